Context: an optimization exercise on an open-source flow, tuned for small area, a short achievable clock period and few clock cycles. The choices shown serve that exercise and are no tape-out recipe.
At most, simulation tests tie the RTL to the original design; equivalence was not proved.
Runs are listed by start time; runs that overlapped did not see each other's results, and the first one shown may already differ from the original design.
The series may have gaps, and a smaller design here may also do less where the tests do not look.
Only the layout flow was run in runs 2 to 9, 13 to 19, 21 and 24; the RTL was not checked for function there.

==> flow/design.v <==
module brv32p_muldiv (
  input  logic        clk,
  input  logic        rst_n,
  input  logic        start,
  input  logic        hold,        
  input  logic [2:0]  op,          
  input  logic [31:0] a,           
  input  logic [31:0] b,           
  output logic [31:0] result,
  output logic        busy,
  output logic        valid        
);
  localparam logic [2:0] MD_MUL    = 3'b000;
  localparam logic [2:0] MD_MULH   = 3'b001;
  localparam logic [2:0] MD_MULHSU = 3'b010;
  localparam logic [2:0] MD_MULHU  = 3'b011;
  localparam logic [2:0] MD_DIV    = 3'b100;
  localparam logic [2:0] MD_DIVU   = 3'b101;
  localparam logic [2:0] MD_REM    = 3'b110;
  localparam logic [2:0] MD_REMU   = 3'b111;
  logic signed [63:0] mul_ss;
  logic signed [63:0] mul_su;
  logic        [63:0] mul_uu;
  assign mul_ss = $signed(a) * $signed(b);
  assign mul_su = $signed(a) * $signed({1'b0, b});
  assign mul_uu = $unsigned(a) * $unsigned(b);
  logic        div_active;
  logic [5:0]  div_count;
  logic        div_signed;
  logic        div_rem;
  logic        negate_result;
  logic        negate_remainder;
  logic [31:0] dividend;
  logic [31:0] divisor_reg;
  logic [63:0] div_acc;     
  logic [31:0] div_result;
  logic        div_done;
  assign div_done = div_active && (div_count == 6'd32);
  logic is_div_op;
  logic div_launch;
  assign is_div_op  = (op == MD_DIV || op == MD_DIVU || op == MD_REM || op == MD_REMU);
  assign div_launch = start && !div_active && is_div_op;
  always_ff @(posedge clk or negedge rst_n) begin
    if (!rst_n) begin
      div_active       <= 1'b0;
      div_count        <= 6'd0;
      div_acc          <= 64'd0;
      divisor_reg      <= 32'd0;
      div_signed       <= 1'b0;
      div_rem          <= 1'b0;
      negate_result    <= 1'b0;
      negate_remainder <= 1'b0;
    end else if (div_launch) begin
      div_active <= 1'b1;
      div_count  <= 6'd0;
      div_signed <= (op == MD_DIV) || (op == MD_REM);
      div_rem    <= (op == MD_REM) || (op == MD_REMU);
      if ((op == MD_DIV) || (op == MD_REM)) begin
        logic [31:0] abs_a, abs_b;
        abs_a = a[31] ? (~a + 1) : a;
        abs_b = b[31] ? (~b + 1) : b;
        div_acc     <= {32'd0, abs_a};
        divisor_reg <= abs_b;
        negate_result    <= a[31] ^ b[31];
        negate_remainder <= a[31];
      end else begin
        div_acc     <= {32'd0, a};
        divisor_reg <= b;
        negate_result    <= 1'b0;
        negate_remainder <= 1'b0;
      end
    end else if (div_active) begin
      if (div_count < 6'd32) begin
        logic [32:0] rem_sh;
        logic [33:0] diff;
        rem_sh = {div_acc[63:32], div_acc[31]};
        diff   = {1'b0, rem_sh} - {2'b0, divisor_reg};
        if (!diff[33]) begin
          div_acc <= {diff[31:0], div_acc[30:0], 1'b1};
        end else begin
          div_acc <= {rem_sh[31:0], div_acc[30:0], 1'b0};
        end
        div_count <= div_count + 1'b1;
      end else if (!hold) begin
        div_active <= 1'b0;
      end
    end
  end
  always_comb begin
    if (div_rem) begin
      div_result = negate_remainder ? (~div_acc[63:32] + 1) : div_acc[63:32];
    end else begin
      div_result = negate_result ? (~div_acc[31:0] + 1) : div_acc[31:0];
    end
    if (divisor_reg == 32'd0) begin
      if (div_rem)
        div_result = dividend;
      else
        div_result = 32'hFFFF_FFFF;
    end
  end
  logic is_mul;
  assign is_mul = (op == MD_MUL || op == MD_MULH || op == MD_MULHSU || op == MD_MULHU);
  always_comb begin
    valid  = 1'b0;
    busy   = div_launch || (div_active && !div_done);
    result = 32'b0;
    if (start && !div_active && is_mul) begin
      valid = 1'b1;
      case (op)
        MD_MUL:    result = mul_ss[31:0];
        MD_MULH:   result = mul_ss[63:32];
        MD_MULHSU: result = mul_su[63:32];
        MD_MULHU:  result = mul_uu[63:32];
        default:   result = 32'b0;
      endcase
    end else if (div_done) begin
      valid  = 1'b1;
      result = div_result;
    end
  end
  always_ff @(posedge clk) begin
    if (div_launch)
      dividend <= a;
  end
endmodule
==> flow/config.mk <==
export PLATFORM = sky130hd
export DESIGN_NAME = brv32p_muldiv
export DESIGN_NICKNAME = brv32p_muldiv
export VERILOG_FILES = /design/flow/design.v
export SDC_FILE = /design/flow/constraint.sdc
export NUM_CORES = 8
export LEC_CHECK = 0
export CAP_MARGIN = 20
export CORE_MARGIN = 2
export CORE_UTILIZATION = 45
export PLACE_DENSITY = 0.6
export SETUP_SLACK_MARGIN = 0.5
export SLEW_MARGIN = 20
==> flow/run.sh <==
#!/bin/bash
# synth_recipe.tcl (not shown) runs the flow's synth.tcl, then flattens the netlist and writes it again
# the make line also repeats each setting of config.mk as NAME=value (left out here)
make -C /OpenROAD-flow-scripts/flow DESIGN_CONFIG=/design/flow/config.mk WORK_HOME=/design/flow/orfs CLKGATE_MAP_FILE= SYNTH_SCRIPT=/design/flow/synth_recipe.tcl finish
==> flow/constraint.sdc <==
create_clock -name core_clock -period 16.0 [get_ports {clk}]
set_input_delay 3.2000 -clock core_clock [delete_from_list [all_inputs] [get_ports {clk}]]
set_output_delay 3.2000 -clock core_clock [all_outputs]
set_load 0.01 [all_outputs]
==> impl_metrics.json, run 1 <==
{
  "syn_area_per_cell_um2": 9.32,
  "finalWirelength_mm": 307,
  "largest_reg_flops": 64,
  "synthTopCellsByArea": "fa_1 (52%), inv_1 (12%), ha_1 (9.9%)",
  "synth_top_area_share_pct": 51.9,
  "antenna_found_initial": 25,
  "htree_levels": 4,
  "track_usage_pct": 31.8,
  "vias": 65100,
  "numCtsBuffers": 17,
  "hpwl_mm": 271,
  "gr-total-overflow": 0,
  "synth-main-ff-cell": "dfrtp_1",
  "nNetsFinal": 12500,
  "synth_area_um2": 87800,
  "grt_max_degree": 97,
  "synth_edf_count": 32,
  "period_share_pct": 95.9,
  "holdWs_ns": 0.525,
  "first_pass_iters": 5,
  "chipHeight_um": 446,
  "syn_inst": 9420,
  "seq_area_frac_synth_pct": 4.12,
  "clock_sinks": 138,
  "rsz0062_at_grt": "false",
  "clkLatencyLatePin_ns": 0.46,
  "dieWidth_um": 446,
  "start_kind": "input port",
  "ioPinCount": 105,
  "start_util_pct": 45.2,
  "wire_per_inst_um": 25.5,
  "cpPeakStageDelay_ns": 0.65,
  "crit_arrival_ns": 12.15,
  "min_path_type": "flop to flop",
  "core.rowCount": 162,
  "path_class": "input port to output port",
  "r2r-start": "div_acc[41]",
  "path_clk_slew_ns": 0.06,
  "coreArea_um2": 194000,
  "slowest_stage": "fa_1",
  "gp_congestion": 0.979,
  "fin_worst_skew_ns": 0.0175,
  "drt_iter0_markers": 4700,
  "ant_nets": 0,
  "finalSetupViolCount": 0,
  "finalHoldViolCount": 0,
  "yosys_warnings": 1,
  "slew_viol_final": 0,
  "synth_top_area_cell": "fa_1",
  "max_freq_mhz": 65.2,
  "critical_path.most_common_cell": "fa_1",
  "async_flop_share_pct": 76.8,
  "grt_pass1_wl_mm": 465,
  "fin_crit_ns": 15.35,
  "cts_buffer_depth": 2,
  "drcViolationCount": 0,
  "vias_per_cell": 5.39,
  "grt_pass1_vias": 72100,
  "drive_gt1_share_pct": 5.65,
  "synth_seq_cells": 138,
  "cts_tree": "built",
  "synth_fp_nets": 12500,
  "min_from": "divisor_reg[4]",
  "critPathMaxFanout": 9,
  "required_ns": 12.80,
  "tightestPinTransition_ns": 1.15,
  "outcome": "timing/DRC/antenna clean",
  "crit_path_start": "b[18]",
  "dieArea_um2": 199000,
  "syn2layout_area_growth_pct": 7.62,
  "numPortBuffers": 104,
  "cap_violations": 0,
  "yosysUniqueCellTypes": 91,
  "root_buffer": "clkbuf_16",
  "slew_headroom_pct": 23.1,
  "endpoint_kind": "output port"
}
## kinds of logic after synthesis
group,count (synthesis),share of synthesized area (%)
buf+inv,3142,13.4
fa+ha+maj,2974,61.8
simple gates,1831,9.96
flops,138,4.12
mux,30,0.345
xor+xnor,280,2.80
compound gates,1025,7.49
## Yosys cell counts (all sizes together) (32+ instances only)
cell type / n
xnor2: 156
edfxtp: 32
o21ai: 287
a22oi: 46
xor2: 124
nand2: 862
nand4: 40
ha: 698
and2: 426
clkbuf: 338
fa: 2276
inv: 2761
nor3: 42
a21o: 79
nor2: 228
a21oi: 263
nand3: 58
o31ai: 38
buf: 42
dfrtp: 106
## path summary, 6_finish.rpt
path / to / slack (ns) / cells past startpoint
max in group asynchronous: div_acc[18] / 11.88 / 2
min in group asynchronous: div_acc[58] / 2.91 / 1
hold reg to reg: divisor_reg[4] / 0.53 / 2
setup / recovery: result[26] / 0.65 / 31
setup reg to reg: div_acc[47] / 12.08 / 12
hold / removal: divisor_reg[4] / 0.53 / 2
## critical path: cells and delay by family
| family | cells | cell delay, ns |
|---|---|---|
| buffers and inverters | 12 | 2.25 |
| adder cells (fa/ha/maj) | 9 | 4.38 |
| AND/OR/NAND/NOR | 4 | 1.01 |
| AO/OA/AOI/OAI | 5 | 1.06 |
| XOR/XNOR | 1 | 0.19 |
## cell usage in the layout, fill, tap and decap left out, types with 26 or more instances in the layout
cell,count
edfxtp_1,32
buf_12,38
a31oi_1,29
nand2_1,860
inv_1,2759
a211oi_1,28
ha_1,690
a221oi_1,26
a21o_1,79
xnor2_1,156
nor2_1,220
or3_1,27
nand4_1,39
a22oi_1,46
dfrtp_1,106
o31ai_1,32
and2_1,425
a21oi_1,255
buf_4,306
nor3_1,41
o21ai_0,264
xor2_1,123
clkdlybuf4s50_1,37
nand3_1,57
mux2i_1,27
fa_1,2271
## metal layers
metal  vias to the layer above  part of all wire, %  wire length [µm]  global-route usage (%)
met2                      2292                   48            148000                    53.2
met1                     34100                   40            121000                    41.1
met5                         -                0.013                39                       0
li1                      28100                    -                 -                       -
met4                         6                  6.0             18500                    15.5
met3                       573                  6.2             19000                    3.79
## area by class of cell
type                       count  area (µm²)
multi-input combinational   6140       72700
clock inverter                14        98.8
sequential                   138        3610
inverter                    2762       10400
antenna                       12        30.0
tap                         2542        3180
fill                       18500       99900
clock buffer                  18         450
timing repair buffer         443        4020
## per-stage QoR
| stage | util [%] | instance area (µm²) | setup TNS, ns | setup WS (ns) | cells |
|---|---|---|---|---|---|
| finish | 48.6 | 94500 | 0 | 0.655 | 12100 |
| global route | 48.6 | 94500 | 0 | 0.499 | 12100 |
| CTS | 48.4 | 94000 | 0 | 0.440 | 12100 |
| detailed placement | 48.0 | 93200 | -1.02 | -0.221 | 12000 |
| global placement | 48.0 | 93200 | -3.94 | -0.663 | 12000 |
| floorplan | - | 87800 | 0 | 1.60 | 9420 |
## what timing repair did
action,4_1_cts,5_1_grt
gates resized for setup,54,104
hold buffers,0,0
endpoints found under the setup margin,29,25
buffers inserted,2,5
pin swaps,3,10
gates cloned,0,2
Testbench counts, summed over its fixed seeds: cycles 103,146.
Power of run 1 is not shown: default switching activity piles up to over one toggle a cycle in this logic, so the estimate is an artifact.
==> run 2: changes to the inputs <==
==> flow/design.v (replaced) <==
module brv32p_muldiv (
  input  logic        clk,
  input  logic        rst_n,
  input  logic        start,
  input  logic        hold,        
  input  logic [2:0]  op,          
  input  logic [31:0] a,           
  input  logic [31:0] b,           
  output logic [31:0] result,
  output logic        busy,
  output logic        valid        
);
  localparam logic [2:0] MD_MUL    = 3'b000;
  localparam logic [2:0] MD_MULH   = 3'b001;
  localparam logic [2:0] MD_MULHSU = 3'b010;
  localparam logic [2:0] MD_MULHU  = 3'b011;
  localparam logic [2:0] MD_DIV    = 3'b100;
  localparam logic [2:0] MD_DIVU   = 3'b101;
  localparam logic [2:0] MD_REM    = 3'b110;
  localparam logic [2:0] MD_REMU   = 3'b111;
  logic        mul_sa, mul_sb;
  logic [32:0] mx;                             
  logic [34:0] my;                             
  assign mul_sa = (op[1:0] == 2'b01) || (op[1:0] == 2'b10);
  assign mul_sb = (op[1:0] == 2'b01);
  assign mx = {mul_sa & a[31], a};
  assign my = {{2{mul_sb & b[31]}}, b, 1'b0};
  logic [65:0] pp_row [18];
  logic [16:0] pp_neg;
  always_comb begin
    for (int k = 0; k < 17; k++) begin
      logic y0, y1, y2, one, two, neg;
      logic [33:0] mag, pp;
      y0  = my[2*k];
      y1  = my[2*k+1];
      y2  = my[2*k+2];
      neg = y2 & ~(y1 & y0);
      one = y1 ^ y0;
      two = (y2 & ~y1 & ~y0) | (~y2 & y1 & y0);
      mag = ({34{one}} & {mx[32], mx}) | ({34{two}} & {mx, 1'b0});
      pp  = mag ^ {34{neg}};
      pp_neg[k] = neg;
      pp_row[k] = ({32'd0, ~pp[33], pp[32:0]} << (2*k))
                | ((k > 0) ? ({65'd0, pp_neg[k-1]} << (2*k-2)) : 66'd0);
    end
    pp_row[17] = ({65'd0, pp_neg[16]} << 32) | 66'h1_5555_5556_0000_0000;
  end
  logic [65:0] prod;
  assign prod = pp_row[0]  + pp_row[1]  + pp_row[2]  + pp_row[3]  + pp_row[4]  + pp_row[5]
              + pp_row[6]  + pp_row[7]  + pp_row[8]  + pp_row[9]  + pp_row[10] + pp_row[11]
              + pp_row[12] + pp_row[13] + pp_row[14] + pp_row[15] + pp_row[16] + pp_row[17];
  logic        div_signed;
  logic        a_neg, b_neg, d_cin;
  logic [31:0] abs_a, b_nx, b_mag;
  assign div_signed = ~op[0];                  
  assign a_neg = div_signed & a[31];
  assign b_neg = div_signed & b[31];
  assign d_cin = ~b_neg;
  assign abs_a = a_neg ? (~a + 32'd1) : a;
  assign b_nx  = b_neg ? b : ~b;               
  assign b_mag = ~b_nx;                        
  logic b_zero, a_lt_b;
  logic [32:0] cmp;
  assign b_zero = (b == 32'd0);
  assign cmp    = {1'b0, abs_a} + {1'b1, b_nx} + {32'd0, d_cin};
  assign a_lt_b = cmp[32];
  function automatic logic [5:0] bitlen(input logic [31:0] x);
    logic [15:0] z1; logic [15:0] c1;
    logic [7:0]  z2; logic [15:0] c2;
    logic [3:0]  z3; logic [11:0] c3;
    logic [1:0]  z4; logic [7:0]  c4;
    logic        z5; logic [4:0]  c5;
    for (int i = 0; i < 16; i++) begin
      z1[i] = ~(x[2*i+1] | x[2*i]);
      c1[i] = ~x[2*i+1];
    end
    for (int i = 0; i < 8; i++) begin
      z2[i] = z1[2*i+1] & z1[2*i];
      c2[2*i +: 2] = z1[2*i+1] ? {1'b1, c1[2*i]} : {1'b0, c1[2*i+1]};
    end
    for (int i = 0; i < 4; i++) begin
      z3[i] = z2[2*i+1] & z2[2*i];
      c3[3*i +: 3] = z2[2*i+1] ? {1'b1, c2[4*i +: 2]} : {1'b0, c2[4*i+2 +: 2]};
    end
    for (int i = 0; i < 2; i++) begin
      z4[i] = z3[2*i+1] & z3[2*i];
      c4[4*i +: 4] = z3[2*i+1] ? {1'b1, c3[6*i +: 3]} : {1'b0, c3[6*i+3 +: 3]};
    end
    z5 = z4[1] & z4[0];
    c5 = z4[1] ? {1'b1, c4[3:0]} : {1'b0, c4[7:4]};
    bitlen = z5 ? 6'd0 : (6'd32 - {1'b0, c5});
  endfunction
  logic [5:0] len_a, len_b;
  assign len_a = bitlen(abs_a);
  assign len_b = (b_mag == 32'd0) ? 6'd1 : bitlen(b_mag);
  logic [5:0] q_bits;
  logic [2:0] k_m1;
  assign q_bits = len_a - len_b + 6'd1;
  assign k_m1   = 3'((q_bits - 6'd1) >> 2);
  logic [35:0] d_init;
  always_comb begin
    logic [35:0] d3;
    d3 = {1'b1, b_nx, {3{d_cin}}};          
    d_init = d3;
    case (k_m1)
      3'd0: d_init = d3;
      3'd1: d_init = {d3[31:0], {4{d_cin}}};
      3'd2: d_init = {d3[27:0], {8{d_cin}}};
      3'd3: d_init = {d3[23:0], {12{d_cin}}};
      3'd4: d_init = {d3[19:0], {16{d_cin}}};
      3'd5: d_init = {d3[15:0], {20{d_cin}}};
      3'd6: d_init = {d3[11:0], {24{d_cin}}};
      default: d_init = {d3[7:0], {28{d_cin}}};
    endcase
  end
  logic        div_active;
  logic [2:0]  div_cnt;                        
  logic        div_rem;
  logic        neg_q, neg_r, cin_r;
  logic [31:0] rem_r, quo_r;
  logic [35:0] dv_r;
  logic is_div_op, div_launch, div_fast;
  assign is_div_op  = op[2];
  assign div_fast   = b_zero | a_lt_b;
  assign div_launch = start && !div_active && is_div_op && !div_fast;
  logic [31:0] rem_n, quo_n;
  logic [35:0] dv_n;
  always_comb begin
    logic [31:0] rm;
    logic [35:0] dv, diff;
    rm = rem_r;
    dv = dv_r;
    quo_n = quo_r;
    for (int s = 0; s < 4; s++) begin
      diff = {4'd0, rm} + dv + {35'd0, cin_r};
      if (!diff[35])
        rm = diff[31:0];
      quo_n = {quo_n[30:0], ~diff[35]};
      dv = {dv[35], dv[35:1]};
    end
    rem_n = rm;
    dv_n  = dv;
  end
  logic div_last;
  assign div_last = div_active && (div_cnt == 3'd0);
  always_ff @(posedge clk or negedge rst_n) begin
    if (!rst_n) begin
      div_active <= 1'b0;
    end else if (div_launch) begin
      div_active <= 1'b1;
    end else if (div_last && !hold) begin
      div_active <= 1'b0;
    end
  end
  always_ff @(posedge clk) begin
    if (div_launch) begin
      div_cnt <= k_m1;
      div_rem <= op[1];
      neg_q   <= a_neg ^ b_neg;
      neg_r   <= a_neg;
      cin_r   <= d_cin;
      rem_r   <= abs_a;
      quo_r   <= 32'd0;
      dv_r    <= d_init;
    end else if (div_active && !div_last) begin
      div_cnt <= div_cnt - 3'd1;
      rem_r   <= rem_n;
      quo_r   <= quo_n;
      dv_r    <= dv_n;
    end
  end
  logic [31:0] div_result;
  always_comb begin
    logic        ng;
    logic [31:0] sel;
    sel = div_rem ? rem_n : quo_n;
    ng  = div_rem ? neg_r : neg_q;
    div_result = (sel ^ {32{ng}}) + {31'd0, ng};
  end
  logic [31:0] fast_result;
  assign fast_result = op[1] ? a : {32{b_zero}};
  always_comb begin
    valid  = 1'b0;
    busy   = 1'b0;
    result = 32'b0;
    if (start) begin
      if (div_active) begin
        valid  = div_last;
        busy   = !div_last;
        result = div_result;
      end else if (!is_div_op) begin
        valid  = 1'b1;
        result = (op[1:0] == 2'b00) ? prod[31:0] : prod[63:32];
      end else if (div_fast) begin
        valid  = 1'b1;
        result = fast_result;
      end else begin
        busy   = 1'b1;
      end
    end
  end
endmodule
==> run 2 against run 1 <==
Net effect:
- count of clock-buffer cells in the layout is 8 lower
- worst setup slack worse by 0.28 ns
- design area is 37% lower
- sequential share of layout area is 0.97 points higher
- global-route usage is 8.6 points higher
- highest routed layer unchanged
- worst hold slack worse by 0.066 ns
- utilization is 6.0 points higher
- final cell count is 33% lower
- critical path depth is 25 higher
- critical path type is now flop to output port
- wire length is 24% lower
==> impl_metrics.json, run 2 <==
{
  "start_util_pct": 45.2,
  "tightestPinTransition_ns": 1.23,
  "yosys_warnings": 2,
  "largest_reg_flops": 36,
  "path_clk_slew_ns": 0.08,
  "regMostFlops": "dv_r",
  "synth_seq_cells": 104,
  "syn_area_per_cell_um2": 7.89,
  "synthTopCellsByArea": "fa_1 (19%), ha_1 (10%), xnor2_1 (9.7%)",
  "numPortBuffers": 104,
  "fin_util_pct": 54.6,
  "fin_worst_skew_ns": 0.0157,
  "finalWirelength_mm": 233,
  "clock_sinks": 104,
  "dieArea_um2": 111000,
  "critical_path.most_common_cell": "buf_4",
  "synth_fp_nets": 7143,
  "grt_pass1_wl_mm": 339,
  "vias_per_cell": 6.50,
  "drcViolationCount": 0,
  "drive_gt1_share_pct": 20.3,
  "async_flop_share_pct": 0.962,
  "cts_tree": "built",
  "root_buffer": "clkbuf_16",
  "synth_common_cells": "xnor2_1 (540), inv_1 (531), a22oi_1 (476)",
  "critPathTopFamily": "simple AND/OR/NAND/NOR gates",
  "synth_top_area_cell": "fa_1",
  "period_share_pct": 97.7,
  "synth_top_area_share_pct": 19.3,
  "seq_area_frac_synth_pct": 5.80,
  "holdWs_ns": 0.460,
  "max_freq_mhz": 64.0,
  "fin_crit_ns": 15.63,
  "numCtsBuffers": 9,
  "syn2layout_area_growth_pct": 21.0,
  "grt_pass1_vias": 50700,
  "synth-main-ff-cell": "edfxtp_1",
  "path_class": "flop to output port",
  "grt_max_degree": 76,
  "outcome": "timing/DRC/antenna clean",
  "endpoint_kind": "output port",
  "gr-total-overflow": 0,
  "syn_inst": 6202,
  "htree_levels": 3,
  "ioPinCount": 105,
  "crit_arrival_ns": 12.43,
  "yosysUniqueCellTypes": 120,
  "yosysMostFrequentCell": "xnor2_1",
  "clkLatencyLatePin_ns": 0.40,
  "fin_setup_tns_ns": 0,
  "layout_common_cells": "buf_4 (774), xnor2_1 (529), inv_1 (523)",
  "stdcell_area_um2": 59200,
  "first_pass_iters": 6,
  "gp_congestion": 1.05,
  "chipHeight_um": 334,
  "final_common_cell": "buf_4",
  "finalHoldViolCount": 0,
  "critPathMaxFanout": 16,
  "ant_nets": 0,
  "post_dp_cell_area_um2": 55600,
  "slew_viol_final": 0,
  "nNetsFinal": 7561,
  "track_usage_pct": 40.5,
  "rsz0062_at_grt": "true",
  "wire_per_inst_um": 29.0,
  "synth_edf_count": 75,
  "coreArea_um2": 108000,
  "start_kind": "flop",
  "vias": 52300,
  "required_ns": 12.80,
  "cap_violations": 0,
  "min_path_type": "flop to flop",
  "hpwl_mm": 178,
  "dieWidth_um": 334,
  "slew_headroom_pct": 18.1,
  "crit_buf_inv": 18,
  "finalSetupViolCount": 0,
  "cpPeakStageDelay_ns": 0.58,
  "drt_iter0_markers": 6420,
  "synth_area_um2": 49000,
  "slowest_stage": "or4_4",
  "antenna_found_initial": 8,
  "cts_buffer_depth": 2,
  "core.rowCount": 121
}
run 2: changes by cell type after synthesis, moves of 60 or more:
cell / change
and2_1: -364
nor3_1: +60
inv_1: -2230
a22oi_1: +430
dfrtp_1: -105
clkbuf_1: +80
a21oi_1: +133
xnor2_1: +384
nor2_1: +83
xor2_1: +145
fa_1: -1803
nand2_1: -420
ha_1: -301
run 2: cell type report:
cell class	count	area, µm²
Fill cell	10300	49200
Multi-Input combinational cell	5018	44300
Timing Repair Buffer	946	7940
Sequential cell	104	2840
Inverter	541	2040
Tap cell	1414	1770
Clock buffer	10	229
Clock inverter	6	85.1
Antenna cell	1	2.50
run 2: routing by layer:
layer | vias up | share of wire (%) | global-route usage (%)
met5 | - | 0.014 | 0
met4 | 6 | 7.6 | 25.2
met3 | 786 | 10 | 8.49
met2 | 3274 | 44 | 62.5
met1 | 25500 | 39 | 51.6
li1 | 22700 | - | -
run 2: worst register-to-register path: cells and delay by family, from the launching register on:
family / cells / cell delay, ns
AOI/OAI and AO/OA: 10 / 3.25
adders and majority gates: 4 / 1.19
buffers and inverters: 15 / 2.42
DFF: 1 / 0.50
and+or+nand+nor: 18 / 3.28
run 2: stage by stage:
step | cells | setup WS (ns)
after detailed placement | 7903 | -0.685
after global routing | 8039 | 0.237
after floorplan | 6202 | 0.568
after global placement | 7902 | -0.587
final | 8040 | 0.372
after CTS | 7966 | 0.366
run 2: path summary, 6_finish.rpt:
| kind | slack (ns) | depth (start not counted) | from | to |
|---|---|---|---|---|
| max reg2reg | 5.04 | 47 | rem_r[15] | rem_r[14] |
| max in group asynchronous | 12.77 | 1 | rst_n | div_active |
| min in group asynchronous | 3.02 | 1 | rst_n | div_active |
| max | 0.37 | 56 | rem_r[15] | result[28] |
| min | 0.46 | 2 | quo_r[27] | quo_r[27] |
| min reg2reg | 0.46 | 2 | quo_r[27] | quo_r[27] |
run 2: logic make-up (layout without fill, tap and decap cells):
| kind of cell | count (synthesis) | after routing | synth area share, % |
|---|---|---|---|
| buffers and inverters | 1080 | 1503 | 8.46 |
| adder cells (fa/ha/maj) | 870 | 870 | 29.5 |
| flip-flops | 104 | 104 | 5.80 |
| multiplexers | 71 | 71 | 1.48 |
| other | 1 | 2 | 0.00766 |
| AND/OR/NAND/NOR | 1429 | 1429 | 14.5 |
| AO/OA/AOI/OAI | 1834 | 1834 | 25.6 |
| XOR/XNOR | 813 | 813 | 14.7 |
run 2: repair_timing:
item	4_1_cts	5_1_grt
endpoints found under the setup margin	31	30
cloned	1	5
pin swaps	57	144
hold buffers	0	0
resized for setup	192	282
setup buffers	46	68
Power of run 2 is left out for the same reason.
--- run 3: outline of the changes from run 2 ---
flow/design.v: 202 -> 1447 lines; modules unchanged: 0
  brv32p_muldiv: edited, 202 -> 1447 lines, shown in part
==> module brv32p_muldiv, changes in run 3, first 34 of 1391 lines <==
@@ -25,30 +25,1268 @@
   assign mul_sb = (op[1:0] == 2'b01);
   assign mx = {mul_sa & a[31], a};
   assign my = {{2{mul_sb & b[31]}}, b, 1'b0};
-  logic [65:0] pp_row [18];
-  logic [16:0] pp_neg;
-  always_comb begin
-    for (int k = 0; k < 17; k++) begin
-      logic y0, y1, y2, one, two, neg;
-      logic [33:0] mag, pp;
-      y0  = my[2*k];
-      y1  = my[2*k+1];
-      y2  = my[2*k+2];
-      neg = y2 & ~(y1 & y0);
-      one = y1 ^ y0;
-      two = (y2 & ~y1 & ~y0) | (~y2 & y1 & y0);
-      mag = ({34{one}} & {mx[32], mx}) | ({34{two}} & {mx, 1'b0});
-      pp  = mag ^ {34{neg}};
-      pp_neg[k] = neg;
-      pp_row[k] = ({32'd0, ~pp[33], pp[32:0]} << (2*k))
-                | ((k > 0) ? ({65'd0, pp_neg[k-1]} << (2*k-2)) : 66'd0);
-    end
-    pp_row[17] = ({65'd0, pp_neg[16]} << 32) | 66'h1_5555_5556_0000_0000;
-  end
-  logic [65:0] prod;
-  assign prod = pp_row[0]  + pp_row[1]  + pp_row[2]  + pp_row[3]  + pp_row[4]  + pp_row[5]
-              + pp_row[6]  + pp_row[7]  + pp_row[8]  + pp_row[9]  + pp_row[10] + pp_row[11]
-              + pp_row[12] + pp_row[13] + pp_row[14] + pp_row[15] + pp_row[16] + pp_row[17];
+  logic [63:0] prod;
+  logic [16:0] bneg, bone, btwo;
+  logic pp0_0, pp0_1, pp0_2, pp0_3, pp0_4, pp0_5, pp0_6, pp0_7, pp0_8, pp0_9, pp0_10, pp0_11, pp0_12, pp0_13, pp0_14, pp0_15;
+  logic pp0_16, pp0_17, pp0_18, pp0_19, pp0_20, pp0_21, pp0_22, pp0_23, pp0_24, pp0_25, pp0_26, pp0_27, pp0_28, pp0_29, pp0_30, pp0_31;
+  logic pp0_32, pp0_33, pp1_0, pp1_1, pp1_2, pp1_3, pp1_4, pp1_5, pp1_6, pp1_7, pp1_8, pp1_9, pp1_10, pp1_11, pp1_12, pp1_13;
+  logic pp1_14, pp1_15, pp1_16, pp1_17, pp1_18, pp1_19, pp1_20, pp1_21, pp1_22, pp1_23, pp1_24, pp1_25, pp1_26, pp1_27, pp1_28, pp1_29;
==> run 3 against run 2 <==
Net effect:
- still clean
- critical path depth fell by 29
- non-clock buffer count fell by 650
- design area fell by 20%
- worst setup slack improved by 0.38 ns
- count of clock-buffer cells in the layout fell by 1
- sequential share of layout area rose by 1.3 points
- area after synthesis fell by 8.8%
- via count fell by 17%
- worst hold slack improved by 0.014 ns
- wire length fell by 20%
==> impl_metrics.json, run 3 <==
{
  "min_path_type": "flop to flop",
  "synth_seq_cells": 107,
  "wire_per_inst_um": 27.9,
  "seq_area_frac_synth_pct": 6.51,
  "synth_common_cells": "xor2_1 (492), a22oi_1 (485), fa_1 (468)",
  "layout_common_cells": "xor2_1 (492), a22oi_1 (485), fa_1 (468)",
  "first_pass_iters": 6,
  "dieWidth_um": 319,
  "clkLatencyLatePin_ns": 0.39,
  "synth_fp_nets": 6398,
  "path_class": "input port to output port",
  "yosys_warnings": 1,
  "crit_path_start": "b[7]",
  "chipHeight_um": 319,
  "required_ns": 12.80,
  "drcViolationCount": 0,
  "fin_util_pct": 48.2,
  "synthTopCellsByArea": "fa_1 (21%), xor2_1 (9.7%), ha_1 (8.6%)",
  "critical_path.most_common_cell": "fa_1",
  "crit_arrival_ns": 12.05,
  "ioPinCount": 105,
  "syn_area_per_cell_um2": 8.04,
  "async_flop_share_pct": 0.935,
  "syn_inst": 5551,
  "yosysUniqueCellTypes": 111,
  "core.rowCount": 115,
  "cap_violations": 0,
  "track_usage_pct": 35.8,
  "drt_iter0_markers": 5116,
  "dieArea_um2": 102000,
  "cts_buffer_depth": 2,
  "cts_hold_buf": 0,
  "vias": 43500,
  "synth_area_um2": 44600,
  "grt_pass1_vias": 42300,
  "regMostFlops": "dv_r",
  "outcome": "timing/DRC/antenna clean",
  "slowest_stage": "ha_2",
  "synth-main-ff-cell": "edfxtp_1",
  "antenna_found_initial": 2,
  "path_clk_slew_ns": 0.09,
  "clock_sinks": 107,
  "largest_reg_flops": 36,
  "nNetsFinal": 6232,
  "max_freq_mhz": 65.6,
  "finalSetupViolCount": 0,
  "fin_crit_ns": 15.25,
  "slew_viol_final": 0,
  "yosysMostFrequentCell": "xor2_1",
  "synth_edf_count": 76,
  "num-fill-cells": 9754,
  "numPortBuffers": 104,
  "tightestPinTransition_ns": 1.11,
  "r2r-start": "rem_r[0]",
  "synth_top_area_cell": "fa_1",
  "fin_worst_skew_ns": 0.0221,
  "final_common_cell": "xor2_1",
  "drive_gt1_share_pct": 6.88,
  "min_from": "quo_r[28]",
  "synth_top_area_share_pct": 21.0,
  "hpwl_mm": 145,
  "critPathMaxFanout": 20,
  "fin_setup_tns_ns": 0,
  "gp_congestion": 1.03,
  "gr-total-overflow": 0,
  "endpoint_kind": "output port",
  "htree_levels": 3,
  "numCtsBuffers": 9,
  "cts_tree": "built",
  "vias_per_cell": 6.52,
  "syn2layout_area_growth_pct": 6.20,
  "coreArea_um2": 98400,
  "grt_max_degree": 91,
  "start_kind": "input port",
  "start_util_pct": 45.4,
  "finalWirelength_mm": 187,
  "period_share_pct": 95.3,
  "finalHoldViolCount": 0,
  "ant_nets": 0,
  "rsz0062_at_grt": "true",
  "grt_pass1_wl_mm": 277,
  "slew_headroom_pct": 26.3,
  "cpPeakStageDelay_ns": 0.73,
  "root_buffer": "clkbuf_16"
}
run 3: changes by cell type after synthesis, moves of 20 or more:
cell	before	now
a21oi_1	395	334
clkbuf_1	418	372
ha_1	397	308
inv_1	531	386
mux2i_1	58	31
nand3_1	116	78
nor2_1	311	268
o211ai_1	41	21
o31ai_1	59	27
xnor2_1	540	321
xor2_1	268	492
run 3: path summary, 6_finish.rpt:
| check | endpoint | slack (ns) | cells past startpoint |
|---|---|---|---|
| max in group asynchronous | div_active | 12.95 | 1 |
| min | quo_r[28] | 0.47 | 2 |
| min in group asynchronous | div_active | 2.94 | 1 |
| min reg2reg | quo_r[28] | 0.47 | 2 |
| max reg2reg | rem_r[0] | 1.43 | 49 |
| max | result[19] | 0.75 | 27 |
run 3: per-layer routing:
layer / wire length (µm) / global-route usage (%) / vias to the layer above
met2: 83300 / 56.7 / 2504
met3: 18200 / 7.06 / 600
met4: 12200 / 19.7 / 4
li1: - / - / 19200
met1: 72900 / 45.8 / 21200
met5: 26 / 0 / -
run 3: logic make-up (layout without fill, tap and decap cells):
kind of cell	Yosys count	in the layout	synth area share (%)
multiplexers	66	66	1.62
buffers and inverters	865	704	7.42
AND/OR/NAND/NOR	1247	1247	13.3
other	1	3	0.00840
flip-flops	107	107	6.51
AO/OA/AOI/OAI	1675	1675	25.5
XOR/XNOR	814	814	16.0
adder cells (fa/ha/maj)	776	776	29.6
run 3: critical path, delay by kind of cell:
family,cells,cell delay (ns)
simple gates,5,0.97
fa+ha+maj,8,3.82
buf+inv,5,1.69
compound gates,7,1.88
xor+xnor,2,0.45
run 3: through the flow:
step	setup WS (ns)	hold slack (ns)	cells	instance area, µm²
5_1_grt	0.436	0.497	6677	47400
6_report	0.754	0.474	6679	47400
4_1_cts	0.503	0.473	6659	47200
2_1_floorplan	2.05	0.435	5551	44600
3_5_place_dp	0.381	0.460	6643	46900
3_3_place_gp	0.343	0.449	6643	46900
run 3: cell type report:
type	count	area, µm²	area share [%]
Clock buffer	9	225	0.475
Clock inverter	7	66.3	0.140
Timing Repair Buffer	296	2380	5.03
Inverter	392	1470	3.11
Sequential cell	107	2910	6.14
Multi-Input combinational cell	4579	38700	81.7
Antenna cell	2	5.00	0.0106
Tap cell	1287	1610	3.40
run 3: what timing repair did:
| item | CTS | global route |
|---|---|---|
| gates resized for setup | 6 | 19 |
| setup buffers | 0 | 18 |
| setup endpoints to repair | 3 | 11 |
| pin swaps | 0 | 2 |
Power of run 3 is left out for the same reason.
==> run 4: changes to the inputs <==
--- a/flow/config.mk
+++ b/flow/config.mk
@@ -5,9 +5,9 @@
 export SDC_FILE = /design/flow/constraint.sdc
 export NUM_CORES = 8
 export LEC_CHECK = 0
-export CAP_MARGIN = 20
+export CAP_MARGIN = 0
 export CORE_MARGIN = 2
 export CORE_UTILIZATION = 45
 export PLACE_DENSITY = 0.6
 export SETUP_SLACK_MARGIN = 0.5
-export SLEW_MARGIN = 20
+export SLEW_MARGIN = 0
==> run 4 against run 3 <==
Net effect:
- area after synthesis stayed put
- sequential cell count stayed put
- still clean on timing, DRC and antenna
- critical endpoint unchanged
- count of clock-buffer cells in the layout stayed put
==> impl_metrics.json, run 4 <==
{
  "synth_edf_count": 76,
  "syn_inst": 5551,
  "root_buffer": "clkbuf_16",
  "yosysUniqueCellTypes": 111,
  "fin_crit_ns": 15.25,
  "track_usage_pct": 35.8,
  "path_clk_slew_ns": 0.09,
  "cpPeakStageDelay_ns": 0.73,
  "cts_buffer_depth": 2,
  "antenna_found_initial": 2,
  "clkLatencyLatePin_ns": 0.39,
  "largest_reg_flops": 36,
  "required_ns": 12.80,
  "rsz0062_at_grt": "true",
  "drcViolationCount": 0,
  "first_pass_iters": 6,
  "dieWidth_um": 319,
  "syn_area_per_cell_um2": 8.04,
  "finalHoldViolCount": 0,
  "setup_ws_ns": 0.754,
  "yosys_warnings": 1,
  "cap_violations": 0,
  "gr-total-overflow": 0,
  "vias": 43500,
  "ant_nets": 0,
  "synth_common_cells": "xor2_1 (492), a22oi_1 (485), fa_1 (468)",
  "htree_levels": 3,
  "slew_headroom_pct": 26.3,
  "coreArea_um2": 98400,
  "hpwl_mm": 145,
  "synth_seq_cells": 107,
  "gp_congestion": 1.03,
  "synth_area_um2": 44600,
  "fin_util_pct": 48.2,
  "outcome": "timing/DRC/antenna clean",
  "synth_top_area_share_pct": 21.0,
  "chipHeight_um": 319,
  "grt_max_degree": 91,
  "num-fill-cells": 9754,
  "dp_slack_ns": 0.381,
  "synth_top_area_cell": "fa_1",
  "layout_common_cells": "xor2_1 (492), a22oi_1 (485), fa_1 (468)",
  "synth-main-ff-cell": "edfxtp_1",
  "min_path_type": "flop to flop",
  "tightestPinTransition_ns": 1.11,
  "synthTopCellsByArea": "fa_1 (21%), xor2_1 (9.7%), ha_1 (8.6%)",
  "dieArea_um2": 102000,
  "fin_worst_skew_ns": 0.0221,
  "finalSetupViolCount": 0,
  "slew_viol_final": 0,
  "drt_iter0_markers": 5116,
  "critical_path.most_common_cell": "fa_1",
  "max_freq_mhz": 65.6,
  "cts_tree": "built",
  "clock_sinks": 107,
  "vias_per_cell": 6.52,
  "drive_gt1_share_pct": 6.88,
  "core.rowCount": 115,
  "slowest_stage": "ha_2",
  "numCtsBuffers": 9,
  "yosysMostFrequentCell": "xor2_1",
  "crit_arrival_ns": 12.05,
  "stdcell_count": 6679,
  "regMostFlops": "dv_r",
  "numPortBuffers": 104,
  "ioPinCount": 105,
  "nNetsFinal": 6232,
  "wire_per_inst_um": 27.9,
  "period_share_pct": 95.3,
  "seq_area_frac_synth_pct": 6.51,
  "path_class": "input port to output port",
  "fin_setup_tns_ns": 0,
  "critPathMaxFanout": 20,
  "synth_fp_nets": 6398,
  "grt_pass1_wl_mm": 277,
  "syn2layout_area_growth_pct": 6.20,
  "start_kind": "input port",
  "finalWirelength_mm": 187,
  "async_flop_share_pct": 0.935,
  "grt_pass1_vias": 42300,
  "final_common_cell": "xor2_1",
  "dpl.cell_count": 6643,
  "endpoint_kind": "output port",
  "start_util_pct": 45.4
}
==> run 4: per-stage QoR <==
stage	instance area, µm²	hold slack (ns)
6_report	47400	0.474
5_1_grt	47400	0.497
4_1_cts	47200	0.473
3_5_place_dp	46900	0.460
3_3_place_gp	46900	0.449
2_1_floorplan	44600	0.435
==> run 4: kinds of logic (layout without fill, tap and decap cells) <==
logic type / after synthesis / after routing / share of synthesized area, %
fa+ha+maj: 776 / 776 / 29.6
mux: 66 / 66 / 1.62
compound gates: 1675 / 1675 / 25.5
other cells: 1 / 3 / 0.00840
buf+inv: 865 / 704 / 7.42
flops: 107 / 107 / 6.51
xor+xnor: 814 / 814 / 16.0
simple gates: 1247 / 1247 / 13.3
==> run 4: worst paths after layout <==
| kind | cells after the start | startpoint | slack [ns] | to |
|---|---|---|---|---|
| min reg2reg | 2 | quo_r[28] | 0.47 | quo_r[28] |
| min in group asynchronous | 1 | rst_n | 2.94 | div_active |
| max in group asynchronous | 1 | rst_n | 12.95 | div_active |
| max | 27 | b[7] | 0.75 | result[19] |
| max reg2reg | 49 | rem_r[0] | 1.43 | rem_r[0] |
| min | 2 | quo_r[28] | 0.47 | quo_r[28] |
==> run 4: area by class of cell <==
cell class / count / area (µm²) / area share, %
antenna: 2 / 5.00 / 0.0106
tap: 1287 / 1610 / 3.40
clock buffer: 9 / 225 / 0.475
timing repair buffer: 296 / 2380 / 5.03
sequential: 107 / 2910 / 6.14
multi-input combinational: 4579 / 38700 / 81.7
inverter: 392 / 1470 / 3.11
clock inverter: 7 / 66.3 / 0.140
==> run 4: layer usage <==
metal | share of wire (%) | track usage [%] | up-vias
met5 | 0.014 | 0 | -
met4 | 6.5 | 19.7 | 4
met3 | 9.7 | 7.06 | 600
met2 | 45 | 56.7 | 2504
met1 | 39 | 45.8 | 21200
li1 | - | - | 19200
==> run 4: worst max-delay path, delay by kind of cell <==
| kind | cells | cell delay (ns) |
|---|---|---|
| adders and majority gates | 8 | 3.82 |
| AOI/OAI and AO/OA | 7 | 1.88 |
| buffers and inverters | 5 | 1.69 |
| and+or+nand+nor | 5 | 0.97 |
| xor gates and xnor gates | 2 | 0.45 |
==> run 4: what timing repair did <==
action	in CTS	in global routing
gates resized for setup	6	19
buffers inserted	0	18
pin swaps	0	2
hold buffers	0	0
gates cloned	0	0
setup endpoints to repair	3	11
Power of run 4 is left out for the same reason.
==> run 5: changes to the inputs <==
==> flow/config.mk (replaced) <==
export PLATFORM = sky130hd
export DESIGN_NAME = brv32p_muldiv
export DESIGN_NICKNAME = brv32p_muldiv
export VERILOG_FILES = /design/flow/design.v
export SDC_FILE = /design/flow/constraint.sdc
export NUM_CORES = 8
export LEC_CHECK = 0
export CAP_MARGIN = 20
export CORE_MARGIN = 2
export CORE_UTILIZATION = 45
export PLACE_DENSITY = 0.6
export SETUP_SLACK_MARGIN = 2
export SLEW_MARGIN = 20
==> run 5 against run 4 <==
Net effect:
- still clean on timing, DRC and antenna
- synthesized cell count unchanged
- die area unchanged
- maximum frequency up 9.3%
- register-to-register slack better by 1.2 ns
- first-iteration DRC count up 4.0%
- non-clock buffer count up 72
- worst hold slack worse by 0.0049 ns
- area after synthesis unchanged
- via count up 1.3%
- wire length up 1.5%
- highest routed layer unchanged
==> impl_metrics.json, run 5 <==
{
  "endpoint_kind": "output port",
  "synth_xor_area_share_pct": 16.0,
  "path_class": "input port to output port",
  "fin_crit_ns": 13.95,
  "vias_per_cell": 6.53,
  "crit_arrival_ns": 10.75,
  "holdWs_ns": 0.469,
  "drcViolationCount": 0,
  "slew_viol_final": 0,
  "synth_compound_area_share_pct": 25.5,
  "period_share_pct": 87.2,
  "numPortBuffers": 104,
  "synth_top_family_by_area": "adder cells",
  "grt_pass1_wl_mm": 280,
  "r2r_slack_ns": 2.60,
  "ioPinCount": 105,
  "synth-main-ff-cell": "edfxtp_1",
  "start_util_pct": 45.4,
  "synthAdderAreaFrac_pct": 29.6,
  "slew_headroom_pct": 22.0,
  "syn_inst": 5551,
  "synth_top_area_cell": "fa_1",
  "r2r_end": "rem_r[29]",
  "synthTopCellsByArea": "fa_1 (21%), xor2_1 (9.7%), ha_1 (8.6%)",
  "htree_levels": 3,
  "nNetsFinal": 6304,
  "grt_pass1_vias": 42700,
  "dieWidth_um": 319,
  "gr-total-overflow": 0,
  "r2r-start": "rem_r[0]",
  "rsz0062_at_grt": "true",
  "tightestPinTransition_ns": 1.17,
  "track_usage_pct": 36.1,
  "setup_ws_ns": 2.05,
  "slowest_stage": "clkdlybuf4s50_1",
  "finalSetupViolCount": 0,
  "yosysMostFrequentCell": "xor2_1",
  "cts_hold_buf": 0,
  "layout_common_cells": "xor2_1 (486), a22oi_1 (484), nand2_1 (451)",
  "crit_path_start": "b[3]",
  "async_flop_share_pct": 0.935,
  "first_pass_iters": 6,
  "finalWirelength_mm": 189,
  "synth_common_cells": "xor2_1 (492), a22oi_1 (485), fa_1 (468)",
  "yosys_warnings": 1,
  "max_freq_mhz": 71.7,
  "outcome": "timing/DRC/antenna clean",
  "stdcell_area_um2": 49200,
  "drive_gt1_share_pct": 11.3,
  "yosysUniqueCellTypes": 111,
  "antenna_cells": 0,
  "critPathMaxFanout": 11,
  "num-fill-cells": 9591,
  "hpwl_mm": 145,
  "core.rowCount": 115,
  "synth_area_um2": 44600,
  "dieArea_um2": 102000,
  "post_dp_cell_area_um2": 46900,
  "synthMuxAreaShare_pct": 1.62,
  "fin_setup_tns_ns": 0,
  "coreArea_um2": 98400,
  "syn_area_per_cell_um2": 8.04,
  "regArea_um2": 2910,
  "finalHoldViolCount": 0,
  "gp_congestion": 1.03,
  "cap_violations": 0,
  "synthSimpleGateAreaFrac_pct": 13.3,
  "cts_buffer_depth": 2,
  "cpPeakStageDelay_ns": 0.61,
  "syn2layout_area_growth_pct": 10.2,
  "min_path_type": "flop to flop",
  "regMostFlops": "dv_r",
  "cts_tree": "built",
  "clkLatencyLatePin_ns": 0.39,
  "largest_reg_flops": 36,
  "vias": 44100,
  "crit_path_end": "result[6]",
  "synth_seq_cells": 107,
  "grt_max_degree": 91,
  "start_kind": "input port",
  "path_clk_slew_ns": 0.08,
  "synth_top_area_share_pct": 21.0,
  "root_buffer": "clkbuf_16",
  "antenna_found_initial": 2,
  "hold_depth": 2,
  "ant_nets": 0,
  "clock_sinks": 107,
  "numCtsBuffers": 9,
  "reg2regPathDepth": 49,
  "synth_fp_nets": 6398,
  "dp_slack_ns": 0.381,
  "chipHeight_um": 319,
  "synth_edf_count": 76,
  "wire_per_inst_um": 28.1,
  "critical_path.most_common_cell": "fa_1",
  "seq_area_frac_synth_pct": 6.51,
  "fin_worst_skew_ns": 0.0197,
  "drt_iter0_markers": 5322,
  "required_ns": 12.80,
  "multiInputGateArea_um2": 39700,
  "final_common_cell": "xor2_1"
}
run 5: how the worst min path moves through the flow:
stage	start	slack (ns)	to
2_1_floorplan	quo_r[27]	0.44	quo_r[27]
5_1_grt	quo_r[28]	0.50	quo_r[28]
4_1_cts	quo_r[29]	0.47	quo_r[29]
3_5_place_dp	quo_r[29]	0.46	quo_r[29]
3_3_place_gp	quo_r[29]	0.45	quo_r[29]
6_report	quo_r[28]	0.47	quo_r[28]
run 5: what timing repair did:
item,4_1_cts,5_1_grt
hold endpoints to repair,0,0
setup endpoints to repair,42,65
gates cloned,1,2
pin swaps,35,81
gates resized for setup,227,200
buffers inserted,49,38
run 5: cell type report:
| type | instances | share of cell area, % |
|---|---|---|
| clock buffer | 9 | 0.458 |
| clock inverter | 7 | 0.135 |
| inverter | 392 | 3.01 |
| multi-input combinational | 4579 | 80.6 |
| sequential | 107 | 5.91 |
| tap | 1287 | 3.27 |
| timing repair buffer | 368 | 6.59 |
run 5: per-layer routing:
layer | global-route usage, % | wire length (µm) | part of all wire [%] | up-vias
li1 | - | - | - | 19300
met1 | 45.7 | 72700 | 38 | 21400
met2 | 57.1 | 83700 | 44 | 2677
met3 | 7.61 | 19600 | 10 | 661
met4 | 20.4 | 13500 | 7.1 | 4
met5 | 0 | 24 | 0.013 | -
run 5: stage by stage:
| stage | std cells | utilization [%] |
|---|---|---|
| after floorplan | 5551 | - |
| after global placement | 6643 | 47.6 |
| after detailed placement | 6643 | 47.6 |
| after CTS | 6709 | 49.1 |
| after global routing | 6749 | 50.0 |
| final | 6749 | 50.0 |
run 5: critical path: cells and delay by family:
kind                     cells  cell delay (ns)
AO/OA/AOI/OAI               14             2.92
adder cells (fa/ha/maj)      5             2.33
buffers and inverters        6             1.43
XOR/XNOR                     2             0.57
AND/OR/NAND/NOR              2             0.26
run 5: kinds of logic (layout without fill, tap and decap cells):
group | count (synthesis) | in the layout
AND/OR/NAND/NOR | 1247 | 1247
AO/OA/AOI/OAI | 1675 | 1675
multiplexers | 66 | 66
buffers and inverters | 865 | 776
XOR/XNOR | 814 | 814
adder cells (fa/ha/maj) | 776 | 776
other | 1 | 1
flip-flops | 107 | 107
Power of run 5 is left out for the same reason.
==> run 6: changes to the inputs <==
--- a/flow/config.mk
+++ b/flow/config.mk
@@ -9,5 +9,5 @@
 export CORE_MARGIN = 2
 export CORE_UTILIZATION = 45
 export PLACE_DENSITY = 0.6
-export SETUP_SLACK_MARGIN = 2
+export SETUP_SLACK_MARGIN = 4
 export SLEW_MARGIN = 20
==> run 6 against run 5 <==
Net effect:
- still clean
- area after synthesis unchanged
- sequential share of layout area down 0.51 points
- maximum frequency increased by 3.5%
- worst hold slack got worse by 0.0053 ns
- critical path depth rose by 5
- count of clock-buffer cells in the layout stayed put
- die area unchanged
- wire length grew 6.0%
- via count grew 3.6%
- synthesized cell count unchanged
==> impl_metrics.json, run 6 <==
{
  "cpPeakStageDelay_ns": 0.56,
  "grt_pass1_vias": 45100,
  "chipHeight_um": 319,
  "cts_tree": "built",
  "gr-total-overflow": 0,
  "track_usage_pct": 38.4,
  "wire_per_inst_um": 28.8,
  "ant_nets": 0,
  "synth_seq_cells": 107,
  "finalHoldViolCount": 0,
  "syn_area_per_cell_um2": 8.04,
  "finalSetupViolCount": 0,
  "start_util_pct": 45.4,
  "dieArea_um2": 102000,
  "fin_setup_tns_ns": 0,
  "synth_compound_area_share_pct": 25.5,
  "r2r-start": "dv_r[0]",
  "drive_gt1_share_pct": 21.1,
  "synth_top_area_cell": "fa_1",
  "crit_path_end": "result[22]",
  "slew_viol_final": 0,
  "critPathMaxFanout": 6,
  "r2r_slack_ns": 4.44,
  "coreArea_um2": 98400,
  "finalWirelength_mm": 201,
  "dieWidth_um": 319,
  "largest_reg_flops": 36,
  "stdcell_area_um2": 53900,
  "synthTopCellsByArea": "fa_1 (21%), xor2_1 (9.7%), ha_1 (8.6%)",
  "seq_area_frac_synth_pct": 6.51,
  "crit_buf_inv": 10,
  "synthAdderAreaFrac_pct": 29.6,
  "synth_fp_nets": 6398,
  "root_buffer": "clkbuf_16",
  "path_clk_slew_ns": 0.08,
  "synthSimpleGateAreaFrac_pct": 13.3,
  "clock_sinks": 107,
  "hpwl_mm": 146,
  "slew_headroom_pct": 27.6,
  "async_flop_share_pct": 0.935,
  "vias_per_cell": 6.55,
  "vias": 45700,
  "layout_common_cells": "xor2_1 (473), a22oi_1 (448), nand2_1 (443)",
  "drt_iter0_markers": 5472,
  "crit_path_start": "b[1]",
  "synth_top_family_by_area": "adder cells",
  "yosys_warnings": 1,
  "yosysMostFrequentCell": "xor2_1",
  "ioPinCount": 105,
  "cap_violations": 0,
  "htree_levels": 3,
  "fin_worst_skew_ns": 0.0147,
  "synth_edf_count": 76,
  "synth_xor_area_share_pct": 16.0,
  "fin_crit_ns": 13.48,
  "final_common_cell": "xor2_1",
  "synth_area_um2": 44600,
  "r2r_end": "rem_r[29]",
  "path_class": "input port to output port",
  "critPathTopFamily": "adder cells",
  "tightestPinTransition_ns": 1.09,
  "outcome": "timing/DRC/antenna clean",
  "cts_buffer_depth": 2,
  "reg2regPathDepth": 48,
  "num-fill-cells": 9004,
  "first_pass_iters": 6,
  "period_share_pct": 84.2,
  "start_kind": "input port",
  "rsz0062_at_grt": "true",
  "clkLatencyLatePin_ns": 0.39,
  "synth_common_cells": "xor2_1 (492), a22oi_1 (485), fa_1 (468)",
  "max_freq_mhz": 74.2,
  "regMostFlops": "dv_r",
  "yosysUniqueCellTypes": 111,
  "critical_path.most_common_cell": "fa_2",
  "drcViolationCount": 0,
  "slowest_stage": "fa_1",
  "numPortBuffers": 104,
  "crit_arrival_ns": 10.28,
  "cts_hold_buf": 0,
  "syn2layout_area_growth_pct": 20.7,
  "grt_max_degree": 74,
  "nNetsFinal": 6527,
  "required_ns": 12.80,
  "core.rowCount": 115,
  "synth_top_area_share_pct": 21.0,
  "endpoint_kind": "output port",
  "worstSetupPathDepth": 34,
  "gp_congestion": 0.983,
  "synthMuxAreaShare_pct": 1.62,
  "antenna_found_initial": 7,
  "syn_inst": 5551,
  "grt_pass1_wl_mm": 296,
  "post_dp_cell_area_um2": 47100,
  "min_path_type": "flop to flop",
  "synth-main-ff-cell": "edfxtp_1",
  "numCtsBuffers": 9
}
run 6: cell types whose count changed in the layout (fill, tap and decap cells not counted), sizes merged, moves of 2 or more:
cell / before / now
clkdlybuf4s15: 6 / 4
inv: 391 / 389
diode: 0 / 4
dlygate4sd2: 16 / 5
bufbuf: 1 / 7
clkdlybuf4s50: 22 / 7
dlymetal6s2s: 9 / 0
buf: 297 / 560
clkbuf: 25 / 14
run 6: how the worst min path moves through the flow:
stage | startpoint | end | slack [ns] | depth (start not counted)
finish | quo_r[27] | quo_r[27] | 0.46 | 2
CTS | quo_r[27] | quo_r[27] | 0.47 | 2
global placement | quo_r[27] | quo_r[27] | 0.45 | 2
detailed placement | quo_r[28] | quo_r[28] | 0.46 | 2
global route | quo_r[24] | quo_r[24] | 0.49 | 2
floorplan | quo_r[27] | quo_r[27] | 0.44 | 2
run 6: metal layers:
metal  track usage (%)  wire length [µm]
met5                 0                66
met4              25.4             16200
met3              9.20             20400
met2              60.4             89200
met1              46.8             74800
run 6: metrics by stage:
step	worst slack, ns	hold WS, ns	cells	util, %
2_1_floorplan	2.97	0.435	5551	-
3_3_place_gp	0.569	0.446	6636	47.8
3_5_place_dp	0.634	0.457	6638	47.8
4_1_cts	2.70	0.470	6881	52.9
5_1_grt	2.37	0.494	6973	54.7
6_report	2.52	0.463	6976	54.7
run 6: kinds of logic after synthesis:
family,Yosys count
multiplexers,66
AND/OR/NAND/NOR,1247
other,1
buffers and inverters,865
AO/OA/AOI/OAI,1675
XOR/XNOR,814
adder cells (fa/ha/maj),776
flip-flops,107
run 6: area by class of cell:
type | count | area (µm²) | share of cell area, %
diodes | 4 | 10.0 | 0.0186
clock buffers | 9 | 225 | 0.418
clock inverters | 7 | 72.6 | 0.135
inverters | 392 | 1490 | 2.76
multi-input cells | 4582 | 41800 | 77.5
flip-flops and latches | 107 | 2910 | 5.40
well taps | 1287 | 1610 | 2.99
repair buffers | 588 | 5780 | 10.7
run 6: what timing repair did:
item / CTS / global route
gates resized for setup: 897 / 222
setup endpoints to repair: 102 / 102
pin swaps: 277 / 174
buffers inserted: 217 / 88
cloned: 10 / 3
run 6: worst register-to-register path: cells and delay by family (launching register included):
| family | cells | cell delay (ns) |
|---|---|---|
| AOI/OAI and AO/OA | 26 | 5.85 |
| adders and majority gates | 6 | 2.11 |
| buffers and inverters | 4 | 0.62 |
| DFF | 1 | 0.43 |
| muxes | 1 | 0.33 |
| and+or+nand+nor | 11 | 1.99 |
Power of run 6 is left out for the same reason.
==> run 7: changes to the inputs <==
--- a/flow/design.v
+++ b/flow/design.v
@@ -1365,17 +1365,18 @@
   logic [35:0] dv_n;
   always_comb begin
     logic [31:0] rm, qv;
-    logic [35:0] dv, diff;
+    logic [35:0] dv;
+    logic [36:0] diff;
     rm = rem_r;
     dv = dv_r;
     qv = quo_r;
     rem_2 = rem_r;
     quo_2 = quo_r;
     for (int s = 0; s < 4; s++) begin
-      diff = {4'd0, rm} + dv + {35'd0, cin_r};
-      if (!diff[35])
-        rm = diff[31:0];
-      qv = {qv[30:0], ~diff[35]};
+      diff = {4'd0, rm, 1'b1} + {dv, cin_r};
+      if (!diff[36])
+        rm = diff[32:1];
+      qv = {qv[30:0], ~diff[36]};
       dv = {dv[35], dv[35:1]};
       if (s == 1) begin
         rem_2 = rm;
--- a/flow/config.mk
+++ b/flow/config.mk
@@ -9,5 +9,5 @@
 export CORE_MARGIN = 2
 export CORE_UTILIZATION = 45
 export PLACE_DENSITY = 0.6
-export SETUP_SLACK_MARGIN = 4
+export SETUP_SLACK_MARGIN = 2
 export SLEW_MARGIN = 20
==> run 7 against run 6 <==
Net effect:
- still clean on timing, DRC and antenna
- sequential share of layout area increased by 0.44 points
- final cell count decreased by 2.3%
- die area decreased by 0.94%
- critical path depth decreased by 2
- register-to-register slack got worse by 1.7 ns
- count of clock-buffer cells in the layout increased by 1
- worst setup slack got worse by 0.50 ns
- global-route usage decreased by 1.1 points
- non-clock buffer count decreased by 149
- via count decreased by 2.2%
- synthesized cell count decreased by 0.34%
- highest routed layer unchanged
==> impl_metrics.json, run 7 <==
{
  "period_share_pct": 87.3,
  "fin_crit_ns": 13.98,
  "syn_inst": 5532,
  "ant_nets": 0,
  "dieArea_um2": 101000,
  "yosysUniqueCellTypes": 99,
  "path_class": "input port to output port",
  "dieWidth_um": 317,
  "post_dp_cell_area_um2": 47100,
  "slew_viol_final": 0,
  "chipHeight_um": 317,
  "yosysMostFrequentCell": "xor2_1",
  "final_common_cell": "xor2_1",
  "cpPeakStageDelay_ns": 0.55,
  "syn2layout_area_growth_pct": 12.7,
  "drcViolationCount": 0,
  "cts_buffer_depth": 2,
  "slowest_stage": "fa_1",
  "antenna_found_initial": 8,
  "synth_area_um2": 44200,
  "regMostFlops": "dv_r",
  "drt_iter0_markers": 5724,
  "rsz0062_at_grt": "true",
  "numCtsBuffers": 9,
  "fin_setup_tns_ns": 0,
  "fin_util_pct": 51.4,
  "largest_reg_flops": 36,
  "cts_tree": "built",
  "ioPinCount": 105,
  "dpl.cell_count": 6705,
  "yosys_warnings": 1,
  "layout_common_cells": "xor2_1 (497), a22oi_1 (474), fa_1 (442)",
  "htree_levels": 3,
  "synth_common_cells": "xor2_1 (503), a22oi_1 (485), fa_1 (464)",
  "synth_top_area_share_pct": 21.0,
  "gr-total-overflow": 0,
  "synth_seq_cells": 107,
  "tightestPinTransition_ns": 1.25,
  "start_kind": "input port",
  "core.rowCount": 114,
  "synthTopCellsByArea": "fa_1 (21%), xor2_1 (10%), ha_1 (8.8%)",
  "cap_violations": 0,
  "nNetsFinal": 6375,
  "vias_per_cell": 6.55,
  "critPathMaxFanout": 8,
  "crit_arrival_ns": 10.78,
  "start_util_pct": 45.6,
  "hpwl_mm": 150,
  "finalHoldViolCount": 0,
  "synth-main-ff-cell": "edfxtp_1",
  "grt_pass1_vias": 42700,
  "async_flop_share_pct": 0.935,
  "outcome": "timing/DRC/antenna clean",
  "clock_sinks": 107,
  "stdcell_count": 6813,
  "grt_pass1_wl_mm": 286,
  "slew_headroom_pct": 16.2,
  "drive_gt1_share_pct": 12.7,
  "vias": 44600,
  "finalWirelength_mm": 194,
  "coreArea_um2": 97000,
  "seq_area_frac_synth_pct": 6.58,
  "cts_hold_buf": 0,
  "root_buffer": "clkbuf_16",
  "endpoint_kind": "output port",
  "required_ns": 12.80,
  "fin_worst_skew_ns": 0.0233,
  "syn_area_per_cell_um2": 7.99,
  "clkLatencyLatePin_ns": 0.41,
  "path_clk_slew_ns": 0.09,
  "stdcell_area_um2": 49900,
  "synth_fp_nets": 6379,
  "min_path_type": "flop to flop",
  "first_pass_iters": 7,
  "max_freq_mhz": 71.6,
  "gp_congestion": 1.02,
  "track_usage_pct": 37.2,
  "grt_max_degree": 73,
  "synth_top_area_cell": "fa_1",
  "wire_per_inst_um": 28.5,
  "finalSetupViolCount": 0,
  "synth_edf_count": 76,
  "numPortBuffers": 104
}
-- run 7: cell type report --
class,instances,area [µm²]
fill,9450,47100
antenna,4,10.0
inverter,396,1490
tap,1276,1600
sequential,107,2910
multi-input combinational,4575,39700
clock buffer,10,229
clock inverter,6,50.0
timing repair buffer,439,3900
-- run 7: logic make-up after synthesis --
kind of cell,Yosys count,synth area share (%)
AOI/OAI and AO/OA,1662,25.4
DFF,107,6.58
buffers and inverters,851,7.23
xor gates and xnor gates,834,16.5
and+or+nand+nor,1249,13.2
adders and majority gates,776,29.8
other,1,0.00848
muxes,52,1.23
-- run 7: final timing paths --
path	startpoint	endpoint	slack, ns	depth (start not counted)
worst max-delay path	op[0]	result[29]	2.02	32
worst min-delay path	quo_r[28]	quo_r[28]	0.46	2
worst max register to register	cin_r	rem_r[9]	2.73	51
worst min register to register	quo_r[28]	quo_r[28]	0.46	2
max in group asynchronous	rst_n	div_active	12.94	1
min in group asynchronous	rst_n	div_active	2.95	1
-- run 7: timing repair --
item,in CTS,in global routing
buffers inserted,51,30
gates resized for setup,234,187
cloned,3,4
pin swaps,41,69
setup endpoints to repair,50,65
-- run 7: metrics by stage --
| step | hold WS (ns) | worst slack, ns |
|---|---|---|
| after floorplan | 0.429 | 2.68 |
| after global placement | 0.442 | 0.404 |
| after detailed placement | 0.448 | 0.343 |
| after CTS | 0.462 | 1.89 |
| after global routing | 0.490 | 1.85 |
| final | 0.462 | 2.02 |
-- run 7: metal layers --
metal  vias to the layer above  part of all wire (%)  global-route usage (%)
li1                      19400                     -                       -
met3                       466                    13                    9.87
met5                         -                 0.012                       0
met1                     21900                    41                    52.0
met2                      2799                    41                    53.9
met4                         4                   5.0                    16.1
-- run 7: critical path: cells and delay by family --
| kind | cells | cell delay (ns) |
|---|---|---|
| AOI/OAI and AO/OA | 8 | 1.25 |
| muxes | 1 | 0.20 |
| adders and majority gates | 8 | 3.51 |
| buffers and inverters | 9 | 1.47 |
| and+or+nand+nor | 6 | 1.12 |
Power of run 7 is left out for the same reason.
==> run 8: changes to the inputs <==
==> flow/flow/run.sh (new file) <==
#!/bin/bash
# Own flow: the standard layout, except that the synthesis maps the logic
# with an area-oriented ABC script (flow/abc_area.script) in place of ORFS's
# speed script. Everything else, registers included, is the standard synthesis:
# the same synth_recipe.tcl and ORFS synth.tcl, with only the abc call's script
# swapped. Timing is then repaired by the standard placement and CTS steps.
set -euo pipefail
W=$(pwd)
FLOWDIR=$(cd "$(dirname "${BASH_SOURCE[0]}")" && pwd)

# ORFS synth.tcl with the abc script replaced
sed "s#log_cmd abc {\*}\$abc_args#log_cmd abc {*}[lreplace \$abc_args 0 1 -script $FLOWDIR/abc_area.script]#" \
  "$FLOW_HOME/scripts/synth.tcl" > "$W/own_synth_body.tcl"
grep -q "abc_area.script" "$W/own_synth_body.tcl"
sed "s#source \$::env(SCRIPTS_DIR)/synth.tcl#source $W/own_synth_body.tcl#" \
  "$W/synth_recipe.tcl" > "$W/own_synth.tcl"
grep -q "own_synth_body.tcl" "$W/own_synth.tcl"

# standard.sh with the synthesis script swapped, for the synthesis step only
sed "s#SYNTH_SCRIPT=[^ ]*#SYNTH_SCRIPT=$W/own_synth.tcl#" "$W/standard.sh" > "$W/own_standard.sh"
grep -q "own_synth.tcl" "$W/own_standard.sh"

bash "$W/own_standard.sh" synth > "$W/synth_make.log" 2>&1
bash "$W/standard.sh" finish > "$W/finish_make.log" 2>&1
test -f "$W/out/final.def"
==> flow/flow/abc_area.script (new file) <==
strash
dch
map -a
topo
stime -c
==> flow/standard.sh (new file) <==
#!/bin/bash
# synth_recipe.tcl (not shown) runs the flow's synth.tcl, then flattens the netlist and writes it again
# the make line also repeats each setting of config.mk as NAME=value (left out here)
make -C /OpenROAD-flow-scripts/flow DESIGN_CONFIG=/design/flow/config.mk WORK_HOME=/design/flow/orfs CLKGATE_MAP_FILE= SYNTH_SCRIPT=/design/flow/synth_recipe.tcl "${@:-finish}"
removed: flow/run.sh
==> run 8 against run 7 <==
Net effect:
- worst setup slack gained 0.037 ns
- area after synthesis shrank 9.7%
- largest cell class unchanged
- final cell count grew 0.60%
- first-iteration DRC count shrank 13%
- worst hold slack gained 0.0032 ns
- non-clock buffer count grew 12
- design area shrank 5.1%
==> impl_metrics.json, run 8 <==
{
  "synth_xor_area_share_pct": 16.6,
  "reg2regPathDepth": 90,
  "finalSetupViolCount": 0,
  "grt_use_met1_pct": 50.4,
  "post_dp_cell_area_um2": 44600,
  "dieWidth_um": 302,
  "synthAdderAreaFrac_pct": 33.0,
  "cts_tree": "built",
  "vias_per_cell": 6.29,
  "synth_top_area_share_pct": 23.3,
  "synth_top_family_by_area": "adder cells",
  "ioPinCount": 105,
  "regMostFlops": "dv_r",
  "syn_inst": 5214,
  "drt_iter0_markers": 4968,
  "clkLatencyLatePin_ns": 0.39,
  "finalWirelength_mm": 192,
  "yosysUniqueCellTypes": 47,
  "root_buffer": "clkbuf_16",
  "gr-total-overflow": 0,
  "grt.busiest_layer": "met2",
  "chipHeight_um": 302,
  "synthSimpleGateAreaFrac_pct": 12.0,
  "synth_edf_count": 76,
  "drcViolationCount": 0,
  "synth-main-ff-cell": "edfxtp_1",
  "critPathMaxFanout": 9,
  "numCtsBuffers": 9,
  "synth_common_cells": "clkinv_1 (800), xor2_1 (728), o22ai_1 (586)",
  "slew_viol_final": 0,
  "hold_end": "quo_r[27]",
  "coreArea_um2": 88200,
  "synthMuxAreaShare_pct": 0,
  "slowest_stage": "clkdlybuf4s50_1",
  "antenna_found_initial": 11,
  "outcome": "timing/DRC/antenna clean",
  "clock_sinks": 107,
  "cts_buffer_depth": 2,
  "min_from": "quo_r[27]",
  "htree_levels": 3,
  "met3_usage_pct": 7.76,
  "endpoint_kind": "output port",
  "first_pass_iters": 8,
  "wire_per_inst_um": 28.0,
  "critPathTopFamily": "adder cells",
  "grt_pass1_vias": 42400,
  "ant_nets": 0,
  "required_ns": 12.80,
  "grtUsageMet2_pct": 64.4,
  "synth_seq_cells": 107,
  "path_class": "input port to output port",
  "syn_area_per_cell_um2": 7.66,
  "synth_area_um2": 39900,
  "dieArea_um2": 91200,
  "tightestPinTransition_ns": 1.19,
  "syn2layout_area_growth_pct": 18.5,
  "final_common_cell": "xor2_1",
  "cpPeakStageDelay_ns": 0.67,
  "start_kind": "input port",
  "yosys_warnings": 1,
  "seq_area_frac_synth_pct": 7.28,
  "nNetsFinal": 6527,
  "critical_path.most_common_cell": "clkinv_1",
  "cts_hold_buf": 0,
  "fin_setup_tns_ns": 0,
  "grt_pass1_wl_mm": 277,
  "slew_headroom_pct": 19.9,
  "period_share_pct": 87.1,
  "stdcell_area_um2": 47300,
  "synth_fp_nets": 6061,
  "synthTopCellsByArea": "fa_1 (23%), xor2_1 (16%), ha_1 (9.8%)",
  "track_usage_pct": 41.0,
  "path_clk_slew_ns": 0.09,
  "drive_gt1_share_pct": 12.9,
  "numPortBuffers": 104,
  "synth_top_area_cell": "fa_1",
  "r2r_slack_ns": 2.90,
  "r2r_end": "rem_r[18]",
  "cap_violations": 0,
  "max_freq_mhz": 71.7,
  "layout_common_cells": "xor2_1 (719), clkinv_1 (715), o22ai_1 (569)",
  "fin_worst_skew_ns": 0.0100,
  "largest_reg_flops": 36,
  "r2r-start": "cin_r",
  "hpwl_mm": 150,
  "rsz0062_at_grt": "true",
  "gp_congestion": 1.07,
  "synth_compound_area_share_pct": 23.5,
  "fin_crit_ns": 13.94,
  "crit_buf_inv": 12,
  "crit_arrival_ns": 10.74,
  "core.rowCount": 109,
  "min_path_type": "flop to flop",
  "vias": 43100,
  "finalHoldViolCount": 0,
  "grt_max_degree": 62,
  "start_util_pct": 45.3,
  "yosysMostFrequentCell": "clkinv_1",
  "async_flop_share_pct": 0.935,
  "hold_depth": 2
}
==> run 8: cell types whose count changed after synthesis, sizes merged, moves of 225 or more <==
cell and change:
clkinv +795, o22ai +561, a22oi -468, inv -391, clkbuf -381, xnor2 -300
xor2 +225
==> run 8: routing by layer <==
layer / vias to the layer above / routed length, µm
met5: - / 105
met4: 16 / 17200
met3: 626 / 20000
met2: 2515 / 83900
met1: 20800 / 70600
li1: 19100 / -
==> run 8: worst min-delay path: stages (launching register included) <==
cell,delay (ns)
dfxtp_1,0.31
clkinv_1,0.05
o22ai_1,0.06
==> run 8: worst max path at each step <==
stage	end	from	depth (start not counted)
finish	result[4]	b[2]	30
global route	result[27]	a[15]	29
CTS	result[21]	b[22]	32
detailed placement	rem_r[18]	cin_r	93
global placement	result[21]	op[0]	32
floorplan	result[30]	b[21]	31
==> run 8: repair_timing <==
item	4_1_cts	5_1_grt
endpoints found under the setup margin	65	66
pin swaps	28	63
setup buffers	40	41
gates resized for setup	358	308
gates cloned	2	7
==> run 8: through the flow <==
stage          std cells  hold WS (ns)  setup slack [ns]  util [%]
3_3_place_gp        6744         0.444             0.527      50.6
6_report            6854         0.465              2.06      53.6
5_1_grt             6850         0.499              1.82      53.6
2_1_floorplan       5214         0.434              2.01         -
4_1_cts             6802         0.465              2.00      52.2
3_5_place_dp        6744         0.452             0.415      50.6
==> run 8: layout make-up <==
| cell class | count | area [µm²] |
|---|---|---|
| repair inverters | 4 | 21.3 |
| inverters | 800 | 3240 |
| flip-flops and latches | 107 | 2910 |
| repair buffers | 451 | 4070 |
| diodes | 4 | 10.0 |
| well taps | 1165 | 1460 |
| multi-input cells | 4307 | 35300 |
| clock buffers | 9 | 225 |
| fillers | 8659 | 40900 |
| clock inverters | 7 | 81.3 |
==> run 8: cells by family (layout without fill, tap and decap cells) <==
family                   count (synthesis)  in the layout
XOR/XNOR                               759            759
AND/OR/NAND/NOR                       1161           1162
buffers and inverters                  801           1271
other                                    1              5
adder cells (fa/ha/maj)                776            776
flip-flops                             107            107
AO/OA/AOI/OAI                         1609           1609
Power of run 8 is left out for the same reason.
==> run 9: changes to the inputs <==
--- a/flow/config.mk
+++ b/flow/config.mk
@@ -9,5 +9,5 @@
 export CORE_MARGIN = 2
 export CORE_UTILIZATION = 45
 export PLACE_DENSITY = 0.6
-export SETUP_SLACK_MARGIN = 2
+export SETUP_SLACK_MARGIN = 3
 export SLEW_MARGIN = 20
==> run 9 against run 8 <==
Net effect:
- highest routed layer unchanged
- critical path depth decreased by 4
- synthesized cell count unchanged
- final cell count grew 2.5%
- area after synthesis unchanged
- wire length grew 8.9%
- first-iteration DRC count increased by 14%
- maximum frequency is 4.4% higher
- utilization is 5.9 points higher
- sequential cell count is the same
- worst setup slack better by 0.59 ns
- largest cell class unchanged
==> impl_metrics.json, run 9 <==
{
  "outcome": "timing/DRC/antenna clean",
  "synth_top_area_cell": "fa_1",
  "synth_common_cells": "clkinv_1 (800), xor2_1 (728), o22ai_1 (586)",
  "fin_setup_tns_ns": 0,
  "synth_area_um2": 39900,
  "vias": 45700,
  "grtUsageMet2_pct": 67.3,
  "syn_area_per_cell_um2": 7.66,
  "root_buffer": "clkbuf_16",
  "grt_max_degree": 85,
  "met3_usage_pct": 13.9,
  "ant_nets": 0,
  "tightestPinTransition_ns": 1.32,
  "hpwl_mm": 148,
  "yosysUniqueCellTypes": 47,
  "grt_pass1_wl_mm": 298,
  "final_common_cell": "xor2_1",
  "crit_arrival_ns": 10.15,
  "start_util_pct": 45.3,
  "yosys_warnings": 1,
  "nNetsFinal": 6694,
  "core.rowCount": 109,
  "period_share_pct": 83.4,
  "required_ns": 12.80,
  "grt_pass1_vias": 44600,
  "numCtsBuffers": 9,
  "start_kind": "input port",
  "slew_viol_final": 0,
  "synth_seq_cells": 107,
  "cap_violations": 0,
  "yosysMostFrequentCell": "clkinv_1",
  "path_class": "input port to output port",
  "dieWidth_um": 302,
  "cts_hold_buf": 0,
  "slew_headroom_pct": 10.8,
  "finalHoldViolCount": 0,
  "gr-total-overflow": 0,
  "wire_per_inst_um": 29.7,
  "synth_fp_nets": 6061,
  "gp_congestion": 1.12,
  "seq_area_frac_synth_pct": 7.28,
  "drcViolationCount": 0,
  "cts_buffer_depth": 2,
  "synth-main-ff-cell": "edfxtp_1",
  "syn2layout_area_growth_pct": 31.5,
  "dieArea_um2": 91200,
  "clock_sinks": 107,
  "regMostFlops": "dv_r",
  "layout_common_cells": "xor2_1 (708), clkinv_1 (609), o22ai_1 (528)",
  "clkLatencyLatePin_ns": 0.39,
  "grt_use_met1_pct": 52.3,
  "numPortBuffers": 104,
  "first_pass_iters": 6,
  "vias_per_cell": 6.50,
  "synthTopCellsByArea": "fa_1 (23%), xor2_1 (16%), ha_1 (9.8%)",
  "rsz0062_at_grt": "true",
  "critPathMaxFanout": 21,
  "drt_iter0_markers": 5655,
  "synth_edf_count": 76,
  "ioPinCount": 105,
  "drive_gt1_share_pct": 24.3,
  "track_usage_pct": 44.5,
  "cts_tree": "built",
  "fin_worst_skew_ns": 0.0176,
  "finalSetupViolCount": 0,
  "max_freq_mhz": 74.9,
  "htree_levels": 3,
  "syn_inst": 5214,
  "path_clk_slew_ns": 0.09,
  "chipHeight_um": 302,
  "grt.busiest_layer": "met2",
  "coreArea_um2": 88200,
  "finalWirelength_mm": 209,
  "largest_reg_flops": 36,
  "async_flop_share_pct": 0.935,
  "fin_crit_ns": 13.35,
  "min_path_type": "flop to flop",
  "antenna_found_initial": 13,
  "endpoint_kind": "output port",
  "synth_top_area_share_pct": 23.3
}
==> run 9: cell counts after synthesis <==
No cell type changed its count.
==> run 9: what timing repair did <==
item,in CTS,in global routing
cloned,23,5
resized for setup,1273,412
buffers inserted,189,87
endpoints found under the setup margin,92,99
pin swaps,281,250
==> run 9: cell families (layout without fill, tap and decap cells) <==
logic type	Yosys count	in the layout	synth area share, %
xor gates and xnor gates	759	759	16.6
AOI/OAI and AO/OA	1609	1609	23.5
and+or+nand+nor	1161	1162	12.0
buffers and inverters	801	1438	7.53
adders and majority gates	776	776	33.0
other	1	8	0.00939
DFF	107	107	7.28
==> run 9: layout make-up <==
cell class	count	area, µm²
clock inverters	7	88.8
well taps	1165	1460
flip-flops and latches	107	2910
fillers	8007	35700
multi-input cells	4307	38000
diodes	7	17.5
clock buffers	9	225
repair inverters	8	75.1
repair buffers	614	6060
inverters	800	3680
==> run 9: stage by stage <==
stage	setup slack [ns]	utilization (%)	area (µm²)	hold WS [ns]	cells
2_1_floorplan	3.01	-	40100	0.434	5214
3_5_place_dp	0.680	50.3	44400	0.447	6696
4_1_cts	2.71	56.8	50100	0.460	6924
3_3_place_gp	0.694	50.3	44400	0.444	6696
6_report	2.65	59.5	52500	0.457	7024
5_1_grt	2.50	59.5	52500	0.477	7018
==> run 9: metal layers <==
layer | vias up | wire length [µm]
met3 | 1039 | 25700
li1 | 19500 | -
met4 | 10 | 21300
met1 | 22000 | 73600
met2 | 3157 | 88200
met5 | - | 64
==> run 9: critical path, stage by stage <==
cell and delay (ns):
buf_2 0.18, clkinv_2 0.13, buf_6 0.24, buf_8 0.29, o22ai_1 0.14, xor2_1 0.20, fa_2 0.64, fa_1 0.47
fa_2 0.50, fa_2 0.38, fa_1 0.50, fa_1 0.58, clkinv_2 0.12, ha_4 0.25, a21oi_1 0.30, o21a_1 0.19
clkinv_1 0.10, a21oi_1 0.17, nand2_1 0.11, clkinv_2 0.08, buf_4 0.11, o21ai_0 0.08, a21oi_1 0.31, nor3_1 0.10
o311a_4 0.44, dlygate4sd2_1 0.30
==> run 9: worst paths after layout <==
| path | startpoint | to | slack, ns | cells past startpoint |
|---|---|---|---|---|
| max | a[21] | result[6] | 2.65 | 26 |
| min | quo_r[26] | quo_r[26] | 0.46 | 2 |
| max reg2reg | rem_r[0] | rem_r[24] | 3.59 | 106 |
| min reg2reg | quo_r[26] | quo_r[26] | 0.46 | 2 |
| max in group asynchronous | rst_n | div_active | 12.92 | 1 |
| min in group asynchronous | rst_n | div_active | 2.96 | 1 |
Power of run 9 is left out for the same reason.
==> run 10: changes to the inputs <==
--- a/flow/design.v
+++ b/flow/design.v
@@ -1425,24 +1425,16 @@
   end
   logic [31:0] fast_result;
   assign fast_result = op[1] ? a : {32{b_zero}};
+  logic [31:0] mul_result;
+  assign mul_result = (op[1:0] == 2'b00) ? prod[31:0] : prod[63:32];
   always_comb begin
-    valid  = 1'b0;
-    busy   = 1'b0;
-    result = 32'b0;
-    if (start) begin
-      if (div_active) begin
-        valid  = div_last;
-        busy   = !div_last;
-        result = div_result;
-      end else if (!is_div_op) begin
-        valid  = 1'b1;
-        result = (op[1:0] == 2'b00) ? prod[31:0] : prod[63:32];
-      end else if (div_fast) begin
-        valid  = 1'b1;
-        result = fast_result;
-      end else begin
-        busy   = 1'b1;
-      end
-    end
+    if (div_active)
+      result = div_result;
+    else if (is_div_op)
+      result = fast_result;
+    else
+      result = mul_result;
+    valid = start & (div_active ? div_last : (!is_div_op || div_fast));
+    busy  = start & (div_active ? !div_last : (is_div_op && !div_fast));
   end
 endmodule
==> flow/flow/abc_area.script (replaced) <==
&get -n
&st
&dch
&nf -D 11000
&put
topo
stime -c
--- a/flow/config.mk
+++ b/flow/config.mk
@@ -9,5 +9,5 @@
 export CORE_MARGIN = 2
 export CORE_UTILIZATION = 45
 export PLACE_DENSITY = 0.6
-export SETUP_SLACK_MARGIN = 3
+export SETUP_SLACK_MARGIN = 2
 export SLEW_MARGIN = 20
==> run 10 against run 9 <==
Net effect:
- worst setup slack got worse by 0.62 ns
- sequential cell count unchanged
- count of clock-buffer cells in the layout did not move
- die area grew 2.5%
- final cell count fell by 9.6%
- area after synthesis rose by 2.5%
- critical path type unchanged
==> impl_metrics.json, run 10 <==
{
  "regMostFlops": "dv_r",
  "chipHeight_um": 306,
  "vias_per_cell": 6.61,
  "slowest_stage": "fa_1",
  "wire_per_inst_um": 28.5,
  "tightestPinTransition_ns": 1.13,
  "synth_top_area_share_pct": 22.7,
  "dieArea_um2": 93400,
  "cap_violations": 0,
  "crit_buf_inv": 7,
  "critPathMaxFanout": 10,
  "drive_gt1_share_pct": 8.50,
  "ant_nets": 0,
  "antenna_found_initial": 8,
  "slew_headroom_pct": 24.9,
  "root_buffer": "clkbuf_16",
  "met3_usage_pct": 8.00,
  "vias": 42000,
  "nNetsFinal": 6007,
  "critPathTopFamily": "adder cells",
  "path_clk_slew_ns": 0.08,
  "gr-total-overflow": 0,
  "slew_viol_final": 0,
  "core.rowCount": 110,
  "cts_buffer_depth": 2,
  "finalWirelength_mm": 181,
  "dieWidth_um": 306,
  "clkLatencyLatePin_ns": 0.40,
  "fin_setup_tns_ns": 0,
  "synth-main-ff-cell": "edfxtp_1",
  "min_path_type": "flop to flop",
  "synth_fp_nets": 5663,
  "crit_arrival_ns": 10.77,
  "grt.busiest_layer": "met2",
  "endpoint_kind": "output port",
  "grt_pass1_wl_mm": 270,
  "clock_sinks": 107,
  "syn_inst": 4817,
  "outcome": "timing/DRC/antenna clean",
  "required_ns": 12.80,
  "synth_area_um2": 40900,
  "cts_tree": "built",
  "cts_hold_buf": 0,
  "coreArea_um2": 90100,
  "syn2layout_area_growth_pct": 13.7,
  "grtUsageMet2_pct": 60.2,
  "fin_worst_skew_ns": 0.0130,
  "start_kind": "input port",
  "path_class": "input port to output port",
  "finalSetupViolCount": 0,
  "drcViolationCount": 0,
  "numCtsBuffers": 9,
  "fin_util_pct": 51.6,
  "final_common_cell": "a22oi_1",
  "critical_path.most_common_cell": "fa_1",
  "track_usage_pct": 38.0,
  "drt_iter0_markers": 4962,
  "htree_levels": 3,
  "hpwl_mm": 138,
  "ioPinCount": 105,
  "grt_pass1_vias": 42300,
  "max_freq_mhz": 71.6,
  "gp_congestion": 0.986,
  "largest_reg_flops": 36,
  "synthTopCellsByArea": "fa_1 (23%), a22oi_1 (9.6%), ha_1 (9.5%)",
  "yosysMostFrequentCell": "a22oi_1",
  "grt_use_met1_pct": 49.6,
  "synth_common_cells": "a22oi_1 (524), fa_1 (464), a21oi_1 (442)",
  "yosys_warnings": 1,
  "seq_area_frac_synth_pct": 7.10,
  "fin_crit_ns": 13.97,
  "synth_edf_count": 76,
  "synth_seq_cells": 107,
  "first_pass_iters": 9,
  "cpPeakStageDelay_ns": 0.63,
  "finalHoldViolCount": 0,
  "start_util_pct": 45.4,
  "grt_max_degree": 75,
  "numPortBuffers": 104,
  "period_share_pct": 87.3,
  "rsz0062_at_grt": "true",
  "async_flop_share_pct": 0.935,
  "yosysUniqueCellTypes": 65,
  "synth_top_area_cell": "fa_1",
  "syn_area_per_cell_um2": 8.50,
  "layout_common_cells": "a22oi_1 (521), fa_1 (461), xor2_1 (436)"
}
==> run 10: cell types whose count changed after synthesis, sizes merged, moves of 125 or more <==
cell / change
a22oi: +507
nand2: -125
xor2: -289
clkinv: -449
xnor2: +355
o22ai: -562
==> run 10: logic make-up after synthesis <==
| group | after synthesis | share of synthesized area (%) |
|---|---|---|
| AO/OA/AOI/OAI | 1684 | 26.8 |
| AND/OR/NAND/NOR | 1003 | 11.2 |
| XOR/XNOR | 825 | 17.6 |
| adder cells (fa/ha/maj) | 775 | 32.2 |
| buffers and inverters | 351 | 3.22 |
| flip-flops | 107 | 7.10 |
| multiplexers | 71 | 1.88 |
| other | 1 | 0.00916 |
==> run 10: layout make-up <==
type | count | area (µm²)
Inverter | 351 | 1330
Tap cell | 1176 | 1470
Antenna cell | 5 | 12.5
Sequential cell | 107 | 2910
Timing Repair Buffer | 331 | 2930
Clock buffer | 9 | 225
Fill cell | 8693 | 43600
Clock inverter | 7 | 91.3
Multi-Input combinational cell | 4361 | 37600
==> run 10: metal layers <==
| metal | share of wire [%] | vias up |
|---|---|---|
| li1 | - | 18400 |
| met1 | 39 | 20500 |
| met2 | 45 | 2563 |
| met3 | 11 | 543 |
| met4 | 5.7 | 6 |
| met5 | 0.020 | - |
==> run 10: metrics by stage <==
step / setup WS (ns) / cells / area [µm²] / hold WS, ns
2_1_floorplan: 2.00 / 4817 / 41000 / 0.442
3_3_place_gp: 0.358 / 6258 / 44800 / 0.462
3_5_place_dp: 0.440 / 6258 / 44800 / 0.460
4_1_cts: 1.98 / 6328 / 46100 / 0.480
5_1_grt: 1.89 / 6343 / 46500 / 0.503
6_report: 2.03 / 6347 / 46500 / 0.485
==> run 10: timing repair <==
item	CTS	global route
pin swaps	13	31
setup endpoints to repair	32	61
gates cloned	3	2
hold endpoints to repair	0	0
setup buffers	51	12
resized for setup	164	132
==> run 10: path summary, 6_finish.rpt <==
path,to,depth (start not counted),slack [ns],start
setup / recovery,result[28],29,2.03,b[11]
hold / removal,quo_r[27],1,0.49,quo_r[27]
setup reg to reg,rem_r[31],47,2.92,dv_r[8]
hold reg to reg,quo_r[27],1,0.49,quo_r[27]
max in group asynchronous,div_active,1,12.97,rst_n
min in group asynchronous,div_active,1,2.94,rst_n
Testbench counts for the RTL of run 10, summed over its fixed seeds: cycles 17,182.
Power of run 10 is left out for the same reason.
==> run 11: changes to the inputs <==
--- a/flow/flow/run.sh
+++ b/flow/flow/run.sh
@@ -4,6 +4,7 @@
 # speed script. Everything else, registers included, is the standard synthesis:
 # the same synth_recipe.tcl and ORFS synth.tcl, with only the abc call's script
 # swapped. Timing is then repaired by the standard placement and CTS steps.
+# Port buffers are buf_2 cells instead of ORFS's default pick.
 set -euo pipefail
 W=$(pwd)
 FLOWDIR=$(cd "$(dirname "${BASH_SOURCE[0]}")" && pwd)
@@ -19,7 +20,11 @@
 # standard.sh with the synthesis script swapped, for the synthesis step only
 sed "s#SYNTH_SCRIPT=[^ ]*#SYNTH_SCRIPT=$W/own_synth.tcl#" "$W/standard.sh" > "$W/own_standard.sh"
 grep -q "own_synth.tcl" "$W/own_standard.sh"
+# standard.sh whose port buffers are buf_2 cells (ORFS's default pick is a
+# delay cell); every port still gets its buffer
+sed "s#CLKGATE_MAP_FILE= #CLKGATE_MAP_FILE= BUFFER_PORTS_ARGS=-buffer_cell\\\\ sky130_fd_sc_hd__buf_2 #" "$W/standard.sh" > "$W/own_finish.sh"
+grep -q "BUFFER_PORTS_ARGS" "$W/own_finish.sh"
 
 bash "$W/own_standard.sh" synth > "$W/synth_make.log" 2>&1
-bash "$W/standard.sh" finish > "$W/finish_make.log" 2>&1
+bash "$W/own_finish.sh" finish > "$W/finish_make.log" 2>&1
 test -f "$W/out/final.def"
==> run 11 against run 10 <==
Net effect:
- wire length is 1.2% higher
- critical path depth is 4 lower
- clock skew is 0.0052 ns higher
- still clean on timing, DRC and antenna
==> impl_metrics.json, run 11 <==
{
  "outcome": "timing/DRC/antenna clean",
  "drt_iter0_markers": 5168,
  "coreArea_um2": 90100,
  "stdcell_count": 6328,
  "drcViolationCount": 0,
  "syn2layout_area_growth_pct": 11.2,
  "drive_gt1_share_pct": 7.92,
  "antenna_found_initial": 8,
  "period_share_pct": 86.5,
  "clock_sinks": 107,
  "dieWidth_um": 306,
  "final_common_cell": "a22oi_1",
  "synth_top_area_cell": "fa_1",
  "numPortBuffers": 104,
  "syn_area_per_cell_um2": 8.50,
  "endpoint_kind": "output port",
  "yosysMostFrequentCell": "a22oi_1",
  "yosys_warnings": 1,
  "grt_max_degree": 75,
  "layout_common_cells": "a22oi_1 (524), fa_1 (464), xor2_1 (439)",
  "finalWirelength_mm": 183,
  "ioPinCount": 105,
  "critical_path.most_common_cell": "fa_1",
  "largest_reg_flops": 36,
  "track_usage_pct": 38.3,
  "critPathTopFamily": "adder cells",
  "max_freq_mhz": 72.3,
  "core.rowCount": 110,
  "root_buffer": "clkbuf_16",
  "regMostFlops": "dv_r",
  "cap_violations": 0,
  "path_class": "input port to output port",
  "grt_pass1_wl_mm": 271,
  "dieArea_um2": 93400,
  "nNetsFinal": 5990,
  "seq_area_frac_synth_pct": 7.10,
  "finalHoldViolCount": 0,
  "start_kind": "input port",
  "synthAdderAreaFrac_pct": 32.2,
  "critPathMaxFanout": 24,
  "dpl.cell_count": 6258,
  "cts_hold_buf": 0,
  "hpwl_mm": 138,
  "required_ns": 12.80,
  "synth_edf_count": 76,
  "async_flop_share_pct": 0.935,
  "slew_headroom_pct": 33.6,
  "vias": 42300,
  "synth_compound_area_share_pct": 26.8,
  "crit_arrival_ns": 10.64,
  "syn_inst": 4817,
  "start_util_pct": 45.4,
  "cts_buffer_depth": 2,
  "finalSetupViolCount": 0,
  "synthTopCellsByArea": "fa_1 (23%), a22oi_1 (9.6%), ha_1 (9.5%)",
  "path_clk_slew_ns": 0.08,
  "htree_levels": 3,
  "vias_per_cell": 6.68,
  "synth_xor_area_share_pct": 17.6,
  "min_path_type": "flop to flop",
  "wire_per_inst_um": 29.0,
  "yosysUniqueCellTypes": 65,
  "crit_buf_inv": 5,
  "fin_worst_skew_ns": 0.0181,
  "cpPeakStageDelay_ns": 0.66,
  "numCtsBuffers": 9,
  "clkLatencyLatePin_ns": 0.39,
  "first_pass_iters": 9,
  "grt_pass1_vias": 42000,
  "gr-total-overflow": 0,
  "synth_fp_nets": 5663,
  "fin_setup_tns_ns": 0,
  "fin_crit_ns": 13.84,
  "cts_tree": "built",
  "synthSimpleGateAreaFrac_pct": 11.2,
  "synth-main-ff-cell": "edfxtp_1",
  "synth_seq_cells": 107,
  "synth_common_cells": "a22oi_1 (524), fa_1 (464), a21oi_1 (442)",
  "chipHeight_um": 306,
  "fin_util_pct": 50.5,
  "synthMuxAreaShare_pct": 1.88,
  "slowest_stage": "fa_1",
  "rsz0062_at_grt": "true",
  "synth_area_um2": 40900,
  "gp_congestion": 1.01,
  "tightestPinTransition_ns": 0.990,
  "slew_viol_final": 0,
  "ant_nets": 0,
  "synth_top_area_share_pct": 22.7,
  "synth_top_family_by_area": "adder cells"
}
[run 11: final timing paths]
kind | start | end | slack (ns) | cells past startpoint
min in group asynchronous | rst_n | div_active | 2.58 | 1
setup reg to reg | dv_r[17] | rem_r[15] | 2.95 | 48
hold / removal | quo_r[28] | quo_r[28] | 0.49 | 1
hold reg to reg | quo_r[28] | quo_r[28] | 0.49 | 1
max in group asynchronous | rst_n | div_active | 13.33 | 1
setup / recovery | op[1] | result[29] | 2.16 | 25
[run 11: area by class of cell]
class,instances,area [µm²]
fillers,8792,44600
multi-input cells,4361,37200
well taps,1176,1470
clock inverters,7,91.3
clock buffers,9,225
diodes,3,7.51
repair buffers,314,2290
inverters,351,1320
flip-flops and latches,107,2910
[run 11: metal layers]
metal	share of wire (%)	routed length [µm]	up-vias	global-route usage, %
li1	-	-	18300	-
met5	0.092	169	-	0
met4	5.9	10800	12	18.4
met3	11	20100	629	8.84
met1	40	72500	20600	50.3
met2	44	79800	2696	59.3
[run 11: stage by stage]
stage	hold WS [ns]	instance area [µm²]	setup WS (ns)
finish	0.493	45500	2.16
global route	0.523	45500	1.99
CTS	0.490	45000	1.92
detailed placement	0.462	44400	1.04
global placement	0.463	44400	0.773
floorplan	0.442	41000	2.00
[run 11: worst register-to-register path, delay by kind of cell, from the launching register on]
family	cells	cell delay, ns
mux	1	0.43
flops	1	0.57
simple gates	12	2.33
xor+xnor	1	0.15
buf+inv	5	1.52
compound gates	25	6.16
fa+ha+maj	4	1.61
[run 11: kinds of logic after synthesis]
kind of cell | after synthesis
AND/OR/NAND/NOR | 1003
XOR/XNOR | 825
AO/OA/AOI/OAI | 1684
multiplexers | 71
adder cells (fa/ha/maj) | 775
other | 1
buffers and inverters | 351
flip-flops | 107
[run 11: what timing repair did]
action | in CTS | in global routing
gates resized for setup | 28 | 55
endpoints found under the setup margin | 24 | 55
gates cloned | 1 | 1
pin swaps | 3 | 8
setup buffers | 12 | 37
hold endpoints to repair | 0 | 0
Power of run 11 is left out for the same reason.
==> run 12: changes to the inputs <==
--- a/flow/config.mk
+++ b/flow/config.mk
@@ -9,5 +9,5 @@
 export CORE_MARGIN = 2
 export CORE_UTILIZATION = 45
 export PLACE_DENSITY = 0.6
-export SETUP_SLACK_MARGIN = 2
+export SETUP_SLACK_MARGIN = 2.5
 export SLEW_MARGIN = 20
==> run 12 against run 11 <==
Net effect:
- sequential cell count did not move
- design area grew 4.1%
- register-to-register slack better by 0.45 ns
- critical endpoint is now result[25]
- largest cell class unchanged
- final cell count grew 1.4%
- die area did not move
- worst setup slack gained 0.23 ns
- worst hold slack got worse by 0.0095 ns
==> impl_metrics.json, run 12 <==
{
  "r2r_end": "rem_r[3]",
  "critical_path.most_common_cell": "fa_1",
  "endpoint_kind": "output port",
  "yosysUniqueCellTypes": 65,
  "dieWidth_um": 306,
  "drt_iter0_markers": 5108,
  "finalHoldViolCount": 0,
  "grt_pass1_wl_mm": 275,
  "grt_max_degree": 75,
  "nNetsFinal": 6078,
  "start_util_pct": 45.4,
  "finalSetupViolCount": 0,
  "numCtsBuffers": 9,
  "numPortBuffers": 104,
  "crit_buf_inv": 3,
  "core.rowCount": 110,
  "grt_pass1_vias": 42300,
  "yosys_warnings": 1,
  "cts_tree": "built",
  "path_cells": "clkbuf_4 -> ha_4 -> nor2b_4 -> xor2_1 -> fa_1 -> fa_1 -> fa_1 -> fa_1 -> fa_1 -> fa_1 -> clkinv_1 -> ha_2 -> a21oi_2 -> o21ai_0 -> a21oi_1 -> o41ai_4 -> a31oi_2 -> o21ai_1 -> a21oi_1 -> xor2_1 -> o21ai_1 -> nand2_2 -> o31ai_1 -> buf_2",
  "critPathTopFamily": "adder cells",
  "synth_fp_nets": 5663,
  "r2r_slack_ns": 3.40,
  "vias": 42900,
  "hold_depth": 1,
  "synth_top_area_cell": "fa_1",
  "yosysMostFrequentCell": "a22oi_1",
  "start_kind": "input port",
  "finalWirelength_mm": 192,
  "fin_setup_tns_ns": 0,
  "synthTopCellsByArea": "fa_1 (23%), a22oi_1 (9.6%), ha_1 (9.5%)",
  "synth_edf_count": 76,
  "clock_sinks": 107,
  "regMostFlops": "dv_r",
  "gr-total-overflow": 0,
  "final_common_cell": "a22oi_1",
  "rsz0062_at_grt": "true",
  "cts_hold_buf": 0,
  "drcViolationCount": 0,
  "synth-main-ff-cell": "edfxtp_1",
  "required_ns": 12.80,
  "ant_nets": 0,
  "htree_levels": 3,
  "vias_per_cell": 6.69,
  "antenna_found_initial": 9,
  "hpwl_mm": 138,
  "min_from": "quo_r[29]",
  "clkLatencyLatePin_ns": 0.39,
  "synth_seq_cells": 107,
  "wire_per_inst_um": 30.0,
  "critPathMaxFanout": 10,
  "first_pass_iters": 6,
  "period_share_pct": 85.0,
  "layout_common_cells": "a22oi_1 (522), fa_1 (460), xor2_1 (436)",
  "syn_inst": 4817,
  "slowest_stage": "nor2b_4",
  "reg2regPathDepth": 50,
  "max_freq_mhz": 73.5,
  "track_usage_pct": 39.2,
  "syn_area_per_cell_um2": 8.50,
  "chipHeight_um": 306,
  "root_buffer": "clkbuf_16",
  "fin_worst_skew_ns": 0.0113,
  "coreArea_um2": 90100,
  "slew_viol_final": 0,
  "syn2layout_area_growth_pct": 15.8,
  "synth_top_area_share_pct": 22.7,
  "cap_violations": 0,
  "fin_crit_ns": 13.61,
  "drive_gt1_share_pct": 11.2,
  "min_path_type": "flop to flop",
  "async_flop_share_pct": 0.935,
  "outcome": "timing/DRC/antenna clean",
  "slew_headroom_pct": 20.7,
  "hold_end": "quo_r[29]",
  "gp_congestion": 0.998,
  "largest_reg_flops": 36,
  "path_clk_slew_ns": 0.08,
  "cpPeakStageDelay_ns": 0.62,
  "synth_common_cells": "a22oi_1 (524), fa_1 (464), a21oi_1 (442)",
  "crit_arrival_ns": 10.41,
  "synth_area_um2": 40900,
  "tightestPinTransition_ns": 1.19,
  "cts_buffer_depth": 2,
  "dieArea_um2": 93400,
  "seq_area_frac_synth_pct": 7.10,
  "path_class": "input port to output port",
  "ioPinCount": 105,
  "r2r-start": "dv_r[9]"
}
-- run 12: cell counts after synthesis --
Identical to the previous run, type by type.
-- run 12: worst max path at each step --
| stage | startpoint | end | slack (ns) | depth (start not counted) |
|---|---|---|---|---|
| 2_1_floorplan | b[30] | result[30] | 2.51 | 24 |
| 3_3_place_gp | b[1] | result[30] | 1.43 | 27 |
| 3_5_place_dp | b[1] | result[30] | 1.38 | 27 |
| 4_1_cts | b[1] | result[31] | 2.35 | 27 |
| 5_1_grt | b[8] | result[25] | 2.35 | 24 |
| 6_report | b[8] | result[25] | 2.39 | 24 |
-- run 12: routing by layer --
layer  part of all wire (%)  GRT usage (%)
met1                     38           49.5
met2                     44           62.3
met3                     11           8.64
met4                    7.4           21.2
met5                  0.023              0
-- run 12: final cells by class --
type,instances,area [µm²]
antenna,5,12.5
clock buffer,9,225
clock inverter,7,90.1
fill,8671,42700
inverter,351,1330
multi-input combinational,4364,37900
sequential,107,2910
tap,1176,1470
timing repair buffer,398,3490
timing repair inverter,1,8.76
-- run 12: cell families (layout without fill, tap and decap cells) --
logic type	Yosys count	in the layout	synth area share, %
compound gates	1684	1686	26.8
xor+xnor	825	825	17.6
fa+ha+maj	775	775	32.2
buf+inv	351	766	3.22
flops	107	107	7.10
mux	71	71	1.88
other cells	1	6	0.00916
simple gates	1003	1006	11.2
-- run 12: metrics by stage --
| step | std cells | worst slack, ns | area [µm²] | hold slack, ns | util, % |
|---|---|---|---|---|---|
| after floorplan | 4817 | 2.51 | 41000 | 0.442 | - |
| after global placement | 6255 | 1.43 | 44400 | 0.464 | 49.3 |
| after detailed placement | 6255 | 1.38 | 44400 | 0.459 | 49.3 |
| after CTS | 6322 | 2.35 | 45700 | 0.480 | 50.7 |
| after global routing | 6415 | 2.35 | 47400 | 0.508 | 52.6 |
| final | 6418 | 2.39 | 47400 | 0.484 | 52.6 |
-- run 12: repair_timing --
item	4_1_cts	5_1_grt
cloned	6	12
gates resized for setup	109	177
setup endpoints to repair	65	61
pin swaps	15	49
buffers inserted	45	79
-- run 12: worst register-to-register path: cells and delay by family, from the launching register on --
family          cells  cell delay (ns)
buf+inv             5             1.13
simple gates       13             2.51
xor+xnor            1             0.19
fa+ha+maj           4             1.48
mux                 1             0.40
flops               1             0.57
compound gates     26             6.03
Power of run 12 is left out for the same reason.
==> run 13: changes to the inputs <==
--- a/flow/design.v
+++ b/flow/design.v
@@ -1297,11 +1297,8 @@
   assign abs_a = a_neg ? (~a + 32'd1) : a;
   assign b_nx  = b_neg ? b : ~b;               
   assign b_mag = ~b_nx;                        
-  logic b_zero, a_lt_b;
-  logic [32:0] cmp;
+  logic b_zero;
   assign b_zero = (b == 32'd0);
-  assign cmp    = {1'b0, abs_a} + {1'b1, b_nx} + {32'd0, d_cin};
-  assign a_lt_b = cmp[32];
   function automatic logic [5:0] bitlen(input logic [31:0] x);
     logic [15:0] z1; logic [15:0] c1;
     logic [7:0]  z2; logic [15:0] c2;
@@ -1359,7 +1356,7 @@
   logic [35:0] dv_r;
   logic is_div_op, div_launch, div_fast;
   assign is_div_op  = op[2];
-  assign div_fast   = b_zero | a_lt_b;
+  assign div_fast   = b_zero | (len_a < len_b);    
   assign div_launch = start && !div_active && is_div_op && !div_fast;
   logic [31:0] rem_n, quo_n, rem_2, quo_2;
   logic [35:0] dv_n;
--- a/flow/config.mk
+++ b/flow/config.mk
@@ -9,5 +9,5 @@
 export CORE_MARGIN = 2
 export CORE_UTILIZATION = 45
 export PLACE_DENSITY = 0.6
-export SETUP_SLACK_MARGIN = 2.5
+export SETUP_SLACK_MARGIN = 2
 export SLEW_MARGIN = 20
==> run 13 against run 12 <==
Net effect:
- non-clock buffer count fell by 75
- count of clock-buffer cells in the layout rose by 1
- utilization fell by 2.4 points
- critical endpoint is now result[30]
- sequential share of layout area rose by 0.31 points
- worst hold slack barely moved
- wire length fell by 7.1%
- synthesized cell count rose by 0.46%
- global-route usage fell by 1.8 points
==> impl_metrics.json, run 13 <==
{
  "synth_top_area_cell": "fa_1",
  "synthMuxAreaShare_pct": 2.12,
  "critPathTopFamily": "adder cells",
  "synth_edf_count": 76,
  "fin_crit_ns": 13.88,
  "path_cells": "buf_2 -> ha_2 -> buf_4 -> a22oi_1 -> xnor2_1 -> fa_1 -> fa_1 -> fa_1 -> fa_1 -> fa_1 -> fa_1 -> clkinv_1 -> ha_1 -> nand2_1 -> nor2_1 -> nand2_1 -> o21ai_0 -> a31oi_2 -> o21ai_0 -> a31oi_1 -> xor2_1 -> o21ai_0 -> a22o_1 -> buf_2",
  "async_flop_share_pct": 0.935,
  "chipHeight_um": 305,
  "yosysUniqueCellTypes": 61,
  "outcome": "timing/DRC/antenna clean",
  "numCtsBuffers": 9,
  "finalSetupViolCount": 0,
  "fin_util_pct": 50.3,
  "wire_per_inst_um": 28.1,
  "cpPeakStageDelay_ns": 0.60,
  "cts_buffer_depth": 2,
  "synth_seq_cells": 107,
  "clock_sinks": 107,
  "largest_reg_flops": 36,
  "ioPinCount": 105,
  "start_util_pct": 45.3,
  "stdcell_area_um2": 45200,
  "min_path_type": "flop to flop",
  "cts_tree": "built",
  "critical_path.most_common_cell": "fa_1",
  "synth-main-ff-cell": "edfxtp_1",
  "antenna_found_initial": 5,
  "fin_setup_tns_ns": 0,
  "dieArea_um2": 92900,
  "path_class": "input port to output port",
  "synth_area_um2": 40700,
  "r2r-start": "cin_r",
  "synth_xor_area_share_pct": 18.2,
  "crit_path_start": "b[15]",
  "drt_iter0_markers": 5211,
  "slew_headroom_pct": 18.5,
  "vias": 41800,
  "synthTopCellsByArea": "fa_1 (23%), xor2_1 (11%), a22oi_1 (9.5%)",
  "coreArea_um2": 89900,
  "crit_arrival_ns": 10.68,
  "min_from": "quo_r[28]",
  "num-fill-cells": 8823,
  "vias_per_cell": 6.57,
  "dieWidth_um": 305,
  "rsz0062_at_grt": "false",
  "regMostFlops": "dv_r",
  "track_usage_pct": 37.3,
  "yosys_warnings": 1,
  "post_dp_cell_area_um2": 43900,
  "endpoint_kind": "output port",
  "numPortBuffers": 104,
  "critPathMaxFanout": 21,
  "synth_top_family_by_area": "adder cells",
  "finalWirelength_mm": 179,
  "nNetsFinal": 5995,
  "syn2layout_area_growth_pct": 10.9,
  "slew_viol_final": 0,
  "start_kind": "input port",
  "yosysMostFrequentCell": "xor2_1",
  "dp_slack_ns": 1.80,
  "fin_worst_skew_ns": 0.0193,
  "setup_ws_ns": 2.12,
  "root_buffer": "clkbuf_16",
  "period_share_pct": 86.7,
  "grt_max_degree": 70,
  "synth_compound_area_share_pct": 25.9,
  "core.rowCount": 110,
  "grt_pass1_vias": 41300,
  "first_pass_iters": 6,
  "tightestPinTransition_ns": 1.22,
  "synth_common_cells": "xor2_1 (517), a22oi_1 (516), fa_1 (466)",
  "gr-total-overflow": 0,
  "syn_area_per_cell_um2": 8.42,
  "finalHoldViolCount": 0,
  "hpwl_mm": 134,
  "ant_nets": 0,
  "synthAdderAreaFrac_pct": 31.6,
  "required_ns": 12.80,
  "path_clk_slew_ns": 0.08,
  "synth_top_area_share_pct": 22.9,
  "syn_inst": 4839,
  "clkLatencyLatePin_ns": 0.39,
  "grt_pass1_wl_mm": 262,
  "seq_area_frac_synth_pct": 7.14,
  "crit_buf_inv": 4,
  "slowest_stage": "ha_2",
  "synth_fp_nets": 5660,
  "drcViolationCount": 0,
  "max_freq_mhz": 72.0,
  "synthSimpleGateAreaFrac_pct": 12.0,
  "layout_common_cells": "xor2_1 (516), a22oi_1 (516), fa_1 (466)",
  "htree_levels": 3,
  "drive_gt1_share_pct": 7.78,
  "gp_congestion": 1.02,
  "cap_violations": 0
}
## run 13: cells by family (layout without fill, tap and decap cells)
kind of cell	Yosys count	in the layout
compound gates	1657	1657
fa+ha+maj	750	750
xor+xnor	848	848
other cells	1	2
buf+inv	325	664
mux	79	79
simple gates	1072	1073
flops	107	107
## run 13: repair_timing
action / 4_1_cts / 5_1_grt
resized for setup: 1 / 48
setup endpoints to repair: 4 / 48
setup buffers: 0 / 96
hold buffers: 0 / 0
cloned: 0 / 1
pin swaps: 0 / 3
## run 13: final cells by class
class / count / area [µm²] / share of cell area, %
multi-input cells: 4408 / 37000 / 81.8
flip-flops and latches: 107 / 2910 / 6.44
clock inverters: 6 / 52.6 / 0.116
clock buffers: 10 / 229 / 0.507
inverters: 325 / 1220 / 2.70
diodes: 1 / 2.50 / 0.00554
well taps: 1176 / 1470 / 3.26
repair buffers: 323 / 2320 / 5.14
## run 13: final timing paths
| check | depth (start not counted) | slack, ns | end |
|---|---|---|---|
| max in group asynchronous | 1 | 13.35 | div_active |
| max | 24 | 2.12 | result[30] |
| min reg2reg | 1 | 0.48 | quo_r[28] |
| min in group asynchronous | 1 | 2.57 | div_active |
| min | 1 | 0.48 | quo_r[28] |
| max reg2reg | 45 | 2.76 | rem_r[28] |
## run 13: layer usage
| layer | global-route usage (%) | wire [µm] |
|---|---|---|
| met5 | 0 | 16 |
| met4 | 24.5 | 14200 |
| met3 | 6.68 | 17200 |
| met2 | 59.3 | 79100 |
| met1 | 46.6 | 68300 |
## run 13: metrics by stage
step / cells / hold slack [ns]
4_1_cts: 6258 / 0.487
5_1_grt: 6355 / 0.513
6_report: 6356 / 0.484
3_5_place_dp: 6242 / 0.460
2_1_floorplan: 4839 / 0.442
3_3_place_gp: 6242 / 0.459
Power of run 13 is left out for the same reason.
==> run 14: changes to the inputs <==
--- a/flow/config.mk
+++ b/flow/config.mk
@@ -9,5 +9,5 @@
 export CORE_MARGIN = 2
 export CORE_UTILIZATION = 45
 export PLACE_DENSITY = 0.6
-export SETUP_SLACK_MARGIN = 2
+export SETUP_SLACK_MARGIN = 1.5
 export SLEW_MARGIN = 20
==> run 14 against run 13 <==
Net effect:
- still clean on timing, DRC and antenna
- via count fell by 1.4%
- sequential cell count did not move
- die area did not move
- wire length fell by 0.83%
- utilization fell by 0.90 points
- non-clock buffer count fell by 81
- clock skew fell by 0.0065 ns
- count of clock-buffer cells in the layout fell by 1
- global-route usage rose by 0.19 points
- critical endpoint unchanged
- largest cell class unchanged
==> impl_metrics.json, run 14 <==
{
  "synth_seq_cells": 107,
  "vias": 41200,
  "grt_max_degree": 66,
  "min_path_type": "flop to flop",
  "path_clk_slew_ns": 0.08,
  "endpoint_kind": "output port",
  "cts_hold_buf": 0,
  "wire_per_inst_um": 28.3,
  "finalHoldViolCount": 0,
  "yosysMostFrequentCell": "xor2_1",
  "max_freq_mhz": 70.0,
  "syn_area_per_cell_um2": 8.42,
  "vias_per_cell": 6.57,
  "seq_area_frac_synth_pct": 7.14,
  "outcome": "timing/DRC/antenna clean",
  "finalWirelength_mm": 177,
  "numPortBuffers": 104,
  "clkLatencyLatePin_ns": 0.39,
  "syn2layout_area_growth_pct": 8.91,
  "antenna_found_initial": 4,
  "start_util_pct": 45.3,
  "synth-main-ff-cell": "edfxtp_1",
  "dieArea_um2": 92900,
  "tightestPinTransition_ns": 1.23,
  "clock_sinks": 107,
  "yosys_warnings": 1,
  "synth_top_area_cell": "fa_1",
  "rsz0062_at_grt": "false",
  "slew_viol_final": 0,
  "crit_arrival_ns": 11.09,
  "reg2regPathDepth": 44,
  "synth_area_um2": 40700,
  "cts_tree": "built",
  "period_share_pct": 89.3,
  "ioPinCount": 105,
  "fin_crit_ns": 14.29,
  "yosysUniqueCellTypes": 61,
  "gr-total-overflow": 0,
  "grt_pass1_wl_mm": 264,
  "cts_buffer_depth": 2,
  "path_class": "input port to output port",
  "chipHeight_um": 305,
  "coreArea_um2": 89900,
  "finalSetupViolCount": 0,
  "r2r-start": "dv_r[6]",
  "synthTopCellsByArea": "fa_1 (23%), xor2_1 (11%), a22oi_1 (9.5%)",
  "num-fill-cells": 8873,
  "synth_top_area_share_pct": 22.9,
  "first_pass_iters": 6,
  "synth_fp_nets": 5660,
  "dieWidth_um": 305,
  "cap_violations": 0,
  "final_common_cell": "xor2_1",
  "grt_pass1_vias": 41500,
  "min_from": "quo_r[28]",
  "syn_inst": 4839,
  "root_buffer": "clkbuf_16",
  "htree_levels": 3,
  "ant_nets": 0,
  "async_flop_share_pct": 0.935,
  "gp_congestion": 1.02,
  "drt_iter0_markers": 4831,
  "synth_edf_count": 76,
  "slew_headroom_pct": 17.9,
  "numCtsBuffers": 9,
  "synth_common_cells": "xor2_1 (517), a22oi_1 (516), fa_1 (466)",
  "required_ns": 12.80,
  "hold_depth": 1,
  "largest_reg_flops": 36,
  "track_usage_pct": 37.5,
  "start_kind": "input port",
  "nNetsFinal": 5913,
  "critPathMaxFanout": 19,
  "crit_path_start": "b[17]",
  "core.rowCount": 110,
  "regMostFlops": "dv_r",
  "fin_worst_skew_ns": 0.0128,
  "fin_setup_tns_ns": 0,
  "drcViolationCount": 0,
  "layout_common_cells": "xor2_1 (517), a22oi_1 (516), fa_1 (466)",
  "hpwl_mm": 135,
  "drive_gt1_share_pct": 6.08
}
[run 14: metal layers]
metal	track usage, %	part of all wire (%)	vias to the layer above
met5	0	0.0085	-
met4	24.0	7.3	2
met3	7.29	9.7	536
met2	60.4	45	2340
met1	46.0	38	20200
li1	-	-	18200
[run 14: final timing paths]
path	slack, ns	endpoint
max in group asynchronous	13.34	div_active
max	1.71	result[30]
min	0.49	quo_r[28]
min reg2reg	0.49	quo_r[28]
min in group asynchronous	2.57	div_active
max reg2reg	2.39	rem_r[28]
[run 14: final cells by class]
cell class,instances,area [µm²],share of cell area (%)
antenna,3,7.51,0.0169
tap,1176,1470,3.32
clock inverter,7,62.6,0.141
inverter,325,1220,2.75
timing repair buffer,242,1590,3.57
clock buffer,9,225,0.508
sequential,107,2910,6.56
multi-input combinational,4407,36900,83.1
[run 14: critical path, cell delays in order]
cell      delay [ns]
buf_2           0.18
ha_1            0.25
nor2b_4         0.78
buf_4           0.47
xor2_1          0.14
fa_1            0.51
clkinv_1        0.08
fa_1            0.51
clkinv_1        0.09
fa_1            0.41
fa_1            0.47
fa_1            0.54
clkinv_1        0.14
ha_1            0.48
a21oi_1         0.17
o21ai_0         0.43
a21o_1          0.15
a31oi_2         0.07
o21ai_0         0.40
a31oi_1         0.19
o21ai_0         0.48
a31oi_1         0.18
xor2_1          0.16
o21ai_0         0.22
a22o_1          0.23
buf_2           0.14
[run 14: metrics by stage]
stage | worst slack [ns] | hold slack, ns | utilization (%) | std cells | instance area (µm²)
floorplan | 1.72 | 0.442 | - | 4839 | 40700
global placement | 1.53 | 0.459 | 48.9 | 6248 | 43900
CTS | 1.53 | 0.488 | 49.2 | 6264 | 44200
detailed placement | 1.48 | 0.460 | 48.9 | 6248 | 43900
finish | 1.71 | 0.488 | 49.3 | 6276 | 44400
global route | 1.51 | 0.511 | 49.3 | 6274 | 44300
[run 14: repair_timing]
item                                    in CTS  in global routing
gates cloned                                 0                  0
buffers inserted                             0                  8
pin swaps                                    0                  1
endpoints found under the setup margin       1                 49
resized for setup                            2                 16
hold endpoints to repair                     0                  0
[run 14: cells by family after synthesis]
kind of cell,synth area share (%)
compound gates,25.9
xor+xnor,18.2
fa+ha+maj,31.6
buf+inv,3.00
flops,7.14
mux,2.12
other cells,0.00921
simple gates,12.0
Power of run 14 is left out for the same reason.
==> run 15: changes to the inputs <==
==> flow/flow/abc_area.script (replaced) <==
&get -n
&st
&dch
&nf
&st
&dch
&nf
&put
topo
stime -c
--- a/flow/config.mk
+++ b/flow/config.mk
@@ -9,5 +9,5 @@
 export CORE_MARGIN = 2
 export CORE_UTILIZATION = 45
 export PLACE_DENSITY = 0.6
-export SETUP_SLACK_MARGIN = 1.5
+export SETUP_SLACK_MARGIN = 2
 export SLEW_MARGIN = 20
==> run 15 against run 14 <==
Net effect:
- worst hold slack got worse by 0.0041 ns
- final cell count rose by 2.1%
- synthesized cell count rose by 1.2%
- critical endpoint is now result[18]
- area after synthesis barely moved
- register-to-register slack improved by 0.31 ns
- sequential cell count did not move
- critical path type unchanged
- largest cell class unchanged
- still clean on timing, DRC and antenna
- global-route usage rose by 2.7 points
- wire length rose by 7.9%
- count of clock-buffer cells in the layout rose by 1
==> impl_metrics.json, run 15 <==
{
  "dieWidth_um": 305,
  "htree_levels": 3,
  "clock_sinks": 107,
  "async_flop_share_pct": 0.935,
  "start_util_pct": 45.3,
  "required_ns": 12.80,
  "gr-total-overflow": 0,
  "period_share_pct": 86.7,
  "crit_arrival_ns": 10.67,
  "yosysUniqueCellTypes": 69,
  "r2r_end": "rem_r[8]",
  "endpoint_kind": "output port",
  "slowest_stage": "ha_2",
  "outcome": "timing/DRC/antenna clean",
  "slew_viol_final": 0,
  "synth_edf_count": 76,
  "grt_pass1_wl_mm": 280,
  "critPathMaxFanout": 20,
  "hold_depth": 1,
  "hpwl_mm": 146,
  "path_cells": "buf_2 -> ha_2 -> buf_4 -> a22oi_1 -> xor2_1 -> ha_1 -> clkinv_1 -> fa_1 -> fa_1 -> fa_1 -> fa_1 -> fa_1 -> clkinv_1 -> ha_2 -> a21oi_2 -> o21ai_1 -> a221o_1 -> a221o_1 -> a221o_1 -> xnor2_1 -> nor2_1 -> or3_1 -> a32o_1 -> buf_2",
  "syn_inst": 4898,
  "crit_buf_inv": 5,
  "layout_common_cells": "xnor2_1 (622), a22oi_1 (485), nand2_1 (469)",
  "root_buffer": "clkbuf_16",
  "core.rowCount": 110,
  "antenna_found_initial": 6,
  "first_pass_iters": 7,
  "fin_worst_skew_ns": 0.0283,
  "slew_headroom_pct": 21.9,
  "cts_tree": "built",
  "finalHoldViolCount": 0,
  "gp_congestion": 1.09,
  "synth_seq_cells": 107,
  "path_clk_slew_ns": 0.08,
  "r2r_slack_ns": 2.70,
  "coreArea_um2": 89900,
  "start_kind": "input port",
  "drt_iter0_markers": 4995,
  "track_usage_pct": 40.2,
  "stdcell_count": 6407,
  "ioPinCount": 105,
  "cap_violations": 0,
  "vias": 42700,
  "tightestPinTransition_ns": 1.16,
  "drcViolationCount": 0,
  "max_freq_mhz": 72.1,
  "syn2layout_area_growth_pct": 11.2,
  "cpPeakStageDelay_ns": 0.69,
  "wire_per_inst_um": 29.9,
  "finalSetupViolCount": 0,
  "seq_area_frac_synth_pct": 7.15,
  "nNetsFinal": 6044,
  "hold_end": "quo_r[27]",
  "ant_nets": 0,
  "synthTopCellsByArea": "fa_1 (23%), xnor2_1 (13%), a22oi_1 (8.9%)",
  "regMostFlops": "dv_r",
  "synth_top_area_cell": "fa_1",
  "vias_per_cell": 6.66,
  "largest_reg_flops": 36,
  "grt_max_degree": 69,
  "synth_fp_nets": 5719,
  "numPortBuffers": 104,
  "synth_area_um2": 40700,
  "setup_ws_ns": 2.13,
  "clkLatencyLatePin_ns": 0.40,
  "min_from": "quo_r[27]",
  "rsz0062_at_grt": "true",
  "finalWirelength_mm": 191,
  "syn_area_per_cell_um2": 8.31,
  "critical_path.most_common_cell": "fa_1",
  "reg2regPathDepth": 52,
  "dpl.cell_count": 6349,
  "yosysMostFrequentCell": "xnor2_1",
  "synth_common_cells": "xnor2_1 (623), a22oi_1 (485), nand2_1 (472)",
  "chipHeight_um": 305,
  "min_path_type": "flop to flop",
  "path_class": "input port to output port",
  "dieArea_um2": 92900,
  "r2r-start": "dv_r[14]",
  "cts_hold_buf": 0,
  "grt_pass1_vias": 41900,
  "dp_slack_ns": 1.27,
  "drive_gt1_share_pct": 8.21,
  "fin_setup_tns_ns": 0,
  "synth-main-ff-cell": "edfxtp_1",
  "yosys_warnings": 1,
  "synth_top_area_share_pct": 22.9,
  "critPathTopFamily": "adder cells",
  "cts_buffer_depth": 2,
  "final_common_cell": "xnor2_1",
  "numCtsBuffers": 9,
  "fin_crit_ns": 13.87
}
-- run 15: changes by cell type after synthesis, moves of 27 or more --
| cell | delta |
|---|---|
| xor2_1 | -376 |
| xnor2_1 | +292 |
| a21oi_1 | -73 |
| nand2_1 | +56 |
| mux2_1 | -53 |
| clkinv_1 | +45 |
| o31ai_1 | +43 |
| a31oi_1 | +42 |
| o22ai_1 | -35 |
| a222oi_1 | +34 |
| a22oi_1 | -31 |
| nand3_1 | +27 |
-- run 15: cells by family (layout without fill, tap and decap cells) --
group / after synthesis / count (layout) / synth area share, %
AO/OA/AOI/OAI: 1694 / 1694 / 27.5
AND/OR/NAND/NOR: 1180 / 1182 / 13.0
XOR/XNOR: 764 / 764 / 16.4
adder cells (fa/ha/maj): 750 / 750 / 31.7
buffers and inverters: 370 / 698 / 3.41
flip-flops: 107 / 107 / 7.15
multiplexers: 32 / 32 / 0.802
other: 1 / 4 / 0.00922
-- run 15: worst max path at each step --
stage / start / to / slack (ns) / depth (start not counted)
floorplan: b[1] / result[22] / 2.07 / 25
detailed placement: op[0] / result[22] / 1.27 / 26
CTS: b[3] / result[22] / 1.94 / 25
global placement: dv_r[6] / rem_r[2] / 1.29 / 52
finish: b[17] / result[18] / 2.13 / 24
global route: b[1] / result[18] / 1.97 / 25
-- run 15: layout make-up --
type	instances	area (µm²)
fillers	8980	44600
multi-input cells	4423	36900
flip-flops and latches	107	2910
repair buffers	312	2230
well taps	1176	1470
inverters	370	1400
clock buffers	10	239
clock inverters	6	51.3
diodes	3	7.51
-- run 15: metal layers --
| layer | GRT usage [%] | share of wire [%] | wire (µm) |
|---|---|---|---|
| met1 | 49.9 | 38 | 73000 |
| met5 | 0 | 0 | 0 |
| met4 | 29.4 | 8.6 | 16400 |
| met3 | 6.82 | 9.0 | 17300 |
| met2 | 63.2 | 44 | 84700 |
-- run 15: stage by stage --
stage                     instance area [µm²]  hold slack, ns  utilization (%)
after detailed placement                44200           0.455             49.1
after CTS                               44800           0.477             49.8
after global routing                    45200           0.506             50.3
final                                   45200           0.483             50.3
after global placement                  44200           0.458             49.1
after floorplan                         40700           0.435                -
-- run 15: timing repair --
action,in CTS,in global routing
setup buffers,16,21
pin swaps,4,8
gates resized for setup,41,65
gates cloned,1,1
setup endpoints to repair,60,56
Power of run 15 is left out for the same reason.
==> run 16: changes to the inputs <==
==> flow/flow/abc_area.script (replaced) <==
&get -n
&st
&dch
&nf -D 11000
&put
topo
stime -c
--- a/flow/config.mk
+++ b/flow/config.mk
@@ -7,7 +7,7 @@
 export LEC_CHECK = 0
 export CAP_MARGIN = 20
 export CORE_MARGIN = 2
-export CORE_UTILIZATION = 45
-export PLACE_DENSITY = 0.6
+export CORE_UTILIZATION = 50
+export PLACE_DENSITY = 0.65
 export SETUP_SLACK_MARGIN = 2
 export SLEW_MARGIN = 20
==> run 16 against run 15 <==
Net effect:
- still clean
- die area down 9.8%
- worst setup slack better by 0.049 ns
- non-clock buffer count down 46
- area after synthesis about the same
- wire length down 8.9%
- largest cell class unchanged
==> impl_metrics.json, run 16 <==
{
  "ant_nets": 0,
  "min_from": "quo_r[28]",
  "dieWidth_um": 289,
  "clock_sinks": 107,
  "yosys_warnings": 1,
  "r2r_slack_ns": 2.46,
  "cts_tree": "built",
  "core.rowCount": 104,
  "synth_fp_nets": 5660,
  "finalHoldViolCount": 0,
  "slew_viol_final": 0,
  "multiInputGateArea_um2": 37100,
  "synth_seq_cells": 107,
  "r2r_end": "rem_r[4]",
  "htree_levels": 3,
  "hold_end": "quo_r[28]",
  "slew_headroom_pct": 26.7,
  "period_share_pct": 86.4,
  "async_flop_share_pct": 0.935,
  "crit_buf_inv": 5,
  "tightestPinTransition_ns": 1.10,
  "syn2layout_area_growth_pct": 9.84,
  "vias_per_cell": 6.73,
  "reg2regPathDepth": 47,
  "synth_area_um2": 40700,
  "path_class": "input port to output port",
  "syn_area_per_cell_um2": 8.42,
  "drcViolationCount": 0,
  "grt_pass1_vias": 40800,
  "num-fill-cells": 7690,
  "dieArea_um2": 83700,
  "finalWirelength_mm": 174,
  "max_freq_mhz": 72.4,
  "antenna_found_initial": 5,
  "largest_reg_flops": 36,
  "drt_iter0_markers": 4820,
  "min_path_type": "flop to flop",
  "final_common_cell": "xor2_1",
  "numCtsBuffers": 9,
  "track_usage_pct": 40.5,
  "grt_max_degree": 72,
  "synth_top_area_cell": "fa_1",
  "rsz0062_at_grt": "true",
  "wire_per_inst_um": 28.2,
  "first_pass_iters": 6,
  "numPortBuffers": 104,
  "coreArea_um2": 80500,
  "hold_depth": 1,
  "crit_arrival_ns": 10.62,
  "slowest_stage": "ha_2",
  "cpPeakStageDelay_ns": 0.71,
  "ioPinCount": 105,
  "cts_buffer_depth": 2,
  "cts_hold_buf": 0,
  "synth_top_area_share_pct": 22.9,
  "finalSetupViolCount": 0,
  "clkLatencyLatePin_ns": 0.39,
  "regMostFlops": "dv_r",
  "critPathTopFamily": "adder cells",
  "start_kind": "input port",
  "fin_worst_skew_ns": 0.0191,
  "synth-main-ff-cell": "edfxtp_1",
  "fin_crit_ns": 13.82,
  "yosysUniqueCellTypes": 61,
  "root_buffer": "clkbuf_16",
  "critPathMaxFanout": 21,
  "synth_edf_count": 76,
  "synthTopCellsByArea": "fa_1 (23%), xor2_1 (11%), a22oi_1 (9.5%)",
  "grt_pass1_wl_mm": 256,
  "vias": 41600,
  "critical_path.most_common_cell": "fa_1",
  "outcome": "timing/DRC/antenna clean",
  "fin_setup_tns_ns": 0,
  "seq_area_frac_synth_pct": 7.14,
  "r2r-start": "dv_r[6]",
  "gr-total-overflow": 0,
  "gp_congestion": 1.02,
  "drive_gt1_share_pct": 6.87,
  "regArea_um2": 2910,
  "layout_common_cells": "xor2_1 (517), a22oi_1 (516), fa_1 (466)",
  "required_ns": 12.80,
  "endpoint_kind": "output port",
  "synth_common_cells": "xor2_1 (517), a22oi_1 (516), fa_1 (466)",
  "yosysMostFrequentCell": "xor2_1",
  "cap_violations": 0,
  "syn_inst": 4839,
  "hpwl_mm": 132,
  "chipHeight_um": 289,
  "start_util_pct": 50.6,
  "path_clk_slew_ns": 0.07,
  "nNetsFinal": 5942
}
[run 16: cell type report]
cell class / count / area share [%]
Multi-Input combinational cell: 4412 / 82.9
Tap cell: 1060 / 2.97
Inverter: 325 / 2.73
Clock buffer: 9 / 0.504
Timing Repair Buffer: 266 / 4.27
Antenna cell: 3 / 0.0168
Clock inverter: 7 / 0.157
Sequential cell: 107 / 6.50
[run 16: timing repair]
item | 4_1_cts | 5_1_grt
gates resized for setup | 12 | 49
buffers inserted | 0 | 32
pin swaps | 0 | 4
setup endpoints to repair | 41 | 51
gates cloned | 0 | 6
[run 16: how the worst max path moves through the flow]
stage                from    endpoint  slack [ns]  cells past startpoint
floorplan           b[14]  result[28]        2.03                     26
global placement     b[1]  result[30]        1.77                     29
detailed placement   b[1]  result[30]        1.65                     29
CTS                  b[1]  result[30]        1.89                     29
global route        b[11]  result[28]        1.97                     30
finish               b[3]  result[30]        2.18                     26
[run 16: cells by family (layout without fill, tap and decap cells)]
group                      after synthesis  in the layout  share of synthesized area (%)
AOI/OAI and AO/OA                     1657           1657                           25.9
and+or+nand+nor                       1072           1076                           12.0
xor gates and xnor gates               848            849                           18.2
adders and majority gates              750            750                           31.6
buffers and inverters                  325            607                           3.00
DFF                                    107            107                           7.14
muxes                                   79             79                           2.12
other                                    1              4                        0.00921
[run 16: stage by stage]
step | worst slack [ns] | utilization, % | hold WS (ns) | std cells | cell area (µm²)
floorplan | 2.03 | - | 0.442 | 4839 | 40800
global placement | 1.77 | 54.3 | 0.469 | 6132 | 43800
detailed placement | 1.65 | 54.3 | 0.460 | 6132 | 43800
CTS | 1.89 | 54.7 | 0.490 | 6148 | 44100
global route | 1.97 | 55.5 | 0.529 | 6186 | 44700
finish | 2.18 | 55.5 | 0.493 | 6189 | 44700
[run 16: metal layers]
metal / part of all wire (%) / routed length [µm] / vias to the layer above / GRT usage, %
met4: 7.6 / 13300 / 4 / 24.9
met3: 10 / 17600 / 615 / 6.36
met5: 0.013 / 23 / - / 0
li1: - / - / 18300 / -
met1: 38 / 65900 / 20100 / 51.7
met2: 45 / 77700 / 2663 / 64.5
Power of run 16 is left out for the same reason.
==> run 17: changes to the inputs <==
--- a/flow/config.mk
+++ b/flow/config.mk
@@ -7,7 +7,7 @@
 export LEC_CHECK = 0
 export CAP_MARGIN = 20
 export CORE_MARGIN = 2
-export CORE_UTILIZATION = 50
-export PLACE_DENSITY = 0.65
+export CORE_UTILIZATION = 55
+export PLACE_DENSITY = 0.7
 export SETUP_SLACK_MARGIN = 2
 export SLEW_MARGIN = 20
==> run 17 against run 16 <==
Net effect:
- sequential cell count unchanged
- critical path depth down 2
- maximum frequency down 0.82%
==> impl_metrics.json, run 17 <==
{
  "outcome": "timing/DRC/antenna clean",
  "core.rowCount": 99,
  "vias": 42100,
  "critPathMaxFanout": 15,
  "vias_per_cell": 6.91,
  "nNetsFinal": 5944,
  "multiInputGateArea_um2": 37000,
  "regArea_um2": 2910,
  "num-fill-cells": 6812,
  "synth_compound_area_share_pct": 25.9,
  "crit_path_start": "b[1]",
  "drcViolationCount": 0,
  "tightestPinTransition_ns": 1.22,
  "start_util_pct": 55.7,
  "ioPinCount": 105,
  "gp_congestion": 1.02,
  "slew_viol_final": 0,
  "numCtsBuffers": 9,
  "path_clk_slew_ns": 0.08,
  "grt_max_degree": 75,
  "r2r_slack_ns": 2.53,
  "yosys_warnings": 1,
  "root_buffer": "clkbuf_16",
  "dieArea_um2": 76200,
  "endpoint_kind": "output port",
  "fin_crit_ns": 13.93,
  "drt_iter0_markers": 4528,
  "seq_area_frac_synth_pct": 7.14,
  "numPortBuffers": 104,
  "hpwl_mm": 131,
  "gr-total-overflow": 0,
  "reg2regPathDepth": 45,
  "synth_top_area_cell": "fa_1",
  "path_class": "input port to output port",
  "finalSetupViolCount": 0,
  "max_freq_mhz": 71.8,
  "synth_top_area_share_pct": 22.9,
  "required_ns": 12.80,
  "synth_edf_count": 76,
  "cpPeakStageDelay_ns": 0.82,
  "crit_arrival_ns": 10.73,
  "wire_per_inst_um": 28.6,
  "synth_common_cells": "xor2_1 (517), a22oi_1 (516), fa_1 (466)",
  "start_kind": "input port",
  "ant_nets": 0,
  "critical_path.most_common_cell": "fa_1",
  "grt_pass1_vias": 41900,
  "synthSimpleGateAreaFrac_pct": 12.0,
  "slowest_stage": "nor2b_2",
  "first_pass_iters": 9,
  "period_share_pct": 87.1,
  "async_flop_share_pct": 0.935,
  "synthAdderAreaFrac_pct": 31.6,
  "cts_tree": "built",
  "min_path_type": "flop to flop",
  "r2r_end": "rem_r[4]",
  "largest_reg_flops": 36,
  "drive_gt1_share_pct": 6.84,
  "syn_inst": 4839,
  "slew_headroom_pct": 18.6,
  "synth_seq_cells": 107,
  "crit_path_end": "result[19]",
  "clock_sinks": 107,
  "syn_area_per_cell_um2": 8.42,
  "synth_top_family_by_area": "adder cells",
  "path_cells": "buf_6 -> ha_2 -> nor2b_2 -> xnor2_1 -> ha_1 -> fa_1 -> clkinv_1 -> fa_1 -> fa_1 -> fa_1 -> fa_1 -> clkinv_1 -> ha_1 -> a21oi_1 -> o21ai_0 -> a21o_1 -> a21oi_1 -> o21ai_0 -> a21oi_1 -> xor2_1 -> o21ai_0 -> nand2_1 -> o21ai_0 -> buf_2",
  "synthTopCellsByArea": "fa_1 (23%), xor2_1 (11%), a22oi_1 (9.5%)",
  "htree_levels": 3,
  "yosysUniqueCellTypes": 61,
  "synth_area_um2": 40700,
  "syn2layout_area_growth_pct": 9.33,
  "cts_hold_buf": 0,
  "clkLatencyLatePin_ns": 0.39,
  "final_common_cell": "xor2_1",
  "cts_buffer_depth": 2,
  "regMostFlops": "dv_r",
  "rsz0062_at_grt": "false",
  "dieWidth_um": 276,
  "r2r-start": "cin_r",
  "layout_common_cells": "xor2_1 (517), a22oi_1 (516), fa_1 (466)",
  "chipHeight_um": 276,
  "synth_xor_area_share_pct": 18.2,
  "fin_setup_tns_ns": 0,
  "synth_fp_nets": 5660,
  "coreArea_um2": 73100,
  "antenna_found_initial": 3,
  "finalHoldViolCount": 0,
  "yosysMostFrequentCell": "xor2_1",
  "track_usage_pct": 44.1,
  "finalWirelength_mm": 174,
  "synthMuxAreaShare_pct": 2.12,
  "grt_pass1_wl_mm": 257,
  "fin_worst_skew_ns": 0.0172,
  "synth-main-ff-cell": "edfxtp_1",
  "cap_violations": 0
}
==> run 17: cell counts after synthesis <==
Identical to the previous run, type by type.
==> run 17: cell families (layout without fill, tap and decap cells) <==
family	count (synthesis)	count (layout)
XOR/XNOR	848	848
AO/OA/AOI/OAI	1657	1657
flip-flops	107	107
multiplexers	79	79
other	1	2
AND/OR/NAND/NOR	1072	1075
adder cells (fa/ha/maj)	750	750
buffers and inverters	325	611
==> run 17: through the flow <==
stage | cells | instance area [µm²] | hold WS, ns | worst slack (ns) | util (%)
finish | 6088 | 44500 | 0.488 | 2.07 | 60.9
floorplan | 4839 | 40800 | 0.442 | 2.03 | -
CTS | 6052 | 44000 | 0.488 | 1.99 | 60.3
detailed placement | 6034 | 43700 | 0.460 | 1.72 | 59.8
global route | 6087 | 44500 | 0.507 | 2.00 | 60.9
global placement | 6034 | 43700 | 0.456 | 1.83 | 59.8
==> run 17: worst max-delay path, delay by kind of cell <==
kind	cells	cell delay (ns)
adders and majority gates	8	3.40
xor gates and xnor gates	2	0.27
and+or+nand+nor	2	1.06
AOI/OAI and AO/OA	8	2.29
buffers and inverters	4	0.46
==> run 17: final cells by class <==
type / count / area share (%)
Multi-Input combinational cell: 4410 / 83.1
Sequential cell: 107 / 6.53
Timing Repair Buffer: 270 / 4.26
Inverter: 325 / 2.74
Tap cell: 959 / 2.70
Clock buffer: 10 / 0.537
Clock inverter: 6 / 0.124
Antenna cell: 1 / 0.00562
==> run 17: how the worst min path moves through the flow <==
stage,start,endpoint,cells after the start
global route,quo_r[27],quo_r[27],1
detailed placement,quo_r[26],quo_r[26],1
floorplan,quo_r[26],quo_r[26],1
finish,quo_r[27],quo_r[27],1
CTS,quo_r[27],quo_r[27],1
global placement,quo_r[26],quo_r[26],1
==> run 17: timing repair <==
| action | CTS | global route |
|---|---|---|
| gates cloned | 2 | 1 |
| setup endpoints to repair | 10 | 51 |
| resized for setup | 7 | 48 |
| setup buffers | 0 | 34 |
| pin swaps | 0 | 3 |
==> run 17: layer usage <==
metal  global-route usage [%]  routed length (µm)  vias to the layer above
met2                     71.2               77400                     2922
met4                     31.3               15000                        2
met1                     53.0               62500                    20100
li1                         -                   -                    18300
met5                        0                  14                        -
met3                     8.77               18900                      788
Power of run 17 is left out for the same reason.
==> run 18: changes to the inputs <==
--- a/flow/config.mk
+++ b/flow/config.mk
@@ -7,7 +7,7 @@
 export LEC_CHECK = 0
 export CAP_MARGIN = 20
 export CORE_MARGIN = 2
-export CORE_UTILIZATION = 55
-export PLACE_DENSITY = 0.7
+export CORE_UTILIZATION = 60
+export PLACE_DENSITY = 0.75
 export SETUP_SLACK_MARGIN = 2
 export SLEW_MARGIN = 20
==> run 18 against run 17 <==
Net effect:
- global-route usage is 3.0 points higher
- highest routed layer unchanged
- die area is 8.2% lower
- first-iteration DRC count is 10% higher
- maximum frequency hardly changed
- sequential cell count stayed put
- critical endpoint is now result[12]
- wire length is 2.7% lower
- area after synthesis stayed put
- critical path type unchanged
==> impl_metrics.json, run 18 <==
{
  "outcome": "timing/DRC/antenna clean",
  "grt_max_degree": 83,
  "largest_reg_flops": 36,
  "cts_tree": "built",
  "syn_inst": 4839,
  "grt.busiest_layer": "met2",
  "layout_common_cells": "xor2_1 (517), a22oi_1 (516), fa_1 (466)",
  "gp_congestion": 1.05,
  "track_usage_pct": 47.1,
  "htree_levels": 3,
  "syn_area_per_cell_um2": 8.42,
  "path_class": "input port to output port",
  "cts_hold_buf": 0,
  "gr-total-overflow": 0,
  "chipHeight_um": 265,
  "numCtsBuffers": 9,
  "yosys_warnings": 1,
  "slew_headroom_pct": 18.3,
  "antenna_found_initial": 4,
  "stdcell_area_um2": 44200,
  "min_path_type": "flop to flop",
  "fin_util_pct": 65.9,
  "synth-main-ff-cell": "edfxtp_1",
  "clkLatencyLatePin_ns": 0.38,
  "drive_gt1_share_pct": 6.50,
  "max_freq_mhz": 71.8,
  "vias_per_cell": 7.09,
  "root_buffer": "clkbuf_16",
  "grt_pass1_wl_mm": 252,
  "reg2regPathDepth": 47,
  "fin_worst_skew_ns": 0.0136,
  "seq_area_frac_synth_pct": 7.14,
  "synth_seq_cells": 107,
  "period_share_pct": 87.1,
  "post_dp_cell_area_um2": 43500,
  "hold_depth": 1,
  "slew_viol_final": 0,
  "vias": 42400,
  "synth_fp_nets": 5660,
  "cap_violations": 0,
  "grt_use_met1_pct": 56.6,
  "dieWidth_um": 265,
  "coreArea_um2": 67200,
  "holdWs_ns": 0.490,
  "synth_top_area_cell": "fa_1",
  "ioPinCount": 105,
  "start_kind": "input port",
  "syn2layout_area_growth_pct": 8.65,
  "finalWirelength_mm": 169,
  "fin_setup_tns_ns": 0,
  "drt_iter0_markers": 4996,
  "critPathMaxFanout": 25,
  "synth_edf_count": 76,
  "cts_buffer_depth": 2,
  "required_ns": 12.80,
  "numPortBuffers": 104,
  "wire_per_inst_um": 28.3,
  "clock_sinks": 107,
  "synth_common_cells": "xor2_1 (517), a22oi_1 (516), fa_1 (466)",
  "crit_arrival_ns": 10.74,
  "grtUsageMet2_pct": 74.5,
  "ant_nets": 0,
  "yosysMostFrequentCell": "xor2_1",
  "synthTopCellsByArea": "fa_1 (23%), xor2_1 (11%), a22oi_1 (9.5%)",
  "dieArea_um2": 70000,
  "rsz0062_at_grt": "true",
  "regMostFlops": "dv_r",
  "met3_usage_pct": 11.3,
  "finalSetupViolCount": 0,
  "drcViolationCount": 0,
  "async_flop_share_pct": 0.935,
  "synth_area_um2": 40700,
  "first_pass_iters": 7,
  "final_common_cell": "xor2_1",
  "core.rowCount": 95,
  "path_clk_slew_ns": 0.08,
  "fin_crit_ns": 13.94,
  "start_util_pct": 60.6,
  "synth_top_area_share_pct": 22.9,
  "nNetsFinal": 5925,
  "yosysUniqueCellTypes": 61,
  "tightestPinTransition_ns": 1.22,
  "endpoint_kind": "output port",
  "finalHoldViolCount": 0,
  "grt_pass1_vias": 42200,
  "hpwl_mm": 128
}
run 18: cell families (layout without fill, tap and decap cells):
group	count (synthesis)	in the layout	synth area share [%]
AOI/OAI and AO/OA	1657	1657	25.9
xor gates and xnor gates	848	848	18.2
adders and majority gates	750	750	31.6
buffers and inverters	325	591	3.00
DFF	107	107	7.14
muxes	79	79	2.12
other	1	2	0.00921
and+or+nand+nor	1072	1076	12.0
run 18: path summary, 6_finish.rpt:
| path | slack, ns | to | start |
|---|---|---|---|
| setup / recovery | 2.06 | result[12] | a[25] |
| hold / removal | 0.49 | quo_r[26] | quo_r[26] |
| setup reg to reg | 2.58 | rem_r[0] | dv_r[6] |
| hold reg to reg | 0.49 | quo_r[26] | quo_r[26] |
| max in group asynchronous | 13.35 | div_active | rst_n |
| min in group asynchronous | 2.57 | div_active | rst_n |
run 18: area by class of cell:
class / count / area (µm²)
repair buffers: 250 / 1730
well taps: 873 / 1090
clock inverters: 7 / 63.8
diodes: 1 / 2.50
clock buffers: 9 / 225
inverters: 325 / 1220
fillers: 5976 / 22900
multi-input cells: 4411 / 37000
flip-flops and latches: 107 / 2910
run 18: what timing repair did:
item | 4_1_cts | 5_1_grt
endpoints found under the setup margin | 8 | 51
setup buffers | 0 | 21
cloned | 1 | 3
resized for setup | 9 | 34
pin swaps | 0 | 1
run 18: through the flow:
step	cells	setup WS (ns)
5_1_grt	5982	1.85
4_1_cts	5958	2.02
6_report	5983	2.06
3_5_place_dp	5941	1.83
2_1_floorplan	4839	2.03
3_3_place_gp	5941	1.90
run 18: critical path, stage by stage:
cell and delay, ns:
buf_2 0.60, buf_4 0.41, a22oi_1 0.13, xor2_1 0.20
fa_1 0.57, fa_1 0.44, fa_1 0.41, fa_1 0.47
fa_1 0.54, fa_1 0.52, clkinv_1 0.08, ha_1 0.42
a21oi_1 0.24, o21ai_0 0.18, a211o_1 0.32, a221oi_1 0.52
nor2_1 0.09, a211oi_1 0.41, xor2_1 0.16, o21ai_0 0.45
a22o_1 0.22, buf_2 0.13
run 18: layer usage:
layer,vias to the layer above,share of wire (%)
met3,878,12
met5,-,0.024
li1,18200,-
met2,3094,44
met4,6,9.0
met1,20200,35
Power of run 18 is left out for the same reason.
==> run 19: changes to the inputs <==
--- a/flow/config.mk
+++ b/flow/config.mk
@@ -7,7 +7,7 @@
 export LEC_CHECK = 0
 export CAP_MARGIN = 20
 export CORE_MARGIN = 2
-export CORE_UTILIZATION = 60
-export PLACE_DENSITY = 0.75
+export CORE_UTILIZATION = 55
+export PLACE_DENSITY = 0.85
 export SETUP_SLACK_MARGIN = 2
 export SLEW_MARGIN = 20
==> run 19 against run 18 <==
Net effect:
- still clean on timing, DRC and antenna
- register-to-register slack lost 0.03 ns
- non-clock buffer count grew 12
- sequential cell count is the same
- worst hold slack lost 0.0018 ns
- critical path depth grew 2
- final cell count grew 1.7%
- first-iteration DRC count grew 29%
- maximum frequency grew 0.53%
- die area grew 8.9%
- largest cell class unchanged
==> impl_metrics.json, run 19 <==
{
  "ioPinCount": 105,
  "gp_congestion": 1.06,
  "critPathMaxFanout": 12,
  "synth_area_um2": 40700,
  "tightestPinTransition_ns": 1.18,
  "endpoint_kind": "output port",
  "drive_gt1_share_pct": 6.68,
  "rsz0062_at_grt": "false",
  "synth_common_cells": "xor2_1 (517), a22oi_1 (516), fa_1 (466)",
  "fin_crit_ns": 13.86,
  "start_util_pct": 55.7,
  "crit_arrival_ns": 10.66,
  "regMostFlops": "dv_r",
  "chipHeight_um": 276,
  "fin_worst_skew_ns": 0.0175,
  "multiInputGateArea_um2": 37000,
  "synth_fp_nets": 5660,
  "cts_tree": "built",
  "grt_max_degree": 72,
  "hold_end": "quo_r[28]",
  "finalSetupViolCount": 0,
  "outcome": "timing/DRC/antenna clean",
  "max_freq_mhz": 72.1,
  "r2r_slack_ns": 2.55,
  "vias_per_cell": 7.04,
  "path_class": "input port to output port",
  "min_path_type": "flop to flop",
  "period_share_pct": 86.6,
  "ant_nets": 0,
  "grt_pass1_vias": 42900,
  "antenna_found_initial": 6,
  "syn2layout_area_growth_pct": 9.28,
  "finalHoldViolCount": 0,
  "r2r-start": "cin_r",
  "synth-main-ff-cell": "edfxtp_1",
  "htree_levels": 3,
  "r2r_end": "rem_r[10]",
  "regArea_um2": 2910,
  "synth_seq_cells": 107,
  "finalWirelength_mm": 169,
  "num-fill-cells": 6459,
  "async_flop_share_pct": 0.935,
  "synth_edf_count": 76,
  "yosysUniqueCellTypes": 61,
  "cap_violations": 0,
  "final_common_cell": "xor2_1",
  "slew_viol_final": 0,
  "required_ns": 12.80,
  "slew_headroom_pct": 21.1,
  "numPortBuffers": 104,
  "largest_reg_flops": 36,
  "dieWidth_um": 276,
  "path_clk_slew_ns": 0.08,
  "hold_depth": 1,
  "first_pass_iters": 19,
  "hpwl_mm": 126,
  "syn_area_per_cell_um2": 8.42,
  "track_usage_pct": 43.0,
  "fin_setup_tns_ns": 0,
  "min_from": "quo_r[28]",
  "synth_top_area_share_pct": 22.9,
  "syn_inst": 4839,
  "core.rowCount": 99,
  "yosys_warnings": 1,
  "cts_buffer_depth": 2,
  "drt_iter0_markers": 6446,
  "grt_pass1_wl_mm": 254,
  "seq_area_frac_synth_pct": 7.14,
  "start_kind": "input port",
  "reg2regPathDepth": 45,
  "gr-total-overflow": 0,
  "coreArea_um2": 73100,
  "numCtsBuffers": 9,
  "layout_common_cells": "xor2_1 (517), a22oi_1 (516), fa_1 (466)",
  "yosysMostFrequentCell": "xor2_1",
  "vias": 42800,
  "nNetsFinal": 5936,
  "clkLatencyLatePin_ns": 0.38,
  "wire_per_inst_um": 27.8,
  "synth_top_area_cell": "fa_1",
  "drcViolationCount": 0,
  "synthTopCellsByArea": "fa_1 (23%), xor2_1 (11%), a22oi_1 (9.5%)",
  "root_buffer": "clkbuf_16",
  "dieArea_um2": 76200,
  "clock_sinks": 107
}
==> run 19: cell count changes in the layout (fill, tap and decap cells not counted), moves of 3 or more <==
cell / previous run / this run
o21ai_4: 4 / 7
buf_4: 136 / 143
o21ai_1: 4 / 1
clkbuf_4: 0 / 3
inv_4: 0 / 3
o21ai_2: 6 / 3
buf_6: 4 / 7
o21ai_0: 315 / 318
==> run 19: critical path, cell delays in order <==
cell,delay (ns)
buf_2,0.20
ha_4,0.23
nor2b_2,0.91
xor2_1,0.21
fa_1,0.57
clkinv_1,0.08
fa_1,0.48
clkinv_1,0.08
fa_1,0.44
fa_1,0.45
fa_1,0.50
clkinv_1,0.06
ha_1,0.40
a21oi_1,0.22
o21a_1,0.15
o21ai_0,0.14
a211o_1,0.39
a221oi_1,0.42
nor2_1,0.09
a211oi_1,0.33
xor2_1,0.15
o21ai_0,0.51
a22o_1,0.26
buf_2,0.15
==> run 19: worst max path at each step <==
| stage | from | end | slack, ns | cells past startpoint |
|---|---|---|---|---|
| floorplan | b[14] | result[28] | 2.03 | 26 |
| detailed placement | b[1] | result[28] | 1.65 | 28 |
| CTS | b[8] | result[28] | 1.97 | 25 |
| global placement | b[1] | result[28] | 1.76 | 28 |
| global route | op[0] | result[28] | 1.94 | 28 |
| finish | b[3] | result[12] | 2.14 | 24 |
==> run 19: timing repair <==
action,4_1_cts,5_1_grt
hold buffers,0,0
pin swaps,0,5
resized for setup,12,42
setup buffers,3,33
endpoints found under the setup margin,7,53
cloned,0,3
==> run 19: routing by layer <==
layer / part of all wire (%) / global-route usage, % / vias to the layer above
li1: - / - / 18200
met1: 35 / 52.1 / 20100
met2: 43 / 66.6 / 3453
met3: 13 / 10.9 / 1001
met4: 8.9 / 31.0 / 6
met5: 0.024 / 0 / -
==> run 19: per-stage QoR <==
stage	utilization [%]	worst slack [ns]	cells	instance area (µm²)	hold slack, ns
4_1_cts	60.2	1.97	6043	44000	0.487
2_1_floorplan	-	2.03	4839	40800	0.442
5_1_grt	60.9	1.94	6079	44500	0.498
6_report	60.9	2.14	6082	44500	0.488
3_3_place_gp	59.7	1.76	6024	43600	0.460
3_5_place_dp	59.7	1.65	6024	43600	0.460
==> run 19: kinds of logic (layout without fill, tap and decap cells) <==
logic type,Yosys count,in the layout,synth area share [%]
compound gates,1657,1657,25.9
buf+inv,325,603,3.00
flops,107,107,7.14
fa+ha+maj,750,750,31.6
xor+xnor,848,848,18.2
mux,79,79,2.12
simple gates,1072,1075,12.0
other cells,1,4,0.00921
==> run 19: layout make-up <==
cell class | count | area share, %
clock inverters | 5 | 0.0928
well taps | 959 | 2.70
repair buffers | 262 | 4.16
diodes | 3 | 0.0169
clock buffers | 11 | 0.571
flip-flops and latches | 107 | 6.53
inverters | 325 | 2.75
multi-input cells | 4410 | 83.2
Power of run 19 is left out for the same reason.
==> run 20: changes to the inputs <==
--- a/flow/design.v
+++ b/flow/design.v
@@ -1286,7 +1286,8 @@
   assign {c1054, s1053} = c930 + pp15_33 + pp16_31;
   assign sum_a = {c1052, c1050, c1048, c1046, c1044, c1042, c1040, c1038, c1036, c1034, c1032, c1030, c1028, c1026, c1024, c1022, c1020, c1018, c1016, c1014, c1012, c1010, c1008, c1006, c1004, c1002, c1000, c998, c996, c994, c992, c990, c988, c986, c984, c982, c980, c978, c976, c974, c972, c970, c968, c966, c964, c962, c960, c958, c956, c954, c952, c950, c948, c946, c944, c942, c940, c938, c936, c934, c932, s931, pp0_1, pp0_0};
   assign sum_b = {s1053, s1051, s1049, s1047, s1045, s1043, s1041, s1039, s1037, s1035, s1033, s1031, s1029, s1027, s1025, s1023, s1021, s1019, s1017, s1015, s1013, s1011, s1009, s1007, s1005, s1003, s1001, s999, s997, s995, s993, s991, s989, s987, s985, s983, s981, s979, s977, s975, s973, s971, s969, s967, s965, s963, s961, s959, s957, s955, s953, s951, s949, s947, s945, s943, s941, s939, s937, s935, s933, bneg[1], 1'b0, bneg[0]};
-  assign prod = sum_a + sum_b;
+  logic prod_co;
+  pfx_add #(.W(64)) u_prod_add (.a(sum_a), .b(sum_b), .cin(1'b0), .s(prod), .cout(prod_co));
   logic        div_signed;
   logic        a_neg, b_neg, d_cin;
   logic [31:0] abs_a, b_nx, b_mag;
@@ -1360,30 +1361,26 @@
   assign div_launch = start && !div_active && is_div_op && !div_fast;
   logic [31:0] rem_n, quo_n, rem_2, quo_2;
   logic [35:0] dv_n;
-  always_comb begin
-    logic [31:0] rm, qv;
-    logic [35:0] dv;
-    logic [36:0] diff;
-    rm = rem_r;
-    dv = dv_r;
-    qv = quo_r;
-    rem_2 = rem_r;
-    quo_2 = quo_r;
-    for (int s = 0; s < 4; s++) begin
-      diff = {4'd0, rm, 1'b1} + {dv, cin_r};
-      if (!diff[36])
-        rm = diff[32:1];
-      qv = {qv[30:0], ~diff[36]};
-      dv = {dv[35], dv[35:1]};
-      if (s == 1) begin
-        rem_2 = rm;
-        quo_2 = qv;
-      end
-    end
-    rem_n = rm;
-    quo_n = qv;
-    dv_n  = dv;
-  end
+  logic [31:0] st_rm [5];
+  logic [31:0] st_qv [5];
+  logic [35:0] st_dv [5];
+  logic [35:0] st_sum [4];
+  logic [3:0]  st_co;
+  assign st_rm[0] = rem_r;
+  assign st_qv[0] = quo_r;
+  assign st_dv[0] = dv_r;
+  for (genvar s = 0; s < 4; s++) begin : g_step
+    pfx_add #(.W(36)) u_add (.a({4'd0, st_rm[s]}), .b(st_dv[s]), .cin(cin_r),
+                             .s(st_sum[s]), .cout(st_co[s]));
+    assign st_rm[s+1] = st_co[s] ? st_sum[s][31:0] : st_rm[s];
+    assign st_qv[s+1] = {st_qv[s][30:0], st_co[s]};
+    assign st_dv[s+1] = {st_dv[s][35], st_dv[s][35:1]};
+  end
+  assign rem_2 = st_rm[2];
+  assign quo_2 = st_qv[2];
+  assign rem_n = st_rm[4];
+  assign quo_n = st_qv[4];
+  assign dv_n  = st_dv[4];
   logic div_last;
   assign div_last = div_active && (div_cnt == 4'd0);
   always_ff @(posedge clk or negedge rst_n) begin
@@ -1435,3 +1432,44 @@
     busy  = start & (div_active ? !div_last : (is_div_op && !div_fast));
   end
 endmodule
+module pfx_add #(parameter int W = 64) (
+  input  logic [W-1:0] a,
+  input  logic [W-1:0] b,
+  input  logic         cin,
+  output logic [W-1:0] s,
+  output logic         cout
+);
+  always_comb begin
+    logic [W:0] g, p, gn, pn;                 
+    g[0] = cin;
+    p[0] = 1'b0;
+    for (int i = 0; i < W; i++) begin
+      g[i+1] = a[i] & b[i];
+      p[i+1] = a[i] ^ b[i];
+    end
+    s = p[W:1];
+    gn = g;
+    pn = p;
+    for (int i = 1; i <= W; i += 2) begin
+      gn[i] = g[i] | (p[i] & g[i-1]);
+      pn[i] = p[i] & p[i-1];
+    end
+    g = gn;
+    p = pn;
+    for (int d = 2; d <= W; d *= 2) begin
+      gn = g;
+      pn = p;
+      for (int i = 1; i <= W; i += 2)
+        if (i - d >= 1) begin
+          gn[i] = g[i] | (p[i] & g[i-d]);
+          pn[i] = p[i] & p[i-d];
+        end
+      g = gn;
+      p = pn;
+    end
+    for (int i = 2; i <= W; i += 2)
+      g[i] = g[i] | (p[i] & g[i-1]);
+    s = s ^ g[W-1:0];
+    cout = g[W];
+  end
+endmodule
--- a/flow/config.mk
+++ b/flow/config.mk
@@ -8,6 +8,6 @@
 export CAP_MARGIN = 20
 export CORE_MARGIN = 2
 export CORE_UTILIZATION = 55
-export PLACE_DENSITY = 0.85
+export PLACE_DENSITY = 0.7
 export SETUP_SLACK_MARGIN = 2
 export SLEW_MARGIN = 20
==> run 20 against run 19 <==
Net effect:
- register-to-register slack better by 0.15 ns
- utilization up 0.67 points
- final cell count down 7.9%
- still clean on timing, DRC and antenna
- die area down 3.9%
- global-route usage is 1.2 points higher
- worst setup slack lost 0.013 ns
- design area decreased by 2.8%
- count of clock-buffer cells in the layout down 2
==> impl_metrics.json, run 20 <==
{
  "syn2layout_area_growth_pct": 10.6,
  "cts_tree": "built",
  "r2r_slack_ns": 2.70,
  "synthAdderAreaFrac_pct": 37.4,
  "synth_area_um2": 39100,
  "crit_buf_inv": 4,
  "synth_common_cells": "xnor2_1 (598), fa_1 (556), a22oi_1 (524)",
  "grt_pass1_wl_mm": 245,
  "rsz0062_at_grt": "true",
  "hold_depth": 1,
  "slew_viol_final": 0,
  "ant_nets": 0,
  "track_usage_pct": 44.2,
  "outcome": "timing/DRC/antenna clean",
  "regMostFlops": "dv_r",
  "min_path_type": "flop to flop",
  "endpoint_kind": "output port",
  "yosys_warnings": 10,
  "drive_gt1_share_pct": 8.24,
  "path_clk_slew_ns": 0.08,
  "period_share_pct": 86.7,
  "fin_crit_ns": 13.88,
  "post_dp_cell_area_um2": 42100,
  "slew_headroom_pct": 25.2,
  "finalHoldViolCount": 0,
  "yosysMostFrequentCell": "xnor2_1",
  "critPathMaxFanout": 24,
  "cts_hold_buf": 0,
  "synth_top_area_share_pct": 28.5,
  "start_kind": "input port",
  "max_freq_mhz": 72.1,
  "fin_setup_tns_ns": 0,
  "synthTopCellsByArea": "fa_1 (28%), xnor2_1 (13%), a22oi_1 (10%)",
  "wire_per_inst_um": 29.5,
  "synth_xor_area_share_pct": 17.2,
  "synth_top_area_cell": "fa_1",
  "path_class": "input port to output port",
  "dp_slack_ns": 1.38,
  "core.rowCount": 97,
  "critical_path.most_common_cell": "fa_1",
  "numCtsBuffers": 9,
  "ioPinCount": 105,
  "clkLatencyLatePin_ns": 0.39,
  "synth_fp_nets": 5270,
  "tightestPinTransition_ns": 1.11,
  "required_ns": 12.80,
  "fin_worst_skew_ns": 0.0120,
  "vias_per_cell": 7.00,
  "slowest_stage": "fa_1",
  "nNetsFinal": 5562,
  "synth_compound_area_share_pct": 23.7,
  "first_pass_iters": 13,
  "finalWirelength_mm": 165,
  "syn_area_per_cell_um2": 8.97,
  "worstSetupPathDepth": 26,
  "seq_area_frac_synth_pct": 7.43,
  "hold_end": "quo_r[27]",
  "coreArea_um2": 70300,
  "dieWidth_um": 271,
  "synth_top_family_by_area": "adder cells",
  "synthMuxAreaShare_pct": 1.01,
  "cts_buffer_depth": 2,
  "syn_inst": 4362,
  "hpwl_mm": 123,
  "largest_reg_flops": 36,
  "final_common_cell": "xnor2_1",
  "grt_max_degree": 78,
  "chipHeight_um": 271,
  "layout_common_cells": "xnor2_1 (597), fa_1 (554), a22oi_1 (524)",
  "antenna_found_initial": 7,
  "synth-main-ff-cell": "edfxtp_1",
  "async_flop_share_pct": 0.935,
  "reg2regPathDepth": 51,
  "drt_iter0_markers": 5102,
  "setup_ws_ns": 2.12,
  "critPathTopFamily": "adder cells",
  "drcViolationCount": 0,
  "vias": 39200,
  "min_from": "quo_r[27]",
  "num-fill-cells": 6214,
  "gp_congestion": 1.03,
  "dieArea_um2": 73300,
  "grt_pass1_vias": 39000,
  "start_util_pct": 55.7,
  "r2r_end": "rem_r[30]",
  "cap_violations": 0,
  "crit_arrival_ns": 10.68,
  "yosysUniqueCellTypes": 59,
  "finalSetupViolCount": 0,
  "r2r-start": "dv_r[6]",
  "gr-total-overflow": 0,
  "numPortBuffers": 104,
  "root_buffer": "clkbuf_16",
  "synthSimpleGateAreaFrac_pct": 9.20,
  "stdcell_area_um2": 43300,
  "cpPeakStageDelay_ns": 0.58,
  "synth_edf_count": 76,
  "clock_sinks": 107,
  "synth_seq_cells": 107,
  "htree_levels": 3
}
run 20: what timing repair did:
action,in CTS,in global routing
pin swaps,3,19
gates cloned,1,6
setup buffers,13,21
gates resized for setup,37,86
endpoints found under the setup margin,25,58
run 20: how the worst max path moves through the flow:
stage                     startpoint          to  slack (ns)
after CTS                      b[13]  result[27]        2.00
final                          b[19]  result[27]        2.12
after global routing            b[2]  result[28]        1.98
after floorplan                b[15]  result[27]        2.12
after global placement         b[12]  result[27]        1.56
after detailed placement       b[12]  result[27]        1.38
run 20: worst register-to-register path: cells and delay by family, from the launching register on:
family | cells | cell delay, ns
xor+xnor | 1 | 0.15
flops | 1 | 0.58
buf+inv | 5 | 0.96
fa+ha+maj | 5 | 1.99
simple gates | 10 | 1.44
mux | 1 | 0.43
compound gates | 29 | 7.46
run 20: final cells by class:
cell class | count | area [µm²] | area share (%)
timing repair buffer | 277 | 2080 | 4.82
sequential | 107 | 2910 | 6.72
antenna | 3 | 7.51 | 0.0174
clock buffer | 9 | 225 | 0.521
clock inverter | 7 | 85.1 | 0.197
tap | 940 | 1180 | 2.72
inverter | 416 | 1580 | 3.65
multi-input combinational | 3843 | 35200 | 81.4
run 20: logic make-up (layout without fill, tap and decap cells):
kind of cell | after synthesis | count (layout)
adder cells (fa/ha/maj) | 837 | 837
AND/OR/NAND/NOR | 806 | 810
multiplexers | 37 | 37
buffers and inverters | 416 | 709
XOR/XNOR | 767 | 767
flip-flops | 107 | 107
other | 1 | 4
AO/OA/AOI/OAI | 1391 | 1391
run 20: metrics by stage:
step	hold slack, ns	cells	util (%)
3_3_place_gp	0.463	5542	59.9
2_1_floorplan	0.442	4362	-
5_1_grt	0.496	5600	61.5
3_5_place_dp	0.462	5542	59.9
6_report	0.481	5602	61.6
4_1_cts	0.483	5572	60.7
run 20: metal layers:
metal	wire length, µm	vias up	share of wire [%]	GRT usage, %
met3	20700	882	12	12.0
met4	15800	6	9.5	32.7
met5	32	-	0.019	0
li1	-	16400	-	-
met2	71100	3004	43	68.0
met1	57900	18900	35	53.1
Testbench counts for the RTL of run 20, summed over its fixed seeds: cycles 17,273.
Power of run 20 is left out for the same reason.
==> run 21: changes to the inputs <==
--- a/flow/design.v
+++ b/flow/design.v
@@ -1287,7 +1287,7 @@
   assign sum_a = {c1052, c1050, c1048, c1046, c1044, c1042, c1040, c1038, c1036, c1034, c1032, c1030, c1028, c1026, c1024, c1022, c1020, c1018, c1016, c1014, c1012, c1010, c1008, c1006, c1004, c1002, c1000, c998, c996, c994, c992, c990, c988, c986, c984, c982, c980, c978, c976, c974, c972, c970, c968, c966, c964, c962, c960, c958, c956, c954, c952, c950, c948, c946, c944, c942, c940, c938, c936, c934, c932, s931, pp0_1, pp0_0};
   assign sum_b = {s1053, s1051, s1049, s1047, s1045, s1043, s1041, s1039, s1037, s1035, s1033, s1031, s1029, s1027, s1025, s1023, s1021, s1019, s1017, s1015, s1013, s1011, s1009, s1007, s1005, s1003, s1001, s999, s997, s995, s993, s991, s989, s987, s985, s983, s981, s979, s977, s975, s973, s971, s969, s967, s965, s963, s961, s959, s957, s955, s953, s951, s949, s947, s945, s943, s941, s939, s937, s935, s933, bneg[1], 1'b0, bneg[0]};
   logic prod_co;
-  pfx_add #(.W(64)) u_prod_add (.a(sum_a), .b(sum_b), .cin(1'b0), .s(prod), .cout(prod_co));
+  sk_add #(.W(64)) u_prod_add (.a(sum_a), .b(sum_b), .cin(1'b0), .s(prod), .cout(prod_co));
   logic        div_signed;
   logic        a_neg, b_neg, d_cin;
   logic [31:0] abs_a, b_nx, b_mag;
@@ -1472,4 +1472,35 @@
     s = s ^ g[W-1:0];
     cout = g[W];
   end
+endmodule
+module sk_add #(parameter int W = 64) (
+  input  logic [W-1:0] a,
+  input  logic [W-1:0] b,
+  input  logic         cin,
+  output logic [W-1:0] s,
+  output logic         cout
+);
+  always_comb begin
+    logic [W:0] g, p, gn, pn;                 
+    g[0] = cin;
+    p[0] = 1'b0;
+    for (int i = 0; i < W; i++) begin
+      g[i+1] = a[i] & b[i];
+      p[i+1] = a[i] ^ b[i];
+    end
+    s = p[W:1];
+    for (int d = 1; d <= W; d *= 2) begin
+      gn = g;
+      pn = p;
+      for (int i = 0; i <= W; i++)
+        if ((i / d) % 2 == 1) begin
+          gn[i] = g[i] | (p[i] & g[(i / d) * d - 1]);
+          pn[i] = p[i] & p[(i / d) * d - 1];
+        end
+      g = gn;
+      p = pn;
+    end
+    s = s ^ g[W-1:0];
+    cout = g[W];
+  end
 endmodule
==> run 21 against run 20 <==
Net effect:
- still clean
- maximum frequency decreased by 0.35%
- global-route usage fell by 0.45 points
- synthesized cell count increased by 0.99%
- critical path type unchanged
- largest cell class unchanged
- highest routed layer unchanged
==> impl_metrics.json, run 21 <==
{
  "outcome": "timing/DRC/antenna clean",
  "grt_pass1_vias": 39000,
  "synth_area_um2": 39200,
  "synth_top_area_cell": "fa_1",
  "syn_inst": 4405,
  "cts_buffer_depth": 2,
  "nNetsFinal": 5568,
  "period_share_pct": 87.0,
  "min_from": "quo_r[29]",
  "drt_iter0_markers": 5122,
  "r2r-start": "dv_r[4]",
  "critPathMaxFanout": 13,
  "start_util_pct": 55.7,
  "dp_slack_ns": 1.35,
  "seq_area_frac_synth_pct": 7.43,
  "min_path_type": "flop to flop",
  "max_freq_mhz": 71.8,
  "yosysMostFrequentCell": "xnor2_1",
  "numCtsBuffers": 9,
  "required_ns": 12.80,
  "start_kind": "input port",
  "clkLatencyLatePin_ns": 0.39,
  "dieArea_um2": 73300,
  "gr-total-overflow": 0,
  "final_common_cell": "xnor2_1",
  "yosysUniqueCellTypes": 66,
  "chipHeight_um": 271,
  "htree_levels": 3,
  "synth_fp_nets": 5286,
  "fin_crit_ns": 13.92,
  "slew_viol_final": 0,
  "root_buffer": "clkbuf_16",
  "syn_area_per_cell_um2": 8.89,
  "synth_common_cells": "xnor2_1 (568), fa_1 (530), a22oi_1 (521)",
  "clock_sinks": 107,
  "stdcell_count": 5636,
  "wire_per_inst_um": 28.9,
  "grt_max_degree": 69,
  "ant_nets": 0,
  "synth_edf_count": 76,
  "finalWirelength_mm": 163,
  "num-fill-cells": 6288,
  "setup_ws_ns": 2.08,
  "critPathTopFamily": "adder cells",
  "endpoint_kind": "output port",
  "fin_setup_tns_ns": 0,
  "cts_tree": "built",
  "crit_arrival_ns": 10.72,
  "yosys_warnings": 10,
  "path_clk_slew_ns": 0.08,
  "hpwl_mm": 120,
  "core.rowCount": 97,
  "grt_pass1_wl_mm": 244,
  "synthTopCellsByArea": "fa_1 (27%), xnor2_1 (13%), a22oi_1 (10%)",
  "crit_buf_inv": 8,
  "dieWidth_um": 271,
  "crit_path_start": "b[17]",
  "slew_headroom_pct": 24.8,
  "slowest_stage": "fa_1",
  "gp_congestion": 1.04,
  "async_flop_share_pct": 0.935,
  "path_class": "input port to output port",
  "rsz0062_at_grt": "true",
  "regMostFlops": "dv_r",
  "dpl.cell_count": 5596,
  "synth-main-ff-cell": "edfxtp_1",
  "antenna_found_initial": 6,
  "cpPeakStageDelay_ns": 0.58,
  "cap_violations": 0,
  "tightestPinTransition_ns": 1.13,
  "ioPinCount": 105,
  "vias_per_cell": 6.97,
  "track_usage_pct": 43.7,
  "synth_seq_cells": 107,
  "finalSetupViolCount": 0,
  "numPortBuffers": 104,
  "vias": 39300,
  "critical_path.most_common_cell": "fa_1",
  "syn2layout_area_growth_pct": 9.88,
  "synth_top_area_share_pct": 27.1,
  "drcViolationCount": 0,
  "drive_gt1_share_pct": 8.03,
  "fin_worst_skew_ns": 0.0153,
  "first_pass_iters": 6,
  "coreArea_um2": 70300,
  "largest_reg_flops": 36,
  "layout_common_cells": "xnor2_1 (566), fa_1 (530), a22oi_1 (520)",
  "finalHoldViolCount": 0
}
[run 21: cell count changes after synthesis, sizes merged, moves of 26 or more]
cell    delta
nand2     -62
xor2      +54
a21oi     +50
xnor2     -30
a211oi    +29
fa        -26
[run 21: layer usage]
metal / global-route usage (%) / wire (µm) / up-vias / share of wire (%)
li1: - / - / 16500 / -
met1: 56.6 / 60700 / 19000 / 37
met2: 64.9 / 68600 / 3029 / 42
met3: 12.4 / 22000 / 669 / 14
met4: 26.4 / 11200 / 8 / 6.9
met5: 0 / 55 / - / 0.034
[run 21: logic make-up after synthesis]
family                     Yosys count  synth area share, %
xor gates and xnor gates           791                 17.7
adders and majority gates          810                 36.0
other                                1              0.00958
AOI/OAI and AO/OA                 1444                 24.5
and+or+nand+nor                    807                 9.49
buffers and inverters              410                 3.93
muxes                               35                0.930
DFF                                107                 7.43
[run 21: final cells by class]
class                   instances  area [µm²]  area share [%]
diodes                          4        10.0          0.0233
inverters                     410        1550            3.60
well taps                     940        1180            2.73
clock buffers                  10         229           0.532
flip-flops and latches        107        2910            6.76
clock inverters                 6        73.8           0.172
multi-input cells            3888       35200            81.8
repair buffers                271        1860            4.32
[run 21: what timing repair did]
item | CTS | global route
hold buffers | 0 | 0
setup buffers | 10 | 10
setup endpoints to repair | 21 | 56
gates resized for setup | 25 | 67
pin swaps | 0 | 5
[run 21: final timing paths]
kind                            depth (start not counted)  slack (ns)    endpoint
worst min register to register                          1        0.49   quo_r[29]
worst min-delay path                                    1        0.49   quo_r[29]
worst max register to register                         45        3.15   rem_r[16]
max in group asynchronous                               1       13.30  div_active
min in group asynchronous                               1        2.58  div_active
worst max-delay path                                   29        2.08  result[24]
[run 21: through the flow]
step	hold slack (ns)	cell area, µm²	utilization, %
2_1_floorplan	0.442	39200	-
3_3_place_gp	0.460	42100	60.0
3_5_place_dp	0.463	42100	60.0
4_1_cts	0.485	42600	60.7
5_1_grt	0.501	43000	61.2
6_report	0.488	43000	61.2
[run 21: worst reg2reg max path, delay by kind of cell (launching register included)]
kind                     cells  cell delay (ns)
buffers and inverters        3             0.65
multiplexers                 1             0.37
AND/OR/NAND/NOR             10             1.33
flip-flops                   1             0.58
AO/OA/AOI/OAI               26             7.80
adder cells (fa/ha/maj)      5             1.83
Power of run 21 is left out for the same reason.
==> run 22: changes to the inputs <==
--- a/flow/design.v
+++ b/flow/design.v
@@ -1287,7 +1287,7 @@
   assign sum_a = {c1052, c1050, c1048, c1046, c1044, c1042, c1040, c1038, c1036, c1034, c1032, c1030, c1028, c1026, c1024, c1022, c1020, c1018, c1016, c1014, c1012, c1010, c1008, c1006, c1004, c1002, c1000, c998, c996, c994, c992, c990, c988, c986, c984, c982, c980, c978, c976, c974, c972, c970, c968, c966, c964, c962, c960, c958, c956, c954, c952, c950, c948, c946, c944, c942, c940, c938, c936, c934, c932, s931, pp0_1, pp0_0};
   assign sum_b = {s1053, s1051, s1049, s1047, s1045, s1043, s1041, s1039, s1037, s1035, s1033, s1031, s1029, s1027, s1025, s1023, s1021, s1019, s1017, s1015, s1013, s1011, s1009, s1007, s1005, s1003, s1001, s999, s997, s995, s993, s991, s989, s987, s985, s983, s981, s979, s977, s975, s973, s971, s969, s967, s965, s963, s961, s959, s957, s955, s953, s951, s949, s947, s945, s943, s941, s939, s937, s935, s933, bneg[1], 1'b0, bneg[0]};
   logic prod_co;
-  sk_add #(.W(64)) u_prod_add (.a(sum_a), .b(sum_b), .cin(1'b0), .s(prod), .cout(prod_co));
+  pfx_add #(.W(64)) u_prod_add (.a(sum_a), .b(sum_b), .cin(1'b0), .s(prod), .cout(prod_co));
   logic        div_signed;
   logic        a_neg, b_neg, d_cin;
   logic [31:0] abs_a, b_nx, b_mag;
@@ -1419,15 +1419,14 @@
   end
   logic [31:0] fast_result;
   assign fast_result = op[1] ? a : {32{b_zero}};
-  logic [31:0] mul_result;
-  assign mul_result = (op[1:0] == 2'b00) ? prod[31:0] : prod[63:32];
+  logic sel_lo, sel_hi, sel_dv, sel_fs;
+  assign sel_dv = div_active;
+  assign sel_fs = !div_active && is_div_op;
+  assign sel_lo = !div_active && !is_div_op && (op[1:0] == 2'b00);
+  assign sel_hi = !div_active && !is_div_op && (op[1:0] != 2'b00);
   always_comb begin
-    if (div_active)
-      result = div_result;
-    else if (is_div_op)
-      result = fast_result;
-    else
-      result = mul_result;
+    result = ({32{sel_lo}} & prod[31:0]) | ({32{sel_hi}} & prod[63:32])
+           | ({32{sel_dv}} & div_result) | ({32{sel_fs}} & fast_result);
     valid = start & (div_active ? div_last : (!is_div_op || div_fast));
     busy  = start & (div_active ? !div_last : (is_div_op && !div_fast));
   end
@@ -1472,35 +1471,4 @@
     s = s ^ g[W-1:0];
     cout = g[W];
   end
-endmodule
-module sk_add #(parameter int W = 64) (
-  input  logic [W-1:0] a,
-  input  logic [W-1:0] b,
-  input  logic         cin,
-  output logic [W-1:0] s,
-  output logic         cout
-);
-  always_comb begin
-    logic [W:0] g, p, gn, pn;                 
-    g[0] = cin;
-    p[0] = 1'b0;
-    for (int i = 0; i < W; i++) begin
-      g[i+1] = a[i] & b[i];
-      p[i+1] = a[i] ^ b[i];
-    end
-    s = p[W:1];
-    for (int d = 1; d <= W; d *= 2) begin
-      gn = g;
-      pn = p;
-      for (int i = 0; i <= W; i++)
-        if ((i / d) % 2 == 1) begin
-          gn[i] = g[i] | (p[i] & g[(i / d) * d - 1]);
-          pn[i] = p[i] & p[(i / d) * d - 1];
-        end
-      g = gn;
-      p = pn;
-    end
-    s = s ^ g[W-1:0];
-    cout = g[W];
-  end
 endmodule
==> run 22 against run 21 <==
Net effect:
- clock skew increased by 0.0019 ns
- sequential cell count unchanged
- wire length increased by 0.65%
- maximum frequency decreased by 0.33%
- register-to-register slack got worse by 0.36 ns
- count of clock-buffer cells in the layout unchanged
- design area decreased by 0.92%
- global-route usage increased by 0.77 points
- worst setup slack got worse by 0.046 ns
- critical path depth unchanged
==> impl_metrics.json, run 22 <==
{
  "synth-main-ff-cell": "edfxtp_1",
  "vias": 38200,
  "regMostFlops": "dv_r",
  "clock_sinks": 107,
  "syn_area_per_cell_um2": 9.02,
  "endpoint_kind": "output port",
  "cts_hold_buf": 0,
  "async_flop_share_pct": 0.935,
  "grt_use_met1_pct": 54.1,
  "yosysMostFrequentCell": "xnor2_1",
  "syn_inst": 4298,
  "slew_viol_final": 0,
  "regArea_um2": 2910,
  "critical_path.most_common_cell": "fa_1",
  "dieWidth_um": 269,
  "synth_edf_count": 76,
  "path_class": "input port to output port",
  "outcome": "timing/DRC/antenna clean",
  "crit_arrival_ns": 10.77,
  "seq_area_frac_synth_pct": 7.50,
  "cpPeakStageDelay_ns": 0.59,
  "fin_setup_tns_ns": 0,
  "tightestPinTransition_ns": 1.10,
  "synthTopCellsByArea": "fa_1 (29%), xnor2_1 (13%), a22oi_1 (10%)",
  "synth_seq_cells": 107,
  "period_share_pct": 87.3,
  "finalWirelength_mm": 164,
  "cts_tree": "built",
  "grt.busiest_layer": "met2",
  "yosysUniqueCellTypes": 63,
  "slew_headroom_pct": 25.9,
  "yosys_warnings": 10,
  "first_pass_iters": 7,
  "antenna_found_initial": 8,
  "rsz0062_at_grt": "true",
  "root_buffer": "clkbuf_16",
  "grt_max_degree": 64,
  "hpwl_mm": 123,
  "path_clk_slew_ns": 0.08,
  "track_usage_pct": 44.5,
  "chipHeight_um": 269,
  "wire_per_inst_um": 29.5,
  "largest_reg_flops": 36,
  "fin_crit_ns": 13.97,
  "drive_gt1_share_pct": 8.22,
  "cap_violations": 0,
  "critPathMaxFanout": 26,
  "synth_fp_nets": 5204,
  "min_path_type": "flop to flop",
  "synth_area_um2": 38800,
  "multiInputGateArea_um2": 34600,
  "grt_pass1_wl_mm": 243,
  "core.rowCount": 97,
  "start_util_pct": 55.4,
  "synth_top_area_cell": "fa_1",
  "start_kind": "input port",
  "cts_buffer_depth": 2,
  "slowest_stage": "ha_2",
  "dieArea_um2": 72600,
  "finalHoldViolCount": 0,
  "htree_levels": 3,
  "ioPinCount": 105,
  "met3_usage_pct": 12.4,
  "numPortBuffers": 104,
  "finalSetupViolCount": 0,
  "num-fill-cells": 6304,
  "synth_top_area_share_pct": 28.7,
  "fin_worst_skew_ns": 0.0172,
  "coreArea_um2": 69900,
  "required_ns": 12.80,
  "numCtsBuffers": 9,
  "final_common_cell": "xnor2_1",
  "drt_iter0_markers": 5241,
  "ant_nets": 0,
  "syn2layout_area_growth_pct": 9.99,
  "synth_common_cells": "xnor2_1 (574), fa_1 (556), a22oi_1 (536)",
  "gp_congestion": 1.05,
  "grtUsageMet2_pct": 67.6,
  "crit_buf_inv": 6,
  "clkLatencyLatePin_ns": 0.39,
  "max_freq_mhz": 71.6,
  "gr-total-overflow": 0,
  "vias_per_cell": 6.90,
  "layout_common_cells": "xnor2_1 (573), fa_1 (556), a22oi_1 (535)",
  "grt_pass1_vias": 38300,
  "drcViolationCount": 0,
  "nNetsFinal": 5499,
  "critPathTopFamily": "adder cells"
}
run 22: changes by cell type after synthesis, moves of 20 or more:
cell      delta
o21ai_0     +22
o22ai_1     +24
nor2_1      -24
o31ai_1     -22
a21oi_1     -92
fa_1        +26
clkinv_1    +20
run 22: metal layers:
layer  vias to the layer above  part of all wire (%)
li1                      16100                     -
met1                     18600                    35
met2                      2841                    43
met3                       762                    13
met4                         4                   9.3
met5                         -                 0.015
run 22: final timing paths:
path                       startpoint         end  slack [ns]  depth (start not counted)
max                             b[20]  result[27]        2.03                         29
min                         quo_r[26]   quo_r[26]        0.48                          1
max reg2reg                   dv_r[6]   rem_r[30]        2.79                         48
min reg2reg                 quo_r[26]   quo_r[26]        0.48                          1
max in group asynchronous       rst_n  div_active       13.35                          1
min in group asynchronous       rst_n  div_active        2.56                          1
run 22: through the flow:
| step | utilization [%] | hold slack, ns | setup slack (ns) | std cells | cell area, µm² |
|---|---|---|---|---|---|
| floorplan | - | 0.442 | 2.17 | 4298 | 38800 |
| global placement | 59.8 | 0.457 | 1.09 | 5496 | 41800 |
| detailed placement | 59.8 | 0.459 | 1.05 | 5496 | 41800 |
| CTS | 60.4 | 0.479 | 1.99 | 5518 | 42200 |
| global route | 61.0 | 0.502 | 1.89 | 5539 | 42600 |
| finish | 61.0 | 0.480 | 2.03 | 5542 | 42600 |
run 22: cell type report:
cell class | instances | share of cell area (%)
Clock buffer | 10 | 0.561
Timing Repair Buffer | 282 | 4.63
Tap cell | 940 | 2.76
Inverter | 430 | 3.81
Antenna cell | 4 | 0.0235
Sequential cell | 107 | 6.82
Multi-Input combinational cell | 3763 | 81.3
Clock inverter | 6 | 0.141
run 22: logic make-up (layout without fill, tap and decap cells):
family	Yosys count	in the layout	synth area share, %
fa+ha+maj	835	835	37.7
simple gates	765	766	9.09
flops	107	107	7.50
mux	20	20	0.549
xor+xnor	778	778	17.6
buf+inv	430	728	4.16
other cells	1	5	0.00968
compound gates	1362	1363	23.4
run 22: timing repair:
| item | CTS | global route |
|---|---|---|
| cloned | 1 | 1 |
| setup endpoints to repair | 58 | 58 |
| resized for setup | 22 | 53 |
| setup buffers | 5 | 19 |
| pin swaps | 0 | 2 |
Testbench counts for the RTL of run 22, summed over its fixed seeds: cycles 17,273.
Power of run 22 is left out for the same reason.
==> run 23: changes to the inputs <==
--- a/flow/flow/run.sh
+++ b/flow/flow/run.sh
@@ -3,7 +3,8 @@
 # with an area-oriented ABC script (flow/abc_area.script) in place of ORFS's
 # speed script. Everything else, registers included, is the standard synthesis:
 # the same synth_recipe.tcl and ORFS synth.tcl, with only the abc call's script
-# swapped. Timing is then repaired by the standard placement and CTS steps.
+# swapped and synth's fine stage run without its generic abc pass. Timing is
+# then repaired by the standard placement and CTS steps.
 # Port buffers are buf_2 cells instead of ORFS's default pick.
 set -euo pipefail
 W=$(pwd)
@@ -13,6 +14,10 @@
 sed "s#log_cmd abc {\*}\$abc_args#log_cmd abc {*}[lreplace \$abc_args 0 1 -script $FLOWDIR/abc_area.script]#" \
   "$FLOW_HOME/scripts/synth.tcl" > "$W/own_synth_body.tcl"
 grep -q "abc_area.script" "$W/own_synth_body.tcl"
+# no generic abc pass inside synth's fine stage: extract_fa then finds the
+# design's adders in their own polarity, without inverters between them
+sed -i "s#synth -top \$::env(DESIGN_NAME) -run fine: {\*}\$synth_full_args#synth -top \$::env(DESIGN_NAME) -run fine: -noabc {*}\$synth_full_args#" "$W/own_synth_body.tcl"
+grep -q "run fine: -noabc" "$W/own_synth_body.tcl"
 sed "s#source \$::env(SCRIPTS_DIR)/synth.tcl#source $W/own_synth_body.tcl#" \
   "$W/synth_recipe.tcl" > "$W/own_synth.tcl"
 grep -q "own_synth_body.tcl" "$W/own_synth.tcl"
==> flow/flow/abc_area.script (replaced) <==
&get -n
&st
&dch
&nf
&st
&dch
&nf
&put
topo
stime -c
==> run 23 against run 22 <==
Net effect:
- final cell count down 4.1%
- highest routed layer unchanged
- worst hold slack lost 0.016 ns
- design area increased by 0.12%
- non-clock buffer count grew 18
- critical path depth decreased by 6
- area after synthesis fell by 1.5%
- first-iteration DRC count fell by 8.0%
- largest cell class unchanged
- clock skew is 0.0019 ns lower
- register-to-register slack better by 0.11 ns
- synthesized cell count fell by 5.5%
- count of clock-buffer cells in the layout down 1
==> impl_metrics.json, run 23 <==
{
  "outcome": "timing/DRC/antenna clean",
  "layout_common_cells": "xnor2_1 (612), fa_1 (561), a22oi_1 (495)",
  "routed-wl-met2_mm": 68.1,
  "path_clk_slew_ns": 0.08,
  "fin_crit_ns": 14.06,
  "grt_pass1_vias": 37100,
  "synth_seq_cells": 107,
  "num-fill-cells": 6004,
  "synth_top_area_cell": "fa_1",
  "dieArea_um2": 71600,
  "start_kind": "input port",
  "cts_tree": "built",
  "clock_sinks": 107,
  "gp_congestion": 1.04,
  "rsz0062_at_grt": "true",
  "synthSimpleGateAreaFrac_pct": 9.99,
  "wl_met3_mm": 21.3,
  "vias": 37400,
  "async_flop_share_pct": 0.935,
  "root_buffer": "clkbuf_16",
  "start_util_pct": 55.6,
  "syn_area_per_cell_um2": 9.40,
  "crit_arrival_ns": 10.86,
  "cts_buffer_depth": 2,
  "synth_xor_area_share_pct": 17.3,
  "slew_headroom_pct": 21.3,
  "wire_per_inst_um": 29.7,
  "ioPinCount": 105,
  "finalHoldViolCount": 0,
  "fin_setup_tns_ns": 0,
  "final_common_cell": "xnor2_1",
  "hpwl_mm": 116,
  "first_pass_iters": 9,
  "coreArea_um2": 68700,
  "vias_per_cell": 7.04,
  "synthTopCellsByArea": "fa_1 (30%), xnor2_1 (14%), a22oi_1 (9.8%)",
  "top_layer_used": "met5",
  "seq_area_frac_synth_pct": 7.61,
  "gr-total-overflow": 0,
  "yosysUniqueCellTypes": 63,
  "slew_viol_final": 0,
  "syn_inst": 4061,
  "drcViolationCount": 0,
  "reg2regPathDepth": 56,
  "track_usage_pct": 43.5,
  "synthMuxAreaShare_pct": 3.08,
  "grt_pass1_wl_mm": 233,
  "synth-main-ff-cell": "edfxtp_1",
  "synthAdderAreaFrac_pct": 38.8,
  "synth_top_family_by_area": "adder cells",
  "cap_violations": 0,
  "dieWidth_um": 268,
  "numCtsBuffers": 9,
  "path_class": "input port to output port",
  "core.rowCount": 96,
  "synth_top_area_share_pct": 29.5,
  "hold_depth": 2,
  "synth_area_um2": 38200,
  "synth_fp_nets": 4978,
  "period_share_pct": 87.9,
  "yosysMostFrequentCell": "xnor2_1",
  "syn2layout_area_growth_pct": 11.7,
  "drive_gt1_share_pct": 9.93,
  "fin_worst_skew_ns": 0.0153,
  "required_ns": 12.80,
  "finalSetupViolCount": 0,
  "largest_reg_flops": 36,
  "drt_iter0_markers": 4824,
  "met1Wirelength_mm": 57.6,
  "max_freq_mhz": 71.1,
  "endpoint_kind": "output port",
  "antenna_found_initial": 7,
  "finalWirelength_mm": 158,
  "numPortBuffers": 104,
  "htree_levels": 3,
  "regMostFlops": "dv_r",
  "grt_max_degree": 67,
  "tightestPinTransition_ns": 1.18,
  "clkLatencyLatePin_ns": 0.38,
  "chipHeight_um": 268,
  "nNetsFinal": 5291,
  "critPathMaxFanout": 19,
  "synth_common_cells": "xnor2_1 (623), fa_1 (563), a22oi_1 (496)",
  "ant_nets": 0,
  "synth_edf_count": 76,
  "yosys_warnings": 10,
  "min_path_type": "flop to flop",
  "synth_compound_area_share_pct": 21.6
}
==> run 23: cell count changes in the layout (fill, tap and decap cells not counted), sizes merged, moves of 27 or more <==
cell / delta
xor2: -72
nand2: +58
mux2i: +32
clkinv: -268
a222oi: +27
a22o: -31
a22oi: -40
xnor2: +49
o22ai: -37
o211ai: -53
a21oi: +31
mux2: +57
==> run 23: what timing repair did <==
action                     CTS  global route
pin swaps                    4            12
hold buffers                 0             0
cloned                       2             2
setup endpoints to repair   35            62
buffers inserted            12            42
resized for setup           40           103
==> run 23: cells by family after synthesis <==
group / Yosys count
AOI/OAI and AO/OA: 1241
DFF: 107
and+or+nand+nor: 838
buffers and inverters: 165
muxes: 109
xor gates and xnor gates: 755
adders and majority gates: 846
==> run 23: metrics by stage <==
stage          utilization, %  std cells  worst slack [ns]  hold slack, ns  cell area, µm²
2_1_floorplan               -       4061              2.15           0.431           38200
3_3_place_gp             59.9       5236              1.46           0.440           41200
3_5_place_dp             59.9       5236              1.42           0.446           41200
4_1_cts                  60.9       5266              1.84           0.458           41800
5_1_grt                  62.1       5311              1.91           0.488           42700
6_report                 62.1       5315              1.94           0.464           42700
==> run 23: critical path, cell delays in order <==
cell	delay (ns)
buf_2	0.29
nor2b_4	0.48
buf_4	0.44
xnor2_1	0.20
fa_1	0.50
fa_1	0.57
fa_1	0.45
fa_1	0.43
fa_1	0.55
fa_1	0.43
ha_1	0.34
nand2_1	0.18
nor3_1	0.08
o21a_1	0.18
or3_1	0.51
a21oi_1	0.27
clkinv_1	0.14
fa_1	0.52
xnor2_4	0.30
o22ai_1	0.14
a21oi_1	0.13
o21ai_0	0.23
buf_2	0.26
==> run 23: final timing paths <==
path | startpoint | endpoint | slack, ns
max | b[11] | result[8] | 1.94
min reg2reg | quo_r[29] | quo_r[29] | 0.46
max reg2reg | dv_r[6] | rem_r[30] | 2.90
max in group asynchronous | rst_n | div_active | 13.35
min | quo_r[29] | quo_r[29] | 0.46
min in group asynchronous | rst_n | div_active | 2.57
==> run 23: layout make-up <==
class	count	area [µm²]	share of cell area [%]
Multi-Input combinational cell	3791	35400	82.9
Tap cell	931	1160	2.73
Clock inverter	7	113	0.264
Antenna cell	5	12.5	0.0293
Clock buffer	9	225	0.528
Sequential cell	107	2910	6.81
Timing Repair Buffer	300	2220	5.21
Inverter	165	637	1.49
==> run 23: metal layers <==
metal	up-vias	GRT usage [%]
met5	-	0
met1	18300	56.0
met2	2913	65.5
met4	6	25.8
li1	15500	-
met3	715	12.1
Power of run 23 is left out for the same reason.
==> run 24: changes to the inputs <==
--- a/flow/design.v
+++ b/flow/design.v
@@ -130,57 +130,57 @@
   logic s1025, c1026, s1027, c1028, s1029, c1030, s1031, c1032, s1033, c1034, s1035, c1036, s1037, c1038, s1039, c1040;
   logic s1041, c1042, s1043, c1044, s1045, c1046, s1047, c1048, s1049, c1050, s1051, c1052, s1053, c1054;
   logic [63:0] sum_a, sum_b;
-  assign bneg[0] = my[2] & ~(my[1] & my[0]);
   assign bone[0] = my[1] ^ my[0];
-  assign btwo[0] = (my[2] & ~my[1] & ~my[0]) | (~my[2] & my[1] & my[0]);
-  assign bneg[1] = my[4] & ~(my[3] & my[2]);
+  assign bneg[0] = my[2] & (bone[0] | ~my[1]);
+  assign btwo[0] = (my[2] ^ my[1]) & ~bone[0];
   assign bone[1] = my[3] ^ my[2];
-  assign btwo[1] = (my[4] & ~my[3] & ~my[2]) | (~my[4] & my[3] & my[2]);
-  assign bneg[2] = my[6] & ~(my[5] & my[4]);
+  assign bneg[1] = my[4] & (bone[1] | ~my[3]);
+  assign btwo[1] = (my[4] ^ my[3]) & ~bone[1];
   assign bone[2] = my[5] ^ my[4];
-  assign btwo[2] = (my[6] & ~my[5] & ~my[4]) | (~my[6] & my[5] & my[4]);
-  assign bneg[3] = my[8] & ~(my[7] & my[6]);
+  assign bneg[2] = my[6] & (bone[2] | ~my[5]);
+  assign btwo[2] = (my[6] ^ my[5]) & ~bone[2];
   assign bone[3] = my[7] ^ my[6];
-  assign btwo[3] = (my[8] & ~my[7] & ~my[6]) | (~my[8] & my[7] & my[6]);
-  assign bneg[4] = my[10] & ~(my[9] & my[8]);
+  assign bneg[3] = my[8] & (bone[3] | ~my[7]);
+  assign btwo[3] = (my[8] ^ my[7]) & ~bone[3];
   assign bone[4] = my[9] ^ my[8];
-  assign btwo[4] = (my[10] & ~my[9] & ~my[8]) | (~my[10] & my[9] & my[8]);
-  assign bneg[5] = my[12] & ~(my[11] & my[10]);
+  assign bneg[4] = my[10] & (bone[4] | ~my[9]);
+  assign btwo[4] = (my[10] ^ my[9]) & ~bone[4];
   assign bone[5] = my[11] ^ my[10];
-  assign btwo[5] = (my[12] & ~my[11] & ~my[10]) | (~my[12] & my[11] & my[10]);
-  assign bneg[6] = my[14] & ~(my[13] & my[12]);
+  assign bneg[5] = my[12] & (bone[5] | ~my[11]);
+  assign btwo[5] = (my[12] ^ my[11]) & ~bone[5];
   assign bone[6] = my[13] ^ my[12];
-  assign btwo[6] = (my[14] & ~my[13] & ~my[12]) | (~my[14] & my[13] & my[12]);
-  assign bneg[7] = my[16] & ~(my[15] & my[14]);
+  assign bneg[6] = my[14] & (bone[6] | ~my[13]);
+  assign btwo[6] = (my[14] ^ my[13]) & ~bone[6];
   assign bone[7] = my[15] ^ my[14];
-  assign btwo[7] = (my[16] & ~my[15] & ~my[14]) | (~my[16] & my[15] & my[14]);
-  assign bneg[8] = my[18] & ~(my[17] & my[16]);
+  assign bneg[7] = my[16] & (bone[7] | ~my[15]);
+  assign btwo[7] = (my[16] ^ my[15]) & ~bone[7];
   assign bone[8] = my[17] ^ my[16];
-  assign btwo[8] = (my[18] & ~my[17] & ~my[16]) | (~my[18] & my[17] & my[16]);
-  assign bneg[9] = my[20] & ~(my[19] & my[18]);
+  assign bneg[8] = my[18] & (bone[8] | ~my[17]);
+  assign btwo[8] = (my[18] ^ my[17]) & ~bone[8];
   assign bone[9] = my[19] ^ my[18];
-  assign btwo[9] = (my[20] & ~my[19] & ~my[18]) | (~my[20] & my[19] & my[18]);
-  assign bneg[10] = my[22] & ~(my[21] & my[20]);
+  assign bneg[9] = my[20] & (bone[9] | ~my[19]);
+  assign btwo[9] = (my[20] ^ my[19]) & ~bone[9];
   assign bone[10] = my[21] ^ my[20];
-  assign btwo[10] = (my[22] & ~my[21] & ~my[20]) | (~my[22] & my[21] & my[20]);
-  assign bneg[11] = my[24] & ~(my[23] & my[22]);
+  assign bneg[10] = my[22] & (bone[10] | ~my[21]);
+  assign btwo[10] = (my[22] ^ my[21]) & ~bone[10];
   assign bone[11] = my[23] ^ my[22];
-  assign btwo[11] = (my[24] & ~my[23] & ~my[22]) | (~my[24] & my[23] & my[22]);
-  assign bneg[12] = my[26] & ~(my[25] & my[24]);
+  assign bneg[11] = my[24] & (bone[11] | ~my[23]);
+  assign btwo[11] = (my[24] ^ my[23]) & ~bone[11];
   assign bone[12] = my[25] ^ my[24];
-  assign btwo[12] = (my[26] & ~my[25] & ~my[24]) | (~my[26] & my[25] & my[24]);
-  assign bneg[13] = my[28] & ~(my[27] & my[26]);
+  assign bneg[12] = my[26] & (bone[12] | ~my[25]);
+  assign btwo[12] = (my[26] ^ my[25]) & ~bone[12];
   assign bone[13] = my[27] ^ my[26];
-  assign btwo[13] = (my[28] & ~my[27] & ~my[26]) | (~my[28] & my[27] & my[26]);
-  assign bneg[14] = my[30] & ~(my[29] & my[28]);
+  assign bneg[13] = my[28] & (bone[13] | ~my[27]);
+  assign btwo[13] = (my[28] ^ my[27]) & ~bone[13];
   assign bone[14] = my[29] ^ my[28];
-  assign btwo[14] = (my[30] & ~my[29] & ~my[28]) | (~my[30] & my[29] & my[28]);
-  assign bneg[15] = my[32] & ~(my[31] & my[30]);
+  assign bneg[14] = my[30] & (bone[14] | ~my[29]);
+  assign btwo[14] = (my[30] ^ my[29]) & ~bone[14];
   assign bone[15] = my[31] ^ my[30];
-  assign btwo[15] = (my[32] & ~my[31] & ~my[30]) | (~my[32] & my[31] & my[30]);
-  assign bneg[16] = my[34] & ~(my[33] & my[32]);
+  assign bneg[15] = my[32] & (bone[15] | ~my[31]);
+  assign btwo[15] = (my[32] ^ my[31]) & ~bone[15];
   assign bone[16] = my[33] ^ my[32];
-  assign btwo[16] = (my[34] & ~my[33] & ~my[32]) | (~my[34] & my[33] & my[32]);
+  assign bneg[16] = my[34] & (bone[16] | ~my[33]);
+  assign btwo[16] = (my[34] ^ my[33]) & ~bone[16];
   assign pp0_0 = ((bone[0] & mx[0]) | (btwo[0] & 1'b0)) ^ bneg[0];
   assign pp0_1 = ((bone[0] & mx[1]) | (btwo[0] & mx[0])) ^ bneg[0];
   assign pp0_2 = ((bone[0] & mx[2]) | (btwo[0] & mx[1])) ^ bneg[0];
==> flow/flow/abc_area.script (replaced) <==
&get -n
&st
&dch
&nf -D 11000
&put
topo
stime -c
==> run 24 against run 23 <==
Net effect:
- count of clock-buffer cells in the layout rose by 1
- global-route usage rose by 0.48 points
- register-to-register slack improved by 0.08 ns
- maximum frequency increased by 0.72%
- design area up 1.2%
- wire length grew 5.0%
- area after synthesis is 1.5% higher
- clock skew about the same
==> impl_metrics.json, run 24 <==
{
  "fin_util_pct": 61.8,
  "r2r_slack_ns": 2.98,
  "synth-main-ff-cell": "edfxtp_1",
  "finalSetupViolCount": 0,
  "slew_viol_final": 0,
  "synth_top_area_share_pct": 29.1,
  "cts_tree": "built",
  "ioPinCount": 105,
  "grt_max_degree": 68,
  "yosys_warnings": 10,
  "clkLatencyLatePin_ns": 0.38,
  "hold_depth": 2,
  "min_path_type": "flop to flop",
  "yosysUniqueCellTypes": 57,
  "regMostFlops": "dv_r",
  "reg2regPathDepth": 52,
  "start_util_pct": 55.5,
  "required_ns": 12.80,
  "finalWirelength_mm": 166,
  "synth_edf_count": 76,
  "setup_ws_ns": 2.04,
  "path_clk_slew_ns": 0.09,
  "critical_path.most_common_cell": "fa_1",
  "rsz0062_at_grt": "true",
  "clock_sinks": 107,
  "drcViolationCount": 0,
  "coreArea_um2": 69900,
  "htree_levels": 3,
  "endpoint_kind": "output port",
  "dp_slack_ns": 1.28,
  "syn_inst": 4152,
  "finalHoldViolCount": 0,
  "nNetsFinal": 5389,
  "slew_headroom_pct": 19.1,
  "antenna_found_initial": 6,
  "synth_fp_nets": 5086,
  "fin_crit_ns": 13.96,
  "syn2layout_area_growth_pct": 11.4,
  "synth_common_cells": "xnor2_1 (748), fa_1 (563), a22oi_1 (518)",
  "cpPeakStageDelay_ns": 0.59,
  "crit_arrival_ns": 10.76,
  "syn_area_per_cell_um2": 9.34,
  "fin_worst_skew_ns": 0.0154,
  "synthTopCellsByArea": "fa_1 (29%), xnor2_1 (17%), a22oi_1 (10%)",
  "synth_area_um2": 38800,
  "cap_violations": 0,
  "start_kind": "input port",
  "yosysMostFrequentCell": "xnor2_1",
  "seq_area_frac_synth_pct": 7.50,
  "max_freq_mhz": 71.6,
  "grt_pass1_vias": 38100,
  "dieArea_um2": 72600,
  "core.rowCount": 97,
  "period_share_pct": 87.3,
  "num-fill-cells": 6230,
  "numCtsBuffers": 9,
  "layout_common_cells": "xnor2_1 (744), fa_1 (556), a22oi_1 (518)",
  "first_pass_iters": 7,
  "synth_seq_cells": 107,
  "largest_reg_flops": 36,
  "critPathMaxFanout": 4,
  "grt_pass1_wl_mm": 241,
  "tightestPinTransition_ns": 1.21,
  "wire_per_inst_um": 30.6,
  "hpwl_mm": 119,
  "ant_nets": 0,
  "vias_per_cell": 7.05,
  "path_class": "input port to output port",
  "numPortBuffers": 104,
  "outcome": "timing/DRC/antenna clean",
  "gr-total-overflow": 0,
  "async_flop_share_pct": 0.935,
  "root_buffer": "clkbuf_16",
  "cts_hold_buf": 0,
  "slowest_stage": "fa_1",
  "cts_buffer_depth": 2,
  "drive_gt1_share_pct": 9.26,
  "holdWs_ns": 0.459,
  "dieWidth_um": 269,
  "track_usage_pct": 44.0,
  "chipHeight_um": 269,
  "drt_iter0_markers": 5691,
  "synth_top_area_cell": "fa_1",
  "gp_congestion": 1.04,
  "vias": 38100,
  "fin_setup_tns_ns": 0,
  "final_common_cell": "xnor2_1"
}
==> run 24: cell types whose count changed after synthesis, sizes merged, moves of 26 or more <==
cell and change:
a211oi +26, mux2 -47, mux2i -27, nand2 -52, o21ai -26, o22ai +30, or2 +44, xnor2 +125
xor2 -69
==> run 24: area by class of cell <==
class	instances	area, µm²	share of cell area (%)
clock inverter	6	80.1	0.185
antenna	3	7.51	0.0174
timing repair buffer	289	2230	5.16
tap	940	1180	2.72
inverter	184	773	1.79
sequential	107	2910	6.73
clock buffer	10	229	0.530
multi-input combinational	3864	35800	82.9
==> run 24: critical path: cells and delay by family <==
family / cells / cell delay, ns
compound gates: 9 / 1.69
buf+inv: 5 / 0.77
fa+ha+maj: 9 / 4.04
simple gates: 5 / 0.53
xor+xnor: 2 / 0.50
==> run 24: through the flow <==
| step | instances | instance area, µm² |
|---|---|---|
| after CTS | 5364 | 42300 |
| after detailed placement | 5337 | 41700 |
| after global placement | 5337 | 41700 |
| final | 5403 | 43200 |
| after floorplan | 4152 | 38800 |
| after global routing | 5401 | 43200 |
==> run 24: cell families (layout without fill, tap and decap cells) <==
family | count (synthesis) | after routing | synth area share (%)
fa+ha+maj | 863 | 863 | 38.8
xor+xnor | 811 | 811 | 18.3
mux | 35 | 35 | 0.968
flops | 107 | 107 | 7.50
compound gates | 1310 | 1310 | 22.5
other cells | 0 | 3 | 0
buf+inv | 184 | 489 | 1.78
simple gates | 842 | 845 | 10.1
==> run 24: repair_timing <==
item                                   4_1_cts  5_1_grt
setup endpoints to repair                   59       59
pin swaps                                    3       30
endpoints found under the hold margin        0        0
setup buffers                               10       31
gates cloned                                 1        5
resized for setup                           48      112
==> run 24: final timing paths <==
path / start / end
worst min-delay path: quo_r[28] / quo_r[28]
worst max-delay path: b[3] / result[28]
max in group asynchronous: rst_n / div_active
min in group asynchronous: rst_n / div_active
worst min register to register: quo_r[28] / quo_r[28]
worst max register to register: cin_r / rem_r[14]
==> run 24: per-layer routing <==
metal	GRT usage (%)	routed length, µm	vias to the layer above
li1	-	-	15800
met1	54.5	58200	18500
met2	67.0	71300	3001
met3	11.8	21800	774
met4	30.3	14100	6
met5	0.658	142	-
Power of run 24 is left out for the same reason.
==> run 25: changes to the inputs <==
==> flow/design.v: back to that of run 22 <==
==> run 25 against run 24 <==
Net effect:
- still clean
- final cell count decreased by 0.11%
- synthesized cell count decreased by 0.12%
- sequential cell count unchanged
- global-route usage decreased by 1.4 points
- design area decreased by 1.2%
- highest routed layer unchanged
==> impl_metrics.json, run 25 <==
{
  "outcome": "timing/DRC/antenna clean",
  "final_common_cell": "xnor2_1",
  "hold_depth": 2,
  "synth_top_area_share_pct": 29.4,
  "drive_gt1_share_pct": 8.94,
  "grtUsageMet2_pct": 60.3,
  "nNetsFinal": 5376,
  "clock_sinks": 107,
  "synth_fp_nets": 5064,
  "hpwl_mm": 116,
  "ioPinCount": 105,
  "start_kind": "input port",
  "met3_usage_pct": 14.7,
  "root_buffer": "clkbuf_16",
  "crit_buf_inv": 3,
  "stdcell_count": 5397,
  "cts_buffer_depth": 2,
  "cap_violations": 0,
  "max_freq_mhz": 72.3,
  "stdcell_area_um2": 42700,
  "hold_end": "quo_r[29]",
  "slew_viol_final": 0,
  "syn_area_per_cell_um2": 9.26,
  "synthTopCellsByArea": "fa_1 (29%), xnor2_1 (16%), a22oi_1 (10%)",
  "min_from": "quo_r[29]",
  "required_ns": 12.80,
  "synth_seq_cells": 107,
  "grt.busiest_layer": "met2",
  "finalSetupViolCount": 0,
  "core.rowCount": 96,
  "rsz0062_at_grt": "true",
  "largest_reg_flops": 36,
  "critPathMaxFanout": 17,
  "regMostFlops": "dv_r",
  "path_cells": "buf_2 -> ha_1 -> nand2b_1 -> clkinv_2 -> xnor2_1 -> fa_1 -> fa_1 -> fa_1 -> fa_1 -> fa_1 -> ha_1 -> a21oi_2 -> o21ai_0 -> a21o_1 -> a21oi_4 -> o21bai_2 -> nand3_1 -> nand2_1 -> nand3_1 -> nand2_1 -> fa_1 -> a221oi_1 -> o21ai_0 -> buf_2",
  "synth_area_um2": 38400,
  "vias_per_cell": 7.00,
  "ant_nets": 0,
  "grt_pass1_wl_mm": 230,
  "grt_pass1_vias": 36800,
  "yosysUniqueCellTypes": 57,
  "gp_congestion": 1.03,
  "vias": 37800,
  "endpoint_kind": "output port",
  "seq_area_frac_synth_pct": 7.57,
  "start_util_pct": 55.8,
  "coreArea_um2": 68800,
  "numCtsBuffers": 9,
  "synth_edf_count": 76,
  "post_dp_cell_area_um2": 41400,
  "critPathTopFamily": "adder cells",
  "path_clk_slew_ns": 0.07,
  "synth_common_cells": "xnor2_1 (718), fa_1 (563), a22oi_1 (511)",
  "wire_per_inst_um": 28.8,
  "synth_top_area_cell": "fa_1",
  "slew_headroom_pct": 15.7,
  "tightestPinTransition_ns": 1.26,
  "dpl.cell_count": 5334,
  "setup_ws_ns": 2.16,
  "gr-total-overflow": 0,
  "grt_max_degree": 85,
  "clkLatencyLatePin_ns": 0.39,
  "r2r-start": "dv_r[28]",
  "slowest_stage": "nand2b_1",
  "syn2layout_area_growth_pct": 11.1,
  "antenna_found_initial": 4,
  "grt_use_met1_pct": 58.5,
  "r2r_end": "rem_r[3]",
  "cpPeakStageDelay_ns": 0.66,
  "dp_slack_ns": 1.38,
  "r2r_slack_ns": 2.81,
  "cts_tree": "built",
  "drt_iter0_markers": 5649,
  "dieWidth_um": 268,
  "yosys_warnings": 10,
  "fin_crit_ns": 13.84,
  "finalHoldViolCount": 0,
  "critical_path.most_common_cell": "fa_1",
  "track_usage_pct": 42.6,
  "crit_arrival_ns": 10.64,
  "min_path_type": "flop to flop",
  "first_pass_iters": 6,
  "chipHeight_um": 268,
  "yosysMostFrequentCell": "xnor2_1",
  "fin_worst_skew_ns": 0.0138,
  "syn_inst": 4147,
  "fin_setup_tns_ns": 0,
  "reg2regPathDepth": 52,
  "htree_levels": 3,
  "finalWirelength_mm": 155,
  "path_class": "input port to output port",
  "period_share_pct": 86.5,
  "dieArea_um2": 71900,
  "synth-main-ff-cell": "edfxtp_1",
  "numPortBuffers": 104,
  "layout_common_cells": "xnor2_1 (713), fa_1 (561), a22oi_1 (510)",
  "async_flop_share_pct": 0.935,
  "drcViolationCount": 0
}
## run 25: routing by layer
metal  vias to the layer above  routed length [µm]  part of all wire (%)
li1                      15900                   -                     -
met5                         -                  92                 0.059
met4                        10                8140                   5.2
met2                      2969               63700                    41
met3                       536               23100                    15
met1                     18400               60400                    39
## run 25: metrics by stage
step	hold WS, ns	utilization [%]
6_report	0.465	62.0
5_1_grt	0.490	62.0
4_1_cts	0.462	60.9
3_5_place_dp	0.448	60.2
3_3_place_gp	0.442	60.2
2_1_floorplan	0.432	-
## run 25: kinds of logic (layout without fill, tap and decap cells)
group	after synthesis	in the layout	synth area share, %
simple gates	861	865	10.3
flops	107	107	7.57
fa+ha+maj	846	846	38.6
buf+inv	175	488	1.71
other cells	0	2	0
xor+xnor	803	803	18.3
compound gates	1319	1319	22.6
mux	36	36	0.997
## run 25: worst max path at each step
stage / from / to / slack [ns] / depth (start not counted)
after global placement: b[3] / result[26] / 1.51 / 32
final: b[29] / result[27] / 2.16 / 24
after detailed placement: b[1] / result[23] / 1.38 / 26
after floorplan: b[16] / result[23] / 2.02 / 21
after CTS: b[3] / result[26] / 2.00 / 32
after global routing: b[2] / result[30] / 1.93 / 31
## run 25: final cells by class
cell class / count / area (µm²)
Sequential cell: 107 / 2910
Fill cell: 6024 / 26200
Timing Repair Buffer: 297 / 2240
Clock buffer: 10 / 229
Clock inverter: 6 / 65.1
Inverter: 175 / 688
Multi-Input combinational cell: 3869 / 35400
Antenna cell: 2 / 5.00
Tap cell: 931 / 1160
## run 25: timing repair
| action | in CTS | in global routing |
|---|---|---|
| hold buffers | 0 | 0 |
| endpoints found under the setup margin | 23 | 52 |
| setup buffers | 2 | 37 |
| gates cloned | 2 | 3 |
| pin swaps | 0 | 11 |
| resized for setup | 32 | 71 |
## run 25: worst reg2reg max path: cells and delay by family (launching register included)
kind / cells / cell delay [ns]
buffers and inverters: 8 / 1.55
AOI/OAI and AO/OA: 29 / 6.79
and+or+nand+nor: 9 / 1.73
muxes: 2 / 0.64
adders and majority gates: 4 / 1.53
DFF: 1 / 0.62
Testbench counts for the RTL of run 25, summed over its fixed seeds: cycles 17,273.
Power of run 25 is left out for the same reason.
==> run 26: changes to the inputs <==
--- a/flow/config.mk
+++ b/flow/config.mk
@@ -8,6 +8,7 @@
 export CAP_MARGIN = 20
 export CORE_MARGIN = 2
 export CORE_UTILIZATION = 55
+export GPL_TIMING_DRIVEN = 0
 export PLACE_DENSITY = 0.7
 export SETUP_SLACK_MARGIN = 2
 export SLEW_MARGIN = 20
==> run 26 against run 25 <==
Net effect:
- first-iteration DRC count up 9.2%
- sequential cell count unchanged
- die area unchanged
- worst setup slack worse by 0.21 ns
==> impl_metrics.json, run 26 <==
{
  "outcome": "timing/DRC/antenna clean",
  "gp_congestion": 0.956,
  "synth_seq_cells": 107,
  "start_util_pct": 55.8,
  "required_ns": 12.80,
  "synth_top_area_cell": "fa_1",
  "layout_common_cells": "xnor2_1 (707), fa_1 (561), a22oi_1 (510)",
  "wire_per_inst_um": 29.5,
  "fin_crit_ns": 14.05,
  "antenna_found_initial": 6,
  "hpwl_mm": 110,
  "ant_nets": 0,
  "chipHeight_um": 268,
  "numPortBuffers": 104,
  "reg2regPathDepth": 52,
  "path_class": "input port to output port",
  "dp_slack_ns": 0.307,
  "min_from": "quo_r[29]",
  "cpPeakStageDelay_ns": 0.58,
  "setup_ws_ns": 1.95,
  "slew_headroom_pct": 15.3,
  "grt_pass1_vias": 38000,
  "synth_edf_count": 76,
  "drcViolationCount": 0,
  "track_usage_pct": 43.3,
  "gr-total-overflow": 0,
  "yosys_warnings": 10,
  "period_share_pct": 87.8,
  "synth_top_family_by_area": "adder cells",
  "cap_violations": 0,
  "synthSimpleGateAreaFrac_pct": 10.3,
  "synth_compound_area_share_pct": 22.6,
  "slowest_stage": "fa_1",
  "syn_area_per_cell_um2": 9.26,
  "vias": 38700,
  "synthTopCellsByArea": "fa_1 (29%), xnor2_1 (16%), a22oi_1 (10%)",
  "crit_arrival_ns": 10.85,
  "dieArea_um2": 71900,
  "yosysUniqueCellTypes": 57,
  "slew_viol_final": 0,
  "synth_fp_nets": 5064,
  "hold_depth": 2,
  "async_flop_share_pct": 0.935,
  "fin_worst_skew_ns": 0.0111,
  "synth_xor_area_share_pct": 18.3,
  "start_kind": "input port",
  "max_freq_mhz": 71.2,
  "synth_common_cells": "xnor2_1 (718), fa_1 (563), a22oi_1 (511)",
  "first_pass_iters": 10,
  "grt_pass1_wl_mm": 234,
  "cts_tree": "built",
  "synth_area_um2": 38400,
  "largest_reg_flops": 36,
  "synth-main-ff-cell": "edfxtp_1",
  "r2r-start": "dv_r[12]",
  "synth_top_area_share_pct": 29.4,
  "num-fill-cells": 5741,
  "htree_levels": 3,
  "dieWidth_um": 268,
  "cts_hold_buf": 0,
  "core.rowCount": 96,
  "path_clk_slew_ns": 0.08,
  "syn_inst": 4147,
  "rsz0062_at_grt": "true",
  "endpoint_kind": "output port",
  "finalHoldViolCount": 0,
  "regArea_um2": 2910,
  "seq_area_frac_synth_pct": 7.57,
  "synthAdderAreaFrac_pct": 38.6,
  "tightestPinTransition_ns": 1.27,
  "yosysMostFrequentCell": "xnor2_1",
  "finalSetupViolCount": 0,
  "multiInputGateArea_um2": 35700,
  "synthMuxAreaShare_pct": 0.997,
  "syn2layout_area_growth_pct": 14.3,
  "crit_path_start": "b[4]",
  "clock_sinks": 107,
  "coreArea_um2": 68800,
  "min_path_type": "flop to flop",
  "regMostFlops": "dv_r",
  "critPathMaxFanout": 13,
  "drt_iter0_markers": 6168,
  "nNetsFinal": 5328,
  "cts_buffer_depth": 2,
  "vias_per_cell": 7.24,
  "final_common_cell": "xnor2_1",
  "grt_max_degree": 105,
  "ioPinCount": 105,
  "finalWirelength_mm": 158,
  "drive_gt1_share_pct": 8.85,
  "root_buffer": "clkbuf_16",
  "numCtsBuffers": 9,
  "clkLatencyLatePin_ns": 0.39
}
-- run 26: cell count changes in the layout (fill, tap and decap cells not counted), sizes merged, moves of 2 or more --
cell | previous run | this run
o21ai | 205 | 208
nor2b | 33 | 29
clkinvlp | 3 | 0
bufinv | 1 | 3
clkinv | 171 | 173
buf | 294 | 238
diode | 2 | 6
o21a | 28 | 31
clkbuf | 13 | 17
-- run 26: final cells by class --
cell class	instances	area share, %
multi-input combinational	3871	81.4
timing repair buffer	247	6.88
sequential	107	6.63
tap	931	2.65
inverter	175	1.63
clock buffer	9	0.513
clock inverter	7	0.242
antenna	6	0.0342
-- run 26: path summary, 6_finish.rpt --
path                         endpoint  slack (ns)
max                        result[18]        1.95
min                         quo_r[29]        0.46
max reg2reg                 rem_r[20]        2.63
min reg2reg                 quo_r[29]        0.46
max in group asynchronous  div_active       13.35
min in group asynchronous  div_active        2.57
-- run 26: repair_timing --
action,4_1_cts,5_1_grt
setup buffers,23,40
gates cloned,6,2
pin swaps,11,28
resized for setup,61,68
endpoints found under the setup margin,61,56
-- run 26: critical path: cells and delay by family --
family                   cells  cell delay, ns
AO/OA/AOI/OAI               15            2.70
XOR/XNOR                     2            0.63
adder cells (fa/ha/maj)      7            3.17
buffers and inverters        4            0.74
AND/OR/NAND/NOR              3            0.40
-- run 26: metrics by stage --
step | instances | hold WS (ns) | setup TNS [ns] | utilization, % | instance area (µm²)
after floorplan | 4147 | 0.432 | 0 | - | 38400
after global placement | 5182 | 0.438 | -312.38 | 58.3 | 40100
after detailed placement | 5259 | 0.445 | 0 | 61.3 | 42200
after CTS | 5304 | 0.455 | 0 | 62.7 | 43100
after global routing | 5347 | 0.494 | 0 | 63.7 | 43900
final | 5353 | 0.455 | 0 | 63.8 | 43900
-- run 26: cell families (layout without fill, tap and decap cells) --
logic type | after synthesis | count (layout)
AOI/OAI and AO/OA | 1319 | 1325
xor gates and xnor gates | 803 | 803
adders and majority gates | 846 | 846
buffers and inverters | 175 | 438
DFF | 107 | 107
muxes | 36 | 36
other | 0 | 6
and+or+nand+nor | 861 | 861
-- run 26: metal layers --
layer,vias to the layer above,routed length (µm),global-route usage [%]
met5,-,535,0
met4,14,9280,20.7
met3,764,24900,16.6
met2,3424,65700,62.4
met1,18800,57500,57.1
li1,15800,-,-
Power of run 26 is left out for the same reason.
==> run 27: changes to the inputs <==
--- a/flow/config.mk
+++ b/flow/config.mk
@@ -8,7 +8,7 @@
 export CAP_MARGIN = 20
 export CORE_MARGIN = 2
 export CORE_UTILIZATION = 55
-export GPL_TIMING_DRIVEN = 0
+export GPL_ROUTABILITY_DRIVEN = 0
 export PLACE_DENSITY = 0.7
 export SETUP_SLACK_MARGIN = 2
 export SLEW_MARGIN = 20
==> run 27 against run 26 <==
Net effect:
- synthesized cell count stayed put
- sequential cell count stayed put
- critical endpoint is now result[7]
- utilization is 2.3 points lower
- highest routed layer unchanged
- sequential share of layout area is 0.25 points higher
==> impl_metrics.json, run 27 <==
{
  "outcome": "timing/DRC/antenna clean",
  "first_pass_iters": 8,
  "period_share_pct": 87.0,
  "final_common_cell": "xnor2_1",
  "numPortBuffers": 104,
  "synth_fp_nets": 5064,
  "rsz0062_at_grt": "true",
  "seq_area_frac_synth_pct": 7.57,
  "synth-main-ff-cell": "edfxtp_1",
  "fin_setup_tns_ns": 0,
  "cts_buffer_depth": 2,
  "stdcell_area_um2": 42300,
  "tightestPinTransition_ns": 1.19,
  "r2r_end": "rem_r[20]",
  "nNetsFinal": 5352,
  "endpoint_kind": "output port",
  "min_path_type": "flop to flop",
  "r2r-start": "dv_r[2]",
  "core.rowCount": 96,
  "ioPinCount": 105,
  "synth_top_area_share_pct": 29.4,
  "clkLatencyLatePin_ns": 0.40,
  "setup_ws_ns": 2.09,
  "slew_viol_final": 0,
  "path_class": "input port to output port",
  "dieWidth_um": 268,
  "yosysMostFrequentCell": "xnor2_1",
  "gr-total-overflow": 0,
  "num-fill-cells": 6072,
  "syn_area_per_cell_um2": 9.26,
  "crit_arrival_ns": 10.71,
  "async_flop_share_pct": 0.935,
  "finalHoldViolCount": 0,
  "numCtsBuffers": 9,
  "cts_tree": "built",
  "r2r_slack_ns": 2.77,
  "path_clk_slew_ns": 0.08,
  "wire_per_inst_um": 27.9,
  "required_ns": 12.80,
  "regMostFlops": "dv_r",
  "drt_iter0_markers": 5880,
  "ant_nets": 0,
  "dp_slack_ns": 1.38,
  "start_util_pct": 55.8,
  "vias_per_cell": 7.00,
  "post_dp_cell_area_um2": 41300,
  "min_from": "quo_r[28]",
  "dieArea_um2": 71900,
  "syn_inst": 4147,
  "synthTopCellsByArea": "fa_1 (29%), xnor2_1 (16%), a22oi_1 (10%)",
  "antenna_found_initial": 4,
  "cap_violations": 0,
  "drive_gt1_share_pct": 8.29,
  "fin_worst_skew_ns": 0.0176,
  "synth_seq_cells": 107,
  "syn2layout_area_growth_pct": 10.2,
  "yosys_warnings": 10,
  "finalWirelength_mm": 150,
  "synth_edf_count": 76,
  "yosysUniqueCellTypes": 57,
  "reg2regPathDepth": 56,
  "coreArea_um2": 68800,
  "grt_pass1_vias": 36100,
  "hpwl_mm": 112,
  "vias": 37600,
  "grt_pass1_wl_mm": 224,
  "htree_levels": 3,
  "start_kind": "input port",
  "synth_common_cells": "xnor2_1 (718), fa_1 (563), a22oi_1 (511)",
  "grt_max_degree": 82,
  "drcViolationCount": 0,
  "largest_reg_flops": 36,
  "clock_sinks": 107,
  "fin_crit_ns": 13.91,
  "hold_depth": 2,
  "synth_area_um2": 38400,
  "root_buffer": "clkbuf_16",
  "critPathMaxFanout": 18,
  "hold_end": "quo_r[28]",
  "track_usage_pct": 41.4,
  "layout_common_cells": "xnor2_1 (716), fa_1 (563), a22oi_1 (510)",
  "finalSetupViolCount": 0,
  "slew_headroom_pct": 20.2,
  "chipHeight_um": 268,
  "max_freq_mhz": 71.9,
  "synth_top_area_cell": "fa_1"
}
run 27: timing repair:
action / CTS / global route
hold buffers: 0 / 0
resized for setup: 23 / 73
buffers inserted: 10 / 20
setup endpoints to repair: 54 / 56
cloned: 2 / 0
endpoints found under the hold margin: 0 / 0
pin swaps: 2 / 5
run 27: critical path, stage by stage:
cell	delay [ns]
buf_2	0.17
ha_2	0.22
nor2b_4	0.78
buf_4	0.35
xnor2_1	0.12
fa_1	0.58
fa_1	0.44
fa_1	0.40
fa_1	0.54
fa_1	0.42
ha_1	0.38
a21oi_1	0.20
o21a_1	0.16
o221a_1	0.19
o31ai_2	0.09
a21o_1	0.22
a21oi_4	0.19
clkinv_1	0.14
fa_1	0.63
a222oi_1	0.55
o21ai_0	0.40
buf_2	0.28
run 27: worst max-delay path by stage:
| stage | start | endpoint | cells past startpoint |
|---|---|---|---|
| finish | b[17] | result[7] | 22 |
| global route | b[4] | result[29] | 29 |
| CTS | b[3] | result[26] | 32 |
| detailed placement | b[3] | result[26] | 32 |
| global placement | b[3] | result[26] | 32 |
| floorplan | b[16] | result[23] | 21 |
run 27: logic make-up (layout without fill, tap and decap cells):
group,Yosys count,count (layout),share of synthesized area [%]
AOI/OAI and AO/OA,1319,1319,22.6
xor gates and xnor gates,803,803,18.3
adders and majority gates,846,846,38.6
buffers and inverters,175,466,1.71
DFF,107,107,7.57
muxes,36,36,0.997
other,0,1,0
and+or+nand+nor,861,863,10.3
run 27: per-stage QoR:
stage	std cells	util (%)	hold WS, ns
2_1_floorplan	4147	-	0.432
3_3_place_gp	5322	60.0	0.441
3_5_place_dp	5322	60.0	0.447
4_1_cts	5350	60.8	0.461
5_1_grt	5371	61.5	0.490
6_report	5372	61.5	0.458
run 27: metal layers:
layer / up-vias / routed length, µm / GRT usage (%) / part of all wire, %
met5: - / 61 / 0.0676 / 0.041
met4: 10 / 8240 / 18.8 / 5.5
met3: 549 / 22600 / 13.3 / 15
met2: 2996 / 61600 / 59.1 / 41
met1: 18200 / 57500 / 57.0 / 38
li1: 15800 / - / - / -
run 27: layout make-up:
class                   instances  area, µm²  area share (%)
clock inverters                 7       58.8           0.139
well taps                     931       1160            2.75
clock buffers                   9        225           0.532
multi-input cells            3867      35300            83.4
repair buffers                275       1960            4.63
inverters                     175        687            1.62
flip-flops and latches        107       2910            6.87
diodes                          1       2.50         0.00592
Power of run 27 is left out for the same reason.
==> run 28: changes to the inputs <==
==> flow/flow/abc_area.script (replaced) <==
&get -n
&st
&dch
&nf -R 1000
&put
topo
stime -c
--- a/flow/config.mk
+++ b/flow/config.mk
@@ -8,7 +8,6 @@
 export CAP_MARGIN = 20
 export CORE_MARGIN = 2
 export CORE_UTILIZATION = 55
-export GPL_ROUTABILITY_DRIVEN = 0
 export PLACE_DENSITY = 0.7
 export SETUP_SLACK_MARGIN = 2
 export SLEW_MARGIN = 20
==> run 28 against run 27 <==
Net effect:
- utilization up 0.84 points
- area after synthesis decreased by 1.6%
- via count fell by 0.64%
- final cell count down 0.69%
- count of clock-buffer cells in the layout increased by 1
- sequential cell count is the same
- largest cell class unchanged
==> impl_metrics.json, run 28 <==
{
  "layout_common_cells": "xnor2_1 (711), fa_1 (562), a22oi_1 (517)",
  "clock_sinks": 107,
  "crit_buf_inv": 5,
  "synthTopCellsByArea": "fa_1 (30%), xnor2_1 (17%), a22oi_1 (10%)",
  "endpoint_kind": "output port",
  "yosysMostFrequentCell": "xnor2_1",
  "grt_pass1_wl_mm": 232,
  "synth_fp_nets": 5006,
  "drcViolationCount": 0,
  "slowest_stage": "fa_1",
  "htree_levels": 3,
  "finalHoldViolCount": 0,
  "gr-total-overflow": 0,
  "outcome": "timing/DRC/antenna clean",
  "core.rowCount": 96,
  "grt_pass1_vias": 37000,
  "ioPinCount": 105,
  "synthMuxAreaShare_pct": 1.04,
  "crit_path_start": "b[12]",
  "syn_area_per_cell_um2": 9.24,
  "synth_top_area_cell": "fa_1",
  "dieWidth_um": 266,
  "root_buffer": "clkbuf_16",
  "coreArea_um2": 68300,
  "synth_top_family_by_area": "adder cells",
  "hpwl_mm": 116,
  "synth_xor_area_share_pct": 18.5,
  "numCtsBuffers": 9,
  "period_share_pct": 87.0,
  "final_common_cell": "xnor2_1",
  "critical_path.most_common_cell": "fa_1",
  "synth_top_area_share_pct": 29.8,
  "required_ns": 12.80,
  "synth_seq_cells": 107,
  "cpPeakStageDelay_ns": 0.56,
  "synth_area_um2": 37800,
  "synth_edf_count": 76,
  "grt_max_degree": 75,
  "clkLatencyLatePin_ns": 0.38,
  "synthAdderAreaFrac_pct": 39.2,
  "yosys_warnings": 10,
  "start_util_pct": 55.3,
  "cts_tree": "built",
  "fin_setup_tns_ns": 0,
  "critPathTopFamily": "adder cells",
  "max_freq_mhz": 71.9,
  "wire_per_inst_um": 29.9,
  "slew_headroom_pct": 20.9,
  "min_path_type": "flop to flop",
  "critPathMaxFanout": 11,
  "antenna_found_initial": 8,
  "start_kind": "input port",
  "drt_iter0_markers": 5343,
  "drive_gt1_share_pct": 10.6,
  "syn2layout_area_growth_pct": 12.7,
  "seq_area_frac_synth_pct": 7.70,
  "finalSetupViolCount": 0,
  "tightestPinTransition_ns": 1.18,
  "cts_buffer_depth": 2,
  "synth-main-ff-cell": "edfxtp_1",
  "synthSimpleGateAreaFrac_pct": 10.6,
  "crit_arrival_ns": 10.71,
  "track_usage_pct": 44.0,
  "rsz0062_at_grt": "false",
  "largest_reg_flops": 36,
  "vias_per_cell": 7.00,
  "chipHeight_um": 266,
  "cap_violations": 0,
  "syn_inst": 4089,
  "numPortBuffers": 104,
  "first_pass_iters": 10,
  "min_from": "quo_r[27]",
  "path_clk_slew_ns": 0.08,
  "yosysUniqueCellTypes": 54,
  "nNetsFinal": 5360,
  "cts_hold_buf": 0,
  "ant_nets": 0,
  "dieArea_um2": 70800,
  "fin_worst_skew_ns": 0.00949,
  "gp_congestion": 1.03,
  "path_class": "input port to output port",
  "vias": 37400,
  "slew_viol_final": 0,
  "finalWirelength_mm": 159,
  "r2r-start": "rem_r[2]",
  "regMostFlops": "dv_r",
  "synth_compound_area_share_pct": 21.1,
  "fin_crit_ns": 13.91,
  "synth_common_cells": "xnor2_1 (712), fa_1 (563), a22oi_1 (518)",
  "async_flop_share_pct": 0.935
}
-- run 28: area by class of cell --
| type | count | area [µm²] |
|---|---|---|
| multi-input cells | 3806 | 35000 |
| fillers | 5961 | 25800 |
| flip-flops and latches | 107 | 2910 |
| repair buffers | 337 | 2530 |
| well taps | 882 | 1100 |
| inverters | 182 | 707 |
| clock buffers | 10 | 229 |
| clock inverters | 6 | 87.6 |
| diodes | 5 | 12.5 |
-- run 28: worst reg2reg max path, delay by kind of cell, from the launching register on --
family / cells / cell delay (ns)
AO/OA/AOI/OAI: 25 / 4.64
adder cells (fa/ha/maj): 4 / 1.41
buffers and inverters: 8 / 1.42
flip-flops: 1 / 0.43
AND/OR/NAND/NOR: 43 / 4.93
-- run 28: through the flow --
| stage | hold WS [ns] | cells | setup WS, ns | area (µm²) | util [%] |
|---|---|---|---|---|---|
| 2_1_floorplan | 0.432 | 4089 | 2.01 | 37900 | - |
| 3_3_place_gp | 0.441 | 5233 | 1.26 | 40800 | 59.7 |
| 3_5_place_dp | 0.445 | 5233 | 0.940 | 40800 | 59.7 |
| 4_1_cts | 0.456 | 5280 | 2.00 | 41700 | 61.0 |
| 5_1_grt | 0.477 | 5332 | 1.88 | 42600 | 62.3 |
| 6_report | 0.452 | 5335 | 2.09 | 42600 | 62.3 |
-- run 28: final timing paths --
kind	endpoint	slack, ns	depth (start not counted)
max in group asynchronous	div_active	13.34	1
setup reg to reg	rem_r[14]	2.86	80
setup / recovery	result[10]	2.09	26
hold / removal	quo_r[27]	0.45	2
hold reg to reg	quo_r[27]	0.45	2
min in group asynchronous	div_active	2.58	1
-- run 28: logic make-up (layout without fill, tap and decap cells) --
| group | count (synthesis) | in the layout |
|---|---|---|
| fa+ha+maj | 846 | 846 |
| flops | 107 | 107 |
| mux | 39 | 39 |
| other cells | 0 | 5 |
| buf+inv | 182 | 535 |
| simple gates | 887 | 892 |
| compound gates | 1228 | 1229 |
| xor+xnor | 800 | 800 |
-- run 28: metal layers --
layer | up-vias | part of all wire [%] | GRT usage, %
met4 | 2 | 7.8 | 27.5
met5 | - | 0.033 | 0.554
met3 | 725 | 13 | 12.4
li1 | 15600 | - | -
met2 | 2865 | 44 | 67.9
met1 | 18200 | 35 | 54.5
-- run 28: timing repair --
action / in CTS / in global routing
buffers inserted: 28 / 44
gates cloned: 3 / 5
resized for setup: 52 / 91
endpoints found under the setup margin: 58 / 58
pin swaps: 9 / 24
Power of run 28 is left out for the same reason.

## what the ideal ports hide
How much do the figures lean on ideal ports? The routed layouts below were timed once more, with nothing changed but the port constraints. Step 1 sets driving cells, clkbuf_16 on the clock port and buf_2 on the other inputs (assumed; they add their load-dependent delay and slew). Step 2 adds t to the input delays and takes it off the output delays; t is the mean of the earliest and latest rising clock arrival at the registers after step 1. Input paths then give back, and output paths get back, about the clock's delay inside the block. a / b / c = ideal ports / drivers / drivers and shift; a / b = the first two.
| run | shift t [ns] | setup WS [ns] | worst hold slack (ns) | worst setup path at the end |
|---|---|---|---|---|
| run 1 | 0.497 | 0.655 / 0.518 / 0.518 | 0.525 / 0.525 / 0.525 | input to output |
| run 2 | 0.475 | 0.372 / 0.291 / 0.506 | 0.460 / 0.460 / 0.460 | input to output |
| run 3 | 0.444 | 0.754 / 0.731 / 0.731 | 0.474 / 0.474 / 0.474 | input to output |
| run 4 | 0.444 | 0.754 / 0.731 / 0.731 | 0.474 / 0.474 / 0.474 | input to output |
| run 5 | 0.445 | 2.054 / 2.030 / 2.030 | 0.469 / 0.469 / 0.469 | input to output |
| run 6 | 0.452 | 2.521 / 2.457 / 2.457 | 0.463 / 0.463 / 0.463 | input to output |
| run 7 | 0.474 | 2.025 / 2.001 / 2.001 | 0.462 / 0.462 / 0.462 | input to output |
| run 8 | 0.435 | 2.061 / 1.998 / 1.998 | 0.465 / 0.465 / 0.465 | input to output |
| run 9 | 0.436 | 2.652 / 2.549 / 2.549 | 0.457 / 0.457 / 0.457 | input to output |
| run 10 | 0.442 | 2.034 / 2.017 / 2.017 | 0.485 / 0.485 / 0.485 | input to output |
| run 11 | 0.438 | 2.165 / 2.095 / 2.095 | 0.493 / 0.493 / 0.493 | input to output |
| run 12 | 0.439 | 2.394 / 2.372 / 2.372 | 0.484 / 0.484 / 0.484 | input to output |
| run 13 | 0.443 | 2.120 / 2.040 / 2.040 | 0.484 / 0.484 / 0.484 | input to output |
| run 14 | 0.438 | 1.713 / 1.692 / 1.692 | 0.488 / 0.488 / 0.488 | input to output |
| run 15 | 0.446 | 2.134 / 2.070 / 2.070 | 0.483 / 0.483 / 0.483 | input to output |
| run 16 | 0.443 | 2.183 / 2.099 / 2.099 | 0.493 / 0.493 / 0.493 | input to output |
| run 17 | 0.435 | 2.069 / 2.021 / 2.021 | 0.488 / 0.488 / 0.488 | input to output |
| run 18 | 0.433 | 2.064 / 2.041 / 2.041 | 0.490 / 0.490 / 0.490 | input to output |
| run 19 | 0.423 | 2.138 / 2.120 / 2.120 | 0.488 / 0.488 / 0.488 | input to output |
| run 20 | 0.433 | 2.125 / 2.074 / 2.074 | 0.481 / 0.481 / 0.481 | input to output |
| run 21 | 0.430 | 2.076 / 1.991 / 1.991 | 0.488 / 0.488 / 0.488 | input to output |
| run 22 | 0.434 | 2.030 / 1.984 / 1.984 | 0.480 / 0.480 / 0.480 | input to output |
| run 23 | 0.411 | 1.938 / 1.859 / 1.859 | 0.464 / 0.464 / 0.464 | input to output |
| run 24 | 0.425 | 2.038 / 2.017 / 2.017 | 0.459 / 0.459 / 0.459 | input to output |
| run 25 | 0.424 | 2.163 / 2.108 / 2.108 | 0.465 / 0.465 / 0.465 | input to output |
| run 26 | 0.429 | 1.950 / 1.867 / 1.867 | 0.455 / 0.455 / 0.455 | input to output |
| run 27 | 0.434 | 2.087 / 2.063 / 2.063 | 0.458 / 0.458 / 0.458 | input to output |
| run 28 | 0.430 | 2.088 / 2.039 / 2.039 | 0.452 / 0.452 / 0.452 | input to output |
After both steps every run listed still meets setup and hold. The setup slack of run 1, which loses most, moves by -0.137 ns with the drivers and by -0.137 ns with both steps.
